Source: an optimization exercise on an open RTL-to-GDS flow (aim: small area, a short achievable clock period and few clock cycles). Production flows keep margins and buffers that such runs may drop.
Function was checked by simulation only, so behaviour that the tests miss may differ from the original.
Runs are listed by start time; runs that overlapped did not see each other's results, and the first one shown may already differ from the original design.
Some runs may be left out. An edit can pass the tests and still lose a function that they never use.
Power and IR drop assume default switching activity.

==> flow/design.v <==
module Cache (
    clk,
    tag,
    index,
    hit,
    dataout,
    datain,
    reset,
    we,
    re,
    loade,
    cache_enable
);
  parameter CASHENTRIES = 256;
  parameter WAYS = 4;
  parameter DATALENGTH = 32;
  parameter TAGLENGTH = 8;
  parameter LRULENGTH = 32;
  localparam INDEXLENGTH = $clog2(CASHENTRIES / WAYS);
  localparam NUM_SETS = CASHENTRIES / WAYS;
  input wire clk;
  input wire [TAGLENGTH-1:0] tag;
  input wire [INDEXLENGTH-1:0] index;
  input wire reset;
  input wire we;
  input wire re;
  input wire [DATALENGTH-1:0] datain;
  input wire cache_enable;
  output reg [DATALENGTH-1:0] dataout;
  output reg hit;
  input wire loade;
  integer i, j;
  reg     [DATALENGTH-1:0] Data         [0:NUM_SETS-1][0:WAYS-1];
  reg     [ TAGLENGTH-1:0] Tag          [0:NUM_SETS-1][0:WAYS-1];
  reg                      Valid       [0:NUM_SETS-1][0:WAYS-1];
  reg     [ LRULENGTH-1:0] LRUcounter   [0:NUM_SETS-1][0:WAYS-1];
  integer                  selected_way;
  reg                      found_place;
  reg     [ LRULENGTH-1:0] min_lru;
  always @(*) begin
    hit = 0;
    if (cache_enable && (re || we)) begin
      for (i = 0; i < WAYS; i = i + 1) if (Valid[index][i] && Tag[index][i] == tag) hit = 1;
    end
  end
  always @(posedge clk or posedge reset) begin
    if (reset) begin
      dataout <= 0;
      for (j = 0; j < NUM_SETS; j = j + 1) begin
        for (i = 0; i < WAYS; i = i + 1) begin
          Valid[j][i]      <= 0;
          LRUcounter[j][i] <= 0;
        end
      end
    end else if (loade && cache_enable) begin
      found_place  = 0;
      selected_way = 0;
      for (i = 0; i < WAYS; i = i + 1) begin
        if (!Valid[index][i] && !found_place) begin
          selected_way = i;
          found_place  = 1;
        end
      end
      if (!found_place) begin
        min_lru = LRUcounter[index][0];
        selected_way = 0;
        for (i = 1; i < WAYS; i = i + 1) begin
          if (LRUcounter[index][i] < min_lru) begin
            min_lru = LRUcounter[index][i];
            selected_way = i;
          end
        end
      end
      Data[index][selected_way]  <= datain;
      Tag[index][selected_way]   <= tag;
      Valid[index][selected_way] <= 1'b1;
      for (j = 0; j < NUM_SETS; j = j + 1) begin
        for (i = 0; i < WAYS; i = i + 1) begin
          LRUcounter[j][i] <= 0;
        end
      end
      LRUcounter[index][selected_way] <= LRUcounter[index][selected_way] + 1;
    end else if (re && cache_enable) begin
      for (i = 0; i < WAYS; i = i + 1) begin
        if (Valid[index][i] && Tag[index][i] == tag) begin
          dataout              <= Data[index][i];
          LRUcounter[index][i] <= LRUcounter[index][i] + 1;
        end
      end
    end else if (we && cache_enable) begin
      for (i = 0; i < WAYS; i = i + 1) begin
        if (Valid[index][i] && Tag[index][i] == tag) begin
          Data[index][i]       <= datain;
          LRUcounter[index][i] <= LRUcounter[index][i] + 1;
        end
      end
    end
  end
endmodule
module cache_controller (
    input wire clk,
    input wire reset,
    input wire        cpu_re,
    input wire        cpu_we,
    input wire [15:0] cpu_addr,
    input wire [31:0] cpu_wdata,
    output reg [31:0] cpu_rdata,
    output reg        ready,
    output wire        mem_re,
    output wire        mem_we,
    output wire [13:0] mem_addr,
    output wire [31:0] mem_wdata,
    input  wire [31:0] mem_rdata
);
  parameter ADDRESSLENGTH = 16;
  parameter DATALENGTH = 32;
  parameter CASHENTRIES = 64;
  parameter WAYS = 4;
  parameter BLOCKSIZE = 32;
  localparam NUM_SETS = CASHENTRIES / WAYS;
  localparam INDEXLENGTH = $clog2(NUM_SETS);
  localparam OFFSETLENGTH = $clog2(BLOCKSIZE / 8);
  localparam TAGLENGTH = ADDRESSLENGTH - INDEXLENGTH - OFFSETLENGTH;
  parameter LRULENGTH = 8;
  wire [  TAGLENGTH-1:0] tag = cpu_addr[ADDRESSLENGTH-1-:TAGLENGTH];
  wire [INDEXLENGTH-1:0] index = cpu_addr[OFFSETLENGTH+:INDEXLENGTH];
  wire [           31:0] cache_rdata;
  wire [           31:0] ram_rdata;
  wire                   hit;
  reg  [           31:0] ram_rdata_reg;
  reg ram_re, ram_we;
  reg loade;
  reg cache_enable;
  localparam IDLE = 3'd0,
                CHECK_HIT1 = 3'd1,
                WAITHIT = 3'd2,
                CHECK_HIT2 = 3'd3,
                RAM_WAIT = 3'd4,
                LOAD1 = 3'd5,
                LOAD2 = 3'd6,
                DONE = 3'd7;
  reg [2:0] state, next_state;
  Cache 
  #(
    .CASHENTRIES(CASHENTRIES),
    .WAYS(WAYS),
    .DATALENGTH(DATALENGTH),
    .TAGLENGTH(TAGLENGTH),
    .LRULENGTH(LRULENGTH)
  )cache_inst (
      .clk(clk),
      .tag(tag),
      .index(index),
      .reset(reset),
      .we(cpu_we),
      .re(cpu_re),
      .datain(loade ? ram_rdata_reg : cpu_wdata),
      .dataout(cache_rdata),
      .hit(hit),
      .loade(loade),
      .cache_enable(cache_enable)
  );
  assign ram_rdata = mem_rdata;
  assign mem_re    = ram_re;
  assign mem_we    = ram_we;
  assign mem_addr  = cpu_addr[ADDRESSLENGTH-1:OFFSETLENGTH];
  assign mem_wdata = cpu_wdata;
  reg hit_q;
  always @(posedge clk or posedge reset) begin
    if (reset) state <= IDLE;
    else state <= next_state;
  end
  always @(*) begin
    next_state = state;
    case (state)
      IDLE: begin
        if (cpu_re || cpu_we) next_state = CHECK_HIT1;
      end
      CHECK_HIT1: begin
        next_state = WAITHIT;
      end
      WAITHIT: begin
        next_state = CHECK_HIT2;
      end
      CHECK_HIT2: begin
        if (cpu_re||cpu_we) begin
          if (hit) next_state = DONE;
          else next_state = RAM_WAIT;
        end
      end
      RAM_WAIT: begin
        next_state = LOAD1;
      end
      LOAD1: begin
        next_state = LOAD2;
      end
      LOAD2: begin
        next_state = DONE;
      end
      DONE: begin
        next_state = IDLE;
      end
    endcase
  end
  always @(posedge clk or posedge reset) begin
    if (reset) begin
      ready         <= 0;
      cpu_rdata     <= 0;
      ram_re        <= 0;
      ram_we        <= 0;
      loade         <= 0;
      ram_rdata_reg <= 0;
      cache_enable  <= 0;
      hit_q         <= 0;
    end else begin
      ready <= 0;
      ram_re <= 0;
      ram_we <= 0;
      loade <= 0;
      cache_enable <= 0;
      case (state)
        IDLE: begin
        end
        CHECK_HIT1: begin
          cache_enable <= 1;
        end
        WAITHIT: begin
             cache_enable <= 1;
              if (cpu_we) ram_we <= 1;
        end
        CHECK_HIT2: begin
          if (!hit) ram_re <= 1;
          hit_q <= hit;
        end
        RAM_WAIT: begin
          ram_re <= 1;
        end
        LOAD1: begin
          ram_rdata_reg <= ram_rdata;
        end
        LOAD2: begin
          loade <= 1;
          cache_enable <= 1;
        end
        DONE: begin
          cpu_rdata <= hit_q ? cache_rdata : ram_rdata_reg;
          ready <= 1;
          cache_enable <= 0;
        end
      endcase
    end
  end
endmodule
==> flow/run.sh <==
#!/bin/bash
# synth_recipe.tcl (not shown) runs the flow's synth.tcl, then flattens the netlist and writes it again
# the make line also repeats each setting of config.mk as NAME=value (left out here)
make -C /OpenROAD-flow-scripts/flow DESIGN_CONFIG=/design/flow/config.mk WORK_HOME=/design/flow/orfs CLKGATE_MAP_FILE= SYNTH_SCRIPT=/design/flow/synth_recipe.tcl finish
==> flow/config.mk <==
export PLATFORM = sky130hd
export DESIGN_NAME = cache_controller
export DESIGN_NICKNAME = cache_controller
export VERILOG_FILES = /design/flow/design.v
export SDC_FILE = /design/flow/constraint.sdc
export NUM_CORES = 4
export LEC_CHECK = 0
export CAP_MARGIN = 20
export CORE_MARGIN = 2
export CORE_UTILIZATION = 40
export PLACE_DENSITY = 0.6
export SLEW_MARGIN = 20
==> flow/constraint.sdc <==
create_clock -name core_clock -period 10.0 [get_ports {clk}]
set_input_delay 2.0000 -clock core_clock [delete_from_list [all_inputs] [get_ports {clk}]]
set_output_delay 2.0000 -clock core_clock [all_outputs]
set_load 0.01 [all_outputs]
==> results of run 1 <==
## per-stage QoR
stage | cell area [µm²] | utilization [%] | worst slack, ns
after global placement | 147000 | 44.6 | -1.71
after floorplan | 133000 | - | -4.07
after global routing | 158000 | 48.0 | -0.0282
after detailed placement | 147000 | 44.6 | -1.62
final | 158000 | 48.0 | 0.261
after CTS | 158000 | 47.8 | 0.0136
## worst max-delay path, delay by kind of cell
kind	cells	cell delay, ns
adders and majority gates	3	0.88
xor gates and xnor gates	1	0.15
and+or+nand+nor	10	1.69
buffers and inverters	17	2.58
AOI/OAI and AO/OA	18	3.06
## layout make-up
class                   count  area [µm²]
diodes                      5        12.5
clock buffers             425        8940
clock inverters           164        1480
fillers                 28000      172000
inverters                  35         135
multi-input cells        4674       33100
flip-flops and latches   3369       97800
well taps                4366        5460
repair buffers           1142       11600
## cells by family (layout without fill, tap and decap cells)
logic type      after synthesis  after routing  share of synthesized area, %
fa+ha+maj                    26             26                         0.245
buf+inv                     758           1766                          2.48
simple gates               1443           1444                          5.25
compound gates             2849           2849                          15.5
mux                         292            292                          2.36
other cells                   0              5                             0
xor+xnor                     63             63                         0.433
flops                      3369           3369                          73.7
## per-layer routing
layer / wire length (µm) / up-vias / part of all wire (%) / GRT usage, %
li1: - / 36800 / - / -
met1: 184000 / 46600 / 40 / 37.2
met2: 215000 / 5329 / 46 / 42.2
met3: 43500 / 925 / 9.4 / 4.07
met4: 19400 / 4 / 4.2 / 10.1
met5: 25 / - / 0.0054 / 0
## cells in the final DEF (no fill, tap or decap), types with 317 or more instances in the layout
cell type / synthesis / routed
sky130_fd_sc_hd__a21oi_1: 390 / 381
sky130_fd_sc_hd__clkbuf_16: 0 / 344
sky130_fd_sc_hd__nor2_1: 431 / 349
sky130_fd_sc_hd__dfrtp_1: 681 / 679
sky130_fd_sc_hd__nand2_1: 321 / 317
sky130_fd_sc_hd__o21ai_0: 376 / 364
sky130_fd_sc_hd__a22oi_1: 583 / 579
sky130_fd_sc_hd__a22o_1: 450 / 450
sky130_fd_sc_hd__edfxtp_1: 2688 / 2688
sky130_fd_sc_hd__buf_4: 61 / 762
sky130_fd_sc_hd__a221oi_1: 450 / 444
## worst max-delay path by stage
stage	start	to	depth (start not counted)	slack [ns]
6_report	cpu_addr[3]	cache_inst.LRUcounter[26][7]$_DFFE_PP0P_	49	0.26
5_1_grt	cpu_addr[5]	cache_inst.LRUcounter[20][6]$_DFFE_PP0P_	48	-0.03
4_1_cts	cpu_addr[3]	cache_inst.LRUcounter[48][6]$_DFFE_PP0P_	43	0.01
3_5_place_dp	cpu_addr[2]	cache_inst.LRUcounter[41][7]$_DFFE_PP0P_	45	-1.62
3_3_place_gp	cpu_addr[2]	cache_inst.LRUcounter[5][7]$_DFFE_PP0P_	45	-1.71
2_1_floorplan	reset	cache_inst.Data[17][0]$_DFFE_PP_	5	-4.07
## power by group through the flow
stage | Combinational [mW] | Clock, mW | Sequential, mW
floorplan | 3.43 | 0 | 17.3
CTS | 6.40 | 12.4 | 17.1
detailed placement | 6.32 | 0 | 17.4
global route | 7.32 | 12.9 | 17.2
global placement | 6.20 | 0 | 17.4
finish | 6.87 | 12.3 | 17.2
## timing repair
item	CTS	global route
cloned	0	6
setup buffers	8	31
hold buffers	0	0
pin swaps	8	48
resized for setup	26	78
setup endpoints to repair	2847	1924
==> run notes, run 1 <==
CTS:
- The TritonCTS clock tree is done.
- The deepest level of the CTS H-tree is 5.
- The count of clock tree sinks is around 3400.
- The later-pin clock latency in the skew report is around 0.91 ns.
- The total clock buffers created by CTS is ~330.
- The clock tree root buffer cell is sky130_fd_sc_hd__clkbuf_16.
- The maximum clock path buffer count is 4.
- After clock tree synthesis, the clock-pin slew on the worst setup and hold paths is 0.06 ns.

Placed design:
- At the end of routability-driven placement, the weighted congestion stood at ~0.93.
- The cell count after placement is about 14000.
- The port buffer count is 162.
- The half-perimeter wire length after detailed placement is roughly 270000 µm.

Synth:
- The post-synthesis sequential element count is roughly 3400.
- The share of the Yosys chip area taken by registers is between 70 and 80%.
- Of the post-synthesis cell area, the dominant cell type holds roughly three fifths.
- Summed over all instances, the cell type with the most area after synthesis is sky130_fd_sc_hd__edfxtp_1.
- The number of library cell types mapped by synthesis is 100.
- In this run, synthesis inferred between 2000 and 3000 flip-flops with an integrated enable.
- The netlist area before placement is between 100000 and 150000 µm².
- The fraction of synthesis flops using an asynchronous set or reset pin is roughly 20%.
- Ranked by total cell area, the synthesized netlist is headed by sky130_fd_sc_hd__edfxtp_1, sky130_fd_sc_hd__dfrtp_1, sky130_fd_sc_hd__a22oi_1, sky130_fd_sc_hd__a221oi_1, sky130_fd_sc_hd__a22o_1.
- After synthesis, the most frequently instantiated cells are sky130_fd_sc_hd__edfxtp_1, sky130_fd_sc_hd__dfrtp_1, sky130_fd_sc_hd__a22oi_1, sky130_fd_sc_hd__a221oi_1, sky130_fd_sc_hd__a22o_1.
- For this run, the number of Yosys warnings is 6.
- The number of nets in the synthesized netlist is approximately 8900.
- By instance count, the leading cell after synthesis is sky130_fd_sc_hd__edfxtp_1.
- The most used flip-flop cell after synthesis is sky130_fd_sc_hd__edfxtp_1.
- Dividing the synthesized area by the synthesized cell count gives 15.1 µm².
- The post-synthesis instance total is 8800.

Layout:
- The post-synthesis to final-layout area growth is 19.5%.
- The largest register by flop count is cache_inst.Data.
- The register with the most flip-flops in the layout has around 2000 of them.
- The final layout net count is about 9700.
- The count of cells in the finished layout, fillers not included, comes to approximately 14000.
- In the final layout, the registers with the most flip-flops are cache_inst.Data (2048), cache_inst.Tag (640), cache_inst.LRUcounter (512).
- In the final layout, the share of cells above drive strength 1 is 19.2%.

STA:
- Between clock sinks in the finished design, the worst skew comes to 0.0653 ns.
- Setup violations remaining at the end of the flow were counted as 0.
- Hold timing on the final database bottoms out at a slack of 0.454 ns.
- The setup TNS after final layout is 0 ns.
- In the finished design, the share of the clock period the worst path needs comes to between 90% and 100%.
- The transition time of the tightest slew-check pin is between 1 and 1.5 ns.
- The worst relative slew slack is 20.6%.
- The achievable frequency is slightly above 100 MHz.
- The count of final max-slew check failures is 0.
- The number of endpoints with negative hold slack in the final report came to 0.
- The worst path in the final design needs a cycle of a little under 10 ns, including I/O delays and setup.

Status:
- The run finished with no timing, DRC or antenna violations.

Drt:
- Summed over all layers, the routed wires come to about 460000 µm.
- The average wire per cell in the routed design is between 30 and 40 µm.
- The first detailed-routing pass took 8 iterations.
- Dividing the detail-routed via count by the number of cells gives 6.33.
- In this run the remaining antenna-violating nets after routing total 0.
- The first routing iteration left 11500 violations.
- The routed via count is 89700.
- In the routed design, unresolved DRC markers number 0.

Setup path:
- The number of cells on the worst reg-to-reg path is 47.
- The worst register-to-register path ends at cache_inst.LRUcounter[26][7]$_DFFE_PP0P_.
- The cell repeated most along the worst path is sky130_fd_sc_hd__buf_4.
- The worst-path maximum fanout is 9.
- STA classifies the critical path startpoint as a primary input.
- For flop-to-flop paths, the worst setup slack is approximately 1.6 ns.
- The worst endpoint data arrival time is approximately 10 ns.
- For this design, the slowest cell found on the critical path is sky130_fd_sc_hd__a222oi_1.
- The startpoint identified for the worst register-to-register timing path is cache_inst.LRUcounter[56][6]$_DFFE_PP0P_.
- The biggest cell delay along the critical path is 0.50 ns.
- At the worst endpoint, the required time is between 10 and 15 ns.
- The startpoint-to-endpoint class of the critical path is primary input to flop.
- The worst setup path is captured at a flop.

GRT:
- Entering global routing, the biggest net connects between 150 and 200 pins.
- The global route total overflow is 0.
- The first-pass GRT wire length is ~650000 µm.
- The initial antenna violation count is 8.
- Global routing used between 20% and 30% of the available tracks.
- The number of global-route vias before repair came to between 80000 and 90000.

Pwr:
- The total leakage power is roughly 54 nW.
- After layout, the design draws a total of about 36 mW.
- VDD sags by at most about 0.17 mV.
- The clock network is responsible for between 30% and 40% of the overall power.
- The cell-internal power is between 20 and 30 mW.
- Net switching is around 28% of the power.
- Dividing total power by cell area gives a power density of between 200 and 250 nW/µm².
- The sequential share of power is 47.3%.
- The combinational fraction of design power is 18.9%.
- The switching power summed over all nets is about 10 mW.

Floorplan:
- From bottom edge to top edge, the die measures ~580 µm.
- The starting utilization of the core area is around two fifths.
- The placeable core area is about 330000 µm².
- The standard-cell row count is 211.
- The number of top-level design ports is 165.
- The width of the die is 580 µm.
- The die covers roughly 340000 µm².

Min path:
- The start point of the worst min-delay path is cache_inst.Valid[44]$_DFFE_PP0P_.
- The class of the worst hold path is flop to flop.
- The endpoint of the worst hold path is cache_inst.Valid[44]$_DFFE_PP0P_.
- The cell depth of the worst hold path is 2.

Job:
- Max-cap violations in this run came to 0.
Testbench counts, summed over its fixed seeds: cycles 227,464.
==> run 2, diff against run 1 <==
==> flow/design.v (replaced) <==
module cache_controller (
    input wire clk,
    input wire reset,
    input wire        cpu_re,
    input wire        cpu_we,
    input wire [15:0] cpu_addr,
    input wire [31:0] cpu_wdata,
    output wire [31:0] cpu_rdata,
    output reg         ready,
    output wire        mem_re,
    output wire        mem_we,
    output wire [13:0] mem_addr,
    output wire [31:0] mem_wdata,
    input  wire [31:0] mem_rdata
);
  localparam LINES = 64;
  wire [3:0] s = cpu_addr[5:2];
  wire [9:0] t = cpu_addr[15:6];
  wire req = cpu_re | cpu_we;
  reg  [LINES-1:0] V;         
  reg  [LINES-1:0] H;         
  wire [LINES*10-1:0] tag_all;
  wire [LINES*7-1:0]  u_all;
  wire [LINES*32-1:0] data_all;
  reg        odd_v;
  reg  [5:0] odd_line;
  reg        fill_pend;
  reg  [5:0] fill_line;
  reg  [5:0] line_q;
  reg        rsel_mem;
  wire [39:0] stag = tag_all[s*40 +: 40];
  wire [27:0] su   = u_all[s*28 +: 28];
  wire [3:0]  sv   = V[s*4 +: 4];
  wire [3:0]  sh   = H[s*4 +: 4];
  wire [3:0] hitw;
  wire [7:0] c [0:3];
  genvar j;
  generate
    for (j = 0; j < 4; j = j + 1) begin : way
      assign hitw[j] = sv[j] && stag[j*10 +: 10] == t;
      assign c[j] = {sh[j] ? su[j*7 +: 7] : 7'd0,
                     odd_v && odd_line == {s, j[1:0]}};
    end
  endgenerate
  wire hit = |hitw;
  wire le01 = c[0] <= c[1];
  wire le02 = c[0] <= c[2];
  wire le03 = c[0] <= c[3];
  wire le12 = c[1] <= c[2];
  wire le13 = c[1] <= c[3];
  wire le23 = c[2] <= c[3];
  reg [3:0] vict;
  always @(*) begin
    if (!sv[0])      vict = 4'b0001;
    else if (!sv[1]) vict = 4'b0010;
    else if (!sv[2]) vict = 4'b0100;
    else if (!sv[3]) vict = 4'b1000;
    else if (le01 && le02 && le03)    vict = 4'b0001;
    else if (!le01 && le12 && le13)   vict = 4'b0010;
    else if (!le02 && !le12 && le23)  vict = 4'b0100;
    else                              vict = 4'b1000;
  end
  wire [3:0] wsel = hit ? hitw : vict;       
  wire [1:0] wenc = {wsel[3] | wsel[2], wsel[3] | wsel[1]};
  wire [5:0] line = {s, wenc};
  wire [7:0] cw = (wsel[0] ? c[0] : 8'd0) | (wsel[1] ? c[1] : 8'd0) |
                  (wsel[2] ? c[2] : 8'd0) | (wsel[3] ? c[3] : 8'd0);
  wire       vw = |(wsel & sv);
  wire [7:0] old = vw ? cw : 8'd0;
  wire [6:0] u_new = old[7:1] + {6'd0, hit | old[0]};
  wire data_wr = cpu_we;                      
  wire fill_do = fill_pend && !data_wr;
  wire [31:0] wbus = data_wr ? cpu_wdata : mem_rdata;
  genvar i;
  generate
    for (i = 0; i < LINES; i = i + 1) begin : ln
      reg [9:0]  tg;
      reg [6:0]  u;
      reg [31:0] d;
      wire sel = req && line == i;
      wire fsel = fill_do && fill_line == i;
      always @(posedge clk) begin
        if (sel && !hit) tg <= t;
        if (sel) u <= u_new;
        if ((sel && data_wr) || fsel) d <= wbus;
      end
      assign tag_all[i*10 +: 10] = tg;
      assign u_all[i*7 +: 7] = u;
      assign data_all[i*32 +: 32] = d;
    end
  endgenerate
  always @(posedge clk or posedge reset) begin
    if (reset) V <= {LINES{1'b0}};
    else if (req && !hit) V[line] <= 1'b1;
  end
  always @(posedge clk) begin
    if (req) begin
      if (!hit) H <= {{(LINES-1){1'b0}}, 1'b1} << line;
      else H[line] <= 1'b1;
    end
  end
  always @(posedge clk or posedge reset) begin
    if (reset) begin
      odd_v     <= 1'b0;
      fill_pend <= 1'b0;
      ready     <= 1'b0;
    end else begin
      ready <= req;
      if (req && !hit) odd_v <= ~old[0];
      if (cpu_re && !hit) fill_pend <= 1'b1;
      else if (fill_do || (data_wr && line == fill_line)) fill_pend <= 1'b0;
    end
  end
  always @(posedge clk) begin
    if (req && !hit) odd_line <= line;
    if (cpu_re && !hit) fill_line <= line;
    line_q   <= line;
    rsel_mem <= cpu_re && !hit;
  end
  assign cpu_rdata = rsel_mem ? mem_rdata : data_all[line_q*32 +: 32];
  assign mem_re    = cpu_re && !hit && !reset;
  assign mem_we    = cpu_we && !reset;
  assign mem_addr  = cpu_addr[15:2];
  assign mem_wdata = cpu_wdata;
endmodule
==> run notes, run 2 <==
Status:
- The flow ran to the end and the layout has no timing, DRC or antenna violations.

Layout:
- The library cell used most frequently in the layout, excluding fill and tap cells, is sky130_fd_sc_hd__edfxtp_1.
- In the layout the commonest cells are sky130_fd_sc_hd__edfxtp_1, sky130_fd_sc_hd__mux4_2, sky130_fd_sc_hd__clkbuf_16, sky130_fd_sc_hd__buf_4, sky130_fd_sc_hd__nand2_1.
- The final cell count without fillers is 11100 (-22%).
- The proportion of layout cells with a drive suffix above 1 is 29.5% (+10 points).
- The largest register by flop count is ln.d.
- The final layout net count is 6595 (-32%).
- The flip-flop count of the largest register, all copies and words added is 2048 (unchanged).
- The largest registers in the layout are ln.d (2048), ln.tg (640), ln.u (448).
- The post-synthesis to final-layout area growth is 14.9%.
- The utilization after layout is 46.1% (-2.0 points).

Synth:
- After synthesis, the most frequently instantiated cells are sky130_fd_sc_hd__edfxtp_1, sky130_fd_sc_hd__mux4_2, sky130_fd_sc_hd__clkbuf_1, sky130_fd_sc_hd__nand2_1, sky130_fd_sc_hd__nor2_1.
- The cell taking the most area after synthesis is sky130_fd_sc_hd__edfxtp_1.
- The fraction of synthesis flops using an asynchronous set or reset pin is 2.04% (-18 points).
- The number of library cell types mapped by synthesis was 102 (+2.0%).
- The average instance area after synthesis is 21.8 µm² (+45%).
- The fraction of the yosys area taken by sequential cells was 74.4% (+0.64 points).
- By instance count, the leading cell after synthesis is sky130_fd_sc_hd__edfxtp_1.
- The netlist area before placement is 132000 µm² (-0.34%).
- The most instantiated flip-flop cell in the synthesis netlist is sky130_fd_sc_hd__edfxtp_1.
- The number of flops mapped to enable cells by yosys is 3212 (+19%).
- Ranked by total cell area, the synthesized netlist is headed by sky130_fd_sc_hd__edfxtp_1, sky130_fd_sc_hd__mux4_2, sky130_fd_sc_hd__dfrtp_1, sky130_fd_sc_hd__mux2i_1, sky130_fd_sc_hd__mux2_2.
- The post-synthesis sequential element count is 3286 (-2.5%).
- The top-area cell type share of the netlist area is 73.0% (+12 points).
- The number of nets in the synthesized netlist is 6192 (-31%).
- The number of warnings issued by yosys is 1 (-5).
- The post-synthesis instance total is 6052 (-31%).

Setup path:
- The nature of the critical path startpoint is a primary input.
- The worst-path maximum fanout was 52 (+43).
- The critical path startpoint is cpu_addr[2].
- The kind of end point of the critical path is a primary output.
- The data required time at the worst endpoint is 8.00 ns (-2.73 ns).
- The startpoint-to-endpoint class of the critical path is primary input to primary output.
- The worst endpoint data arrival time is 7.23 ns (-3.24 ns).
- The startpoint of the worst register-to-register path is H[34]$_DFFE_PN_.

GRT:
- The number of global-route vias before repair is 66100 (-24%).
- The total global-route track usage is 20.4% (-6.3 points).
- The initial antenna violation count is 10 (+2).
- The global route total overflow came to 0 (unchanged).
- The first-pass GRT wire length is 491000 µm (-25%).
- The pin count of the biggest net entering global routing came to 143 (-25%).

STA:
- The post-route minimum period was 9.23 ns (-0.511 ns).
- The number of endpoints with negative hold slack in the final report is 0 (unchanged).
- Setup repair after global routing left no endpoint under its margin.
- The count of final max-slew check failures is 0 (unchanged).
- The setup TNS after final layout is 0 ns (unchanged).
- The worst relative slew slack came to 25.4% (+4.8 points).
- The largest clock skew in the final design is 0.132 ns (+0.0664 ns).
- The total setup violations reported at the end of the flow is 0 (unchanged).
- The minimum setup slack in the final design is 0.771 ns (+0.511 ns).
- The part of the cycle the worst path needs is 92.3% (-5.1 points).
- The achievable frequency is 108 MHz (+5.5%).
- The transition time of the tightest slew-check pin is 1.12 ns (-0.0638 ns).

Placed design:
- The half-perimeter wire length after detailed placement came to 196000 µm (-29%).
- The port buffer count came to 162 (unchanged).
- The worst setup timing slack at the placement stage was 0.663 ns (+2.28 ns).
- The cell count after placement came to 10500 (-23%).
- The global placer's final weighted congestion came to 0.887 (-4.4%).

CTS:
- The clock-pin slew on the worst setup and hold paths is 0.06 ns (about the same).
- The count of clock tree sinks is 3286 (-2.5%).
- The deepest level of the CTS H-tree is 5 (unchanged).
- The count of buffers added by post-CTS timing repair for setup is 0 (-8).
- The number of instances resized during post-cts repair is 0 (-100%).
- The number of buffers inserted by hold repair at cts was 0 (unchanged).
- The TritonCTS clock tree is done.
- The maximum clock path buffer count came to 4 (unchanged).
- The later-pin clock latency in the skew report is 0.97 ns (+0.06 ns).
- The clock tree root buffer cell is sky130_fd_sc_hd__clkbuf_16.
- The total clock buffers created by CTS is 346 (+3.9%).

Floorplan:
- The die outline area is 335000 µm² (-0.34%).
- The placeable core area is 329000 µm² (-0.16%).
- The starting utilization of the core area is 40.1% (-0.072 points).
- The width of the die is 579 µm (-0.17%).
- The die height is 579 µm (-0.17%).
- The standard-cell row count is 211 (unchanged).
- The number of top-level design ports is 165 (unchanged).

Min path:
- The min-delay analysis places its worst path in the category flop to flop.
- The start point of the worst min-delay path is V[56]$_DFFE_PP0P_.

Drt:
- The first-pass detailed-route iteration total was 5 (-3).
- The total wire length after detailed routing is 344000 µm (-26%).
- The routed via count is 65100 (-27%).
- The via count normalized by instance count is 5.87 (-7.2%).
- The count of unresolved DRC violations after routing is 0 (unchanged).
- The first-iteration detailed-routing DRC count is 8218 (-29%).
- The antenna violation net count after detailed routing came to 0 (unchanged).
- The average wire per cell in the routed design was 31.0 µm (-4.9%).

Pwr:
- The total power density per cell area is 225 nW/µm² (-1.7%).
- The peak supply drop is 0.213 mV (+23%).
- The post-route total power was 34.2 mW (-5.9%).
- The total leakage power came to 48.4 nW (-11%).

Job:
- The max-cap check violation count is 0 (unchanged).
[run 2: critical path: stages]
cell	delay (ns)
sky130_fd_sc_hd__buf_8	0.45
sky130_fd_sc_hd__buf_4	0.51
sky130_fd_sc_hd__mux4_2	0.56
sky130_fd_sc_hd__a22oi_1	0.67
sky130_fd_sc_hd__nand2_1	0.49
sky130_fd_sc_hd__o21ai_0	0.34
sky130_fd_sc_hd__nor3_1	0.08
sky130_fd_sc_hd__nand4_1	0.34
sky130_fd_sc_hd__and4_1	0.44
sky130_fd_sc_hd__nand2_1	0.37
sky130_fd_sc_hd__nor2_1	0.19
sky130_fd_sc_hd__clkdlybuf4s50_1	0.56
[run 2: path summary, 6_finish.rpt]
kind	to	depth (start not counted)	slack, ns
setup / recovery	mem_re	12	0.77
hold / removal	V[56]$_DFFE_PP0P_	1	0.46
setup reg to reg	ln[34].d[27]$_DFFE_PP_	20	2.88
hold reg to reg	V[56]$_DFFE_PP0P_	1	0.46
max in group asynchronous	V[40]$_DFFE_PP0P_	3	7.49
min in group asynchronous	ready$_DFF_PP0_	3	1.70
[run 2: cell families after synthesis]
logic type / synth area share (%)
xor+xnor: 0.470
fa+ha+maj: 0.530
flops: 74.4
mux: 18.2
compound gates: 2.48
simple gates: 2.13
buf+inv: 1.80
[run 2: through the flow]
| stage | hold slack, ns | instance area [µm²] |
|---|---|---|
| floorplan | 0.423 | 132000 |
| global route | 0.466 | 152000 |
| CTS | 0.455 | 152000 |
| global placement | 0.433 | 141000 |
| finish | 0.457 | 152000 |
| detailed placement | 0.442 | 141000 |
[run 2: routing by layer]
metal | wire length [µm] | global-route usage [%] | up-vias
li1 | - | - | 26400
met1 | 140000 | 28.2 | 35500
met2 | 170000 | 33.9 | 2654
met3 | 23700 | 2.72 | 531
met4 | 9710 | 5.78 | 2
met5 | 13 | 0 | -
[run 2: cell type report]
type | count | area (µm²)
diodes | 5 | 12.5
clock buffers | 436 | 9170
clock inverters | 177 | 1690
fillers | 27200 | 178000
inverters | 35 | 134
multi-input cells | 2318 | 32400
flip-flops and latches | 3286 | 98300
well taps | 4366 | 5460
repair buffers | 468 | 4650
[run 2: where the power goes]
part | internal (mW) | total [mW] | switching (mW)
clock | 7.13 | 12.4 | 5.29
sequential | 15.6 | 15.8 | 0.189
combinational | 2.80 | 5.92 | 3.12
Testbench counts for the RTL of run 2, summed over its fixed seeds: cycles 32,000.
==> run 3, diff against run 2 <==
==> flow/design.v (replaced) <==
module cache_controller (
    input wire clk,
    input wire reset,
    input wire        cpu_re,
    input wire        cpu_we,
    input wire [15:0] cpu_addr,
    input wire [31:0] cpu_wdata,
    output wire [31:0] cpu_rdata,
    output reg         ready,
    output wire        mem_re,
    output wire        mem_we,
    output wire [13:0] mem_addr,
    output wire [31:0] mem_wdata,
    input  wire [31:0] mem_rdata
);
  localparam LINES = 64;
  function [6:0] inc7(input [6:0] a);
    integer n;
    reg carry;
    begin
      carry = 1'b1;
      for (n = 0; n < 7; n = n + 1) begin
        inc7[n] = a[n] ^ carry;
        carry = carry & a[n];
      end
    end
  endfunction
  function lt8(input [7:0] a, input [7:0] b);
    integer n;
    reg r;
    begin
      r = 1'b0;
      for (n = 0; n < 8; n = n + 1)
        r = (~a[n] & b[n]) | (~(a[n] ^ b[n]) & r);
      lt8 = r;
    end
  endfunction
  wire [3:0] s = cpu_addr[5:2];
  wire [9:0] t = cpu_addr[15:6];
  wire req = cpu_re | cpu_we;
  reg  [LINES-1:0] V;         
  reg  [LINES-1:0] H;         
  wire [LINES*10-1:0] tag_all;
  wire [LINES*7-1:0]  u_all;
  wire [LINES*32-1:0] data_all;
  reg        odd_v;
  reg  [5:0] odd_line;
  reg        fill_pend;
  reg  [5:0] fill_line;
  reg  [5:0] line_q;
  reg        rsel_mem;
  wire [15:0] dec = 16'd1 << s;
  wire [LINES-1:0] m;         
  reg  [27:0] su;
  reg  [3:0]  sv, sh;
  integer k;
  always @(*) begin
    su = 28'd0;
    sv = 4'd0;
    sh = 4'd0;
    for (k = 0; k < 16; k = k + 1) begin
      su = su | ({28{dec[k]}} & u_all[k*28 +: 28]);
      sv = sv | ({4{dec[k]}} & V[k*4 +: 4]);
      sh = sh | ({4{dec[k]}} & H[k*4 +: 4]);
    end
  end
  wire [3:0] hitw;
  wire [7:0] c [0:3];
  wire [6:0] cu [0:3];
  genvar j, q;
  generate
    for (q = 0; q < LINES; q = q + 1) begin : mt
      assign m[q] = V[q] && tag_all[q*10 +: 10] == t;
    end
    for (j = 0; j < 4; j = j + 1) begin : way
      wire [15:0] mw;
      for (q = 0; q < 16; q = q + 1) begin : st
        assign mw[q] = dec[q] & m[q*4+j];
      end
      assign hitw[j] = |mw;
      assign cu[j] = sh[j] ? su[j*7 +: 7] : 7'd0;
      assign c[j] = {cu[j], odd_v && odd_line == {s, j[1:0]}};
    end
  endgenerate
  wire hit = |hitw;
  wire miss = !hit;
  reg  [3:0]  ls;
  reg  [31:0] cmin_q;
  wire [15:0] ldec = 16'd1 << ls;
  reg  [27:0] lu;
  reg  [3:0]  lh;
  always @(*) begin
    lu = 28'd0;
    lh = 4'd0;
    for (k = 0; k < 16; k = k + 1) begin
      lu = lu | ({28{ldec[k]}} & u_all[k*28 +: 28]);
      lh = lh | ({4{ldec[k]}} & H[k*4 +: 4]);
    end
  end
  wire [7:0] lc [0:3];
  generate
    for (j = 0; j < 4; j = j + 1) begin : lway
      assign lc[j] = {lh[j] ? lu[j*7 +: 7] : 7'd0, odd_v && odd_line == {ls, j[1:0]}};
    end
  endgenerate
  wire lt10 = lt8(lc[1], lc[0]);
  wire lt20 = lt8(lc[2], lc[0]);
  wire lt30 = lt8(lc[3], lc[0]);
  wire lt21 = lt8(lc[2], lc[1]);
  wire lt31 = lt8(lc[3], lc[1]);
  wire lt32 = lt8(lc[3], lc[2]);
  wire [3:0] lmin;
  assign lmin[0] = !lt10 && !lt20 && !lt30;
  assign lmin[1] = lt10 && !lt21 && !lt31;
  assign lmin[2] = lt20 && lt21 && !lt32;
  assign lmin[3] = !lmin[0] && !lmin[1] && !lmin[2];
  wire [1:0] lmin_enc = {lmin[3] | lmin[2], lmin[3] | lmin[1]};
  wire [1:0] cq = cmin_q[s*2 +: 2];
  wire [1:0] cm_enc = (s == ls) ? lmin_enc : cq;
  wire [3:0] cmin = 4'd1 << cm_enc;
  always @(posedge clk) begin
    if (req) ls <= s;
    if (req && miss) cmin_q <= 32'd0;
    else cmin_q[ls*2 +: 2] <= lmin_enc;
  end
  wire [3:0] vict = !sv[0] ? 4'b0001 :
                    !sv[1] ? 4'b0010 :
                    !sv[2] ? 4'b0100 :
                    !sv[3] ? 4'b1000 : cmin;
  wire [3:0] wsel = hit ? hitw : vict;       
  wire [1:0] wenc = {wsel[3] | wsel[2], wsel[3] | wsel[1]};
  wire [5:0] line = {s, wenc};
  reg [6:0] u_new;
  reg       old0;
  always @(*) begin
    u_new = 7'd0;
    old0 = 1'b0;
    for (k = 0; k < 4; k = k + 1) begin
      if (wsel[k]) begin
        if (hit) u_new = u_new | inc7(cu[k]);
        else if (sv[k]) u_new = u_new | (c[k][0] ? inc7(cu[k]) : cu[k]);
        old0 = old0 | (sv[k] & c[k][0]);
      end
    end
  end
  wire data_wr = cpu_we;                      
  wire fill_do = fill_pend && !data_wr;
  wire [31:0] wbus = data_wr ? cpu_wdata : mem_rdata;
  wire [LINES-1:0] fdec = {{(LINES-1){1'b0}}, 1'b1} << fill_line;
  wire [LINES-1:0] sel;
  genvar i;
  generate
    for (i = 0; i < LINES; i = i + 1) begin : ln
      reg [9:0]  tg;
      reg [6:0]  u;
      reg [31:0] d;
      assign sel[i] = req && dec[i/4] && wsel[i%4];
      always @(posedge clk) begin
        if (sel[i] && miss) tg <= t;
        if (sel[i]) u <= u_new;
        if ((sel[i] && data_wr) || (fill_do && fdec[i])) d <= wbus;
      end
      assign tag_all[i*10 +: 10] = tg;
      assign u_all[i*7 +: 7] = u;
      assign data_all[i*32 +: 32] = d;
    end
  endgenerate
  always @(posedge clk or posedge reset) begin
    if (reset) V <= {LINES{1'b0}};
    else if (req && miss) V <= V | sel;
  end
  always @(posedge clk) begin
    if (req) H <= miss ? sel : (H | sel);
  end
  always @(posedge clk or posedge reset) begin
    if (reset) begin
      odd_v     <= 1'b0;
      fill_pend <= 1'b0;
      ready     <= 1'b0;
    end else begin
      ready <= req;
      if (req && miss) odd_v <= ~old0;
      if (cpu_re && miss) fill_pend <= 1'b1;
      else if (fill_do || (data_wr && line == fill_line)) fill_pend <= 1'b0;
    end
  end
  always @(posedge clk) begin
    if (req && miss) odd_line <= line;
    if (cpu_re && miss) fill_line <= line;
    line_q   <= line;
    rsel_mem <= cpu_re && miss;
  end
  wire [LINES-1:0] roh = {{(LINES-1){1'b0}}, 1'b1} << line_q;
  reg  [31:0] rd;
  always @(*) begin
    rd = 32'd0;
    for (k = 0; k < LINES; k = k + 1) rd = rd | ({32{roh[k]}} & data_all[k*32 +: 32]);
  end
  assign cpu_rdata = rsel_mem ? mem_rdata : rd;
  assign mem_re    = cpu_re && miss && !reset;
  assign mem_we    = cpu_we && !reset;
  assign mem_addr  = cpu_addr[15:2];
  assign mem_wdata = cpu_wdata;
endmodule
--- a/flow/config.mk
+++ b/flow/config.mk
@@ -9,4 +9,6 @@
 export CORE_MARGIN = 2
 export CORE_UTILIZATION = 40
 export PLACE_DENSITY = 0.6
+export SETUP_SLACK_MARGIN = 4.0
 export SLEW_MARGIN = 20
+export TNS_END_PERCENT = 5
==> run notes, run 3 <==
Drt:
- The antenna violation net count after detailed routing is 0 (unchanged).
- The count of unresolved DRC violations after routing is 0 (unchanged).
- The average wire per cell in the routed design was 40.1 µm (+30%).
- The via count normalized by instance count is 6.79 (+16%).
- The routed via count came to 91200 (+40%).
- The first-pass detailed-route iteration total is 9 (+4).
- The total wire length after detailed routing is 539000 µm (+57%).
- The first-iteration detailed-routing DRC count is 16900 (+110%).

STA:
- The part of the cycle the worst path needs came to 64.6% (-28 points).
- The worst relative slew slack is 18.4% (-7.0 points).
- The largest clock skew in the final design is 0.106 ns (-0.0252 ns).
- The transition time of the tightest slew-check pin came to 1.22 ns (+0.103 ns).
- The achievable frequency was 155 MHz (+43%).
- The total setup violations reported at the end of the flow is 0 (unchanged).
- The number of endpoints with negative hold slack in the final report came to 0 (unchanged).
- Setup repair after global routing could not meet its margin everywhere.
- The setup TNS after final layout is 0 ns (unchanged).
- The count of final max-slew check failures came to 0 (unchanged).
- The worst hold margin is 0.467 ns (+0.0101 ns).
- The post-route minimum period came to 6.46 ns (-2.77 ns).

CTS:
- The count of clock tree sinks was 3322 (+1.1%).
- TritonCTS built the clock tree.
- The clock-pin slew on the worst setup and hold paths is 0.06 ns (about the same).
- The maximum clock path buffer count came to 4 (unchanged).
- The deepest level of the CTS H-tree is 5 (unchanged).
- In this run the clock root is driven by a sky130_fd_sc_hd__clkbuf_16.
- The later-pin clock latency in the skew report is 1.01 ns (+0.04 ns).
- The total clock buffers created by CTS is 343 (-0.87%).

Placed design:
- The half-perimeter wire length after detailed placement is 270000 µm (+38%).
- The cell area reported after detailed placement was 142000 µm² (+0.84%).
- The port buffer count is 162 (unchanged).
- The global placer's final weighted congestion is 0.905 (+2.0%).

Pwr:
- The peak supply drop came to 0.145 mV (-32%).
- The combinational fraction of design power was 10.2% (-7.1 points).
- The total leakage power is 51.9 nW (+7.2%).
- The switching part of the total power is 24.4% (-0.74 points).
- The switching power summed over all nets came to 7.76 mW (-9.8%).
- The post-route total power is 31.7 mW (-7.1%).
- The relative contribution of the clock network to total power is 39.9% (+3.5 points).
- The total power density per cell area came to 197 nW/µm² (-12%).
- The cell-internal power is 24.0 mW (-6.1%).
- The sequential share of power is 49.9% (+3.6 points).

Layout:
- The largest register by flop count is ln.d.
- In the final layout, the registers with the most flip-flops are ln.d (2048), ln.tg (640), ln.u (448).
- The proportion of layout cells with a drive suffix above 1 is 20.8% (-8.7 points).
- The leading cell type in the layout, fill and taps excluded is sky130_fd_sc_hd__edfxtp_1.
- The cell area after layout is 161000 µm² (+6.2%).
- The flip-flop count of the largest register, all copies and words added is 2048 (unchanged).
- The post-synthesis to final-layout area growth is 22.4%.
- The final layout net count is 8938 (+36%).
- The top cell types in the final layout, fill and taps aside, are sky130_fd_sc_hd__edfxtp_1, sky130_fd_sc_hd__a22oi_1, sky130_fd_sc_hd__xnor2_1, sky130_fd_sc_hd__buf_4, sky130_fd_sc_hd__nand4_1.

Setup path:
- The worst setup path is captured at a primary output.
- The worst setup path is launched from a primary input.
- The worst-case reg-to-reg path depth is 25 (+25%).
- The worst-path maximum fanout was 8 (-85%).
- The startpoint-to-endpoint class of the critical path is primary input to primary output.
- The worst endpoint data arrival time came to 4.46 ns (-2.77 ns).
- The data required time at the worst endpoint is 8.00 ns (about the same).

Floorplan:
- The die outline area is 334000 µm² (-0.33%).
- The width of the die is 578 µm (-0.17%).
- The die height is 578 µm (-0.17%).
- The placeable core area is 327000 µm² (-0.63%).
- The standard-cell row count is 210 (-0.47%).
- The number of top-level design ports is 165 (unchanged).
- The starting utilization of the core area is 40.2% (+0.12 points).

Synth:
- The fraction of the yosys area taken by sequential cells was 75.2% (+0.83 points).
- The number of flops mapped to enable cells by yosys is 3216 (+0.12%).
- The number of library cell types mapped by synthesis is 82 (-20%).
- The number of nets in the synthesized netlist is 8141 (+31%).
- The top-area cell type share of the netlist area came to 73.3% (+0.34 points).
- The netlist area before placement was 132000 µm² (-0.34%).
- The post-synthesis instance total is 7988 (+32%).
- The cell with the most instances after synthesis is sky130_fd_sc_hd__edfxtp_1.
- After synthesis, the most frequently instantiated cells are sky130_fd_sc_hd__edfxtp_1, sky130_fd_sc_hd__a22oi_1, sky130_fd_sc_hd__xnor2_1, sky130_fd_sc_hd__nand4_1, sky130_fd_sc_hd__a221oi_1.
- By area the synthesized netlist is led by sky130_fd_sc_hd__edfxtp_1, sky130_fd_sc_hd__a22oi_1, sky130_fd_sc_hd__xnor2_1, sky130_fd_sc_hd__a221oi_1, sky130_fd_sc_hd__a22o_1.
- Summed over all instances, the cell type with the most area after synthesis is sky130_fd_sc_hd__edfxtp_1.
- The most instantiated flip-flop cell in the synthesis netlist is sky130_fd_sc_hd__edfxtp_1.
- The fraction of synthesis flops using an asynchronous set or reset pin is 2.02% (-0.022 points).
- The post-synthesis sequential element count came to 3322 (+1.1%).
- The average instance area after synthesis is 16.5 µm² (-24%).
- The number of warnings issued by yosys is 1 (unchanged).

Status:
- The flow ran to the end and the layout has no timing, DRC or antenna violations.

GRT:
- The first-pass GRT wire length is 717000 µm (+46%).
- The number of global-route vias before repair was 85400 (+29%).
- The initial antenna violation count was 22 (+12).
- The global route total overflow came to 0 (unchanged).
- The total global-route track usage came to 31.2% (+11 points).
- The pin count of the biggest net entering global routing is 85 (-41%).

Min path:
- The cell depth of the worst hold path was 2 (+1).
- The worst hold path belongs to the class flop to flop.

Job:
- The max-cap check violation count was 0 (unchanged).
run 3: changes by cell type after synthesis, moves of 64 or more:
| cell | before | now |
|---|---|---|
| sky130_fd_sc_hd__mux4_2 | 968 | 11 |
| sky130_fd_sc_hd__a22oi_1 | 29 | 812 |
| sky130_fd_sc_hd__xnor2_1 | 38 | 629 |
| sky130_fd_sc_hd__nand4_1 | 19 | 369 |
| sky130_fd_sc_hd__a221oi_1 | 6 | 333 |
| sky130_fd_sc_hd__a22o_1 | 26 | 323 |
| sky130_fd_sc_hd__clkbuf_1 | 184 | 313 |
| sky130_fd_sc_hd__mux2i_1 | 144 | 15 |
| sky130_fd_sc_hd__nor3_1 | 34 | 143 |
| sky130_fd_sc_hd__nand3_1 | 62 | 157 |
| sky130_fd_sc_hd__nor2_1 | 150 | 223 |
| sky130_fd_sc_hd__a21o_1 | 8 | 72 |
run 3: per-stage QoR:
step | std cells | setup WS (ns) | utilization [%]
2_1_floorplan | 7988 | 3.69 | -
3_3_place_gp | 12400 | 1.32 | 43.3
3_5_place_dp | 12400 | 1.21 | 43.4
4_1_cts | 13300 | 3.57 | 48.6
5_1_grt | 13400 | 3.59 | 49.2
6_report | 13400 | 3.54 | 49.2
run 3: kinds of logic after synthesis:
| group | Yosys count | share of synthesized area [%] |
|---|---|---|
| adders and majority gates | 69 | 0.656 |
| muxes | 100 | 0.935 |
| and+or+nand+nor | 1298 | 5.30 |
| buffers and inverters | 600 | 2.10 |
| xor gates and xnor gates | 659 | 4.38 |
| DFF | 3322 | 75.2 |
| AOI/OAI and AO/OA | 1940 | 11.4 |
run 3: routing by layer:
metal  routed length, µm  global-route usage, %
met1              181000                   40.2
met2              229000                   46.1
met3               85400                   9.81
met4               42900                   19.2
met5                 374                  0.355
run 3: cell type report:
class | instances | area, µm²
well taps | 4346 | 5440
clock buffers | 443 | 9250
repair buffers | 992 | 12100
inverters | 59 | 224
multi-input cells | 4067 | 33400
clock inverters | 182 | 1660
fillers | 26900 | 166000
flip-flops and latches | 3322 | 99100
diodes | 20 | 50.0
run 3: critical path, cell delays in order:
cell and delay [ns]:
sky130_fd_sc_hd__buf_16 0.13, sky130_fd_sc_hd__buf_12 0.15, sky130_fd_sc_hd__buf_6 0.11, sky130_fd_sc_hd__xnor2_2 0.12
sky130_fd_sc_hd__nand4_1 0.15, sky130_fd_sc_hd__nor3_2 0.07, sky130_fd_sc_hd__nor4_2 0.39, sky130_fd_sc_hd__nand2_2 0.25
sky130_fd_sc_hd__nor3_4 0.32, sky130_fd_sc_hd__nand2_4 0.11, sky130_fd_sc_hd__nor3_4 0.38, sky130_fd_sc_hd__buf_2 0.22
run 3: final timing paths:
path,to,slack [ns],start
min in group asynchronous,odd_v$_DFFE_PP0P_,1.59,reset
min reg2reg,cmin_q[8]$_SDFF_PP0_,0.47,cmin_q[8]$_SDFF_PP0_
max,mem_re,3.54,cpu_addr[15]
min,cmin_q[8]$_SDFF_PP0_,0.47,cmin_q[8]$_SDFF_PP0_
max reg2reg,ln[47].d[3]$_DFFE_PP_,3.81,ls[0]$_DFFE_PN_
max in group asynchronous,V[13]$_DFFE_PP0P_,7.20,reset
run 3: what timing repair did:
action / CTS / global route
hold buffers: 0 / 0
pin swaps: 125 / 106
buffers inserted: 255 / 81
gates resized for setup: 545 / 227
gates cloned: 56 / 11
endpoints found under the setup margin: 3763 / 2923
run 3: power by group through the flow:
stage,Combinational (mW),Clock [mW],Sequential (mW)
2_1_floorplan,1.33,0,16.1
3_3_place_gp,2.47,0,16.1
3_5_place_dp,2.52,0,16.1
4_1_cts,2.93,12.7,15.8
5_1_grt,3.29,13.2,15.9
6_report,3.24,12.7,15.8
Testbench counts for the RTL of run 3, summed over its fixed seeds: cycles 32,000.
==> run 4, diff against run 3 <==
--- a/flow/design.v
+++ b/flow/design.v
@@ -84,45 +84,17 @@
   endgenerate
   wire hit = |hitw;
   wire miss = !hit;
-  reg  [3:0]  ls;
-  reg  [31:0] cmin_q;
-  wire [15:0] ldec = 16'd1 << ls;
-  reg  [27:0] lu;
-  reg  [3:0]  lh;
-  always @(*) begin
-    lu = 28'd0;
-    lh = 4'd0;
-    for (k = 0; k < 16; k = k + 1) begin
-      lu = lu | ({28{ldec[k]}} & u_all[k*28 +: 28]);
-      lh = lh | ({4{ldec[k]}} & H[k*4 +: 4]);
-    end
-  end
-  wire [7:0] lc [0:3];
-  generate
-    for (j = 0; j < 4; j = j + 1) begin : lway
-      assign lc[j] = {lh[j] ? lu[j*7 +: 7] : 7'd0, odd_v && odd_line == {ls, j[1:0]}};
-    end
-  endgenerate
-  wire lt10 = lt8(lc[1], lc[0]);
-  wire lt20 = lt8(lc[2], lc[0]);
-  wire lt30 = lt8(lc[3], lc[0]);
-  wire lt21 = lt8(lc[2], lc[1]);
-  wire lt31 = lt8(lc[3], lc[1]);
-  wire lt32 = lt8(lc[3], lc[2]);
-  wire [3:0] lmin;
-  assign lmin[0] = !lt10 && !lt20 && !lt30;
-  assign lmin[1] = lt10 && !lt21 && !lt31;
-  assign lmin[2] = lt20 && lt21 && !lt32;
-  assign lmin[3] = !lmin[0] && !lmin[1] && !lmin[2];
-  wire [1:0] lmin_enc = {lmin[3] | lmin[2], lmin[3] | lmin[1]};
-  wire [1:0] cq = cmin_q[s*2 +: 2];
-  wire [1:0] cm_enc = (s == ls) ? lmin_enc : cq;
-  wire [3:0] cmin = 4'd1 << cm_enc;
-  always @(posedge clk) begin
-    if (req) ls <= s;
-    if (req && miss) cmin_q <= 32'd0;
-    else cmin_q[ls*2 +: 2] <= lmin_enc;
-  end
+  wire lt10 = lt8(c[1], c[0]);
+  wire lt20 = lt8(c[2], c[0]);
+  wire lt30 = lt8(c[3], c[0]);
+  wire lt21 = lt8(c[2], c[1]);
+  wire lt31 = lt8(c[3], c[1]);
+  wire lt32 = lt8(c[3], c[2]);
+  wire [3:0] cmin;
+  assign cmin[0] = !lt10 && !lt20 && !lt30;
+  assign cmin[1] = lt10 && !lt21 && !lt31;
+  assign cmin[2] = lt20 && lt21 && !lt32;
+  assign cmin[3] = !cmin[0] && !cmin[1] && !cmin[2];
   wire [3:0] vict = !sv[0] ? 4'b0001 :
                     !sv[1] ? 4'b0010 :
                     !sv[2] ? 4'b0100 :
==> run notes, run 4 <==
Drt:
- The antenna violation net count after detailed routing is 0 (unchanged).
- The total wire length after detailed routing was 513000 µm (-4.8%).
- The average wire per cell in the routed design is 40.0 µm (-0.30%).
- The routed via count is 85300 (-6.5%).
- The first-iteration detailed-routing DRC count is 16500 (-2.5%).
- The count of unresolved DRC violations after routing is 0 (unchanged).
- The via count normalized by instance count is 6.65 (-2.1%).
- The first-pass detailed-route iteration total is 9 (unchanged).

Synth:
- The biggest area contributor in the post-synthesis netlist is sky130_fd_sc_hd__edfxtp_1.
- The post-synthesis instance total is 7410 (-7.2%).
- The number of library cell types mapped by synthesis is 92 (+12%).
- The cell with the most instances after synthesis is sky130_fd_sc_hd__edfxtp_1.
- By count the netlist is led by sky130_fd_sc_hd__edfxtp_1, sky130_fd_sc_hd__xnor2_1, sky130_fd_sc_hd__a22oi_1, sky130_fd_sc_hd__nand4_1, sky130_fd_sc_hd__a22o_1.
- The number of nets in the synthesized netlist is 7556 (-7.2%).
- The fraction of the yosys area taken by sequential cells is 77.1% (+1.9 points).
- The average instance area after synthesis was 17.2 µm² (+4.4%).
- Yosys attributes the largest share of cell area to sky130_fd_sc_hd__edfxtp_1, sky130_fd_sc_hd__xnor2_1, sky130_fd_sc_hd__a22oi_1, sky130_fd_sc_hd__a22o_1, sky130_fd_sc_hd__a221oi_1.
- The number of warnings issued by yosys is 1 (unchanged).
- The number of flops mapped to enable cells by yosys came to 3212 (-0.12%).
- The most used flip-flop cell after synthesis is sky130_fd_sc_hd__edfxtp_1.
- The fraction of synthesis flops using an asynchronous set or reset pin is 2.04% (+0.022 points).
- The netlist area before placement is 128000 µm² (-3.2%).
- The top-area cell type share of the netlist area is 75.6% (+2.3 points).
- The post-synthesis sequential element count was 3286 (-1.1%).

Pwr:
- The switching part of the total power came to 24.0% (-0.43 points).
- The combinational fraction of design power is 9.1% (-1.1 points).
- The post-route total power is 31.0 mW (-2.2%).
- The peak supply drop is 0.141 mV (-2.6%).
- The sequential share of power is 50.5% (+0.6 points).
- The total power density per cell area was 196 nW/µm² (-0.54%).
- The switching power summed over all nets was 7.45 mW (-4.0%).
- The cell-internal power is 23.6 mW (-1.7%).
- The total leakage power is 51.3 nW (-1.3%).
- The relative contribution of the clock network to total power was 40.4% (+0.5 points).

Layout:
- The utilization after layout came to 49.9% (+0.66 points).
- The post-synthesis to final-layout area growth is 24.2%.
- The cell area after layout came to 158000 µm² (-1.7%).
- The largest register by flop count is ln.d.
- The flip-flop count of the largest register, all copies and words added is 2048 (unchanged).
- The library cells used most frequently in the layout, excluding fill and tap cells, are sky130_fd_sc_hd__edfxtp_1, sky130_fd_sc_hd__xnor2_1, sky130_fd_sc_hd__a22oi_1, sky130_fd_sc_hd__buf_4, sky130_fd_sc_hd__nand4_1.
- The proportion of layout cells with a drive suffix above 1 is 22.0% (+1.2 points).
- The leading cell type in the layout, fill and taps excluded is sky130_fd_sc_hd__edfxtp_1.
- The final layout net count was 8493 (-5.0%).
- In the final layout, the registers with the most flip-flops are ln.d (2048), ln.tg (640), ln.u (448).

Setup path:
- The data required time at the worst endpoint is 8.00 ns (about the same).
- The nature of the critical path startpoint is a flop.
- By startpoint and endpoint, the worst setup path is classified as flop to primary output.
- The worst endpoint data arrival time is 4.44 ns (-0.02 ns).
- The slack of the worst reg-to-reg path was 4.86 ns (+1.05 ns).
- The worst-path maximum fanout is 26 (+18).
- The worst setup path is captured at a primary output.

STA:
- The number of endpoints with negative hold slack in the final report is 0 (unchanged).
- The post-route minimum period is 6.44 ns (-0.0194 ns).
- The part of the cycle the worst path needs is 64.4% (-0.19 points).
- The count of final max-slew check failures was 0 (unchanged).
- The transition time of the tightest slew-check pin is 1.23 ns (+0.00817 ns).
- The achievable frequency is 155 MHz (+0.30%).
- Setup repair after global routing could not meet its margin everywhere.
- The largest clock skew in the final design was 0.116 ns (+0.00955 ns).
- The worst hold margin came to 0.481 ns (+0.0140 ns).
- The setup TNS after final layout is 0 ns (unchanged).
- The total setup violations reported at the end of the flow is 0 (unchanged).
- The worst relative slew slack came to 17.8% (-0.55 points).

CTS:
- The count of clock tree sinks is 3286 (-1.1%).
- The root buffer cell chosen for the clock tree is sky130_fd_sc_hd__clkbuf_16.
- The number of buffers inserted by hold repair at cts is 0 (unchanged).
- The deepest level of the CTS H-tree was 5 (unchanged).
- The later-pin clock latency in the skew report is 1.00 ns (about the same).
- The maximum clock path buffer count came to 4 (unchanged).
- The clock-pin slew on the worst setup and hold paths is 0.06 ns (about the same).
- The total clock buffers created by CTS is 340 (-0.87%).
- TritonCTS built the clock tree.

Floorplan:
- The die outline area is 323000 µm² (-3.1%).
- The number of top-level design ports is 165 (unchanged).
- The die height was 569 µm (-1.6%).
- The starting utilization of the core area was 40.2% (-0.065 points).
- The standard-cell row count is 207 (-1.4%).
- The placeable core area was 318000 µm² (-3.0%).
- The width of the die is 569 µm (-1.6%).

GRT:
- The initial antenna violation count came to 17 (-23%).
- The global route total overflow is 0 (unchanged).
- The number of global-route vias before repair came to 79400 (-7.1%).
- The total global-route track usage is 30.5% (-0.74 points).
- The pin count of the biggest net entering global routing is 65 (-24%).
- The first-pass GRT wire length is 678000 µm (-5.5%).

Job:
- The max-cap check violation count is 0 (unchanged).

Placed design:
- The cell area reported after detailed placement is 138000 µm² (-2.7%).
- The half-perimeter wire length after detailed placement came to 260000 µm (-3.5%).
- The global placer's final weighted congestion is 0.865 (-4.4%).
- The port buffer count is 162 (unchanged).

Min path:
- In this run the worst hold path is classified as flop to flop.

Status:
- The run finished with no timing, DRC or antenna violations.
run 4: cell count changes in the layout (fill, tap and decap cells not counted), sizes merged, moves of 36 or more:
cell   before  now
a22oi     812  597
mux2       74    9
nor2      224  166
buf       799  855
o22ai      65   21
a22o      323  365
nand3     157  121
run 4: per-layer routing:
metal	part of all wire (%)	GRT usage [%]
met2	43	45.3
met3	15	10.1
met5	0.017	0
met4	7.0	17.2
met1	34	39.4
run 4: cell type report:
cell class              instances  area, µm²
fillers                     25600     159000
flip-flops and latches       3286      98300
multi-input cells            3608      30300
repair buffers               1048      13400
clock buffers                 425       9020
well taps                    4180       5230
clock inverters               192       1840
inverters                      63        243
diodes                         25       62.6
run 4: repair_timing:
action,CTS,global route
endpoints found under the setup margin,3759,3548
cloned,59,24
buffers inserted,311,42
pin swaps,163,48
gates resized for setup,665,146
run 4: per-stage QoR:
stage	setup WS (ns)	instances
2_1_floorplan	2.66	7410
3_3_place_gp	0.958	11700
3_5_place_dp	0.985	11700
4_1_cts	3.72	12700
5_1_grt	3.52	12800
6_report	3.56	12800
run 4: worst max-delay path, cell delays in order, from the launching register on:
cell and delay (ns):
sky130_fd_sc_hd__dfxtp_4 0.43, sky130_fd_sc_hd__nand2b_4 0.17, sky130_fd_sc_hd__buf_12 0.19, sky130_fd_sc_hd__nor2_4 0.12
sky130_fd_sc_hd__buf_12 0.19, sky130_fd_sc_hd__a22oi_1 0.28, sky130_fd_sc_hd__o2111ai_1 0.20, sky130_fd_sc_hd__or4_4 0.60
sky130_fd_sc_hd__nor4_4 0.71, sky130_fd_sc_hd__a21oi_1 0.08, sky130_fd_sc_hd__dlygate4sd2_1 0.33
run 4: power groups by stage:
stage	clock network [mW]	logic [mW]	registers, mW
CTS	12.5	2.64	15.7
global placement	0	2.17	15.9
floorplan	0	1.16	15.9
global route	13.1	2.87	15.7
detailed placement	0	2.21	15.9
finish	12.5	2.82	15.7
run 4: final timing paths:
kind | start | endpoint | depth (start not counted)
hold reg to reg | V[2]$_DFFE_PP0P_ | V[2]$_DFFE_PP0P_ | 1
hold / removal | V[2]$_DFFE_PP0P_ | V[2]$_DFFE_PP0P_ | 1
min in group asynchronous | reset | odd_v$_DFFE_PP0P_ | 2
setup / recovery | line_q[5]$_DFF_P_ | cpu_rdata[23] | 10
setup reg to reg | H[57]$_DFFE_PN_ | ln[49].d[3]$_DFFE_PP_ | 19
max in group asynchronous | reset | V[59]$_DFFE_PP0P_ | 3
run 4: cells by family after synthesis:
| logic type | count (synthesis) | share of synthesized area (%) |
|---|---|---|
| flip-flops | 3286 | 77.1 |
| AO/OA/AOI/OAI | 1638 | 10.1 |
| AND/OR/NAND/NOR | 1232 | 5.47 |
| XOR/XNOR | 649 | 4.46 |
| buffers and inverters | 525 | 2.12 |
| adder cells (fa/ha/maj) | 62 | 0.608 |
| multiplexers | 18 | 0.150 |
Testbench counts for the RTL of run 4, summed over its fixed seeds: cycles 32,000.
==> run 5, diff against run 4 <==
--- a/flow/config.mk
+++ b/flow/config.mk
@@ -8,6 +8,9 @@
 export CAP_MARGIN = 20
 export CORE_MARGIN = 2
 export CORE_UTILIZATION = 40
+export CTS_BUF_LIST = sky130_fd_sc_hd__clkbuf_16
+export CTS_CLUSTER_DIAMETER = 60
+export CTS_CLUSTER_SIZE = 20
 export PLACE_DENSITY = 0.6
 export SETUP_SLACK_MARGIN = 4.0
 export SLEW_MARGIN = 20
==> run notes, run 5 <==
Drt:
- The total length of routed met3 wires is 79500 µm (+0.11%).
- The antenna violation net count after detailed routing is 0 (unchanged).
- The first-pass detailed-route iteration total was 8 (-1).
- The routed via count is 84500 (-0.93%).
- The met2 layer wire length in the routed design was 221000 µm (-0.53%).
- The highest metal layer carrying signal wires in the routed design is met5.
- The total wire length after detailed routing was 513000 µm (about the same).
- The routed metal-1 wirelength is 176000 µm (-0.18%).
- The average wire per cell in the routed design is 40.7 µm (+1.8%).
- The first-iteration detailed-routing DRC count is 16500 (-0.12%).
- The count of unresolved DRC violations after routing is 0 (unchanged).
- The via count normalized by instance count is 6.72 (+0.96%).

Placed design:
- The port buffer count is 162 (unchanged).
- The cell area reported after detailed placement is 138000 µm² (unchanged).
- The cell count after placement is 11700 (unchanged).
- The half-perimeter wire length after detailed placement is 260000 µm (unchanged).
- The global placer's final weighted congestion is 0.865 (unchanged).

CTS:
- TritonCTS built the clock tree.
- The count of clock tree sinks is 3286 (unchanged).
- The maximum clock path buffer count is 4 (unchanged).
- The total clock buffers created by CTS is 231 (-32%).
- The number of buffers inserted by hold repair at cts was 0 (unchanged).
- CTS placed an instance of sky130_fd_sc_hd__clkbuf_16 at the clock tree root.
- The later-pin clock latency in the skew report is 1.02 ns (+0.02 ns).
- The clock-pin slew on the worst setup and hold paths is 0.08 ns (+0.02 ns).
- The deepest level of the CTS H-tree came to 4 (-1).

Layout:
- The largest registers in the layout are ln.d (2048), ln.tg (640), ln.u (448).
- Leaving out fill and tap cells, the most frequent cell in the layout is sky130_fd_sc_hd__edfxtp_1.
- The cell area after layout was 155000 µm² (-2.3%).
- In the layout the commonest cells are sky130_fd_sc_hd__edfxtp_1, sky130_fd_sc_hd__xnor2_1, sky130_fd_sc_hd__a22oi_1, sky130_fd_sc_hd__buf_4, sky130_fd_sc_hd__nand4_1.
- The post-synthesis to final-layout area growth is 21.4%.
- The final cell count without fillers came to 12600 (-1.9%).
- The final layout net count came to 8356 (-1.6%).
- The flip-flop count of the largest register, all copies and words added came to 2048 (unchanged).
- The proportion of layout cells with a drive suffix above 1 is 21.0% (-0.99 points).
- The largest register by flop count is ln.d.

STA:
- Setup repair after global routing could not meet its margin everywhere.
- The post-route minimum period was 6.59 ns (+0.153 ns).
- The total setup violations reported at the end of the flow is 0 (unchanged).
- The transition time of the tightest slew-check pin was 1.22 ns (-0.00958 ns).
- The achievable frequency is 152 MHz (-2.3%).
- The count of final max-slew check failures is 0 (unchanged).
- The setup TNS after final layout is 0 ns (unchanged).
- The part of the cycle the worst path needs was 65.9% (+1.5 points).
- The worst relative slew slack is 18.5% (+0.64 points).
- The number of endpoints with negative hold slack in the final report is 0 (unchanged).
- The largest clock skew in the final design is 0.151 ns (+0.0350 ns).

Setup path:
- The worst endpoint data arrival time is 4.59 ns (+0.15 ns).
- The kind of end point of the critical path is a primary output.
- Walking the worst path, the cells encountered are nor2_1 -> nand3_2 -> nor2_4 -> buf_6 -> a22o_1 -> a221oi_1 -> nand4_1 -> nor4_4 -> a21oi_1 -> clkdlybuf4s50_1.
- The worst register-to-register path ends at ln[17].d[18]$_DFFE_PP_.
- The worst-case reg-to-reg path depth is 21 (+2).
- The buffering stage count on the worst path with inverters included is 2 (-1).
- The biggest cell delay along the critical path was 0.59 ns (-0.12 ns).
- The data required time at the worst endpoint is 8.00 ns (about the same).
- The critical path in this run is classified as flop to primary output.
- The worst setup path is launched from a flop.
- The cell with the largest stage delay on the worst path is sky130_fd_sc_hd__nor4_4.
- The worst register-to-register path begins at H[57]$_DFFE_PN_.
- The slack of the worst reg-to-reg path is 4.82 ns (-0.04 ns).
- The worst-path maximum fanout came to 22 (-15%).
- The kind of cell with the highest combined delay along the critical path is simple AND/OR/NAND/NOR gates.

Floorplan:
- The die height is 569 µm (unchanged).
- The die outline area is 323000 µm² (unchanged).
- The width of the die is 569 µm (unchanged).
- The standard-cell row count is 207 (unchanged).
- The starting utilization of the core area is 40.2% (unchanged).
- The placeable core area is 318000 µm² (unchanged).
- The number of top-level design ports came to 165 (unchanged).

Min path:
- The endpoint of the worst hold path is V[37]$_DFFE_PP0P_.
- The cell depth of the worst hold path is 1 (unchanged).
- The start point of the worst min-delay path is V[37]$_DFFE_PP0P_.
- In this run the worst hold path is classified as flop to flop.

Synth:
- Yosys instantiated no cell more often than sky130_fd_sc_hd__edfxtp_1.
- The number of library cell types mapped by synthesis is 92 (unchanged).
- The most used flip-flop cell after synthesis is sky130_fd_sc_hd__edfxtp_1.
- The fraction of the yosys area taken by sequential cells is 77.1% (unchanged).
- The number of warnings issued by yosys is 1 (unchanged).
- The post-synthesis instance total was 7410 (unchanged).
- The post-synthesis sequential element count came to 3286 (unchanged).
- The fraction of synthesis flops using an asynchronous set or reset pin came to 2.04% (unchanged).
- The netlist area before placement was 128000 µm² (unchanged).
- The average instance area after synthesis was 17.2 µm² (unchanged).
- The top-area cell type share of the netlist area is 75.6% (unchanged).
- The number of flops mapped to enable cells by yosys is 3212 (unchanged).
- Counting instances in the post-synthesis netlist gives the leading cell types as sky130_fd_sc_hd__edfxtp_1, sky130_fd_sc_hd__xnor2_1, sky130_fd_sc_hd__a22oi_1, sky130_fd_sc_hd__nand4_1, sky130_fd_sc_hd__a22o_1.
- Ranked by total cell area, the synthesized netlist is headed by sky130_fd_sc_hd__edfxtp_1, sky130_fd_sc_hd__xnor2_1, sky130_fd_sc_hd__a22oi_1, sky130_fd_sc_hd__a22o_1, sky130_fd_sc_hd__a221oi_1.
- The number of nets in the synthesized netlist is 7556 (unchanged).
- Of all cell types, the one taking the most synthesized area is sky130_fd_sc_hd__edfxtp_1.

Job:
- The max-cap check violation count is 0 (unchanged).

GRT:
- The global route total overflow is 0 (unchanged).
- The total global-route track usage was 30.2% (-0.29 points).
- The initial antenna violation count is 33 (+16).
- The first-pass GRT wire length is 671000 µm (-1.1%).
- The number of global-route vias before repair is 77400 (-2.5%).
- The pin count of the biggest net entering global routing is 65 (unchanged).

Pwr:
- The peak supply drop is 0.183 mV (+29%).
- The post-route total power is 28.3 mW (-8.9%).
- The total leakage power is 49.6 nW (-3.3%).
- The total power density per cell area came to 183 nW/µm² (-6.7%).

Status:
- The flow ran to the end and the layout has no timing, DRC or antenna violations.
[run 5: cell count changes in the layout (fill, tap and decap cells not counted), moves of 20 or more]
cell and delta:
sky130_fd_sc_hd__clkbuf_16 -102, sky130_fd_sc_hd__clkbuf_1 -71, sky130_fd_sc_hd__clkinv_1 -51, sky130_fd_sc_hd__clkinv_2 -42
sky130_fd_sc_hd__buf_12 -20, sky130_fd_sc_hd__inv_1 +20, sky130_fd_sc_hd__inv_6 +20
[run 5: stage by stage]
stage               worst slack, ns  hold WS, ns  utilization (%)
finish                         3.41        0.479             48.8
global placement              0.958        0.447             43.5
global route                   3.50        0.495             48.7
floorplan                      2.66        0.433                -
CTS                            3.67        0.474             47.9
detailed placement            0.985        0.455             43.5
[run 5: repair_timing]
item	CTS	global route
buffers inserted	214	108
cloned	53	33
endpoints found under the setup margin	3753	3440
resized for setup	546	192
pin swaps	122	78
[run 5: area by class of cell]
class	instances	area (µm²)
inverters	63	243
clock inverters	162	1680
fillers	25900	163000
multi-input cells	3608	30300
repair buffers	1020	13100
clock buffers	233	5830
flip-flops and latches	3286	98300
diodes	35	87.6
well taps	4180	5230
[run 5: power by group]
group | leakage (nW) | switching [mW] | internal (mW)
Combinational | 15.6 | 1.84 | 0.969
Sequential | 30.2 | 0.181 | 15.5
Clock | 3.73 | 5.13 | 4.70
Total | 49.6 | 7.15 | 21.1
[run 5: kinds of logic after synthesis]
| family | count (synthesis) | synth area share (%) |
|---|---|---|
| adders and majority gates | 62 | 0.608 |
| xor gates and xnor gates | 649 | 4.46 |
| muxes | 18 | 0.150 |
| AOI/OAI and AO/OA | 1638 | 10.1 |
| and+or+nand+nor | 1232 | 5.47 |
| buffers and inverters | 525 | 2.12 |
| DFF | 3286 | 77.1 |
[run 5: routing by layer]
layer  track usage (%)  vias to the layer above
met4              16.4                       28
met3              9.72                     1843
met1              39.4                    43100
li1                  -                    31900
met5                 0                        -
met2              44.9                     7663
[run 5: how the worst max path moves through the flow]
stage | start | end | slack, ns | cells past startpoint
detailed placement | cpu_addr[2] | ln[2].u[6]$_DFFE_PP_ | 0.99 | 22
floorplan | cpu_addr[4] | ln[0].u[0]$_DFFE_PP_ | 2.66 | 19
global placement | cpu_addr[5] | ln[2].u[6]$_DFFE_PP_ | 0.96 | 18
CTS | line_q[4]$_DFF_P_ | cpu_rdata[1] | 3.67 | 11
finish | line_q[3]$_DFF_P_ | cpu_rdata[0] | 3.41 | 10
global route | cpu_addr[2] | ln[58].u[6]$_DFFE_PP_ | 3.50 | 26
[run 5: worst register-to-register path, stage by stage, from the launching register on]
cell and delay [ns]:
sky130_fd_sc_hd__edfxtp_1 0.41, sky130_fd_sc_hd__a22o_1 0.23, sky130_fd_sc_hd__a221oi_2 0.20, sky130_fd_sc_hd__nand3_2 0.12
sky130_fd_sc_hd__nor3_4 0.22, sky130_fd_sc_hd__buf_12 0.17, sky130_fd_sc_hd__buf_4 0.12, sky130_fd_sc_hd__a31oi_2 0.06
sky130_fd_sc_hd__buf_6 0.18, sky130_fd_sc_hd__ha_1 0.23, sky130_fd_sc_hd__a211oi_4 0.19, sky130_fd_sc_hd__a31oi_1 0.12
sky130_fd_sc_hd__or4b_4 0.53, sky130_fd_sc_hd__or4b_4 0.63, sky130_fd_sc_hd__o21ai_4 0.25, sky130_fd_sc_hd__buf_12 0.15
sky130_fd_sc_hd__a21boi_2 0.14, sky130_fd_sc_hd__nor2_2 0.15, sky130_fd_sc_hd__buf_6 0.11, sky130_fd_sc_hd__a22o_4 0.29
sky130_fd_sc_hd__buf_12 0.18, sky130_fd_sc_hd__buf_16 0.20
==> run 6, diff against run 5 <==
--- a/flow/design.v
+++ b/flow/design.v
@@ -47,35 +47,27 @@
   reg  [5:0] odd_line;
   reg        fill_pend;
   reg  [5:0] fill_line;
-  reg  [5:0] line_q;
-  reg        rsel_mem;
+  reg  [31:0] rdata_q;
+  reg         rsel_mem;
   wire [15:0] dec = 16'd1 << s;
-  wire [LINES-1:0] m;         
-  reg  [27:0] su;
-  reg  [3:0]  sv, sh;
+  wire [LINES-1:0] m;
   integer k;
-  always @(*) begin
-    su = 28'd0;
-    sv = 4'd0;
-    sh = 4'd0;
-    for (k = 0; k < 16; k = k + 1) begin
-      su = su | ({28{dec[k]}} & u_all[k*28 +: 28]);
-      sv = sv | ({4{dec[k]}} & V[k*4 +: 4]);
-      sh = sh | ({4{dec[k]}} & H[k*4 +: 4]);
-    end
-  end
+  wire [27:0] su = u_all[s*28 +: 28];
+  wire [3:0]  sv = V[s*4 +: 4];
+  wire [3:0]  sh = H[s*4 +: 4];
   wire [3:0] hitw;
   wire [7:0] c [0:3];
   wire [6:0] cu [0:3];
   genvar j, q;
   generate
     for (q = 0; q < LINES; q = q + 1) begin : mt
-      assign m[q] = V[q] && tag_all[q*10 +: 10] == t;
+      wire [3:0] sq = q / 4;
+      assign m[q] = &{V[q], ~(tag_all[q*10 +: 10] ^ t), ~(s ^ sq)};
     end
     for (j = 0; j < 4; j = j + 1) begin : way
       wire [15:0] mw;
       for (q = 0; q < 16; q = q + 1) begin : st
-        assign mw[q] = dec[q] & m[q*4+j];
+        assign mw[q] = m[q*4+j];
       end
       assign hitw[j] = |mw;
       assign cu[j] = sh[j] ? su[j*7 +: 7] : 7'd0;
@@ -84,17 +76,45 @@
   endgenerate
   wire hit = |hitw;
   wire miss = !hit;
-  wire lt10 = lt8(c[1], c[0]);
-  wire lt20 = lt8(c[2], c[0]);
-  wire lt30 = lt8(c[3], c[0]);
-  wire lt21 = lt8(c[2], c[1]);
-  wire lt31 = lt8(c[3], c[1]);
-  wire lt32 = lt8(c[3], c[2]);
-  wire [3:0] cmin;
-  assign cmin[0] = !lt10 && !lt20 && !lt30;
-  assign cmin[1] = lt10 && !lt21 && !lt31;
-  assign cmin[2] = lt20 && lt21 && !lt32;
-  assign cmin[3] = !cmin[0] && !cmin[1] && !cmin[2];
+  reg  [3:0]  ls;
+  reg  [31:0] cmin_q;
+  wire [15:0] ldec = 16'd1 << ls;
+  reg  [27:0] lu;
+  reg  [3:0]  lh;
+  always @(*) begin
+    lu = 28'd0;
+    lh = 4'd0;
+    for (k = 0; k < 16; k = k + 1) begin
+      lu = lu | ({28{ldec[k]}} & u_all[k*28 +: 28]);
+      lh = lh | ({4{ldec[k]}} & H[k*4 +: 4]);
+    end
+  end
+  wire [7:0] lc [0:3];
+  generate
+    for (j = 0; j < 4; j = j + 1) begin : lway
+      assign lc[j] = {lh[j] ? lu[j*7 +: 7] : 7'd0, odd_v && odd_line == {ls, j[1:0]}};
+    end
+  endgenerate
+  wire lt10 = lt8(lc[1], lc[0]);
+  wire lt20 = lt8(lc[2], lc[0]);
+  wire lt30 = lt8(lc[3], lc[0]);
+  wire lt21 = lt8(lc[2], lc[1]);
+  wire lt31 = lt8(lc[3], lc[1]);
+  wire lt32 = lt8(lc[3], lc[2]);
+  wire [3:0] lmin;
+  assign lmin[0] = !lt10 && !lt20 && !lt30;
+  assign lmin[1] = lt10 && !lt21 && !lt31;
+  assign lmin[2] = lt20 && lt21 && !lt32;
+  assign lmin[3] = !lmin[0] && !lmin[1] && !lmin[2];
+  wire [1:0] lmin_enc = {lmin[3] | lmin[2], lmin[3] | lmin[1]};
+  wire [1:0] cq = cmin_q[s*2 +: 2];
+  wire [1:0] cm_enc = (s == ls) ? lmin_enc : cq;
+  wire [3:0] cmin = 4'd1 << cm_enc;
+  always @(posedge clk) begin
+    if (req) ls <= s;
+    if (req && miss) cmin_q <= 32'd0;
+    else cmin_q[ls*2 +: 2] <= lmin_enc;
+  end
   wire [3:0] vict = !sv[0] ? 4'b0001 :
                     !sv[1] ? 4'b0010 :
                     !sv[2] ? 4'b0100 :
@@ -119,6 +139,17 @@
   wire fill_do = fill_pend && !data_wr;
   wire [31:0] wbus = data_wr ? cpu_wdata : mem_rdata;
   wire [LINES-1:0] fdec = {{(LINES-1){1'b0}}, 1'b1} << fill_line;
+  reg  [31:0] rd_arr;
+  reg         fwd;
+  always @(*) begin
+    rd_arr = 32'd0;
+    fwd = 1'b0;
+    for (k = 0; k < LINES; k = k + 1) begin
+      rd_arr = rd_arr | ({32{dec[k/4] & hitw[k%4]}} & data_all[k*32 +: 32]);
+      fwd = fwd | (dec[k/4] & hitw[k%4] & fdec[k]);
+    end
+  end
+  wire [31:0] rd = (fwd && fill_pend) ? mem_rdata : rd_arr;
   wire [LINES-1:0] sel;
   genvar i;
   generate
@@ -159,16 +190,10 @@
   always @(posedge clk) begin
     if (req && miss) odd_line <= line;
     if (cpu_re && miss) fill_line <= line;
-    line_q   <= line;
+    rdata_q  <= rd;
     rsel_mem <= cpu_re && miss;
   end
-  wire [LINES-1:0] roh = {{(LINES-1){1'b0}}, 1'b1} << line_q;
-  reg  [31:0] rd;
-  always @(*) begin
-    rd = 32'd0;
-    for (k = 0; k < LINES; k = k + 1) rd = rd | ({32{roh[k]}} & data_all[k*32 +: 32]);
-  end
-  assign cpu_rdata = rsel_mem ? mem_rdata : rd;
+  assign cpu_rdata = rsel_mem ? mem_rdata : rdata_q;
   assign mem_re    = cpu_re && miss && !reset;
   assign mem_we    = cpu_we && !reset;
   assign mem_addr  = cpu_addr[15:2];
==> run notes, run 6 <==
Setup path:
- The termination of the worst setup path is mem_re.
- The worst-case reg-to-reg path depth came to 24 (+14%).
- The slack of the worst reg-to-reg path is 3.68 ns (-1.14 ns).
- The critical path goes through clkbuf_16 -> and4b_4 -> nand2_2 -> nor4_4 -> nor4_4 -> and4_4 -> nand2_4 -> nor2_4 -> nand2_4 -> nor2_4 -> buf_6.
- The cell with the largest stage delay on the worst path is sky130_fd_sc_hd__nor4_4.
- The critical path is of the primary input to primary output type.
- The data required time at the worst endpoint is 8.00 ns (about the same).
- The startpoint of the worst register-to-register path is ls[3]$_DFFE_PN_.
- The worst endpoint data arrival time is 4.39 ns (-0.20 ns).
- The endpoint of the most critical register-to-register path is ln[13].d[21]$_DFFE_PP_.
- The biggest cell delay along the critical path is 0.71 ns (+0.12 ns).
- The critical path startpoint is cpu_addr[3].
- The worst-path maximum fanout came to 15 (-32%).
- The nature of the critical path startpoint is a primary input.
- The kind of end point of the critical path is a primary output.

Pwr:
- The sequential share of power is 53.3% (-2.0 points).
- The switching power summed over all nets is 7.90 mW (+11%).
- The total power density per cell area is 187 nW/µm² (+2.4%).
- The switching part of the total power is 26.0% (+0.76 points).
- The post-route total power is 30.4 mW (+7.4%).
- The relative contribution of the clock network to total power came to 36.4% (+1.6 points).
- The combinational fraction of design power was 10.3% (+0.4 points).
- The total leakage power is 53.0 nW (+7.0%).
- The cell-internal power is 22.5 mW (+6.3%).
- The peak supply drop is 0.157 mV (-14%).

Synth:
- The netlist area before placement came to 136000 µm² (+7.0%).
- The top-area cell type share of the netlist area came to 70.8% (-4.9 points).
- The post-synthesis sequential element count came to 3348 (+1.9%).
- Ranked by instance count, the synthesized netlist is headed by sky130_fd_sc_hd__edfxtp_1, sky130_fd_sc_hd__xnor2_1, sky130_fd_sc_hd__a22oi_1, sky130_fd_sc_hd__a22o_1, sky130_fd_sc_hd__nand4_1.
- The number of nets in the synthesized netlist is 8304 (+9.9%).
- The number of library cell types mapped by synthesis is 91 (-1.1%).
- The fraction of the yosys area taken by sequential cells is 73.0% (-4.1 points).
- After synthesis, the cell types taking the most area are sky130_fd_sc_hd__edfxtp_1, sky130_fd_sc_hd__xnor2_1, sky130_fd_sc_hd__mux4_2, sky130_fd_sc_hd__a22o_1, sky130_fd_sc_hd__a221oi_1.
- The most common cell in the synthesized netlist is sky130_fd_sc_hd__edfxtp_1.
- The cell taking the most area after synthesis is sky130_fd_sc_hd__edfxtp_1.
- The average instance area after synthesis is 16.7 µm² (-2.7%).
- The fraction of synthesis flops using an asynchronous set or reset pin is 2.00% (-0.038 points).
- The post-synthesis instance total was 8151 (+10%).
- The number of warnings issued by yosys is 1 (unchanged).
- For this run, the leading register cell type out of synthesis is sky130_fd_sc_hd__edfxtp_1.
- The number of flops mapped to enable cells by yosys is 3216 (+0.12%).

Min path:
- The class of the worst hold path is flop to flop.
- The worst hold path begins at V[38]$_DFFE_PP0P_.

Status:
- In this run the layout check failures are max-capacitance violations, max-slew violations.
- The flow ran to the end, but the layout failed its checks.

Floorplan:
- The placeable core area is 340000 µm² (+6.9%).
- The die outline area is 346000 µm² (+6.9%).
- The standard-cell row count is 214 (+3.4%).
- The width of the die is 588 µm (+3.4%).
- The number of top-level design ports is 165 (unchanged).
- The die height is 588 µm (+3.4%).
- The starting utilization of the core area is 40.2% (about the same).

Placed design:
- The port buffer count was 162 (unchanged).
- The half-perimeter wire length after detailed placement came to 294000 µm (+13%).
- The global placer's final weighted congestion was 0.932 (+7.7%).

Drt:
- The first-pass detailed-route iteration total came to 7 (-1).
- The total wire length after detailed routing is 575000 µm (+12%).
- The count of unresolved DRC violations after routing is 0 (unchanged).
- The first-iteration detailed-routing DRC count is 18300 (+11%).
- The antenna violation net count after detailed routing came to 0 (unchanged).
- The routed via count is 93600 (+11%).
- The via count normalized by instance count came to 6.89 (+2.6%).
- The average wire per cell in the routed design was 42.3 µm (+3.8%).

CTS:
- The clock tree root buffer cell is sky130_fd_sc_hd__clkbuf_16.
- The maximum clock path buffer count is 4 (unchanged).
- TritonCTS built the clock tree.
- The later-pin clock latency in the skew report is 1.02 ns (about the same).
- The number of buffers inserted by hold repair at cts is 0 (unchanged).
- The total clock buffers created by CTS is 263 (+14%).
- The count of clock tree sinks is 3348 (+1.9%).
- The deepest level of the CTS H-tree is 5 (+1).
- The clock-pin slew on the worst setup and hold paths is 0.07 ns (about the same).

STA:
- Setup repair after global routing could not meet its margin everywhere.
- The worst relative slew slack is -5.73% (-24 points).
- The total setup violations reported at the end of the flow came to 0 (unchanged).
- The part of the cycle the worst path needs was 63.9% (-2.0 points).
- The transition time of the tightest slew-check pin was 1.59 ns (+0.365 ns).
- The largest clock skew in the final design is 0.111 ns (-0.0402 ns).
- The achievable frequency is 157 MHz (+3.2%).
- The post-route minimum period was 6.39 ns (-0.202 ns).
- The count of final max-slew check failures is 12 (+12).
- The number of endpoints with negative hold slack in the final report is 0 (unchanged).
- The setup TNS after final layout is 0 ns (unchanged).

Layout:
- The final layout net count was 8968 (+7.3%).
- The utilization after layout was 47.8% (-0.93 points).
- The layout filler cell count was 28300 (+9.1%).
- Leaving out fill and tap cells, the most frequent cell in the layout is sky130_fd_sc_hd__edfxtp_1.
- The post-synthesis to final-layout area growth is 19.0%.
- The flip-flop count of the largest register, all copies and words added is 2048 (unchanged).
- More flip-flops sit in one register than any other, and that register is ln.d.
- The proportion of layout cells with a drive suffix above 1 came to 20.9% (-0.11 points).
- The library cells used most frequently in the layout, excluding fill and tap cells, are sky130_fd_sc_hd__edfxtp_1, sky130_fd_sc_hd__xnor2_1, sky130_fd_sc_hd__buf_4, sky130_fd_sc_hd__a22oi_1, sky130_fd_sc_hd__nand4_1.
- In the final layout, the registers with the most flip-flops are ln.d (2048), ln.tg (640), ln.u (448).

Job:
- The max-cap check violation count is 1 (+1).

GRT:
- The initial antenna violation count is 43 (+30%).
- The number of global-route vias before repair came to 85800 (+11%).
- The first-pass GRT wire length is 749000 µm (+12%).
- The total global-route track usage is 31.5% (+1.3 points).
- The global route total overflow is 0 (unchanged).
- The pin count of the biggest net entering global routing is 82 (+26%).
[run 6: kinds of logic after synthesis]
| logic type | count (synthesis) | share of synthesized area (%) |
|---|---|---|
| muxes | 382 | 4.52 |
| buffers and inverters | 575 | 2.01 |
| xor gates and xnor gates | 656 | 4.21 |
| adders and majority gates | 69 | 0.633 |
| and+or+nand+nor | 1503 | 6.08 |
| AOI/OAI and AO/OA | 1618 | 9.58 |
| DFF | 3348 | 73.0 |
[run 6: worst min-delay path by stage]
| stage | end | slack (ns) | depth (start not counted) |
|---|---|---|---|
| after detailed placement | V[38]$_DFFE_PP0P_ | 0.47 | 1 |
| after floorplan | V[41]$_DFFE_PP0P_ | 0.44 | 1 |
| final | V[38]$_DFFE_PP0P_ | 0.48 | 1 |
| after global routing | cmin_q[7]$_SDFF_PP0_ | 0.51 | 2 |
| after global placement | cmin_q[4]$_SDFF_PP0_ | 0.46 | 2 |
| after CTS | cmin_q[21]$_SDFF_PP0_ | 0.48 | 2 |
[run 6: layout make-up]
type / count / area [µm²] / share of cell area [%]
multi-input combinational: 4241 / 36700 / 22.6
sequential: 3348 / 99600 / 61.3
timing repair buffer: 907 / 11300 / 6.95
clock buffer: 268 / 6710 / 4.13
clock inverter: 191 / 2120 / 1.30
inverter: 54 / 219 / 0.135
antenna: 37 / 92.6 / 0.0570
tap: 4536 / 5680 / 3.50
[run 6: metrics by stage]
step                instances  setup slack (ns)  cell area (µm²)  hold slack [ns]
finish                  13600              3.61           162000            0.478
global route            13600              3.61           162000            0.506
CTS                     13400              3.57           160000            0.479
detailed placement      12700              1.82           146000            0.467
global placement        12700              1.84           146000            0.458
floorplan                8151              3.71           137000            0.438
[run 6: power groups by stage]
stage | Clock, mW | Combinational (mW) | Sequential, mW
after floorplan | 0 | 1.49 | 16.4
after global placement | 0 | 2.40 | 16.5
after detailed placement | 0 | 2.45 | 16.5
after CTS | 11.0 | 2.82 | 16.2
after global routing | 11.5 | 3.19 | 16.2
final | 11.1 | 3.11 | 16.2
[run 6: routing by layer]
metal	vias to the layer above	track usage, %	wire (µm)
met1	47700	40.9	195000
li1	34900	-	-
met2	8859	47.0	245000
met4	26	19.2	46300
met5	-	0.328	665
met3	2127	8.85	87600
[run 6: what timing repair did]
item / 4_1_cts / 5_1_grt
cloned: 54 / 25
buffers inserted: 188 / 77
endpoints found under the hold margin: 0 / 0
gates resized for setup: 344 / 191
pin swaps: 65 / 56
endpoints found under the setup margin: 3760 / 3365
[run 6: critical path, delay by kind of cell]
| kind | cells | cell delay (ns) |
|---|---|---|
| simple gates | 9 | 2.01 |
| buf+inv | 2 | 0.30 |
Testbench counts for the RTL of run 6, summed over its fixed seeds: cycles 32,000.
==> run 7, diff against run 6 <==
==> flow/design.v (replaced) <==
module Cache (
    input  wire [639:0] tag_all,    
    input  wire [63:0]  valid,
    input  wire [9:0]   t,
    input  wire [3:0]   s,
    input  wire         re,         
    output wire [3:0]   hitw,
    output wire         mem_re
);
  wire [63:0] m;
  genvar q, j;
  generate
    for (q = 0; q < 64; q = q + 1) begin : mt
      wire [3:0] sq = q / 4;
      assign m[q] = valid[q] && tag_all[q*10 +: 10] == t && s == sq;
    end
    for (j = 0; j < 4; j = j + 1) begin : way
      wire [15:0] mw;
      for (q = 0; q < 16; q = q + 1) begin : st
        assign mw[q] = m[q*4+j];
      end
      assign hitw[j] = |mw;
    end
  endgenerate
  assign mem_re = re && !(|hitw);
endmodule
module cache_controller (
    input wire clk,
    input wire reset,
    input wire        cpu_re,
    input wire        cpu_we,
    input wire [15:0] cpu_addr,
    input wire [31:0] cpu_wdata,
    output wire [31:0] cpu_rdata,
    output reg         ready,
    output wire        mem_re,
    output wire        mem_we,
    output wire [13:0] mem_addr,
    output wire [31:0] mem_wdata,
    input  wire [31:0] mem_rdata
);
  localparam LINES = 64;
  function [6:0] inc7(input [6:0] a);
    integer n;
    begin
      for (n = 0; n < 7; n = n + 1)
        inc7[n] = a[n] ^ (&(a | ~({7{1'b1}} >> (7 - n))));
    end
  endfunction
  function lt8(input [7:0] a, input [7:0] b);
    integer n;
    reg r;
    begin
      r = 1'b0;
      for (n = 0; n < 8; n = n + 1)
        r = (a[n] ^ b[n]) ? b[n] : r;
      lt8 = r;
    end
  endfunction
  wire [3:0] s = cpu_addr[5:2];
  wire [9:0] t = cpu_addr[15:6];
  wire req = cpu_re | cpu_we;
  reg  [LINES-1:0] V;         
  reg  [LINES-1:0] H;         
  wire [LINES*10-1:0] tag_all;
  wire [LINES*7-1:0]  u_all;
  wire [LINES*32-1:0] data_all;
  reg        odd_v;
  reg  [5:0] odd_line;
  reg        fill_pend;
  reg  [5:0] fill_line;
  reg  [31:0] rdata_q;
  reg        rsel_mem;
  reg        p_v;             
  reg  [3:0] p_s;             
  reg  [3:0] p_w;             
  reg        p_hit;           
  reg        p_inv;           
  reg  [31:0] p_c;            
  reg  [31:0] cmin_q;         
  integer k;
  genvar i, j, q;
  function [15:0] dec16(input [3:0] a);
    integer n;
    begin
      for (n = 0; n < 16; n = n + 1) dec16[n] = (a == n);
    end
  endfunction
  function [63:0] dec64(input [5:0] a);
    integer n;
    begin
      for (n = 0; n < 64; n = n + 1) dec64[n] = (a == n);
    end
  endfunction
  wire [15:0] dec = dec16(s);
  wire [3:0] hitw;
  wire       mem_re_hit;
  Cache hit_unit (
      .tag_all(tag_all),
      .valid(V),
      .t(t),
      .s(s),
      .re(cpu_re && !reset),
      .hitw(hitw),
      .mem_re(mem_re_hit)
  );
  wire hit = |hitw;
  wire miss = !hit;
  reg  [27:0] su;
  reg  [3:0]  sh;
  always @(*) begin
    su = 28'd0;
    sh = 4'd0;
    for (k = 0; k < 16; k = k + 1) begin
      su = su | ({28{dec[k]}} & u_all[k*28 +: 28]);
      sh = sh | ({4{dec[k]}} & H[k*4 +: 4]);
    end
  end
  wire [7:0] nc [0:3];        
  wire [7:0] cs [0:3];        
  wire same = p_v && s == p_s;
  generate
    for (j = 0; j < 4; j = j + 1) begin : sway
      wire [7:0] stored = {sh[j] ? su[j*7 +: 7] : 7'd0, odd_v && odd_line == {s, j[1:0]}};
      assign cs[j] = same ? nc[j] : (p_v && !p_hit) ? 8'd0 : stored;
    end
  endgenerate
  reg  [7:0] pold;
  always @(*) begin
    pold = 8'd0;
    for (k = 0; k < 4; k = k + 1)
      if (p_w[k]) pold = pold | p_c[k*8 +: 8];
    if (p_inv) pold = 8'd0;
  end
  wire [6:0] u_new = (p_hit || pold[0]) ? inc7(pold[7:1]) : pold[7:1];
  wire       lsb_new = p_hit ? pold[0] : ~pold[0];
  wire [7:0] x [0:3];
  generate
    for (j = 0; j < 4; j = j + 1) begin : xway
      wire [7:0] pcj = p_c[j*8 +: 8];
      assign x[j] = p_w[j] ? {inc7(pcj[7:1]), pcj[0]} : pcj;
      assign nc[j] = p_hit ? x[j] : p_w[j] ? {u_new, lsb_new} : 8'd0;
    end
  endgenerate
  wire lt10 = lt8(x[1], x[0]);
  wire lt20 = lt8(x[2], x[0]);
  wire lt30 = lt8(x[3], x[0]);
  wire lt21 = lt8(x[2], x[1]);
  wire lt31 = lt8(x[3], x[1]);
  wire lt32 = lt8(x[3], x[2]);
  wire [3:0] hmin;
  assign hmin[0] = !lt10 && !lt20 && !lt30;
  assign hmin[1] = lt10 && !lt21 && !lt31;
  assign hmin[2] = lt20 && lt21 && !lt32;
  assign hmin[3] = !hmin[0] && !hmin[1] && !hmin[2];
  wire v0_wraps = !p_inv && p_c[7:0] == 8'hff;
  wire [3:0] mmin = (p_w[0] && !v0_wraps) ? 4'b0010 : 4'b0001;
  wire [3:0] pmin = p_hit ? hmin : mmin;
  wire [1:0] pmin_enc = {pmin[3] | pmin[2], pmin[3] | pmin[1]};
  wire [15:0] pdec = dec16(p_s);
  wire [LINES-1:0] psel;
  generate
    for (i = 0; i < LINES; i = i + 1) begin : pl
      assign psel[i] = p_v && pdec[i/4] && p_w[i%4];
    end
  endgenerate
  wire [3:0] sv = V[s*4 +: 4];
  wire [1:0] cm_enc = same ? pmin_enc : cmin_q[s*2 +: 2];
  wire [3:0] cmin = {cm_enc == 2'd3, cm_enc == 2'd2, cm_enc == 2'd1, cm_enc == 2'd0};
  wire [3:0] vict = !sv[0] ? 4'b0001 :
                    !sv[1] ? 4'b0010 :
                    !sv[2] ? 4'b0100 :
                    !sv[3] ? 4'b1000 : cmin;
  wire [3:0] wsel = hit ? hitw : vict;       
  wire [1:0] wenc = {wsel[3] | wsel[2], wsel[3] | wsel[1]};
  wire [5:0] line = {s, wenc};
  wire data_wr = cpu_we;                      
  wire fill_do = fill_pend && !data_wr;
  wire [31:0] wbus = data_wr ? cpu_wdata : mem_rdata;
  wire [LINES-1:0] fdec = dec64(fill_line);
  reg  [31:0] rd_arr;
  reg         fwd;
  always @(*) begin
    rd_arr = 32'd0;
    fwd = 1'b0;
    for (k = 0; k < LINES; k = k + 1) begin
      rd_arr = rd_arr | ({32{dec[k/4] & hitw[k%4]}} & data_all[k*32 +: 32]);
      fwd = fwd | (dec[k/4] & hitw[k%4] & fdec[k]);
    end
  end
  wire [31:0] rd = (fwd && fill_pend) ? mem_rdata : rd_arr;
  wire [LINES-1:0] sel;
  generate
    for (i = 0; i < LINES; i = i + 1) begin : ln
      reg [9:0]  tg;
      reg [6:0]  u;
      reg [31:0] d;
      assign sel[i] = req && dec[i/4] && wsel[i%4];
      always @(posedge clk) begin
        if (sel[i] && miss) tg <= t;
        if (psel[i]) u <= u_new;
        if ((sel[i] && data_wr) || (fill_do && fdec[i])) d <= wbus;
      end
      assign tag_all[i*10 +: 10] = tg;
      assign u_all[i*7 +: 7] = u;
      assign data_all[i*32 +: 32] = d;
    end
  endgenerate
  always @(posedge clk or posedge reset) begin
    if (reset) V <= {LINES{1'b0}};
    else if (req && miss) V <= V | sel;
  end
  always @(posedge clk) begin
    if (p_v) H <= p_hit ? (H | psel) : psel;
    if (p_v && !p_hit) odd_line <= {p_s, p_w[3] | p_w[2], p_w[3] | p_w[1]};
    if (req) begin
      p_s   <= s;
      p_w   <= wsel;
      p_hit <= hit;
      p_inv <= !(|(wsel & sv));
      p_c   <= {cs[3], cs[2], cs[1], cs[0]};
    end
    if (req && miss) cmin_q <= 32'd0;
    else if (p_v) cmin_q[p_s*2 +: 2] <= pmin_enc;
  end
  always @(posedge clk or posedge reset) begin
    if (reset) begin
      odd_v     <= 1'b0;
      fill_pend <= 1'b0;
      ready     <= 1'b0;
      p_v       <= 1'b0;
    end else begin
      ready <= req;
      p_v   <= req;
      if (p_v && !p_hit) odd_v <= lsb_new;
      if (cpu_re && miss) fill_pend <= 1'b1;
      else if (fill_do || (data_wr && line == fill_line)) fill_pend <= 1'b0;
    end
  end
  always @(posedge clk) begin
    if (cpu_re && miss) fill_line <= line;
    rdata_q  <= rd;
    rsel_mem <= cpu_re && miss;
  end
  assign cpu_rdata = rsel_mem ? mem_rdata : rdata_q;
  assign mem_re    = mem_re_hit;
  assign mem_we    = cpu_we && !reset;
  assign mem_addr  = cpu_addr[15:2];
  assign mem_wdata = cpu_wdata;
endmodule
--- a/flow/config.mk
+++ b/flow/config.mk
@@ -14,4 +14,5 @@
 export PLACE_DENSITY = 0.6
 export SETUP_SLACK_MARGIN = 4.0
 export SLEW_MARGIN = 20
+export SYNTH_HIERARCHICAL = 1
 export TNS_END_PERCENT = 5
==> run notes, run 7 <==
CTS:
- The number of buffers inserted by hold repair at cts is 0 (unchanged).
- The maximum clock path buffer count came to 4 (unchanged).
- The deepest level of the CTS H-tree is 4 (-1).
- The TritonCTS clock tree is done.
- The count of clock tree sinks came to 3386 (+1.1%).
- The later-pin clock latency in the skew report is 0.97 ns (-0.05 ns).
- The clock-pin slew on the worst setup and hold paths is 0.07 ns (about the same).
- The cell sitting at the root of the clock tree is a sky130_fd_sc_hd__clkbuf_16.
- The total clock buffers created by CTS is 231 (-12%).

STA:
- The worst relative slew slack is 16.0% (+22 points).
- The setup TNS after final layout is 0 ns (unchanged).
- The count of final max-slew check failures is 0 (-12).
- The number of endpoints with negative hold slack in the final report is 0 (unchanged).
- Setup repair after global routing could not meet its margin everywhere.
- The part of the cycle the worst path needs came to 68.0% (+4.1 points).
- The transition time of the tightest slew-check pin came to 1.26 ns (-0.325 ns).
- The achievable frequency is 147 MHz (-6.0%).
- The total setup violations reported at the end of the flow was 0 (unchanged).
- The largest clock skew in the final design came to 0.0864 ns (-0.0243 ns).
- The post-route minimum period was 6.80 ns (+0.407 ns).

Floorplan:
- The standard-cell row count is 210 (-1.9%).
- The die height is 579 µm (-1.6%).
- The placeable core area is 328000 µm² (-3.4%).
- The die outline area is 335000 µm² (-3.2%).
- The number of top-level design ports came to 165 (unchanged).
- The width of the die is 579 µm (-1.6%).
- The starting utilization of the core area came to 40.3% (+0.088 points).

Status:
- The flow ran to the end and the layout has no timing, DRC or antenna violations.

Layout:
- The proportion of layout cells with a drive suffix above 1 is 14.2% (-6.7 points).
- ln.d holds more flip-flops than any other register.
- The layout filler cell count is 27600 (-2.5%).
- The largest registers in the layout are ln.d (2048), ln.tg (640), ln.u (448).
- The final layout net count came to 7971 (-11%).
- The flip-flop count of the largest register, all copies and words added is 2048 (unchanged).
- The library cell used most frequently in the layout, excluding fill and tap cells, is sky130_fd_sc_hd__edfxtp_1.
- The cell area after layout was 151000 µm² (-7.2%).
- In the layout the commonest cells are sky130_fd_sc_hd__edfxtp_1, sky130_fd_sc_hd__xnor2_1, sky130_fd_sc_hd__a221oi_1, sky130_fd_sc_hd__a22o_1, sky130_fd_sc_hd__nand4_1.
- Compared with the post-synthesis result, the final layout area differs by 14.0%.

Synth:
- The netlist area before placement came to 132000 µm² (-3.2%).
- Summed over all instances, the cell type with the most area after synthesis is sky130_fd_sc_hd__edfxtp_1.
- The post-synthesis sequential element count came to 3386 (+1.1%).
- The number of warnings issued by yosys is 7 (+6).
- The number of flops mapped to enable cells by yosys was 3254 (+1.2%).
- The average instance area after synthesis is 17.4 µm² (+3.7%).
- The post-synthesis instance total was 7610 (-6.6%).
- Yosys instantiated no cell more often than sky130_fd_sc_hd__edfxtp_1.
- The number of nets in the synthesized netlist is 7716 (-7.1%).
- The top-area cell type share of the netlist area is 74.0% (+3.2 points).
- The fraction of synthesis flops using an asynchronous set or reset pin is 1.98% (-0.022 points).
- In the synthesized netlist, the cells that appear most often are sky130_fd_sc_hd__edfxtp_1, sky130_fd_sc_hd__xnor2_1, sky130_fd_sc_hd__a221oi_1, sky130_fd_sc_hd__a22o_1, sky130_fd_sc_hd__nand4_1.
- The fraction of the yosys area taken by sequential cells is 76.2% (+3.3 points).
- Ranked by total cell area, the synthesized netlist is headed by sky130_fd_sc_hd__edfxtp_1, sky130_fd_sc_hd__xnor2_1, sky130_fd_sc_hd__a221oi_1, sky130_fd_sc_hd__a22o_1, sky130_fd_sc_hd__nand4_1.
- Among all flip-flop cells after synthesis, the most frequent one is sky130_fd_sc_hd__edfxtp_1.
- The number of library cell types mapped by synthesis is 103 (+13%).

Pwr:
- The peak supply drop came to 0.159 mV (+0.97%).
- The total power density per cell area was 194 nW/µm² (+3.5%).
- The total leakage power is 47.7 nW (-10%).

Setup path:
- The slack of the worst reg-to-reg path is 3.83 ns (+0.15 ns).
- Broken down by cell family, the worst path's largest delay share belongs to simple AND/OR/NAND/NOR gates.
- The worst endpoint data arrival time is 4.80 ns (+0.41 ns).
- The worst register-to-register path ends at ln[11].d[20]$_DFFE_PP_.
- The number of cells on the critical path is 10 (-1).
- The worst register-to-register path begins at p_c[25]$_DFFE_PN_.
- The worst setup path is captured at a primary output.
- The worst-path maximum fanout is 29 (+14).
- By startpoint and endpoint, the worst setup path is classified as primary input to primary output.
- The biggest cell delay along the critical path is 0.85 ns (+0.14 ns).
- The cell with the largest stage delay on the worst path is sky130_fd_sc_hd__nor4_2.
- The worst-case reg-to-reg path depth is 17 (-29%).
- Traced cell by cell, the critical path runs through buf_12 -> nor4_2 -> nand4_1 -> nor3_1 -> nor4_2 -> nand4_1 -> buf_4 -> buf_4 -> nor4_4 -> buf_2.
- The worst setup path is launched from a primary input.
- The buffering stage count on the worst path with inverters included is 4 (+2).
- The data required time at the worst endpoint was 8.00 ns (about the same).

Job:
- The max-cap check violation count was 0 (-1).

Drt:
- The count of unresolved DRC violations after routing was 0 (unchanged).
- The first-iteration detailed-routing DRC count came to 15400 (-16%).
- The routed via count is 82900 (-11%).
- The first-pass detailed-route iteration total was 6 (-1).
- The average wire per cell in the routed design came to 39.6 µm (-6.4%).
- The via count normalized by instance count is 6.69 (-3.0%).
- The total wire length after detailed routing came to 491000 µm (-15%).
- The antenna violation net count after detailed routing is 0 (unchanged).

Min path:
- The start point of the worst min-delay path is cmin_q[9]$_SDFFE_PP0P_.
- The cell depth of the worst hold path is 2 (+1).
- The class of the worst hold path is flop to flop.
- For hold timing, the worst endpoint is cmin_q[9]$_SDFFE_PP0P_.

Placed design:
- The cell area reported after detailed placement is 140000 µm² (-4.0%).
- The global placer's final weighted congestion is 0.879 (-5.6%).
- The half-perimeter wire length after detailed placement is 251000 µm (-15%).
- The port buffer count is 162 (unchanged).

GRT:
- The initial antenna violation count came to 32 (-26%).
- The first-pass GRT wire length is 655000 µm (-13%).
- The pin count of the biggest net entering global routing is 72 (-12%).
- The total global-route track usage is 28.4% (-3.1 points).
- The global route total overflow is 0 (unchanged).
- The number of global-route vias before repair is 76000 (-11%).
run 7: cell types whose count changed after synthesis, sizes merged, moves of 51 or more:
cell	change
nand2	-169
mux2	-67
nand4	-51
buf	-58
and3	+84
mux4	-141
a221oi	+193
nor4	-127
nand3	-126
a22o	+140
a22oi	-233
clkbuf	+71
o22ai	+56
run 7: repair_timing:
| item | in CTS | in global routing |
|---|---|---|
| resized for setup | 116 | 24 |
| cloned | 39 | 2 |
| setup endpoints to repair | 2326 | 1315 |
| buffers inserted | 57 | 22 |
| pin swaps | 13 | 16 |
run 7: how the worst max path moves through the flow:
stage | endpoint | from | slack [ns]
after floorplan | ln[31].d[0]$_DFFE_PP_ | cpu_addr[13] | 3.32
after global placement | ln[62].d[17]$_DFFE_PP_ | cpu_addr[3] | 1.46
after detailed placement | ln[62].d[2]$_DFFE_PP_ | cpu_addr[3] | 1.38
after CTS | mem_re | cpu_addr[5] | 3.25
after global routing | mem_re | cpu_addr[15] | 3.13
final | mem_re | cpu_addr[3] | 3.20
run 7: cells by family after synthesis:
kind of cell,after synthesis,synth area share (%)
mux,152,1.53
xor+xnor,678,4.52
simple gates,1156,4.94
flops,3386,76.2
buf+inv,555,2.14
fa+ha+maj,28,0.257
compound gates,1655,10.4
run 7: tightest hold or removal path, cell delays in order (launching register included):
cell and delay [ns]:
sky130_fd_sc_hd__dfxtp_1 0.32, sky130_fd_sc_hd__nand2_1 0.05, sky130_fd_sc_hd__a21oi_1 0.06
run 7: routing by layer:
layer	track usage (%)	wire [µm]	part of all wire, %
met3	7.42	69500	14
met2	42.8	215000	44
met1	39.2	182000	37
met5	0	60	0.012
met4	11.7	24100	4.9
run 7: power breakdown:
| part | switching, mW | leakage, nW | internal (mW) | total, mW |
|---|---|---|---|---|
| clock network | 5.17 | 3.76 | 4.61 | 9.78 |
| registers | 0.257 | 31.0 | 16.3 | 16.6 |
| logic | 1.96 | 13.0 | 0.831 | 2.79 |
run 7: modules after synthesis, one instance, submodules excluded:
module / flops+latches / times used / cells inside / cell area [µm²]
cache_controller: 3386 / 1 / 6598 / 124000
Cache: 0 / 1 / 1012 / 8250
run 7: cell type report:
class | count | area (µm²) | area share (%)
clock inverter | 168 | 1540 | 1.02
inverter | 21 | 81.3 | 0.0540
tap | 4346 | 5440 | 3.61
antenna | 17 | 42.5 | 0.0282
clock buffer | 234 | 5860 | 3.89
sequential | 3386 | 101000 | 66.9
timing repair buffer | 556 | 6920 | 4.60
multi-input combinational | 3669 | 30000 | 19.9
run 7: through the flow:
| stage | hold WS, ns | instances | util, % | setup WS, ns | total power [mW] |
|---|---|---|---|---|---|
| 5_1_grt | 0.505 | 12400 | 45.9 | 3.13 | 29.8 |
| 4_1_cts | 0.477 | 12400 | 45.8 | 3.25 | 29.1 |
| 3_3_place_gp | 0.460 | 11900 | 42.8 | 1.46 | 19.3 |
| 2_1_floorplan | 0.424 | 7610 | - | 3.32 | 18.2 |
| 6_report | 0.478 | 12400 | 45.9 | 3.20 | 29.1 |
| 3_5_place_dp | 0.461 | 11900 | 42.8 | 1.38 | 19.4 |
Testbench counts for the RTL of run 7, summed over its fixed seeds: cycles 32,000.
==> run 8, diff against run 7 <==
==> flow/design.v: back to that of run 4 <==
--- a/flow/config.mk
+++ b/flow/config.mk
@@ -10,9 +10,8 @@
 export CORE_UTILIZATION = 40
 export CTS_BUF_LIST = sky130_fd_sc_hd__clkbuf_16
 export CTS_CLUSTER_DIAMETER = 60
-export CTS_CLUSTER_SIZE = 20
+export CTS_CLUSTER_SIZE = 24
 export PLACE_DENSITY = 0.6
 export SETUP_SLACK_MARGIN = 4.0
 export SLEW_MARGIN = 20
-export SYNTH_HIERARCHICAL = 1
 export TNS_END_PERCENT = 5
==> run notes, run 8 <==
STA:
- The total setup violations reported at the end of the flow was 0 (unchanged).
- The post-route minimum period is 6.51 ns (-0.283 ns).
- The achievable frequency is 154 MHz (+4.3%).
- The worst relative slew slack is 14.7% (-1.3 points).
- The minimum setup slack in the final design is 3.49 ns (+0.283 ns).
- The count of final max-slew check failures is 0 (unchanged).
- The worst hold margin is 0.483 ns (+0.00518 ns).
- The setup TNS after final layout came to 0 ns (unchanged).
- Setup repair after global routing could not meet its margin everywhere.
- The part of the cycle the worst path needs is 65.1% (-2.8 points).
- The largest clock skew in the final design is 0.149 ns (+0.0628 ns).
- The number of endpoints with negative hold slack in the final report was 0 (unchanged).
- The transition time of the tightest slew-check pin is 1.28 ns (+0.0163 ns).

Drt:
- The total wire length after detailed routing is 518000 µm (+5.6%).
- The count of unresolved DRC violations after routing is 0 (unchanged).
- The antenna violation net count after detailed routing is 0 (unchanged).
- The first-pass detailed-route iteration total came to 6 (unchanged).
- The first-iteration detailed-routing DRC count is 16400 (+6.8%).
- The average wire per cell in the routed design is 41.1 µm (+3.7%).
- The routed via count is 84700 (+2.2%).
- The via count normalized by instance count came to 6.71 (+0.35%).

Synth:
- The post-synthesis instance total came to 7410 (-2.6%).
- The number of nets in the synthesized netlist is 7556 (-2.1%).
- The multiplexer area fraction after synthesis is 0.150% (-1.4 points).
- The post-synthesis sequential element count is 3286 (-3.0%).
- The fraction of the yosys area taken by sequential cells is 77.1% (+0.82 points).
- The average instance area after synthesis is 17.2 µm² (-0.84%).
- The cell taking the most area after synthesis is sky130_fd_sc_hd__edfxtp_1.
- The number of library cell types mapped by synthesis was 92 (-11%).
- In the synthesized netlist the dominant register cell turns out to be sky130_fd_sc_hd__edfxtp_1.
- The number of warnings issued by yosys is 1 (-6).
- The synthesized-area fraction occupied by adder cells is 0.608% (+0.35 points).
- The synthesized-area fraction occupied by ao, oa, aoi and oai cells is 10.1% (-0.23 points).
- The most common cell in the synthesized netlist is sky130_fd_sc_hd__edfxtp_1.
- The fraction of synthesized cell area in xor and xnor cells was 4.46% (-0.064 points).
- The netlist area before placement is 128000 µm² (-3.4%).
- Sorting the synthesized cells by how often they occur yields sky130_fd_sc_hd__edfxtp_1, sky130_fd_sc_hd__xnor2_1, sky130_fd_sc_hd__a22oi_1, sky130_fd_sc_hd__nand4_1, sky130_fd_sc_hd__a22o_1.
- The top-area cell type share of the netlist area is 75.6% (+1.6 points).
- The simple logic cell fraction of the synthesized area is 5.47% (+0.52 points).
- The dominant combinational cell family by area after synthesis is compound AO/OA/AOI/OAI gates.
- The number of flops mapped to enable cells by yosys came to 3212 (-1.3%).
- By area the synthesized netlist is led by sky130_fd_sc_hd__edfxtp_1, sky130_fd_sc_hd__xnor2_1, sky130_fd_sc_hd__a22oi_1, sky130_fd_sc_hd__a22o_1, sky130_fd_sc_hd__a221oi_1.
- The fraction of synthesis flops using an asynchronous set or reset pin came to 2.04% (+0.060 points).

Pwr:
- The combinational fraction of design power came to 9.9% (+0.3 points).
- The relative contribution of the clock network to total power was 35.6% (+2.0 points).
- The peak supply drop is 0.204 mV (+28%).
- The post-route total power came to 28.7 mW (-1.5%).
- The switching power summed over all nets is 7.34 mW (-0.68%).
- The total leakage power was 50.2 nW (+5.2%).
- The sequential share of power is 54.5% (-2.4 points).
- The cell-internal power is 21.4 mW (-1.7%).
- The switching part of the total power is 25.6% (+0.20 points).
- The total power density per cell area is 184 nW/µm² (-5.0%).

Placed design:
- The worst setup timing slack at the placement stage is 0.985 ns (-0.400 ns).
- The global placer's final weighted congestion is 0.865 (-1.6%).
- The cell count after placement was 11700 (-0.89%).
- The half-perimeter wire length after detailed placement came to 260000 µm (+3.8%).
- The port buffer count came to 162 (unchanged).
- The cell area reported after detailed placement is 138000 µm² (-1.5%).

Job:
- The max-cap check violation count is 0 (unchanged).

Status:
- The run finished with no timing, DRC or antenna violations.

GRT:
- The number of global-route vias before repair is 77900 (+2.5%).
- The total global-route track usage is 30.6% (+2.1 points).
- The pin count of the biggest net entering global routing came to 65 (-9.7%).
- The initial antenna violation count is 23 (-28%).
- The global route total overflow is 0 (unchanged).
- The first-pass GRT wire length came to 677000 µm (+3.4%).

Layout:
- The final cell count without fillers is 12600 (+1.9%).
- The cell area after layout is 156000 µm² (+3.8%).
- In the final layout, the registers with the most flip-flops are ln.d (2048), ln.tg (640), ln.u (448).
- The utilization after layout came to 49.2% (+3.3 points).
- Relative to the synthesized area, the layout overhead comes to 22.5%.
- The proportion of layout cells with a drive suffix above 1 is 22.2% (+8.0 points).
- Leaving out fill and tap cells, the most frequent cell in the layout is sky130_fd_sc_hd__edfxtp_1.
- The layout filler cell count came to 25700 (-6.8%).
- In the layout the commonest cells are sky130_fd_sc_hd__edfxtp_1, sky130_fd_sc_hd__xnor2_1, sky130_fd_sc_hd__a22oi_1, sky130_fd_sc_hd__buf_4, sky130_fd_sc_hd__nand4_1.
- The final layout net count is 8398 (+5.4%).
- The largest register by flop count is ln.d.
- The flip-flop count of the largest register, all copies and words added is 2048 (unchanged).

Floorplan:
- The placeable core area is 318000 µm² (-3.2%).
- The die outline area is 323000 µm² (-3.4%).
- The standard-cell row count is 207 (-1.4%).
- The starting utilization of the core area is 40.2% (-0.12 points).
- The number of top-level design ports is 165 (unchanged).
- The die height was 569 µm (-1.7%).
- The width of the die came to 569 µm (-1.7%).

CTS:
- The later-pin clock latency in the skew report was 1.03 ns (+0.06 ns).
- The count of clock tree sinks is 3286 (-3.0%).
- The maximum clock path buffer count is 4 (unchanged).
- The clock-pin slew on the worst setup and hold paths was 0.09 ns (+0.02 ns).
- The TritonCTS clock tree is done.
- The deepest level of the CTS H-tree is 4 (unchanged).
- The total clock buffers created by CTS is 222 (-3.9%).
- In this run the clock root is driven by a sky130_fd_sc_hd__clkbuf_16.
- The number of buffers inserted by hold repair at cts is 0 (unchanged).

Setup path:
- The kind of end point of the critical path is a primary output.
- The worst-path maximum fanout is 11 (-62%).
- The data required time at the worst endpoint is 8.00 ns (about the same).
- The worst endpoint data arrival time is 4.51 ns (-0.29 ns).
- The worst-case reg-to-reg path depth came to 22 (+5).
- The nature of the critical path startpoint is a flop.
- The startpoint-to-endpoint class of the critical path is flop to primary output.

Min path:
- The class of the worst hold path is flop to flop.
- The cell depth of the worst hold path was 1 (-1).
run 8: changes by cell type after synthesis, moves of 39 or more:
cell | before | now
sky130_fd_sc_hd__a22oi_1 | 201 | 597
sky130_fd_sc_hd__a221oi_1 | 565 | 328
sky130_fd_sc_hd__a22o_1 | 562 | 364
sky130_fd_sc_hd__clkbuf_1 | 354 | 214
sky130_fd_sc_hd__mux2_2 | 108 | 8
sky130_fd_sc_hd__and3_1 | 116 | 33
sky130_fd_sc_hd__nand3_1 | 45 | 121
sky130_fd_sc_hd__o22ai_1 | 83 | 21
sky130_fd_sc_hd__dfxtp_1 | 65 | 7
sky130_fd_sc_hd__nor4_1 | 18 | 68
sky130_fd_sc_hd__inv_1 | 19 | 62
sky130_fd_sc_hd__edfxtp_1 | 3254 | 3212
sky130_fd_sc_hd__ha_1 | 22 | 62
sky130_fd_sc_hd__nor3_1 | 85 | 124
run 8: path summary, 6_finish.rpt:
path,from,to,slack [ns]
setup / recovery,line_q[3]$_DFF_P_,cpu_rdata[15],3.49
hold / removal,V[2]$_DFFE_PP0P_,V[2]$_DFFE_PP0P_,0.48
setup reg to reg,H[4]$_DFFE_PN_,ln[51].d[9]$_DFFE_PP_,4.86
hold reg to reg,V[2]$_DFFE_PP0P_,V[2]$_DFFE_PP0P_,0.48
max in group asynchronous,reset,V[2]$_DFFE_PP0P_,7.18
min in group asynchronous,reset,fill_pend$_DFFE_PP0P_,1.54
run 8: repair_timing:
item                                     CTS  global route
gates cloned                              67            32
endpoints found under the setup margin  3753          3395
setup buffers                            292            67
gates resized for setup                  683           189
pin swaps                                167            71
run 8: power by group through the flow:
stage,clock (mW),sequential (mW),combinational [mW]
final,10.2,15.6,2.85
after global routing,10.7,15.7,2.90
after CTS,10.2,15.6,2.64
after detailed placement,0,15.9,2.21
after global placement,0,15.9,2.17
after floorplan,0,15.9,1.16
run 8: critical path: stages, from the launching register on:
cell                              delay (ns)
sky130_fd_sc_hd__dfxtp_4                0.50
sky130_fd_sc_hd__nor2b_2                0.40
sky130_fd_sc_hd__nand3_2                0.27
sky130_fd_sc_hd__nor2_4                 0.31
sky130_fd_sc_hd__buf_4                  0.38
sky130_fd_sc_hd__buf_4                  0.33
sky130_fd_sc_hd__a22oi_1                0.12
sky130_fd_sc_hd__nand3_1                0.12
sky130_fd_sc_hd__nor2_1                 0.09
sky130_fd_sc_hd__nand4_1                0.18
sky130_fd_sc_hd__nor4_4                 0.08
sky130_fd_sc_hd__a21oi_1                0.12
sky130_fd_sc_hd__clkdlybuf4s50_1        0.55
run 8: cell families (layout without fill, tap and decap cells):
family / after synthesis / after routing
AOI/OAI and AO/OA: 1638 / 1643
xor gates and xnor gates: 649 / 649
adders and majority gates: 62 / 62
buffers and inverters: 525 / 1540
DFF: 3286 / 3286
muxes: 18 / 18
other: 0 / 15
and+or+nand+nor: 1232 / 1236
run 8: final cells by class:
cell class                      count  area, µm²  share of cell area [%]
Sequential cell                  3286      98300                    62.9
Timing Repair Buffer             1071      13900                    8.92
Clock inverter                    182       2340                    1.50
Clock buffer                      224       5610                    3.59
Multi-Input combinational cell   3608      30600                    19.6
Antenna cell                       15       37.5                  0.0240
Tap cell                         4180       5230                    3.35
Inverter                           63        240                   0.154
run 8: layer usage:
layer | track usage, % | share of wire [%] | up-vias
met1 | 39.5 | 34 | 43100
met3 | 9.91 | 16 | 1835
met4 | 17.1 | 7.5 | 18
li1 | - | - | 32000
met5 | 0 | 0.041 | -
met2 | 45.4 | 43 | 7769
Testbench counts for the RTL of run 8, summed over its fixed seeds: cycles 32,000.
==> run 9, diff against run 8 <==
==> flow/design.v: back to that of run 7 <==
--- a/flow/config.mk
+++ b/flow/config.mk
@@ -10,7 +10,7 @@
 export CORE_UTILIZATION = 40
 export CTS_BUF_LIST = sky130_fd_sc_hd__clkbuf_16
 export CTS_CLUSTER_DIAMETER = 60
-export CTS_CLUSTER_SIZE = 24
+export CTS_CLUSTER_SIZE = 20
 export PLACE_DENSITY = 0.6
 export SETUP_SLACK_MARGIN = 4.0
 export SLEW_MARGIN = 20
==> run notes, run 9 <==
Status:
- The run finished with no timing, DRC or antenna violations.

Layout:
- The library cell used most frequently in the layout, excluding fill and tap cells, is sky130_fd_sc_hd__edfxtp_1.
- The proportion of layout cells with a drive suffix above 1 is 14.2% (-8.0 points).
- The final cell count without fillers is 12800 (+1.2%).
- The final layout net count is 8365 (-0.39%).
- The utilization after layout is 46.2% (-3.0 points).
- Leaving out fill and tap cells, the most frequent cells in the layout are sky130_fd_sc_hd__edfxtp_1, sky130_fd_sc_hd__a22oi_1, sky130_fd_sc_hd__xnor2_1, sky130_fd_sc_hd__nand2_1, sky130_fd_sc_hd__buf_4.
- In the final layout, the registers with the most flip-flops are ln.d (2048), ln.tg (640), ln.u (448).
- The flip-flop count of the largest register, all copies and words added is 2048 (unchanged).
- Ranked by flip-flop count, first place goes to ln.d.
- Compared with the post-synthesis result, the final layout area differs by 15.0%.

Drt:
- The antenna violation net count after detailed routing is 0 (unchanged).
- The first-iteration detailed-routing DRC count is 16300 (-1.1%).
- The count of unresolved DRC violations after routing is 0 (unchanged).
- The total wire length after detailed routing is 503000 µm (-3.1%).
- The first-pass detailed-route iteration total came to 12 (+6).
- The routed via count is 84200 (-0.66%).
- The average wire per cell in the routed design is 39.3 µm (-4.2%).
- The via count normalized by instance count was 6.58 (-1.9%).

CTS:
- The deepest level of the CTS H-tree is 4 (unchanged).
- The later-pin clock latency in the skew report was 1.00 ns (-0.03 ns).
- In this run the clock root is driven by a sky130_fd_sc_hd__clkbuf_16.
- TritonCTS built the clock tree.
- The number of buffers inserted by hold repair at cts was 0 (unchanged).
- The count of clock tree sinks is 3386 (+3.0%).
- The maximum clock path buffer count is 4 (unchanged).
- The total clock buffers created by CTS is 236 (+6.3%).
- The clock-pin slew on the worst setup and hold paths is 0.07 ns (-0.02 ns).

Floorplan:
- The die outline area is 334000 µm² (+3.3%).
- The placeable core area is 328000 µm² (+3.2%).
- The standard-cell row count is 210 (+1.4%).
- The number of top-level design ports is 165 (unchanged).
- The width of the die was 578 µm (+1.6%).
- The die height is 578 µm (+1.6%).
- The starting utilization of the core area is 40.2% (+0.054 points).

Placed design:
- The worst setup timing slack at the placement stage is 1.46 ns (+0.478 ns).
- The cell count after placement is 12200 (+4.1%).
- The port buffer count is 162 (unchanged).
- The global placer's final weighted congestion is 0.872 (+0.83%).
- The half-perimeter wire length after detailed placement came to 255000 µm (-2.0%).

GRT:
- The first-pass GRT wire length is 670000 µm (-1.0%).
- The initial antenna violation count was 28 (+22%).
- The global route total overflow came to 0 (unchanged).
- The total global-route track usage is 29.3% (-1.2 points).
- The number of global-route vias before repair is 78100 (+0.26%).
- The pin count of the biggest net entering global routing is 69 (+6.2%).

Setup path:
- The startpoint-to-endpoint class of the critical path is primary input to primary output.
- The worst-case reg-to-reg path depth was 17 (-23%).
- The startpoint of the worst register-to-register path is p_c[1]$_DFFE_PN_.
- The slowest stage of the critical path belongs to the cell sky130_fd_sc_hd__nor3_2.
- Walking the worst path, the cells encountered are buf_12 -> buf_6 -> and4bb_4 -> nand4_1 -> nor3_2 -> nor4_1 -> nand2_1 -> or3_4 -> nor2_4 -> nand2_4 -> nor2_1 -> buf_2.
- The worst setup path is launched from a primary input.
- The worst-path maximum fanout is 13 (+2).
- The data required time at the worst endpoint came to 8.00 ns (about the same).
- The biggest cell delay along the critical path was 0.84 ns (+0.29 ns).
- The kind of end point of the critical path is a primary output.
- The slack of the worst reg-to-reg path is 3.89 ns (-0.97 ns).
- The endpoint of the most critical register-to-register path is ln[0].d[22]$_DFFE_PP_.
- The worst endpoint data arrival time came to 4.51 ns (about the same).

STA:
- Setup repair after global routing could not meet its margin everywhere.
- The setup TNS after final layout came to 0 ns (unchanged).
- The worst relative slew slack is 16.8% (+2.1 points).
- The minimum setup slack in the final design is 3.49 ns (+0.00412 ns).
- The number of endpoints with negative hold slack in the final report came to 0 (unchanged).
- The worst hold margin came to 0.465 ns (-0.0187 ns).
- The transition time of the tightest slew-check pin is 1.25 ns (-0.0278 ns).
- The largest clock skew in the final design came to 0.121 ns (-0.0287 ns).
- The achievable frequency is 154 MHz (about the same).
- The part of the cycle the worst path needs came to 65.1% (about the same).
- The total setup violations reported at the end of the flow is 0 (unchanged).
- The post-route minimum period is 6.51 ns (-0.00412 ns).
- The count of final max-slew check failures was 0 (unchanged).

Synth:
- The netlist area before placement came to 132000 µm² (+3.3%).
- The post-synthesis sequential element count is 3386 (+3.0%).
- The number of warnings issued by yosys is 1 (unchanged).
- By area the synthesized netlist is led by sky130_fd_sc_hd__edfxtp_1, sky130_fd_sc_hd__a22oi_1, sky130_fd_sc_hd__xnor2_1, sky130_fd_sc_hd__nand4_1, sky130_fd_sc_hd__nand2_1.
- The number of flops mapped to enable cells by yosys is 3254 (+1.3%).
- Yosys instantiated no cell more often than sky130_fd_sc_hd__edfxtp_1.
- The most used flip-flop cell after synthesis is sky130_fd_sc_hd__edfxtp_1.
- The number of library cell types mapped by synthesis is 92 (unchanged).
- The commonest cells after synthesis are sky130_fd_sc_hd__edfxtp_1, sky130_fd_sc_hd__a22oi_1, sky130_fd_sc_hd__xnor2_1, sky130_fd_sc_hd__nand2_1, sky130_fd_sc_hd__nand4_1.
- The fraction of synthesis flops using an asynchronous set or reset pin came to 1.98% (-0.060 points).
- The average instance area after synthesis is 16.7 µm² (-2.8%).
- The post-synthesis instance total came to 7881 (+6.4%).
- The synthesized design spends more area on one cell type than any other, namely sky130_fd_sc_hd__edfxtp_1.
- The number of nets in the synthesized netlist was 7987 (+5.7%).
- The top-area cell type share of the netlist area came to 74.2% (-1.5 points).
- The fraction of the yosys area taken by sequential cells came to 76.4% (-0.64 points).

Pwr:
- The total power density per cell area is 193 nW/µm² (+5.0%).
- The switching part of the total power is 25.3% (-0.28 points).
- The peak supply drop is 0.159 mV (-22%).
- The sequential share of power is 56.5% (+2.0 points).
- The switching power summed over all nets is 7.39 mW (+0.68%).
- The cell-internal power came to 21.8 mW (+2.2%).
- The total leakage power is 49.0 nW (-2.5%).
- The combinational fraction of design power came to 9.4% (-0.5 points).
- The relative contribution of the clock network to total power is 34.1% (-1.5 points).

Min path:
- The endpoint of the worst hold path is cmin_q[7]$_SDFFE_PP0P_.
- The cell depth of the worst hold path is 2 (+1).
- In this run the worst hold path is classified as flop to flop.
- The start point of the worst min-delay path is cmin_q[7]$_SDFFE_PP0P_.

Job:
- The max-cap check violation count is 0 (unchanged).
## run 9: cell count changes after synthesis, moves of 45 or more
cell / before / now
sky130_fd_sc_hd__a22o_1: 364 / 172
sky130_fd_sc_hd__and2_1: 12 / 57
sky130_fd_sc_hd__nand4_1: 373 / 299
sky130_fd_sc_hd__mux2_2: 8 / 106
sky130_fd_sc_hd__dfxtp_1: 7 / 65
sky130_fd_sc_hd__o21ai_0: 65 / 14
sky130_fd_sc_hd__a221oi_1: 328 / 171
sky130_fd_sc_hd__a22oi_1: 597 / 978
sky130_fd_sc_hd__or2_1: 57 / 5
sky130_fd_sc_hd__nor4_1: 68 / 138
sky130_fd_sc_hd__nor3_1: 124 / 74
sky130_fd_sc_hd__nand2_1: 140 / 477
sky130_fd_sc_hd__o22ai_1: 21 / 73
## run 9: power groups by stage
stage	combinational, mW	clock (mW)	sequential (mW)
2_1_floorplan	1.41	0	16.8
3_3_place_gp	2.44	0	16.8
3_5_place_dp	2.50	0	16.8
4_1_cts	2.68	9.93	16.5
5_1_grt	2.86	10.4	16.6
6_report	2.76	9.96	16.5
## run 9: repair_timing
| action | 4_1_cts | 5_1_grt |
|---|---|---|
| resized for setup | 142 | 3 |
| setup endpoints to repair | 2628 | 888 |
| cloned | 42 | 0 |
| pin swaps | 22 | 4 |
| setup buffers | 87 | 5 |
## run 9: worst max-delay path, delay by kind of cell
family / cells / cell delay (ns)
buf+inv: 3 / 0.42
simple gates: 9 / 2.07
## run 9: how the worst max path moves through the flow
stage                 start                      to  slack (ns)  depth (start not counted)
6_report        cpu_addr[4]                  mem_re        3.49                         12
5_1_grt        cpu_addr[11]                  mem_re        3.47                         12
2_1_floorplan   cpu_addr[2]  ln[44].d[10]$_DFFE_PP_        3.24                         11
3_5_place_dp    cpu_addr[4]                  mem_re        1.46                         14
3_3_place_gp    cpu_addr[4]                  mem_re        1.40                         12
4_1_cts         cpu_addr[9]                  mem_re        3.61                         13
## run 9: final cells by class
type / count / area, µm²
inverter: 29 / 114
fill: 27500 / 176000
sequential: 3386 / 101000
multi-input combinational: 4001 / 30300
clock inverter: 168 / 1620
antenna: 11 / 27.5
tap: 4346 / 5440
clock buffer: 238 / 5960
timing repair buffer: 605 / 7320
## run 9: logic make-up (layout without fill, tap and decap cells)
kind of cell             count (synthesis)  in the layout  synth area share (%)
adder cells (fa/ha/maj)                 34             34                 0.303
flip-flops                            3386           3386                  76.4
buffers and inverters                  494           1040                  1.76
other                                    0             11                     0
AND/OR/NAND/NOR                       1493           1493                  5.78
XOR/XNOR                               670            670                  4.45
multiplexers                           175            175                  1.71
AO/OA/AOI/OAI                         1629           1629                  9.57
## run 9: metal layers
layer | part of all wire, % | routed length [µm] | GRT usage, % | vias up
met5 | 0.032 | 162 | 0 | -
met4 | 5.6 | 28200 | 12.7 | 16
met3 | 15 | 73800 | 8.19 | 1437
met2 | 44 | 220000 | 44.7 | 7081
met1 | 36 | 181000 | 39.4 | 43200
li1 | - | - | - | 32400
## run 9: per-stage QoR
stage	total power, mW	instance area, µm²
2_1_floorplan	18.2	132000
3_3_place_gp	19.3	141000
3_5_place_dp	19.3	141000
4_1_cts	29.1	151000
5_1_grt	29.9	151000
6_report	29.2	152000
Testbench counts for the RTL of run 9, summed over its fixed seeds: cycles 32,000.
==> run 10, diff against run 9 <==
--- a/flow/design.v
+++ b/flow/design.v
@@ -69,7 +69,7 @@
   reg  [5:0] odd_line;
   reg        fill_pend;
   reg  [5:0] fill_line;
-  reg  [31:0] rdata_q;
+  reg  [63:0] rline_q;        
   reg        rsel_mem;
   reg        p_v;             
   reg  [3:0] p_s;             
@@ -178,17 +178,6 @@
   wire fill_do = fill_pend && !data_wr;
   wire [31:0] wbus = data_wr ? cpu_wdata : mem_rdata;
   wire [LINES-1:0] fdec = dec64(fill_line);
-  reg  [31:0] rd_arr;
-  reg         fwd;
-  always @(*) begin
-    rd_arr = 32'd0;
-    fwd = 1'b0;
-    for (k = 0; k < LINES; k = k + 1) begin
-      rd_arr = rd_arr | ({32{dec[k/4] & hitw[k%4]}} & data_all[k*32 +: 32]);
-      fwd = fwd | (dec[k/4] & hitw[k%4] & fdec[k]);
-    end
-  end
-  wire [31:0] rd = (fwd && fill_pend) ? mem_rdata : rd_arr;
   wire [LINES-1:0] sel;
   generate
     for (i = 0; i < LINES; i = i + 1) begin : ln
@@ -239,10 +228,15 @@
   end
   always @(posedge clk) begin
     if (cpu_re && miss) fill_line <= line;
-    rdata_q  <= rd;
+    rline_q  <= sel;
     rsel_mem <= cpu_re && miss;
   end
-  assign cpu_rdata = rsel_mem ? mem_rdata : rdata_q;
+  reg  [31:0] rd;
+  always @(*) begin
+    rd = 32'd0;
+    for (k = 0; k < LINES; k = k + 1) rd = rd | ({32{rline_q[k]}} & data_all[k*32 +: 32]);
+  end
+  assign cpu_rdata = rsel_mem ? mem_rdata : rd;
   assign mem_re    = mem_re_hit;
   assign mem_we    = cpu_we && !reset;
   assign mem_addr  = cpu_addr[15:2];
--- a/flow/config.mk
+++ b/flow/config.mk
@@ -14,4 +14,5 @@
 export PLACE_DENSITY = 0.6
 export SETUP_SLACK_MARGIN = 4.0
 export SLEW_MARGIN = 20
+export SYNTH_HIERARCHICAL = 1
 export TNS_END_PERCENT = 5
==> run notes, run 10 <==
Status:
- The flow ran to the end and the layout has no timing, DRC or antenna violations.

STA:
- The total setup violations reported at the end of the flow is 0 (unchanged).
- The achievable frequency is 153 MHz (-0.32%).
- The post-route minimum period was 6.53 ns (+0.0207 ns).
- The minimum setup slack in the final design was 3.47 ns (-0.0207 ns).
- The number of endpoints with negative hold slack in the final report is 0 (unchanged).
- The worst relative slew slack is 16.4% (-0.37 points).
- Setup repair after global routing could not meet its margin everywhere.
- The transition time of the tightest slew-check pin came to 1.25 ns (+0.00558 ns).
- The largest clock skew in the final design is 0.0742 ns (-0.0463 ns).
- The part of the cycle the worst path needs is 65.3% (+0.21 points).
- The count of final max-slew check failures was 0 (unchanged).
- The setup TNS after final layout was 0 ns (unchanged).

Setup path:
- The worst setup path is of the flop to primary output kind.
- Traced cell by cell, the critical path runs through buf_4 -> a22oi_1 -> nand4_1 -> nor4_1 -> nand4_1 -> nor3_1 -> buf_4 -> a21oi_1 -> clkdlybuf4s50_1.
- The worst endpoint data arrival time is 4.53 ns (+0.02 ns).
- The startpoint identified for the worst register-to-register timing path is p_c[10]$_DFFE_PN_.
- The worst-case reg-to-reg path depth is 16 (-1).
- STA classifies the critical path endpoint as a primary output.
- The biggest cell delay along the critical path is 0.62 ns (-0.22 ns).
- The data required time at the worst endpoint was 8.00 ns (about the same).
- The worst-path maximum fanout is 17 (+4).
- For this design, the slowest cell found on the critical path is sky130_fd_sc_hd__dfxtp_2.
- The most critical setup path has its startpoint at rline_q[17]$_DFF_P_.
- The worst setup path is launched from a flop.

Drt:
- The first-pass detailed-route iteration total is 8 (-4).
- The first-iteration detailed-routing DRC count is 15600 (-3.9%).
- The total wire length after detailed routing is 490000 µm (-2.5%).
- The antenna violation net count after detailed routing is 0 (unchanged).
- The count of unresolved DRC violations after routing is 0 (unchanged).
- The average wire per cell in the routed design is 39.2 µm (-0.22%).
- The routed via count was 82900 (-1.5%).
- The via count normalized by instance count is 6.64 (+0.87%).

GRT:
- The number of global-route vias before repair is 77600 (-0.65%).
- The first-pass GRT wire length was 659000 µm (-1.6%).
- The global route total overflow is 0 (unchanged).
- The total global-route track usage is 28.7% (-0.63 points).
- The pin count of the biggest net entering global routing is 73 (+5.8%).
- The initial antenna violation count came to 23 (-18%).

Synth:
- The number of flops mapped to enable cells by yosys came to 3254 (unchanged).
- Ranked by total cell area, the synthesized netlist is headed by sky130_fd_sc_hd__edfxtp_1, sky130_fd_sc_hd__xnor2_1, sky130_fd_sc_hd__a22oi_1, sky130_fd_sc_hd__a22o_1, sky130_fd_sc_hd__a221oi_1.
- The top-area cell type share of the netlist area is 74.5% (+0.34 points).
- For this run, the leading register cell type out of synthesis is sky130_fd_sc_hd__edfxtp_1.
- The post-synthesis sequential element count is 3418 (+0.95%).
- The netlist area before placement is 131000 µm² (-0.46%).
- The number of library cell types mapped by synthesis is 86 (-6.5%).
- The number of nets in the synthesized netlist is 7745 (-3.0%).
- The fraction of synthesis flops using an asynchronous set or reset pin is 1.96% (-0.019 points).
- The average instance area after synthesis came to 17.2 µm² (+2.7%).
- Counting instances in the post-synthesis netlist gives the leading cell types as sky130_fd_sc_hd__edfxtp_1, sky130_fd_sc_hd__a22oi_1, sky130_fd_sc_hd__xnor2_1, sky130_fd_sc_hd__nand4_1, sky130_fd_sc_hd__clkbuf_1.
- By instance count, the leading cell after synthesis is sky130_fd_sc_hd__edfxtp_1.
- The number of warnings issued by yosys is 7 (+6).
- The post-synthesis instance total came to 7639 (-3.1%).
- The fraction of the yosys area taken by sequential cells is 77.3% (+0.84 points).
- The cell taking the most area after synthesis is sky130_fd_sc_hd__edfxtp_1.

Layout:
- The utilization after layout is 46.0% (-0.29 points).
- In the final layout, the registers with the most flip-flops are ln.d (2048), ln.tg (640), ln.u (448).
- The post-synthesis to final-layout area growth is 14.5%.
- Leaving out fill and tap cells, the most frequent cell in the layout is sky130_fd_sc_hd__edfxtp_1.
- The flip-flop count of the largest register, all copies and words added came to 2048 (unchanged).
- The cell area after layout came to 150000 µm² (-0.87%).
- The proportion of layout cells with a drive suffix above 1 is 13.8% (-0.45 points).
- The final layout net count is 8111 (-3.0%).
- The largest register by flop count is ln.d.
- In the layout the commonest cells are sky130_fd_sc_hd__edfxtp_1, sky130_fd_sc_hd__a22oi_1, sky130_fd_sc_hd__xnor2_1, sky130_fd_sc_hd__nand4_1, sky130_fd_sc_hd__buf_4.

CTS:
- The later-pin clock latency in the skew report was 0.94 ns (-0.06 ns).
- TritonCTS built the clock tree.
- The clock-pin slew on the worst setup and hold paths was 0.08 ns (about the same).
- CTS placed an instance of sky130_fd_sc_hd__clkbuf_16 at the clock tree root.
- The deepest level of the CTS H-tree is 4 (unchanged).
- The total clock buffers created by CTS came to 221 (-6.4%).
- The maximum clock path buffer count is 4 (unchanged).
- The count of clock tree sinks is 3418 (+0.95%).

Floorplan:
- The die height is 577 µm (-0.23%).
- The starting utilization of the core area came to 40.1% (-0.088 points).
- The placeable core area was 327000 µm² (-0.24%).
- The number of top-level design ports came to 165 (unchanged).
- The die outline area is 332000 µm² (-0.46%).
- The standard-cell row count came to 210 (unchanged).
- The width of the die came to 577 µm (-0.23%).

Pwr:
- The peak supply drop is 0.161 mV (+1.2%).
- The total power density per cell area is 195 nW/µm² (+1.1%).
- The total leakage power is 47.2 nW (-3.7%).

Placed design:
- The worst setup timing slack at the placement stage is 1.27 ns (-0.197 ns).
- The cell area reported after detailed placement is 140000 µm² (-0.49%).
- The global placer's final weighted congestion is 0.888 (+1.8%).
- The port buffer count is 162 (unchanged).
- The half-perimeter wire length after detailed placement is 259000 µm (+1.5%).

Min path:
- The cell depth of the worst hold path is 2 (unchanged).
- The class of the worst hold path is flop to flop.
- In this run the most critical hold path is launched from cmin_q[30]$_SDFFE_PP0P_.

Job:
- The max-cap check violation count is 0 (unchanged).
## run 10: kinds of logic after synthesis
group                      count (synthesis)  synth area share (%)
and+or+nand+nor                         1243                  5.14
xor gates and xnor gates                 683                  4.57
AOI/OAI and AO/OA                       1681                  9.96
adders and majority gates                 31                 0.280
muxes                                     56                 0.736
buffers and inverters                    527                  2.05
DFF                                     3418                  77.3
## run 10: Yosys stat by module (local to each module, per instance)
module / cells / flops+latches
Cache: 1012 / 0
cache_controller: 6627 / 3418
## run 10: final timing paths
path	endpoint	slack (ns)
max	cpu_rdata[10]	3.47
min reg2reg	cmin_q[30]$_SDFFE_PP0P_	0.46
max in group asynchronous	V[7]$_DFFE_PP0P_	7.26
min	cmin_q[30]$_SDFFE_PP0P_	0.46
min in group asynchronous	V[18]$_DFFE_PP0P_	1.53
max reg2reg	ln[17].d[20]$_DFFE_PP_	3.70
## run 10: metal layers
| metal | global-route usage (%) | wire length [µm] | vias to the layer above |
|---|---|---|---|
| met5 | 0 | 77 | - |
| met4 | 13.3 | 28500 | 12 |
| met3 | 6.88 | 68600 | 1454 |
| met2 | 44.5 | 219000 | 6936 |
| met1 | 38.3 | 174000 | 42800 |
| li1 | - | - | 31700 |
## run 10: where the power goes
part | switching [mW] | internal [mW] | leakage (nW) | total [mW]
combinational | 2.36 | 1.03 | 12.4 | 3.39
sequential | 0.300 | 16.4 | 31.3 | 16.7
clock | 4.89 | 4.33 | 3.39 | 9.22
total | 7.54 | 21.7 | 47.2 | 29.3
## run 10: what timing repair did
item                                   in CTS  in global routing
pin swaps                                  31                 13
gates cloned                               46                  2
buffers inserted                           63                 18
resized for setup                         193                 36
setup endpoints to repair                2765               2179
endpoints found under the hold margin       0                  0
hold buffers                                0                  0
## run 10: worst max-delay path: cells and delay by family (launching register included)
family          cells  cell delay (ns)
compound gates      2             0.42
buf+inv             3             1.29
flops               1             0.62
simple gates        4             1.27
## run 10: layout make-up
cell class	instances	area, µm²
fill	27700	177000
sequential	3418	101000
antenna	14	35.0
timing repair buffer	615	7570
multi-input combinational	3694	28900
clock buffer	226	5660
tap	4346	5440
inverter	55	209
clock inverter	118	985
## run 10: per-stage QoR
| stage | std cells | hold WS [ns] | power, mW |
|---|---|---|---|
| after floorplan | 7639 | 0.424 | 18.6 |
| after detailed placement | 12000 | 0.451 | 20.1 |
| after global routing | 12500 | 0.487 | 29.9 |
| final | 12500 | 0.465 | 29.3 |
| after global placement | 12000 | 0.440 | 20.0 |
| after CTS | 12500 | 0.462 | 29.2 |
Testbench counts for the RTL of run 10, summed over its fixed seeds: cycles 32,000.
==> run 11, diff against run 10 <==
--- a/flow/design.v
+++ b/flow/design.v
@@ -69,7 +69,7 @@
   reg  [5:0] odd_line;
   reg        fill_pend;
   reg  [5:0] fill_line;
-  reg  [63:0] rline_q;        
+  reg  [31:0] rdata_q;        
   reg        rsel_mem;
   reg        p_v;             
   reg  [3:0] p_s;             
@@ -178,6 +178,23 @@
   wire fill_do = fill_pend && !data_wr;
   wire [31:0] wbus = data_wr ? cpu_wdata : mem_rdata;
   wire [LINES-1:0] fdec = dec64(fill_line);
+  reg  [127:0] swd;
+  reg  [3:0]   sfill;
+  always @(*) begin
+    swd = 128'd0;
+    sfill = 4'd0;
+    for (k = 0; k < 16; k = k + 1) begin
+      swd = swd | ({128{dec[k]}} & data_all[k*128 +: 128]);
+      sfill = sfill | ({4{dec[k]}} & fdec[k*4 +: 4]);
+    end
+  end
+  reg  [31:0] rd_arr;
+  always @(*) begin
+    rd_arr = 32'd0;
+    for (k = 0; k < 4; k = k + 1) rd_arr = rd_arr | ({32{hitw[k]}} & swd[k*32 +: 32]);
+  end
+  wire fwd = fill_pend && |(sfill & hitw);
+  wire [31:0] rd = fwd ? mem_rdata : rd_arr;
   wire [LINES-1:0] sel;
   generate
     for (i = 0; i < LINES; i = i + 1) begin : ln
@@ -228,15 +245,10 @@
   end
   always @(posedge clk) begin
     if (cpu_re && miss) fill_line <= line;
-    rline_q  <= sel;
+    rdata_q  <= rd;
     rsel_mem <= cpu_re && miss;
   end
-  reg  [31:0] rd;
-  always @(*) begin
-    rd = 32'd0;
-    for (k = 0; k < LINES; k = k + 1) rd = rd | ({32{rline_q[k]}} & data_all[k*32 +: 32]);
-  end
-  assign cpu_rdata = rsel_mem ? mem_rdata : rd;
+  assign cpu_rdata = rsel_mem ? mem_rdata : rdata_q;
   assign mem_re    = mem_re_hit;
   assign mem_we    = cpu_we && !reset;
   assign mem_addr  = cpu_addr[15:2];
==> run notes, run 11 <==
Min path:
- The worst hold path begins at cmin_q[15]$_SDFFE_PP0P_.
- The tightest min-delay check is of the flop to flop type.

Setup path:
- The cell repeated most along the worst path is sky130_fd_sc_hd__nor4_4.
- The worst endpoint data arrival time is 4.28 ns (-0.25 ns).
- The startpoint of the worst register-to-register path is p_w[0]$_DFFE_PN_.
- The worst-path maximum fanout is 3 (-14).
- The startpoint-to-endpoint class of the critical path is primary input to primary output.
- The cell family contributing the most delay on the critical path is simple AND/OR/NAND/NOR gates.
- The cell with the largest stage delay on the worst path is sky130_fd_sc_hd__or4_4.
- The nature of the critical path startpoint is a primary input.
- In this run the worst setup path begins at cpu_addr[4].
- The data required time at the worst endpoint came to 8.00 ns (about the same).
- The kind of end point of the critical path is a primary output.
- The buffering stage count on the worst path with inverters included came to 4 (+1).
- The biggest cell delay along the critical path is 0.49 ns (-0.13 ns).
- The critical path goes through buf_16 -> buf_12 -> nor4b_1 -> buf_4 -> nand4_1 -> nor3_1 -> or4_4 -> nor4_4 -> nand3_4 -> nor4_4 -> buf_2.

Floorplan:
- The die height was 578 µm (+0.23%).
- The placeable core area is 328000 µm² (+0.24%).
- The number of top-level design ports is 165 (unchanged).
- The width of the die is 578 µm (+0.23%).
- The standard-cell row count is 210 (unchanged).
- The starting utilization of the core area came to 40.2% (+0.088 points).
- The die outline area is 334000 µm² (+0.46%).

Synth:
- By area the synthesized netlist is led by sky130_fd_sc_hd__edfxtp_1, sky130_fd_sc_hd__a22oi_1, sky130_fd_sc_hd__xnor2_1, sky130_fd_sc_hd__nand4_1, sky130_fd_sc_hd__a221oi_1.
- The fraction of synthesis flops using an asynchronous set or reset pin came to 1.98% (+0.019 points).
- The cell with the most instances after synthesis is sky130_fd_sc_hd__edfxtp_1.
- The post-synthesis sequential element count is 3386 (-0.94%).
- The top-area cell type share of the netlist area is 74.2% (-0.34 points).
- The fraction of the yosys area taken by sequential cells was 76.4% (-0.84 points).
- Counting instances in the post-synthesis netlist gives the leading cell types as sky130_fd_sc_hd__edfxtp_1, sky130_fd_sc_hd__a22oi_1, sky130_fd_sc_hd__xnor2_1, sky130_fd_sc_hd__nand4_1, sky130_fd_sc_hd__clkbuf_1.
- The number of warnings issued by yosys is 7 (unchanged).
- The number of library cell types mapped by synthesis is 88 (+2.3%).
- The number of nets in the synthesized netlist is 7855 (+1.4%).
- The average instance area after synthesis is 17.0 µm² (-0.95%).
- The post-synthesis instance total is 7748 (+1.4%).
- The number of flops mapped to enable cells by yosys is 3254 (unchanged).
- The cell taking the most area after synthesis is sky130_fd_sc_hd__edfxtp_1.
- The netlist area before placement was 132000 µm² (+0.46%).
- In the synthesized netlist the dominant register cell turns out to be sky130_fd_sc_hd__edfxtp_1.

GRT:
- The met1 global-route usage is 33.0% (-5.3 points).
- The global route total overflow is 0 (unchanged).
- The global-route met2 utilization is 38.5% (-6.0 points).
- The first-pass GRT wire length is 569000 µm (-14%).
- The initial antenna violation count is 12 (-48%).
- The fraction of met3 tracks used by global routing is 3.52% (-3.4 points).
- The number of global-route vias before repair is 73900 (-4.8%).
- The pin count of the biggest net entering global routing is 87 (+19%).
- The most heavily used metal layer in global routing is met2.
- The total global-route track usage was 23.7% (-5.0 points).

STA:
- The worst hold margin was 0.477 ns (+0.0125 ns).
- The worst relative slew slack is 15.6% (-0.77 points).
- The transition time of the tightest slew-check pin is 1.25 ns (-0.00166 ns).
- The largest clock skew in the final design was 0.110 ns (+0.0359 ns).
- The number of endpoints with negative hold slack in the final report is 0 (unchanged).
- The total setup violations reported at the end of the flow is 0 (unchanged).
- The count of final max-slew check failures is 0 (unchanged).
- The part of the cycle the worst path needs is 62.8% (-2.5 points).
- Setup repair after global routing could not meet its margin everywhere.
- The post-route minimum period is 6.28 ns (-0.247 ns).
- The setup TNS after final layout is 0 ns (unchanged).
- The achievable frequency is 159 MHz (+3.9%).

Drt:
- The total wire length after detailed routing came to 406000 µm (-17%).
- The routed via count was 77500 (-6.6%).
- The first-pass detailed-route iteration total is 6 (-2).
- The antenna violation net count after detailed routing is 0 (unchanged).
- The count of unresolved DRC violations after routing came to 0 (unchanged).
- The via count normalized by instance count is 6.20 (-6.6%).
- The first-iteration detailed-routing DRC count is 11000 (-30%).
- The average wire per cell in the routed design is 32.5 µm (-17%).

Status:
- The run finished with no timing, DRC or antenna violations.

Pwr:
- The total power density per cell area is 194 nW/µm² (-0.43%).
- The peak supply drop is 0.159 mV (-1.4%).
- The total leakage power is 46.7 nW (-0.98%).

CTS:
- TritonCTS built the clock tree.
- The count of clock tree sinks came to 3386 (-0.94%).
- The clock-pin slew on the worst setup and hold paths was 0.08 ns (about the same).
- The later-pin clock latency in the skew report is 0.98 ns (+0.04 ns).
- The clock tree root buffer cell is sky130_fd_sc_hd__clkbuf_16.
- The number of buffers inserted by hold repair at cts is 0 (unchanged).
- The deepest level of the CTS H-tree is 4 (unchanged).
- The maximum clock path buffer count is 4 (unchanged).
- The total clock buffers created by CTS is 230 (+4.1%).

Layout:
- The final layout net count came to 8093 (-0.22%).
- The area occupied by multi-input gates is 29700 µm² (+2.6%).
- In the final layout, the registers with the most flip-flops are ln.d (2048), ln.tg (640), ln.u (448).
- The proportion of layout cells with a drive suffix above 1 was 12.9% (-0.85 points).
- Leaving out fill and tap cells, the most frequent cells in the layout are sky130_fd_sc_hd__edfxtp_1, sky130_fd_sc_hd__a22oi_1, sky130_fd_sc_hd__xnor2_1, sky130_fd_sc_hd__nand4_1, sky130_fd_sc_hd__clkbuf_16.
- The layout filler cell count was 27500 (-0.42%).
- The flip-flop count of the largest register, all copies and words added was 2048 (unchanged).
- The library cell used most frequently in the layout, excluding fill and tap cells, is sky130_fd_sc_hd__edfxtp_1.
- More flip-flops sit in one register than any other, and that register is ln.d.
- The post-synthesis to final-layout area growth is 13.7%.
- The storage element area is 101000 µm² (-0.71%).

Placed design:
- The half-perimeter wire length after detailed placement is 211000 µm (-19%).
- The global placer's final weighted congestion came to 0.828 (-6.7%).
- The port buffer count came to 162 (unchanged).

Job:
- The max-cap check violation count is 0 (unchanged).
-- run 11: changes by cell type after synthesis, moves of 32 or more --
cell                       before  now
sky130_fd_sc_hd__and3_1       101   37
sky130_fd_sc_hd__dfxtp_1       97   65
sky130_fd_sc_hd__nor3_1       133  101
sky130_fd_sc_hd__a221oi_1     282  217
sky130_fd_sc_hd__buf_1         31   80
sky130_fd_sc_hd__a22o_1       286  217
sky130_fd_sc_hd__and2_1         3   44
sky130_fd_sc_hd__nand3_1      111  165
sky130_fd_sc_hd__a21oi_1      102   38
sky130_fd_sc_hd__a222oi_1      34    2
sky130_fd_sc_hd__nand2_1      164  130
sky130_fd_sc_hd__mux2_2        10  105
sky130_fd_sc_hd__o21ai_0       61  152
sky130_fd_sc_hd__a22oi_1      681  875
-- run 11: where the power goes --
| part | internal (mW) | switching [mW] |
|---|---|---|
| clock network | 4.70 | 5.05 |
| logic | 0.868 | 1.94 |
| registers | 16.3 | 0.256 |
-- run 11: cell families after synthesis --
| logic type | Yosys count | share of synthesized area, % |
|---|---|---|
| mux | 176 | 1.73 |
| fa+ha+maj | 35 | 0.310 |
| compound gates | 1738 | 9.92 |
| simple gates | 1194 | 5.00 |
| xor+xnor | 683 | 4.55 |
| flops | 3386 | 76.4 |
| buf+inv | 536 | 2.06 |
-- run 11: what timing repair did --
| action | CTS | global route |
|---|---|---|
| buffers inserted | 33 | 27 |
| resized for setup | 133 | 18 |
| gates cloned | 33 | 3 |
| pin swaps | 22 | 10 |
| endpoints found under the setup margin | 2089 | 550 |
-- run 11: per-layer routing --
layer,wire [µm],vias up,part of all wire (%)
met5,320,-,0.079
met4,13800,6,3.4
met3,39400,670,9.7
met2,192000,4533,47
met1,161000,40400,40
li1,-,31800,-
-- run 11: per-module statistics from Yosys (local to each module, per instance) --
| module | cells | area, µm² | flops+latches |
|---|---|---|---|
| Cache | 1012 | 8250 | 0 |
| cache_controller | 6736 | 124000 | 3386 |
-- run 11: final timing paths --
check,end,slack (ns),depth (start not counted)
min reg2reg,cmin_q[15]$_SDFFE_PP0P_,0.48,2
max,mem_re,3.72,11
min,cmin_q[15]$_SDFFE_PP0P_,0.48,2
min in group asynchronous,V[4]$_DFFE_PP0P_,1.63,2
max reg2reg,ln[12].tg[3]$_DFFE_PP_,4.13,10
max in group asynchronous,V[9]$_DFFE_PP0P_,7.06,3
-- run 11: layout make-up --
cell class	instances	share of cell area (%)
clock buffer	234	3.91
tap	4346	3.63
timing repair buffer	513	4.30
antenna	2	0.00334
multi-input combinational	3826	19.8
clock inverter	159	1.08
inverter	29	0.0735
sequential	3386	67.2
-- run 11: worst register-to-register path, delay by kind of cell (launching register included) --
kind	cells	cell delay [ns]
and+or+nand+nor	4	2.19
AOI/OAI and AO/OA	5	1.70
DFF	1	0.94
xor gates and xnor gates	1	0.67
-- run 11: through the flow --
step | setup slack, ns | util (%) | cells | total power, mW | instance area (µm²)
2_1_floorplan | 3.34 | - | 7748 | 18.3 | 132000
3_3_place_gp | 1.93 | 42.6 | 12000 | 19.4 | 140000
3_5_place_dp | 1.97 | 42.7 | 12000 | 19.5 | 140000
4_1_cts | 3.63 | 45.6 | 12500 | 29.1 | 149000
5_1_grt | 3.63 | 45.7 | 12500 | 29.9 | 150000
6_report | 3.72 | 45.7 | 12500 | 29.1 | 150000
Testbench counts for the RTL of run 11, summed over its fixed seeds: cycles 32,000.
==> run 12, diff against run 11 <==
--- a/flow/config.mk
+++ b/flow/config.mk
@@ -7,11 +7,11 @@
 export LEC_CHECK = 0
 export CAP_MARGIN = 20
 export CORE_MARGIN = 2
-export CORE_UTILIZATION = 40
+export CORE_UTILIZATION = 46
 export CTS_BUF_LIST = sky130_fd_sc_hd__clkbuf_16
 export CTS_CLUSTER_DIAMETER = 60
 export CTS_CLUSTER_SIZE = 20
-export PLACE_DENSITY = 0.6
+export PLACE_DENSITY = 0.62
 export SETUP_SLACK_MARGIN = 4.0
 export SLEW_MARGIN = 20
 export SYNTH_HIERARCHICAL = 1
==> run notes, run 12 <==
Status:
- The flow ran to the end and the layout has no timing, DRC or antenna violations.

Layout:
- The leading cell type in the layout, fill and taps excluded is sky130_fd_sc_hd__edfxtp_1.
- The proportion of layout cells with a drive suffix above 1 is 14.0% (+1.1 points).
- The final cell count without fillers was 12000 (-3.6%).
- In the final layout, the registers with the most flip-flops are ln.d (2048), ln.tg (640), ln.u (448).
- Relative to the synthesized area, the layout overhead comes to 13.9%.
- The final layout net count came to 8225 (+1.6%).
- The layout filler cell count was 22500 (-18%).
- The cell area after layout is 150000 µm² (+0.19%).
- The flip-flop count of the largest register, all copies and words added came to 2048 (unchanged).
- The library cells used most frequently in the layout, excluding fill and tap cells, are sky130_fd_sc_hd__edfxtp_1, sky130_fd_sc_hd__a22oi_1, sky130_fd_sc_hd__xnor2_1, sky130_fd_sc_hd__nand4_1, sky130_fd_sc_hd__buf_4.
- Counting flops per register, the top entry is ln.d.

Floorplan:
- The starting utilization of the core area is 46.2% (+6.0 points).
- The die height is 539 µm (-6.7%).
- The number of top-level design ports was 165 (unchanged).
- The placeable core area is 285000 µm² (-13%).
- The width of the die came to 539 µm (-6.7%).
- The standard-cell row count is 196 (-6.7%).
- The die outline area came to 291000 µm² (-13%).

STA:
- The total setup violations reported at the end of the flow came to 0 (unchanged).
- The achievable frequency came to 156 MHz (-2.1%).
- The part of the cycle the worst path needs is 64.2% (+1.3 points).
- Setup repair after global routing could not meet its margin everywhere.
- The largest clock skew in the final design came to 0.0694 ns (-0.0408 ns).
- The number of endpoints with negative hold slack in the final report is 0 (unchanged).
- The count of final max-slew check failures was 0 (unchanged).
- The setup TNS after final layout is 0 ns (unchanged).
- The transition time of the tightest slew-check pin is 1.17 ns (-0.0830 ns).
- The post-route minimum period is 6.42 ns (+0.134 ns).
- The worst relative slew slack is 22.0% (+6.4 points).

Min path:
- The class of the worst hold path is flop to flop.

Setup path:
- The worst endpoint data arrival time came to 4.42 ns (+0.14 ns).
- The dominant delay contributor by cell family on the critical path is simple AND/OR/NAND/NOR gates.
- The biggest cell delay along the critical path is 0.40 ns (-0.09 ns).
- Counting stages on the worst path, the most repeated cell is sky130_fd_sc_hd__buf_16.
- The worst setup path is of the primary input to primary output kind.
- The worst setup path is launched from a primary input.
- The worst setup path is captured at a primary output.
- The buffering stage count on the worst path with inverters included is 4 (unchanged).
- The worst-path maximum fanout is 8 (+5).
- Walking the worst path, the cells encountered are buf_16 -> buf_16 -> clkbuf_8 -> xnor2_1 -> nand4_1 -> nor3_1 -> nor4_1 -> nand2_1 -> or3_4 -> nor4_4 -> buf_2.
- The cell with the largest stage delay on the worst path is sky130_fd_sc_hd__or3_4.
- The data required time at the worst endpoint was 8.00 ns (about the same).

CTS:
- The count of clock tree sinks is 3386 (unchanged).
- The clock-pin slew on the worst setup and hold paths is 0.08 ns (about the same).
- The maximum clock path buffer count is 4 (unchanged).
- TritonCTS built the clock tree.
- CTS placed an instance of sky130_fd_sc_hd__clkbuf_16 at the clock tree root.
- The later-pin clock latency in the skew report is 0.94 ns (-0.04 ns).
- The total clock buffers created by CTS was 224 (-2.6%).
- The deepest level of the CTS H-tree came to 4 (unchanged).

Drt:
- The antenna violation net count after detailed routing came to 0 (unchanged).
- The count of unresolved DRC violations after routing is 0 (unchanged).
- The first-pass detailed-route iteration total came to 6 (unchanged).
- The average wire per cell in the routed design is 33.9 µm (+4.3%).
- The first-iteration detailed-routing DRC count is 11400 (+4.0%).
- The routed via count was 78300 (+1.1%).
- The total wire length after detailed routing came to 408000 µm (+0.48%).
- The via count normalized by instance count is 6.50 (+4.9%).

Synth:
- The fraction of the yosys area taken by sequential cells is 76.4% (unchanged).
- The most instantiated flip-flop cell in the synthesis netlist is sky130_fd_sc_hd__edfxtp_1.
- By count the netlist is led by sky130_fd_sc_hd__edfxtp_1, sky130_fd_sc_hd__a22oi_1, sky130_fd_sc_hd__xnor2_1, sky130_fd_sc_hd__nand4_1, sky130_fd_sc_hd__clkbuf_1.
- The netlist area before placement is 132000 µm² (unchanged).
- The synthesized design spends more area on one cell type than any other, namely sky130_fd_sc_hd__edfxtp_1.
- The number of flops mapped to enable cells by yosys is 3254 (unchanged).
- The number of warnings issued by yosys is 7 (unchanged).
- The fraction of synthesis flops using an asynchronous set or reset pin is 1.98% (unchanged).
- By area the synthesized netlist is led by sky130_fd_sc_hd__edfxtp_1, sky130_fd_sc_hd__a22oi_1, sky130_fd_sc_hd__xnor2_1, sky130_fd_sc_hd__nand4_1, sky130_fd_sc_hd__a221oi_1.
- The top-area cell type share of the netlist area is 74.2% (unchanged).
- The number of library cell types mapped by synthesis is 88 (unchanged).
- The post-synthesis instance total came to 7748 (unchanged).
- The average instance area after synthesis is 17.0 µm² (unchanged).
- The post-synthesis sequential element count came to 3386 (unchanged).
- Among all cell types in the netlist, the one instantiated most often is sky130_fd_sc_hd__edfxtp_1.
- The number of nets in the synthesized netlist is 7855 (unchanged).

GRT:
- The pin count of the biggest net entering global routing came to 90 (+3.4%).
- The initial antenna violation count was 16 (+4).
- The total global-route track usage is 27.0% (+3.3 points).
- The global route total overflow is 0 (unchanged).
- The number of global-route vias before repair came to 74900 (+1.4%).
- The first-pass GRT wire length came to 565000 µm (-0.55%).

Placed design:
- The cell area reported after detailed placement is 139000 µm² (-0.43%).
- The cell count after placement is 11400 (-4.7%).
- The half-perimeter wire length after detailed placement came to 208000 µm (-1.2%).
- The port buffer count was 162 (unchanged).
- The global placer's final weighted congestion is 0.837 (+1.1%).

Pwr:
- The switching part of the total power is 24.6% (-0.30 points).
- The cell-internal power was 21.7 mW (-0.41%).
- The total leakage power came to 47.4 nW (+1.6%).
- The combinational fraction of design power was 10.0% (+0.3 points).
- The total power density per cell area is 192 nW/µm² (-0.99%).
- The peak supply drop is 0.139 mV (-13%).
- The post-route total power was 28.9 mW (-0.80%).
- The switching power summed over all nets is 7.11 mW (-2.0%).
- The relative contribution of the clock network to total power is 32.8% (-0.7 points).
- The sequential share of power is 57.2% (+0.4 points).

Job:
- The max-cap check violation count is 0 (unchanged).
## run 12: cell counts after synthesis
No cell type changed its count.
## run 12: layer usage
metal	global-route usage [%]	vias up	wire [µm]
li1	-	32100	-
met1	38.0	40600	159000
met2	42.8	4899	190000
met3	4.88	753	44900
met4	8.54	8	14200
met5	0	-	59
## run 12: cells by family (layout without fill, tap and decap cells)
family | count (synthesis) | in the layout | synth area share, %
simple gates | 1194 | 1194 | 5.00
fa+ha+maj | 35 | 35 | 0.310
other cells | 0 | 5 | 0
compound gates | 1738 | 1738 | 9.92
buf+inv | 536 | 1063 | 2.06
xor+xnor | 683 | 683 | 4.55
mux | 176 | 176 | 1.73
flops | 3386 | 3386 | 76.4
## run 12: final timing paths
kind,start,endpoint,slack (ns),cells past startpoint
max in group asynchronous,reset,V[57]$_DFFE_PP0P_,6.96,3
min in group asynchronous,reset,V[40]$_DFFE_PP0P_,1.75,2
min,cmin_q[15]$_SDFFE_PP0P_,cmin_q[15]$_SDFFE_PP0P_,0.46,2
max reg2reg,p_w[0]$_DFFE_PN_,ln[21].d[25]$_DFFE_PP_,4.26,13
min reg2reg,cmin_q[15]$_SDFFE_PP0P_,cmin_q[15]$_SDFFE_PP0P_,0.46,2
max,cpu_addr[7],mem_re,3.58,11
## run 12: Yosys stat by module (local to each module, per instance)
| module | cells | times used | flops+latches | area [µm²] |
|---|---|---|---|---|
| cache_controller | 6736 | 1 | 3386 | 124000 |
| Cache | 1012 | 1 | 0 | 8250 |
## run 12: power by group through the flow
stage / Clock (mW) / Sequential, mW / Combinational [mW]
after floorplan: 0 / 16.7 / 1.57
after global placement: 0 / 16.8 / 2.56
after detailed placement: 0 / 16.8 / 2.62
after CTS: 9.52 / 16.5 / 2.73
after global routing: 10.0 / 16.6 / 3.02
final: 9.45 / 16.5 / 2.89
## run 12: worst register-to-register path, delay by kind of cell, from the launching register on
family	cells	cell delay (ns)
buffers and inverters	2	1.05
DFF	1	0.77
adders and majority gates	2	0.97
AOI/OAI and AO/OA	7	2.14
and+or+nand+nor	2	0.45
## run 12: what timing repair did
item,CTS,global route
pin swaps,15,33
resized for setup,117,51
buffers inserted,20,140
hold buffers,0,0
cloned,29,20
setup endpoints to repair,2602,1066
## run 12: cell type report
cell class | instances | area [µm²] | area share [%]
Tap cell | 3762 | 4710 | 3.14
Clock inverter | 154 | 1350 | 0.901
Inverter | 29 | 110 | 0.0734
Clock buffer | 229 | 5730 | 3.82
Antenna cell | 5 | 12.5 | 0.00834
Timing Repair Buffer | 651 | 7740 | 5.15
Multi-Input combinational cell | 3826 | 29700 | 19.8
Sequential cell | 3386 | 101000 | 67.1
## run 12: through the flow
step	setup slack [ns]	hold slack, ns	utilization, %
after floorplan	3.34	0.433	-
after global placement	1.86	0.442	48.8
after detailed placement	1.66	0.449	48.9
after CTS	3.57	0.461	51.9
after global routing	3.61	0.490	52.7
final	3.58	0.457	52.7
==> run 13, diff against run 12 <==
--- a/flow/config.mk
+++ b/flow/config.mk
@@ -7,11 +7,11 @@
 export LEC_CHECK = 0
 export CAP_MARGIN = 20
 export CORE_MARGIN = 2
-export CORE_UTILIZATION = 46
+export CORE_UTILIZATION = 40
 export CTS_BUF_LIST = sky130_fd_sc_hd__clkbuf_16
 export CTS_CLUSTER_DIAMETER = 60
 export CTS_CLUSTER_SIZE = 20
-export PLACE_DENSITY = 0.62
+export PLACE_DENSITY = 0.65
 export SETUP_SLACK_MARGIN = 4.0
 export SLEW_MARGIN = 20
 export SYNTH_HIERARCHICAL = 1
==> run notes, run 13 <==
Synth:
- The post-synthesis instance total is 7748 (unchanged).
- The number of nets in the synthesized netlist is 7855 (unchanged).
- The netlist area before placement is 132000 µm² (unchanged).
- In the post-synthesis netlist, the biggest area contributors are sky130_fd_sc_hd__edfxtp_1, sky130_fd_sc_hd__a22oi_1, sky130_fd_sc_hd__xnor2_1, sky130_fd_sc_hd__nand4_1, sky130_fd_sc_hd__a221oi_1.
- The post-synthesis sequential element count is 3386 (unchanged).
- The commonest cells after synthesis are sky130_fd_sc_hd__edfxtp_1, sky130_fd_sc_hd__a22oi_1, sky130_fd_sc_hd__xnor2_1, sky130_fd_sc_hd__nand4_1, sky130_fd_sc_hd__clkbuf_1.
- The top-area cell type share of the netlist area is 74.2% (unchanged).
- The most used flip-flop cell after synthesis is sky130_fd_sc_hd__edfxtp_1.
- The number of flops mapped to enable cells by yosys is 3254 (unchanged).
- The fraction of synthesis flops using an asynchronous set or reset pin is 1.98% (unchanged).
- The average instance area after synthesis is 17.0 µm² (unchanged).
- The cell with the most instances after synthesis is sky130_fd_sc_hd__edfxtp_1.
- The number of warnings issued by yosys came to 7 (unchanged).
- The number of library cell types mapped by synthesis came to 88 (unchanged).
- The fraction of the yosys area taken by sequential cells came to 76.4% (unchanged).
- The cell taking the most area after synthesis is sky130_fd_sc_hd__edfxtp_1.

Min path:
- The tightest min-delay check is of the flop to flop type.
- The cell depth of the worst hold path is 2 (unchanged).
- The worst hold path terminates at cmin_q[7]$_SDFFE_PP0P_.
- The startpoint identified for the worst hold timing path is cmin_q[7]$_SDFFE_PP0P_.

CTS:
- The later-pin clock latency in the skew report was 0.95 ns (about the same).
- Clock tree synthesis selected as its root buffer the cell sky130_fd_sc_hd__clkbuf_16.
- The count of clock tree sinks was 3386 (unchanged).
- The deepest level of the CTS H-tree is 4 (unchanged).
- The total clock buffers created by CTS is 217 (-3.1%).
- The clock-pin slew on the worst setup and hold paths came to 0.08 ns (about the same).
- TritonCTS built the clock tree.
- The number of buffers inserted by hold repair at cts was 0 (unchanged).
- The maximum clock path buffer count came to 4 (unchanged).

Floorplan:
- The placeable core area was 328000 µm² (+15%).
- The die outline area was 334000 µm² (+15%).
- The width of the die came to 578 µm (+7.2%).
- The standard-cell row count is 210 (+7.1%).
- The die height is 578 µm (+7.2%).
- The number of top-level design ports is 165 (unchanged).
- The starting utilization of the core area is 40.2% (-6.0 points).

STA:
- The minimum setup slack in the final design is 3.60 ns (+0.0154 ns).
- The transition time of the tightest slew-check pin is 1.30 ns (+0.127 ns).
- The count of final max-slew check failures was 0 (unchanged).
- The setup TNS after final layout is 0 ns (unchanged).
- Setup repair after global routing could not meet its margin everywhere.
- The post-route minimum period was 6.40 ns (-0.0154 ns).
- The largest clock skew in the final design is 0.109 ns (+0.0396 ns).
- The worst relative slew slack is 12.6% (-9.4 points).
- The achievable frequency is 156 MHz (+0.24%).
- The number of endpoints with negative hold slack in the final report came to 0 (unchanged).
- The worst hold margin is 0.471 ns (+0.0139 ns).
- The part of the cycle the worst path needs came to 64.0% (-0.15 points).
- The total setup violations reported at the end of the flow was 0 (unchanged).

Drt:
- The average wire per cell in the routed design is 32.0 µm (-5.6%).
- The first-iteration detailed-routing DRC count was 11500 (+1.1%).
- The antenna violation net count after detailed routing came to 0 (unchanged).
- The total wire length after detailed routing was 399000 µm (-2.1%).
- The via count normalized by instance count is 6.24 (-4.1%).
- The first-pass detailed-route iteration total is 8 (+2).
- The count of unresolved DRC violations after routing is 0 (unchanged).
- The routed via count is 77900 (-0.51%).

GRT:
- The number of global-route vias before repair is 75200 (+0.33%).
- The initial antenna violation count was 12 (-4).
- The global route total overflow is 0 (unchanged).
- The first-pass GRT wire length is 562000 µm (-0.63%).
- The pin count of the biggest net entering global routing is 93 (+3.3%).
- The total global-route track usage came to 23.3% (-3.7 points).

Layout:
- In the final layout, the registers with the most flip-flops are ln.d (2048), ln.tg (640), ln.u (448).
- The proportion of layout cells with a drive suffix above 1 is 12.7% (-1.3 points).
- The final cell count without fillers is 12500 (+3.7%).
- The flip-flop count of the largest register, all copies and words added is 2048 (unchanged).
- The library cell used most frequently in the layout, excluding fill and tap cells, is sky130_fd_sc_hd__edfxtp_1.
- The area occupied by multi-input gates is 29700 µm² (about the same).
- The cell area after layout is 149000 µm² (-0.60%).
- The storage element area was 101000 µm² (unchanged).
- Relative to the synthesized area, the layout overhead comes to 13.2%.
- In the layout the commonest cells are sky130_fd_sc_hd__edfxtp_1, sky130_fd_sc_hd__a22oi_1, sky130_fd_sc_hd__xnor2_1, sky130_fd_sc_hd__nand4_1, sky130_fd_sc_hd__buf_4.
- The largest register by flop count is ln.d.
- The final layout net count came to 8120 (-1.3%).
- The utilization after layout was 45.5% (-7.1 points).
- The layout filler cell count was 27500 (+22%).

Job:
- The max-cap check violation count was 0 (unchanged).

Placed design:
- The cell area reported after detailed placement is 139000 µm² (+0.19%).
- The half-perimeter wire length after detailed placement is 210000 µm (+0.78%).
- The global placer's final weighted congestion is 0.856 (+2.3%).
- The worst setup timing slack at the placement stage is 1.69 ns (+0.0262 ns).
- The cell count after placement is 12000 (+4.8%).
- The port buffer count is 162 (unchanged).

Setup path:
- The nature of the critical path startpoint is a primary input.
- The worst-path maximum fanout came to 10 (+2).
- The slack of the worst reg-to-reg path is 3.94 ns (-0.32 ns).
- The worst endpoint data arrival time is 4.40 ns (-0.02 ns).
- The worst register-to-register path ends at ln[56].tg[8]$_DFFE_PP_.
- The worst-case reg-to-reg path depth is 10 (-3).
- The data required time at the worst endpoint is 8.00 ns (about the same).
- The startpoint of the worst register-to-register path is p_w[0]$_DFFE_PN_.
- The kind of end point of the critical path is a primary output.
- By startpoint and endpoint, the worst setup path is classified as primary input to primary output.

Pwr:
- The total leakage power is 46.6 nW (-1.9%).
- The total power density per cell area is 189 nW/µm² (-1.4%).
- The post-route total power is 28.3 mW (-2.0%).
- The peak supply drop is 0.161 mV (+16%).

Status:
- The flow ran to the end and the layout has no timing, DRC or antenna violations.
## run 13: cell types whose count changed in the layout (fill, tap and decap cells not counted), moves of 4 or more
cell / previous run / this run
sky130_fd_sc_hd__clkinv_4: 7 / 2
sky130_fd_sc_hd__buf_4: 352 / 277
sky130_fd_sc_hd__buf_12: 55 / 39
sky130_fd_sc_hd__bufbuf_16: 27 / 38
sky130_fd_sc_hd__inv_6: 16 / 12
sky130_fd_sc_hd__clkinv_1: 22 / 16
sky130_fd_sc_hd__bufinv_16: 12 / 5
sky130_fd_sc_hd__clkbuf_16: 249 / 223
sky130_fd_sc_hd__inv_1: 81 / 75
sky130_fd_sc_hd__nor3_2: 13 / 17
sky130_fd_sc_hd__nor3_1: 86 / 82
sky130_fd_sc_hd__clkinv_8: 7 / 2
sky130_fd_sc_hd__clkinv_2: 14 / 10
sky130_fd_sc_hd__inv_8: 3 / 10
## run 13: report_power, final
part	switching [mW]	internal, mW
Clock	4.75	4.18
Sequential	0.257	16.3
Combinational	1.94	0.882
## run 13: area by class of cell
type | count | area share [%]
flip-flops and latches | 3386 | 67.5
multi-input cells | 3826 | 19.9
repair buffers | 553 | 4.52
clock buffers | 220 | 3.69
well taps | 4346 | 3.64
clock inverters | 121 | 0.637
inverters | 29 | 0.0738
diodes | 7 | 0.0117
## run 13: kinds of logic after synthesis
group                    count (synthesis)  share of synthesized area, %
multiplexers                           176                          1.73
adder cells (fa/ha/maj)                 35                         0.310
XOR/XNOR                               683                          4.55
AND/OR/NAND/NOR                       1194                          5.00
flip-flops                            3386                          76.4
AO/OA/AOI/OAI                         1738                          9.92
buffers and inverters                  536                          2.06
## run 13: modules after synthesis (local to each module, per instance)
module | cell area [µm²] | cells inside
cache_controller | 124000 | 6736
Cache | 8250 | 1012
## run 13: what timing repair did
| item | 4_1_cts | 5_1_grt |
|---|---|---|
| gates cloned | 41 | 3 |
| gates resized for setup | 168 | 14 |
| setup buffers | 46 | 55 |
| endpoints found under the hold margin | 0 | 0 |
| pin swaps | 19 | 12 |
| endpoints found under the setup margin | 2755 | 1301 |
## run 13: routing by layer
layer	up-vias	track usage, %	part of all wire (%)
met1	40400	31.8	38
met3	770	3.70	11
met2	4981	37.7	47
met4	6	8.45	4.0
li1	31800	-	-
met5	-	0	0.012
## run 13: critical path, stage by stage
cell	delay, ns
sky130_fd_sc_hd__buf_16	0.15
sky130_fd_sc_hd__buf_16	0.15
sky130_fd_sc_hd__buf_4	0.15
sky130_fd_sc_hd__buf_4	0.13
sky130_fd_sc_hd__xnor2_1	0.11
sky130_fd_sc_hd__nand4_1	0.11
sky130_fd_sc_hd__nor3_2	0.09
sky130_fd_sc_hd__nor4_1	0.27
sky130_fd_sc_hd__nand4_1	0.15
sky130_fd_sc_hd__buf_6	0.17
sky130_fd_sc_hd__or3_4	0.37
sky130_fd_sc_hd__nor4_4	0.31
sky130_fd_sc_hd__buf_2	0.21
## run 13: worst max path at each step
stage,startpoint,endpoint,cells after the start
6_report,cpu_addr[8],mem_re,13
5_1_grt,cpu_addr[8],mem_re,11
4_1_cts,cpu_addr[3],mem_re,11
3_3_place_gp,cpu_addr[2],ln[1].tg[3]$_DFFE_PP_,14
3_5_place_dp,cpu_addr[5],ln[1].tg[4]$_DFFE_PP_,12
2_1_floorplan,cpu_addr[2],ln[3].d[0]$_DFFE_PP_,10
==> run 14, diff against run 13 <==
--- a/flow/config.mk
+++ b/flow/config.mk
@@ -10,8 +10,8 @@
 export CORE_UTILIZATION = 40
 export CTS_BUF_LIST = sky130_fd_sc_hd__clkbuf_16
 export CTS_CLUSTER_DIAMETER = 60
-export CTS_CLUSTER_SIZE = 20
-export PLACE_DENSITY = 0.65
+export CTS_CLUSTER_SIZE = 24
+export PLACE_DENSITY = 0.6
 export SETUP_SLACK_MARGIN = 4.0
 export SLEW_MARGIN = 20
 export SYNTH_HIERARCHICAL = 1
==> run notes, run 14 <==
CTS:
- The later-pin clock latency in the skew report is 0.99 ns (+0.04 ns).
- The count of clock tree sinks is 3386 (unchanged).
- The clock-pin slew on the worst setup and hold paths came to 0.08 ns (about the same).
- The TritonCTS clock tree is done.
- The total clock buffers created by CTS came to 219 (+0.92%).
- The maximum clock path buffer count is 4 (unchanged).
- The clock tree root buffer cell is sky130_fd_sc_hd__clkbuf_16.
- The deepest level of the CTS H-tree came to 4 (unchanged).

STA:
- The worst relative slew slack is 15.0% (+2.4 points).
- The total setup violations reported at the end of the flow is 0 (unchanged).
- The count of final max-slew check failures came to 0 (unchanged).
- The post-route minimum period is 6.28 ns (-0.118 ns).
- The number of endpoints with negative hold slack in the final report is 0 (unchanged).
- Setup repair after global routing could not meet its margin everywhere.
- The setup TNS after final layout is 0 ns (unchanged).
- The achievable frequency is 159 MHz (+1.9%).
- The transition time of the tightest slew-check pin is 1.26 ns (-0.0357 ns).
- The part of the cycle the worst path needs is 62.8% (-1.2 points).
- The largest clock skew in the final design is 0.127 ns (+0.0184 ns).

Drt:
- The uppermost signal routing layer after detailed routing is met5.
- The total length of routed met3 wires is 39800 µm (-5.8%).
- The routed via count is 77300 (-0.78%).
- The first-iteration detailed-routing DRC count is 10700 (-7.6%).
- The routed metal-1 wirelength is 160000 µm (+4.7%).
- The met2 layer wire length in the routed design came to 191000 µm (+1.7%).
- The count of unresolved DRC violations after routing is 0 (unchanged).
- The average wire per cell in the routed design is 32.5 µm (+1.4%).
- The via count normalized by instance count is 6.19 (-0.85%).
- The first-pass detailed-route iteration total is 6 (-2).
- The total wire length after detailed routing is 406000 µm (+1.5%).
- The antenna violation net count after detailed routing came to 0 (unchanged).

Setup path:
- The worst setup path is launched from a primary input.
- The worst setup path is captured at a primary output.
- The cell repeated most along the worst path is sky130_fd_sc_hd__nand4_1.
- The worst endpoint data arrival time is 4.28 ns (-0.12 ns).
- The biggest cell delay along the critical path is 0.36 ns (about the same).
- Walking the worst path, the cells encountered are buf_16 -> buf_4 -> and4_4 -> nand4_1 -> nor3_1 -> nor4_2 -> nand4_1 -> buf_6 -> or3_4 -> nor4_4 -> buf_2.
- The cell with the largest stage delay on the worst path is sky130_fd_sc_hd__or3_4.
- The worst-path maximum fanout is 7 (-3).
- The startpoint-to-endpoint class of the critical path is primary input to primary output.
- The data required time at the worst endpoint is 8.00 ns (about the same).

GRT:
- The pin count of the biggest net entering global routing is 87 (-6.5%).
- The number of global-route vias before repair came to 73700 (-2.0%).
- The first-pass GRT wire length is 568000 µm (+1.1%).
- The global route total overflow is 0 (unchanged).
- The total global-route track usage is 23.7% (+0.43 points).
- The initial antenna violation count is 7 (-5).

Synth:
- The average instance area after synthesis is 17.0 µm² (unchanged).
- The post-synthesis sequential element count came to 3386 (unchanged).
- The netlist area before placement came to 132000 µm² (unchanged).
- By area, the combinational part of the netlist is dominated by compound AO/OA/AOI/OAI gates.
- The multiplexer area fraction after synthesis is 1.73% (unchanged).
- The number of flops mapped to enable cells by yosys is 3254 (unchanged).
- The simple logic cell fraction of the synthesized area was 5.00% (unchanged).
- The fraction of synthesis flops using an asynchronous set or reset pin is 1.98% (unchanged).
- Yosys instantiated no cell more often than sky130_fd_sc_hd__edfxtp_1.
- By count the netlist is led by sky130_fd_sc_hd__edfxtp_1, sky130_fd_sc_hd__a22oi_1, sky130_fd_sc_hd__xnor2_1, sky130_fd_sc_hd__nand4_1, sky130_fd_sc_hd__clkbuf_1.
- The synthesized-area fraction occupied by adder cells is 0.310% (unchanged).
- The top-area cell type share of the netlist area came to 74.2% (unchanged).
- sky130_fd_sc_hd__edfxtp_1 takes more of the synthesized area than any other cell.
- The fraction of the yosys area taken by sequential cells was 76.4% (unchanged).
- The fraction of synthesized cell area in xor and xnor cells is 4.55% (unchanged).
- The number of library cell types mapped by synthesis is 88 (unchanged).
- The number of warnings issued by yosys is 7 (unchanged).
- In the post-synthesis netlist, the biggest area contributors are sky130_fd_sc_hd__edfxtp_1, sky130_fd_sc_hd__a22oi_1, sky130_fd_sc_hd__xnor2_1, sky130_fd_sc_hd__nand4_1, sky130_fd_sc_hd__a221oi_1.
- The number of nets in the synthesized netlist was 7855 (unchanged).
- In the synthesized netlist the dominant register cell turns out to be sky130_fd_sc_hd__edfxtp_1.
- The synthesized-area fraction occupied by ao, oa, aoi and oai cells is 9.92% (unchanged).
- The post-synthesis instance total came to 7748 (unchanged).

Floorplan:
- The die outline area is 334000 µm² (unchanged).
- The width of the die is 578 µm (unchanged).
- The standard-cell row count is 210 (unchanged).
- The die height was 578 µm (unchanged).
- The placeable core area was 328000 µm² (unchanged).
- The number of top-level design ports is 165 (unchanged).
- The starting utilization of the core area is 40.2% (unchanged).

Layout:
- The flip-flop count of the largest register, all copies and words added is 2048 (unchanged).
- Ranked by flip-flop count, first place goes to ln.d.
- The proportion of layout cells with a drive suffix above 1 is 13.2% (+0.47 points).
- From synthesis to final layout, the design area changed by 13.8%.
- The leading cell type in the layout, fill and taps excluded is sky130_fd_sc_hd__edfxtp_1.
- Leaving out fill and tap cells, the most frequent cells in the layout are sky130_fd_sc_hd__edfxtp_1, sky130_fd_sc_hd__a22oi_1, sky130_fd_sc_hd__xnor2_1, sky130_fd_sc_hd__nand4_1, sky130_fd_sc_hd__buf_4.
- The layout filler cell count is 27600 (+0.35%).
- The final layout net count is 8084 (-0.44%).
- The cell area after layout is 150000 µm² (+0.46%).
- In the final layout, the registers with the most flip-flops are ln.d (2048), ln.tg (640), ln.u (448).

Job:
- The max-cap check violation count came to 0 (unchanged).

Placed design:
- The cell area reported after detailed placement came to 140000 µm² (+0.24%).
- The half-perimeter wire length after detailed placement is 211000 µm (+0.42%).
- The port buffer count is 162 (unchanged).
- The global placer's final weighted congestion is 0.828 (-3.3%).

Min path:
- The class of the worst hold path is flop to flop.

Pwr:
- The total power density per cell area is 194 nW/µm² (+2.3%).
- The total leakage power was 46.6 nW (+0.19%).
- The peak supply drop is 0.179 mV (+12%).

Status:
- The run finished with no timing, DRC or antenna violations.
==> run 14: logic make-up after synthesis <==
kind of cell,Yosys count
flops,3386
compound gates,1738
simple gates,1194
xor+xnor,683
buf+inv,536
mux,176
fa+ha+maj,35
==> run 14: worst max-delay path, delay by kind of cell <==
kind	cells	cell delay, ns
and+or+nand+nor	7	1.60
buffers and inverters	4	0.67
==> run 14: path summary, 6_finish.rpt <==
| check | from | end | depth (start not counted) | slack (ns) |
|---|---|---|---|---|
| hold reg to reg | cmin_q[7]$_SDFFE_PP0P_ | cmin_q[7]$_SDFFE_PP0P_ | 2 | 0.47 |
| hold / removal | cmin_q[7]$_SDFFE_PP0P_ | cmin_q[7]$_SDFFE_PP0P_ | 2 | 0.47 |
| setup reg to reg | p_w[0]$_DFFE_PN_ | ln[12].tg[3]$_DFFE_PP_ | 10 | 4.14 |
| min in group asynchronous | reset | V[4]$_DFFE_PP0P_ | 2 | 1.64 |
| max in group asynchronous | reset | V[13]$_DFFE_PP0P_ | 3 | 7.09 |
| setup / recovery | cpu_addr[2] | mem_re | 11 | 3.72 |
==> run 14: metal layers <==
metal  track usage (%)  up-vias
li1                  -    31900
met1              32.9    40400
met2              38.4     4394
met3              3.59      670
met4              7.55        2
met5                 0        -
==> run 14: metrics by stage <==
| step | hold WS, ns | std cells | total power, mW | setup WS [ns] | utilization, % |
|---|---|---|---|---|---|
| after CTS | 0.469 | 12500 | 29.1 | 3.63 | 45.6 |
| after global placement | 0.443 | 12000 | 19.4 | 1.93 | 42.6 |
| after detailed placement | 0.455 | 12000 | 19.5 | 1.97 | 42.7 |
| final | 0.471 | 12500 | 29.1 | 3.72 | 45.7 |
| after global routing | 0.483 | 12500 | 29.8 | 3.64 | 45.7 |
| after floorplan | 0.433 | 7748 | 18.3 | 3.34 | - |
==> run 14: repair_timing <==
action                                  in CTS  in global routing
endpoints found under the setup margin    2116                566
gates cloned                                33                  3
hold buffers                                 0                  0
gates resized for setup                    133                 19
setup buffers                               34                 28
pin swaps                                   22                 10
==> run 14: area by class of cell <==
class	instances	area (µm²)	area share, %
sequential	3386	101000	67.2
multi-input combinational	3826	29700	19.8
timing repair buffer	515	6490	4.33
clock buffer	219	5480	3.66
tap	4346	5440	3.63
clock inverter	173	1990	1.33
inverter	29	110	0.0735
antenna	3	7.51	0.00501
==> run 14: modules after synthesis, one instance, submodules excluded <==
module,flops+latches,area (µm²),cells inside
Cache,0,8250,1012
cache_controller,3386,124000,6736
==> run 14: power by group <==
| part | internal, mW | switching (mW) | total, mW |
|---|---|---|---|
| registers | 16.3 | 0.254 | 16.5 |
| logic | 0.869 | 1.94 | 2.81 |
| clock network | 4.50 | 5.24 | 9.74 |
| total | 21.6 | 7.44 | 29.1 |
==> run 15, diff against run 14 <==
--- a/flow/design.v
+++ b/flow/design.v
@@ -11,15 +11,14 @@
   genvar q, j;
   generate
     for (q = 0; q < 64; q = q + 1) begin : mt
-      wire [3:0] sq = q / 4;
-      assign m[q] = valid[q] && tag_all[q*10 +: 10] == t && s == sq;
+      assign m[q] = valid[q] && tag_all[q*10 +: 10] == t;
     end
     for (j = 0; j < 4; j = j + 1) begin : way
       wire [15:0] mw;
       for (q = 0; q < 16; q = q + 1) begin : st
         assign mw[q] = m[q*4+j];
       end
-      assign hitw[j] = |mw;
+      assign hitw[j] = mw[s];                
     end
   endgenerate
   assign mem_re = re && !(|hitw);
--- a/flow/config.mk
+++ b/flow/config.mk
@@ -10,7 +10,7 @@
 export CORE_UTILIZATION = 40
 export CTS_BUF_LIST = sky130_fd_sc_hd__clkbuf_16
 export CTS_CLUSTER_DIAMETER = 60
-export CTS_CLUSTER_SIZE = 24
+export CTS_CLUSTER_SIZE = 20
 export PLACE_DENSITY = 0.6
 export SETUP_SLACK_MARGIN = 4.0
 export SLEW_MARGIN = 20
==> run notes, run 15 <==
CTS:
- The clock tree root buffer cell is sky130_fd_sc_hd__clkbuf_16.
- The maximum clock path buffer count is 4 (unchanged).
- The clock-pin slew on the worst setup and hold paths is 0.06 ns (-0.02 ns).
- The later-pin clock latency in the skew report is 0.98 ns (about the same).
- The TritonCTS clock tree is done.
- The deepest level of the CTS H-tree came to 4 (unchanged).
- The number of buffers inserted by hold repair at cts was 0 (unchanged).
- The total clock buffers created by CTS is 239 (+9.1%).
- The count of clock tree sinks is 3386 (unchanged).

Pwr:
- The peak supply drop is 0.181 mV (+1.1%).
- The cell-internal power came to 21.7 mW (+0.37%).
- The combinational fraction of design power came to 8.5% (-1.2 points).
- The relative contribution of the clock network to total power is 35.1% (+1.6 points).
- The sequential share of power is 56.4% (-0.4 points).
- The switching power summed over all nets is 7.02 mW (-5.6%).
- The total leakage power is 47.0 nW (+0.76%).
- The total power density per cell area is 193 nW/µm² (-0.44%).
- The switching part of the total power is 24.4% (-1.2 points).

Floorplan:
- The standard-cell row count is 210 (unchanged).
- The number of top-level design ports is 165 (unchanged).
- The die height is 578 µm (about the same).
- The die outline area is 334000 µm² (+0.10%).
- The starting utilization of the core area is 40.3% (+0.042 points).
- The width of the die is 578 µm (about the same).
- The placeable core area came to 328000 µm² (unchanged).

Synth:
- The number of nets in the synthesized netlist is 7801 (-0.69%).
- The cell taking the most area after synthesis is sky130_fd_sc_hd__edfxtp_1.
- The fraction of the yosys area taken by sequential cells is 76.3% (-0.079 points).
- By area the synthesized netlist is led by sky130_fd_sc_hd__edfxtp_1, sky130_fd_sc_hd__a22oi_1, sky130_fd_sc_hd__xnor2_1, sky130_fd_sc_hd__a22o_1, sky130_fd_sc_hd__a221oi_1.
- The post-synthesis instance total is 7694 (-0.70%).
- The number of library cell types mapped by synthesis was 93 (+5.7%).
- The most common cell in the synthesized netlist is sky130_fd_sc_hd__edfxtp_1.
- The number of flops mapped to enable cells by yosys is 3254 (unchanged).
- The fraction of synthesis flops using an asynchronous set or reset pin is 1.98% (unchanged).
- The post-synthesis sequential element count is 3386 (unchanged).
- For this run, the leading register cell type out of synthesis is sky130_fd_sc_hd__edfxtp_1.
- The netlist area before placement is 132000 µm² (+0.10%).
- The number of warnings issued by yosys came to 7 (unchanged).
- The average instance area after synthesis came to 17.1 µm² (+0.81%).
- After synthesis, the most frequently instantiated cells are sky130_fd_sc_hd__edfxtp_1, sky130_fd_sc_hd__a22oi_1, sky130_fd_sc_hd__xnor2_1, sky130_fd_sc_hd__a22o_1, sky130_fd_sc_hd__a221oi_1.
- The top-area cell type share of the netlist area is 74.1% (-0.077 points).

Placed design:
- The half-perimeter wire length after detailed placement is 202000 µm (-4.3%).
- The cell area reported after detailed placement is 139000 µm² (-0.28%).
- The global placer's final weighted congestion is 0.882 (+6.5%).
- The port buffer count is 162 (unchanged).

Setup path:
- The worst endpoint data arrival time is 4.33 ns (+0.05 ns).
- The worst-path maximum fanout is 27 (+20).
- The data required time at the worst endpoint came to 8.00 ns (about the same).
- The kind of end point of the critical path is a primary output.
- The critical path is of the primary input to primary output type.
- STA classifies the critical path startpoint as a primary input.

Drt:
- The count of unresolved DRC violations after routing was 0 (unchanged).
- The first-iteration detailed-routing DRC count is 9848 (-7.6%).
- The antenna violation net count after detailed routing came to 0 (unchanged).
- The total wire length after detailed routing is 394000 µm (-3.0%).
- The uppermost signal routing layer after detailed routing is met5.
- The met2 layer wire length in the routed design was 185000 µm (-3.4%).
- The routed metal-1 wirelength is 161000 µm (+0.71%).
- The routed via count came to 75500 (-2.4%).
- The total length of routed met3 wires was 37600 µm (-5.7%).
- The average wire per cell in the routed design is 31.8 µm (-2.1%).
- The via count normalized by instance count is 6.10 (-1.4%).
- The first-pass detailed-route iteration total came to 8 (+2).

STA:
- The worst relative slew slack is 22.7% (+7.6 points).
- The count of final max-slew check failures is 0 (unchanged).
- The achievable frequency was 158 MHz (-0.68%).
- The number of endpoints with negative hold slack in the final report came to 0 (unchanged).
- The transition time of the tightest slew-check pin is 1.16 ns (-0.101 ns).
- The post-route minimum period is 6.33 ns (+0.0429 ns).
- The total setup violations reported at the end of the flow was 0 (unchanged).
- The setup TNS after final layout is 0 ns (unchanged).
- The part of the cycle the worst path needs is 63.3% (+0.43 points).
- The largest clock skew in the final design is 0.0958 ns (-0.0315 ns).
- Setup repair after global routing could not meet its margin everywhere.

GRT:
- The global route total overflow is 0 (unchanged).
- The total global-route track usage is 23.0% (-0.69 points).
- The number of global-route vias before repair is 73500 (-0.27%).
- The initial antenna violation count is 10 (+3).
- The first-pass GRT wire length is 555000 µm (-2.3%).
- The pin count of the biggest net entering global routing came to 93 (+6.9%).

Layout:
- The post-synthesis to final-layout area growth is 12.8%.
- Counting flops per register, the top entry is ln.d.
- The proportion of layout cells with a drive suffix above 1 was 11.8% (-1.4 points).
- The largest registers in the layout are ln.d (2048), ln.tg (640), ln.u (448).
- The final layout net count is 7961 (-1.5%).
- The cell area after layout was 149000 µm² (-0.73%).
- The top cell types in the final layout, fill and taps aside, are sky130_fd_sc_hd__edfxtp_1, sky130_fd_sc_hd__a22oi_1, sky130_fd_sc_hd__xnor2_1, sky130_fd_sc_hd__a22o_1, sky130_fd_sc_hd__a221oi_1.
- The leading cell type in the layout, fill and taps excluded is sky130_fd_sc_hd__edfxtp_1.
- The flip-flop count of the largest register, all copies and words added is 2048 (unchanged).

Status:
- The flow ran to the end and the layout has no timing, DRC or antenna violations.

Job:
- The max-cap check violation count is 0 (unchanged).

Min path:
- The class of the worst hold path is flop to flop.
[run 15: cell types whose count changed in the layout (fill, tap and decap cells not counted), sizes merged, moves of 42 or more]
cell	delta
xnor2	-271
xor2	+262
a22oi	-191
nand4	-164
a22o	+106
a221oi	+105
buf	-67
nand3	+57
nor3	-50
o21ai	-42
[run 15: timing repair]
item                       in CTS  in global routing
gates cloned                   21                  0
setup buffers                   5                 12
resized for setup             106                  1
pin swaps                      10                  8
setup endpoints to repair    2500               1728
[run 15: Yosys stat by module (local to each module, per instance)]
module	cells inside	copies in the design	flops+latches	area, µm²
Cache	1067	1	0	8540
cache_controller	6627	1	3386	123000
[run 15: kinds of logic after synthesis]
family                   synth area share, %
adder cells (fa/ha/maj)                0.312
AO/OA/AOI/OAI                           10.5
multiplexers                            1.65
buffers and inverters                   2.07
flip-flops                              76.3
XOR/XNOR                                4.48
AND/OR/NAND/NOR                         4.64
[run 15: per-stage QoR]
stage	cells	hold WS (ns)	setup WS [ns]	utilization [%]	total power, mW
2_1_floorplan	7694	0.424	3.33	-	17.8
3_3_place_gp	11900	0.458	2.26	42.6	18.8
3_5_place_dp	11900	0.471	2.17	42.6	18.8
4_1_cts	12400	0.482	3.70	45.3	28.8
5_1_grt	12400	0.510	3.56	45.4	29.5
6_report	12400	0.483	3.67	45.4	28.7
[run 15: power groups by stage]
stage	Sequential (mW)	Combinational (mW)	Clock [mW]
2_1_floorplan	16.5	1.35	0
3_5_place_dp	16.5	2.31	0
5_1_grt	16.2	2.58	10.7
4_1_cts	16.2	2.41	10.2
6_report	16.2	2.44	10.1
3_3_place_gp	16.5	2.26	0
[run 15: cell type report]
cell class	instances	area, µm²
antenna	6	15.0
clock buffer	240	6010
clock inverter	177	1890
fill	27700	179000
inverter	31	121
multi-input combinational	3762	29800
sequential	3386	101000
tap	4346	5440
timing repair buffer	434	4830
[run 15: worst paths after layout]
path	from	end	depth (start not counted)	slack [ns]
setup / recovery	cpu_addr[6]	mem_re	10	3.67
min in group asynchronous	reset	V[53]$_DFFE_PP0P_	2	1.55
max in group asynchronous	reset	V[59]$_DFFE_PP0P_	3	7.20
hold reg to reg	cmin_q[0]$_SDFFE_PP0P_	cmin_q[0]$_SDFFE_PP0P_	2	0.48
hold / removal	cmin_q[0]$_SDFFE_PP0P_	cmin_q[0]$_SDFFE_PP0P_	2	0.48
setup reg to reg	p_c[17]$_DFFE_PN_	ln[40].d[25]$_DFFE_PP_	15	3.89
[run 15: critical path, cell delays in order]
cell and delay [ns]:
sky130_fd_sc_hd__buf_16 0.23, sky130_fd_sc_hd__buf_6 0.33, sky130_fd_sc_hd__xor2_1 0.19, sky130_fd_sc_hd__nor4_1 0.07
sky130_fd_sc_hd__a41oi_1 0.33, sky130_fd_sc_hd__o41ai_4 0.16, sky130_fd_sc_hd__nor2_1 0.20, sky130_fd_sc_hd__a221oi_4 0.14
sky130_fd_sc_hd__nor4_4 0.40, sky130_fd_sc_hd__buf_2 0.20
[run 15: routing by layer]
metal	vias to the layer above	global-route usage, %
met2	3914	37.0
met1	39500	32.3
li1	31500	-
met3	539	4.18
met5	-	0
met4	4	5.88
Testbench counts for the RTL of run 15, summed over its fixed seeds: cycles 32,000.

## port drivers added, routing unchanged
How much do the figures lean on ideal ports? The routed layouts below were timed once more, with nothing changed but the port constraints. Step 1, drivers: a clkbuf_16 drives clk and a buf_2 each remaining input, both assumed. Step 2 adds t to the input delays and takes it off the output delays; t is the mean of the earliest and latest rising clock arrival at the registers after step 1. Input paths then give back, and output paths get back, about the clock's delay inside the block. a / b / c = ideal / step 1 / step 2; a / b = the first two.
run | t (ns) | setup WS [ns] | worst setup path at the end | worst data-port slew with drivers (ns)
run 1 | 0.982 | 0.261 / 0.321 / -0.661 | input to register | 0.10
run 2 | 1.011 | 0.771 / 0.724 / 0.485 | input to register | 0.19
run 3 | 1.068 | 3.544 / 3.188 / 2.599 | input to register | 0.56
run 4 | 1.032 | 3.564 / 3.336 / 2.304 | input to register | 0.35
run 5 | 1.046 | 3.410 / 3.259 / 2.291 | input to register | 0.38
run 6 | 1.059 | 3.612 / 3.379 / 2.639 | input to register | 0.33
run 7 | 1.041 | 3.204 / 3.028 / 2.122 | input to register | 0.25
run 8 | 1.042 | 3.487 / 3.325 / 2.426 | input to register | 0.35
run 9 | 1.033 | 3.491 / 3.229 / 2.640 | input to register | 0.30
run 10 | 0.999 | 3.470 / 3.251 / 2.574 | input to register | 0.34
run 11 | 1.035 | 3.717 / 3.491 / 2.792 | input to register | 0.31
run 12 | 1.013 | 3.583 / 3.307 / 2.570 | input to register | 0.36
run 13 | 1.002 | 3.599 / 3.378 / 2.759 | input to register | 0.29
run 14 | 1.026 | 3.717 / 3.504 / 2.795 | input to register | 0.32
run 15 | 1.028 | 3.674 / 3.405 / 2.670 | input to register | 0.31
With both steps, setup timing fails in run 1, where it was met with ideal ports. The setup slack of run 4, which loses most, moves by -0.228 ns with the drivers and by -1.260 ns with both steps.
